This is an optimization exercise on Yosys and OpenROAD, whose aim is small area, a short achievable clock period and few clock cycles, not a production implementation. Where RTL was checked, it was by simulation tests only, not by an equivalence proof against the original. The runs stand in the order in which they began. Some may have run side by side, so a run need not build on the results above it, and the first need not be the original design. Some runs may be left out. An edit can pass the tests and still lose a function that they never use. Function not checked in runs 2 to 10, 12, 15, 16, 20, 23, 24 and 29: the RTL went through the layout flow alone.

## flow/config.mk

```make
export PLATFORM = sky130hd
export DESIGN_NAME = EUCLIDs_GCD
export DESIGN_NICKNAME = EUCLIDs_GCD
export VERILOG_FILES = /design/flow/design.v
export SDC_FILE = /design/flow/constraint.sdc
export NUM_CORES = 4
export LEC_CHECK = 0
export CAP_MARGIN = 20
export CORE_MARGIN = 2
export CORE_UTILIZATION = 40
export SLEW_MARGIN = 20
```

## flow/constraint.sdc

```tcl
create_clock -name core_clock -period 6.0 [get_ports {clk}]
set_input_delay 1.2000 -clock core_clock [delete_from_list [all_inputs] [get_ports {clk}]]
set_output_delay 1.2000 -clock core_clock [all_outputs]
set_load 0.01 [all_outputs]
```

## flow/design.v

```verilog
`timescale 1ns / 1ps
module EUCLIDs_GCD #(parameter N = 32)(
    input [N-1:0] a,
    input [N-1:0] b,
    input clk, 
    input rst,
    input start,
    output reg [N-1:0] out,
    output reg done
);
    reg [N-1:0] temp_a, temp_b;
    reg [1:0] ps, ns;
    parameter idle = 2'b00,
              compare = 2'b01,
              finish = 2'b10;
    always @(posedge clk or posedge rst) begin
        if (rst) begin
            ps <= idle;
            temp_a <= 0;
            temp_b <= 0;
            out <= 0;
            done <= 1'b0;
        end else begin
            ps <= ns;
            done <= 1'b0;
            if (ps == idle) begin
                temp_a <= a;
                temp_b <= b;
            end else if (ps == compare) begin
                if (temp_a > temp_b) begin
                    temp_a <= temp_a - temp_b;
                end else if (temp_a < temp_b) begin
                    temp_b <= temp_b - temp_a;
                end
            end else if (ps == finish) begin
                out <= (temp_a == 0) ? temp_b : temp_a;
                done <= 1'b1;
            end
        end
    end
    always @(*) begin
        case (ps)
            idle: ns = start ? compare : idle;
            compare: ns = ((temp_a == temp_b) || (temp_a == 0) || (temp_b == 0)) ? finish : compare;
            finish: ns = idle;
            default: ns = idle;
        endcase
    end
endmodule
```

## flow/run.sh

```bash
#!/bin/bash
# synth_recipe.tcl (not shown) runs the flow's synth.tcl, then flattens the netlist and writes it again
# the make line also repeats each setting of config.mk as NAME=value (left out here)
make -C /OpenROAD-flow-scripts/flow DESIGN_CONFIG=/design/flow/config.mk WORK_HOME=/design/flow/orfs CLKGATE_MAP_FILE= SYNTH_SCRIPT=/design/flow/synth_recipe.tcl finish
```

==> out/qor.csv, run 1 <==
metric,value,unit
dr.pass1.iters,5,
synth-seq-area-share,0.308,
hold_path_startpoint,out[11]$_DFFE_PP0P_,
grt_usage,0.260,
min_path_type,register to register,
ios,100,
ys_types,73,
wl_met2,11800,µm
cts-hold-fix-buffers,0,
reg2regPathDepth,11,
cp_num_buf_inv,2,
rsz0062_at_grt,false,
cts_max_path_buffers,2,
critPathMaxStageDelay,0.59,ns
dr_wl_met3,1900,µm
cts_root_buf,clkbuf_16,
die_w,146,µm
max_cap_violations,0,
ys.flop_type,dfrtp_1,
synth.largest_area_cell,dfrtp_1,
clock_skew,0.0114,ns
crit_arrival,4.10,ns
vias,7667,
r2r_slack,2.10,ns
dp_hpwl,20900,µm
clock_sinks,99,
grt_overflow,0,
synth_common_cells,"a21oi_1, nand2_1, dfrtp_1",
critPathSlowestCell,ha_1,
fillers,1968,
worstMarginPinSlew,1.03,ns
synth_most_common_cell,a21oi_1,
coreArea,19600,µm²
fmax,257,MHz
drt-total-wl,27600,µm
r2r-start,temp_a[17]$_DFFE_PP0P_,
path_max_fanout,32,
diodes,0,
row_count,51,
drcViolationCount,0,
grt_pass1_vias,7383,
nets,1194,
postSynthAreaPerCell,7.95,µm²
post_drt_via_cell_ratio,5.76,
htree_levels,3,
holdPathStages,2,
async_reset_ff_frac,1.00,
place_ws,2.13,ns
antenna_found_initial,0,
grt_max_degree,66,
fp.dieH,146,µm
insertion_delay,0.37,ns
reg2reg_to,temp_a[16]$_DFFE_PP0P_,
cp.required,6.20,ns
setup-tns-final,0,ns
critical_path_class,register to register,
met1Wirelength,13400,µm
ant_nets,0,
grt_pass1_wl,43300,µm
path_cells,inv_1 -> ha_1 -> nand4_2 -> nor4_4 -> and3_1 -> nor3b_1 -> a22oi_4 -> buf_4 -> nor3_1 -> mux2i_1 -> o311ai_1,
fin_crit,3.90,ns
hold_path_end,out[11]$_DFFE_PP0P_,
clkTransAtPathRegs,0.07,ns
fin_ws,2.10,ns
syn2layout_area_growth,16.8,%
yosys_warnings,1,
netlist_area,8040,µm²
max_slew_margin,0.313,
worstSetupStartpointType,register,
post-route-period-util,0.649,
dieArea,21200,µm²
setup_viol,0,
synth.top_cell.area_share,0.308,
cts_buffers,9,
ys_ff_latch,99,
synthCells,1011,
post_cts_buffers,0,
portBuffers,99,
endpoint_kind,register,
cts_resized,0,
start_util,0.410,
cts_tree,yes,
highest_layer,met4,
cp_top_family,simple AND/OR/NAND/NOR gates,
drt_iter0_drc,689,
drive_gt1_frac,0.0487,
wl_per_cell,20.7,µm
final_hold_viol_count,0,
syn_nets,1143,
gp_congestion,0.940,
synthTopCellsByArea,"dfrtp_1, ha_1, a21oi_1",
finalMaxSlewViolations,0,
outcome,finished clean,
synth_edf_count,0,
## layer usage
metal	vias up	track usage
li1	3673	-
met1	3669	0.388
met2	294	0.381
met3	31	0.0458
met4	0	0.0784
met5	-	0
## worst max path at each step
stage	startpoint	to	slack (ns)	cells after the start
2_1_floorplan	rst	done$_DFF_PP0_	2.21	1
3_3_place_gp	temp_a[17]$_DFFE_PP0P_	temp_a[16]$_DFFE_PP0P_	2.14	11
3_5_place_dp	temp_a[17]$_DFFE_PP0P_	temp_a[16]$_DFFE_PP0P_	2.13	11
4_1_cts	temp_a[17]$_DFFE_PP0P_	temp_a[16]$_DFFE_PP0P_	2.13	11
5_1_grt	temp_a[17]$_DFFE_PP0P_	temp_a[16]$_DFFE_PP0P_	1.85	11
6_report	temp_a[17]$_DFFE_PP0P_	temp_a[16]$_DFFE_PP0P_	2.10	11
## logic make-up after synthesis
kind of cell,Yosys count,synth area share
compound gates,372,0.285
xor+xnor,55,0.0599
fa+ha+maj,65,0.103
buf+inv,138,0.0746
flops,99,0.308
mux,5,0.00623
simple gates,277,0.163
## placed cells by master (no fill, tap or decap), types with 26 or more instances in the layout
cell / count
nor2_1: 57
o21ai_1: 32
inv_1: 74
a21oi_1: 133
nand2_1: 120
dfrtp_1: 99
o21ai_0: 90
xnor2_1: 29
xor2_1: 26
clkdlybuf4s50_1: 99
ha_1: 63
## layout make-up
type	instances	area [µm²]	area share
Clock buffer	10	239	0.0254
Clock inverter	6	57.6	0.00613
Inverter	75	284	0.0302
Multi-Input combinational cell	774	4980	0.530
Sequential cell	99	2480	0.264
Tap cell	265	332	0.0353
Timing Repair Buffer	103	1020	0.109
## flip-flops by register name, summed over array words and instances, names as in the netlist
register,cells
out,32
temp_a,32
temp_b,32
ps,2
done,1
## per-stage QoR
step / cell area [µm²] / instances / hold WS, ns / util
floorplan: 8040 / 1011 / 0.516 / -
global placement: 9090 / 1316 / 0.460 / 0.464
detailed placement: 9090 / 1316 / 0.471 / 0.464
CTS: 9390 / 1332 / 0.487 / 0.479
global route: 9390 / 1332 / 0.507 / 0.479
finish: 9390 / 1332 / 0.480 / 0.479
## worst min-delay path, cell delays in order (launching register included)
cell	delay [ns]
dfrtp_1	0.34
nand2_1	0.05
o21ai_0	0.06
Testbench counts, summed over its fixed seeds: cycles 265,731.
Power of run 1 is not shown: the default activity estimate is doubtful for this run.
==> run 2: changes to the inputs <==
==> flow/design.v (replaced) <==
`timescale 1ns / 1ps
module EUCLIDs_GCD #(parameter N = 32)(
    input [N-1:0] a,
    input [N-1:0] b,
    input clk,
    input rst,
    input start,
    output [N-1:0] out,
    output reg done
);
    reg [N-1:0] u, v;
    reg [4:0] k;
    reg run, fin;
    assign out = u;
    wire term  = (v == 0) || (u == v);
    wire ue    = ~u[0];
    wire ve    = ~v[0];
    wire strip = ue & ve;
    wire swp0  = ue & ~ve;           
    wire [N-1:0] x = swp0 ? {N{1'b0}} : v;
    wire [N-1:0] y = ve   ? {N{1'b0}} : u;
    wire [N:0]   d1 = {1'b0, x} - {1'b0, y};
    wire         neg = d1[N];
    wire [N-1:0] d2 = y - x;
    wire [N-1:0] m  = neg ? d2 : d1[N-1:0];
    wire [2:0]   z  = x[3:1] ^ y[3:1];
    wire [N-1:0] vn = (strip | z[0]) ? {1'b0, m[N-1:1]} :
                      z[1]           ? {2'b0, m[N-1:2]} :
                                       {3'b0, m[N-1:3]};
    wire fin_now = (run & term) | fin;
    wire k_low = (k[4:1] == 4'd0);
    always @(posedge clk or posedge rst) begin
        if (rst) begin
            run  <= 1'b0;
            fin  <= 1'b0;
            done <= 1'b0;
        end else begin
            done <= 1'b0;
            if (fin_now) begin
                run <= 1'b0;
                fin <= ~k_low;
                done <= k_low;
            end else if (!run) begin
                run <= start;
            end
        end
    end
    always @(posedge clk) begin
        if (fin_now) begin
            if (k != 5'd0) begin
                u <= {u[N-2:0], 1'b0};
                k <= k - 5'd1;
            end
        end else if (run) begin
            v <= vn;
            if (neg | swp0)
                u <= v;
            else if (strip)
                u <= {1'b0, u[N-1:1]};
            if (strip)
                k <= k + 5'd1;
        end else begin
            u <= a;
            v <= b;
            k <= 5'd0;
        end
    end
endmodule
==> run 2 against run 1 <==
Net effect:
- sequential share of layout area shrank 5.2 points
- critical path depth grew 4
- setup slack lost 1.0 ns
- critical path type unchanged
==> out/qor.csv, run 2 <==
metric,value,unit,change
grt_max_degree,54,,was 66
drive_gt1_frac,0.0517,,was 0.0487
hold_path_startpoint,fin$_DFFE_PP0P_,,was out[11]$_DFFE_PP0P_
outcome,finished clean,,unchanged
synth_xor_area_frac,0.0628,,was 0.0599
diodes,0,,unchanged
worstMarginPinSlew,1.08,ns,was 1.03 ns
final_common_cell,nand2_1,,was a21oi_1
synth.top_cell.area_share,0.236,,was 0.308
grt_usage,0.268,,was 0.260
yosys_warnings,1,,unchanged
path_max_fanout,53,,was 32
htree_levels,3,,unchanged
post_drt_via_cell_ratio,6.02,,was 5.76
vias,8679,,"was 7,667"
synthTopCellsByArea,"edfxtp_1, ha_1, nand2_1",,"was dfrtp_1, ha_1, a21oi_1"
clock_skew,0.00990,ns,was 0.0114 ns
nets,1291,,"was 1,194"
syn_nets,1239,,"was 1,143"
grt_overflow,0,,unchanged
max_slew_margin,0.277,,was 0.313
ios,100,,unchanged
grt_pass1_wl,48500,µm,"was 43,300 µm"
ys_types,84,,was 73
drt_iter0_drc,836,,was 689
start_util,0.405,,was 0.410
gr-usage-met3,0.0387,,was 0.0458
post_dp_cell_area,9860,µm²,was 9090 µm²
r2r_slack,1.08,ns,was 2.10 ns
endpoint_kind,register,,unchanged
setup_viol,0,,unchanged
max_cap_violations,0,,unchanged
cts-hold-fix-buffers,0,,unchanged
finalMaxSlewViolations,0,,unchanged
synthMuxAreaShare,0.0416,,was 0.00623
drt-total-wl,31900,µm,"was 27,600 µm"
dieArea,23200,µm²,"was 21,200 µm²"
cts_max_path_buffers,2,,unchanged
gp_congestion,0.906,,was 0.940
post-route-period-util,0.820,,was 0.649
cts_resized,0,,unchanged
postSynthAreaPerCell,7.96,µm²,was 7.95 µm²
ys.flop_type,edfxtp_1,,was dfrtp_1
netlist_area,8790,µm²,was 8040 µm²
final_cell_area,10100,µm²,was 9390 µm²
critical_path_class,register to register,,unchanged
synth.largest_area_cell,edfxtp_1,,was dfrtp_1
dr.pass1.iters,5,,unchanged
die_w,152,µm,was 146 µm
crit_arrival,5.00,ns,was 4.10 ns
cts_tree,yes,,unchanged
cts_buffers,9,,unchanged
portBuffers,99,,unchanged
ys_ff_latch,72,,was 99
reg2reg_to,u[14]$_DFFE_PP_,,was temp_a[16]$_DFFE_PP0P_
r2r-start,u[0]$_SDFFCE_PP0P_,,was temp_a[17]$_DFFE_PP0P_
synth_edf_count,69,,was 0
worstSetupStartpointType,register,,unchanged
final_hold_viol_count,0,,unchanged
fmax,203,MHz,was 257 MHz
clock_sinks,72,,was 99
cp.required,6.08,ns,was 6.20 ns
fin_crit,4.92,ns,was 3.90 ns
ant_nets,0,,unchanged
insertion_delay,0.35,ns,was 0.37 ns
clkTransAtPathRegs,0.06,ns,was 0.07 ns
coreArea,21700,µm²,"was 19,600 µm²"
synthCells,1104,,"was 1,011"
top_regs,"u: 32 flops, v: 32 flops, k: 5 flops",,"was out: 32 flops, temp_a: 32 flops, temp_b: 32 flops"
wl_per_cell,22.2,µm,was 20.7 µm
synth-seq-area-share,0.244,,was 0.308
fillers,2188,,"was 1,968"
hold_path_end,k[0]$_DFFE_PP_,,was out[11]$_DFFE_PP0P_
layout_common_cells,"nand2_1, inv_1, clkdlybuf4s50_1, a21oi_1, edfxtp_1",,"was a21oi_1, nand2_1, dfrtp_1, clkdlybuf4s50_1, o21ai_0"
dp_cells,1425,,"was 1,316"
grt_use_met1,0.389,,was 0.388
regArea,2150,µm²,was 2480 µm²
fp.dieH,152,µm,was 146 µm
synth-compound-area-share,0.284,,was 0.285
use_met2,0.397,,was 0.381
antenna_found_initial,0,,unchanged
min_path_type,register to register,,unchanged
stdcell_count,1441,,"was 1,332"
grt_pass1_vias,8305,,"was 7,383"
reg2regPathDepth,15,,was 11
drcViolationCount,0,,unchanged
post_cts_buffers,0,,unchanged
multi_input_area,5830,µm²,was 4980 µm²
rsz0062_at_grt,false,,unchanged
dp_hpwl,24900,µm,"was 20,900 µm"
holdPathStages,2,,unchanged
synth_most_common_cell,nand2_1,,was a21oi_1
setup-tns-final,0,ns,unchanged
synth_common_cells,"nand2_1, inv_1, a21oi_1",,"was a21oi_1, nand2_1, dfrtp_1"
synth_top_family_by_area,compound AO/OA/AOI/OAI gates,,unchanged
cts_root_buf,clkbuf_16,,unchanged
gr-max-usage-layer,met2,,was met1
syn2layout_area_growth,15.2,%,was 16.8%
row_count,54,,was 51
async_reset_ff_frac,0.0417,,was 1.00
synth_simple_gate_area_frac,0.176,,was 0.163
synth_fa_ha_area_frac,0.0985,,was 0.103
-- run 2: changes by cell type after synthesis, sizes merged, moves of 11 or more --
cell    change
xor2       -11
a21oi      -60
nor2       -18
o221ai     +12
mux2i      +27
o21ai      -35
buf        +11
nor2b      +27
edfxtp     +69
dfrtp      -96
inv        +39
o211ai     +53
xnor2      +19
-- run 2: cell type report --
type,instances,share of cell area
clock inverter,5,0.00321
timing repair buffer,113,0.108
tap,280,0.0346
multi-input combinational,845,0.576
clock buffer,11,0.0230
sequential,72,0.212
inverter,115,0.0426
-- run 2: critical path, stage by stage, from the launching register on --
cell      delay, ns
edfxtp_1       0.38
inv_1          0.12
ha_1           0.16
buf_4          0.35
nor2b_1        0.12
ha_1           0.61
nand4_2        0.25
nor3_2         0.31
o211ai_1       0.27
and4b_1        0.38
or3_2          0.93
buf_4          0.34
nand2_1        0.07
o211ai_1       0.09
o211ai_1       0.14
o21ai_1        0.09
-- run 2: worst max path at each step --
stage                             startpoint            endpoint  slack, ns  cells after the start
after floorplan           u[0]$_SDFFCE_PP0P_  u[0]$_SDFFCE_PP0P_       1.94                     15
after global placement    u[0]$_SDFFCE_PP0P_      u[9]$_DFFE_PP_       1.31                     15
after detailed placement  u[0]$_SDFFCE_PP0P_     u[10]$_DFFE_PP_       1.19                     15
after CTS                 u[0]$_SDFFCE_PP0P_     u[14]$_DFFE_PP_       1.16                     15
after global routing      u[0]$_SDFFCE_PP0P_     u[14]$_DFFE_PP_       0.82                     15
final                     u[0]$_SDFFCE_PP0P_     u[14]$_DFFE_PP_       1.08                     15
-- run 2: cells by family (layout without fill, tap and decap cells) --
logic type	count (synthesis)	after routing
XOR/XNOR	63	63
multiplexers	36	36
AO/OA/AOI/OAI	367	367
adder cells (fa/ha/maj)	68	68
flip-flops	72	72
buffers and inverters	187	244
other	2	2
AND/OR/NAND/NOR	309	309
-- run 2: layer usage --
metal,vias up,part of all wire
met5,-,0
met1,4113,0.46
li1,4107,-
met4,0,0.037
met3,64,0.069
met2,395,0.43
-- run 2: metrics by stage --
| step | hold slack, ns | setup WS, ns | utilization |
|---|---|---|---|
| final | 0.608 | 1.08 | 0.467 |
| after floorplan | 0.542 | 1.94 | - |
| after CTS | 0.616 | 1.16 | 0.467 |
| after global routing | 0.701 | 0.821 | 0.467 |
| after detailed placement | 0.578 | 1.19 | 0.455 |
| after global placement | 0.578 | 1.31 | 0.455 |
Power of run 2 is left out: the tool's default activity adds up to more than one toggle a clock period on the data nets, which glitch-free logic cannot reach.
==> run 3: changes to the inputs <==
--- a/flow/design.v
+++ b/flow/design.v
@@ -20,8 +20,30 @@
     wire [N-1:0] x = swp0 ? {N{1'b0}} : v;
     wire [N-1:0] y = ve   ? {N{1'b0}} : u;
-    wire [N:0]   d1 = {1'b0, x} - {1'b0, y};
-    wire         neg = d1[N];
-    wire [N-1:0] d2 = y - x;
-    wire [N-1:0] m  = neg ? d2 : d1[N-1:0];
+    wire [N-1:0] p = x ^ ~y;
+    wire [N-1:0] g = x & ~y;
+    wire [N-1:0] G, P;
+    localparam L = $clog2(N);
+    wire [N-1:0] gl [0:L];
+    wire [N-1:0] pl [0:L];
+    assign gl[0] = g;
+    assign pl[0] = p;
+    genvar lv, i;
+    generate for (lv = 0; lv < L; lv = lv + 1) begin : lvl
+        for (i = 0; i < N; i = i + 1) begin : bit_
+            if ((i >> lv) & 1) begin : op
+                assign gl[lv+1][i] = gl[lv][i] | (pl[lv][i] & gl[lv][((i >> lv) << lv) - 1]);
+                assign pl[lv+1][i] = pl[lv][i] & pl[lv][((i >> lv) << lv) - 1];
+            end else begin : pass
+                assign gl[lv+1][i] = gl[lv][i];
+                assign pl[lv+1][i] = pl[lv][i];
+            end
+        end
+    end endgenerate
+    assign G = gl[L];
+    assign P = pl[L];
+    wire [N:0] c1 = {G | P, 1'b1};
+    wire [N:0] c0 = {G, 1'b0};
+    wire neg = ~c1[N];
+    wire [N-1:0] m = neg ? ~(p ^ c0[N-1:0]) : (p ^ c1[N-1:0]);
     wire [2:0]   z  = x[3:1] ^ y[3:1];
     wire [N-1:0] vn = (strip | z[0]) ? {1'b0, m[N-1:1]} :
--- a/flow/config.mk
+++ b/flow/config.mk
@@ -9,3 +9,4 @@
 export CORE_MARGIN = 2
 export CORE_UTILIZATION = 40
+export SETUP_SLACK_MARGIN = 2.5
 export SLEW_MARGIN = 20
==> run 3 against run 2 <==
Net effect:
- cell count decreased by 11%
- first-iteration DRC count is 8.0% higher
- synthesized area fell by 15%
- largest cell class unchanged
==> out/qor.csv, run 3 <==
metric,value,unit,change
syn2layout_area_growth,40.7,%,was 15.2%
drt_iter0_drc,903,,was 836
dp_hpwl,19400,µm,"was 24,900 µm"
drt-total-wl,29800,µm,"was 31,900 µm"
cp.required,6.10,ns,was 6.08 ns
max_cap_violations,0,,unchanged
worstMarginPinSlew,0.985,ns,was 1.08 ns
postSynthAreaPerCell,8.20,µm²,was 7.96 µm²
synthCells,916,,"was 1,104"
cp_num_buf_inv,4,,was 3
synth_xor_area_frac,0.0840,,was 0.0628
cts_root_buf,clkbuf_16,,unchanged
clkTransAtPathRegs,0.07,ns,was 0.06 ns
clock_sinks,72,,unchanged
row_count,50,,was 54
grt_pass1_wl,43800,µm,"was 48,500 µm"
synth_edf_count,69,,unchanged
grt_overflow,0,,unchanged
fin_crit,3.96,ns,was 4.92 ns
outcome,finished clean,,unchanged
wl_per_cell,23.3,µm,was 22.2 µm
setup-tns-final,0,ns,unchanged
nets,1153,,"was 1,291"
synthMuxAreaShare,0.0393,,was 0.0416
insertion_delay,0.35,ns,about the same
final_common_cell,nand2_1,,unchanged
finalMaxSlewViolations,0,,unchanged
worstSetupStartpointType,register,,unchanged
cts-hold-fix-buffers,0,,unchanged
path_cells,buf_6 -> ha_4 -> buf_8 -> nor2b_4 -> inv_2 -> fa_2 -> nand2b_4 -> a311oi_4 -> o21bai_4 -> a211oi_4 -> o21a_4 -> buf_6 -> mux2_4 -> xnor2_2 -> a22o_1 -> a221o_1,,was inv_1 -> ha_1 -> buf_4 -> nor2b_1 -> ha_1 -> nand4_2 -> nor3_2 -> o211ai_1 -> and4b_1 -> or3_2 -> buf_4 -> nand2_1 -> o211ai_1 -> o211ai_1 -> o21ai_1
final_hold_viol_count,0,,unchanged
min_path_type,register to register,,unchanged
synth-seq-area-share,0.286,,was 0.244
vias,7993,,"was 8,679"
synth_common_cells,"nand2_1, nor2_1, edfxtp_1",,"was nand2_1, inv_1, a21oi_1"
fmax,253,MHz,was 203 MHz
ys_types,67,,was 84
path_max_fanout,7,,was 53
antenna_found_initial,0,,unchanged
fp.dieH,141,µm,was 152 µm
dr.pass1.iters,5,,unchanged
max_slew_margin,0.341,,was 0.277
dieArea,19900,µm²,"was 23,200 µm²"
synth.largest_area_cell,edfxtp_1,,unchanged
synth_top_family_by_area,compound AO/OA/AOI/OAI gates,,unchanged
grt_usage,0.288,,was 0.268
post-route-period-util,0.659,,was 0.820
ys.flop_type,edfxtp_1,,unchanged
synth-compound-area-share,0.244,,was 0.284
critPathMaxStageDelay,0.43,ns,was 0.93 ns
async_reset_ff_frac,0.0417,,unchanged
yosys_warnings,1,,unchanged
cts_tree,yes,,unchanged
critPathSlowestCell,edfxtp_1,,was or3_2
netlist_area,7510,µm²,was 8790 µm²
crit_arrival,4.06,ns,was 5.00 ns
clock_skew,0.00991,ns,was 0.00990 ns
synth.top_cell.area_share,0.276,,was 0.236
gp_congestion,0.938,,was 0.906
endpoint_kind,register,,unchanged
start_util,0.404,,was 0.405
synth_most_common_cell,nand2_1,,unchanged
portBuffers,99,,unchanged
synth_simple_gate_area_frac,0.213,,was 0.176
critical_path_class,register to register,,unchanged
coreArea,18600,µm²,"was 21,700 µm²"
ant_nets,0,,unchanged
rsz0062_at_grt,true,,was false
cts_max_path_buffers,2,,unchanged
syn_nets,1028,,"was 1,239"
ios,100,,unchanged
die_w,141,µm,was 152 µm
layout_common_cells,"nand2_1, clkdlybuf4s50_1, nor2_1, edfxtp_1, buf_4",,"was nand2_1, inv_1, clkdlybuf4s50_1, a21oi_1, edfxtp_1"
grt_max_degree,71,,was 54
top_regs,"u: 32 flops, v: 32 flops, k: 5 flops",,unchanged
diodes,0,,unchanged
ys_ff_latch,72,,unchanged
critPathMostFrequentCell,buf_6,,was o211ai_1
cts_buffers,9,,unchanged
cp_top_family,compound AO/OA/AOI/OAI gates,,was simple AND/OR/NAND/NOR gates
htree_levels,3,,unchanged
grt_pass1_vias,7444,,"was 8,305"
synth_fa_ha_area_frac,0.0800,,was 0.0985
drive_gt1_frac,0.226,,was 0.0517
drcViolationCount,0,,unchanged
setup_viol,0,,unchanged
post_drt_via_cell_ratio,6.25,,was 6.02
synthTopCellsByArea,"edfxtp_1, nand2_1, ha_1",,"was edfxtp_1, ha_1, nand2_1"
## run 3: cell count changes after synthesis, moves of 26 or more
cell      delta
inv_1       -81
nor2_1      +53
o211ai_1    -50
o21ai_1     -42
a21oi_1     -29
a311oi_1    +27
ha_1        -26
## run 3: worst paths after layout
kind                                startpoint              end  slack, ns  cells past startpoint
worst max register to register  v[0]$_DFFE_PN_  v[18]$_DFFE_PN_       2.04                     16
max in group asynchronous                  rst    run$_DFF_PP0_       4.82                      2
worst min register to register  k[4]$_DFFE_PP_  fin$_DFFE_PP0P_       0.64                      2
worst min-delay path            k[4]$_DFFE_PP_  fin$_DFFE_PP0P_       0.64                      2
worst max-delay path            v[0]$_DFFE_PN_  v[18]$_DFFE_PN_       2.04                     16
min in group asynchronous                  rst   done$_DFF_PP0_       1.04                      2
## run 3: area by class of cell
cell class                      instances  area (µm²)
Multi-Input combinational cell        753        5870
Inverter                               34         136
Timing Repair Buffer                  169        1770
Clock buffer                            9         225
Clock inverter                          6         109
Tap cell                              234         293
Fill cell                            1701        8020
Sequential cell                        72        2150
Timing Repair inverter                  2        12.5
## run 3: repair_timing
action / 4_1_cts / 5_1_grt
setup endpoints to repair: 131 / 97
pin swaps: 26 / 37
gates cloned: 7 / 2
buffers inserted: 38 / 15
gates resized for setup: 86 / 107
## run 3: stage by stage
stage          setup WS [ns]  hold WS, ns  cell area [µm²]  cells  utilization
6_report                2.04        0.640            10600   1279        0.569
4_1_cts                 2.13        0.641             9930   1262        0.534
5_1_grt                 1.97        0.665            10600   1279        0.569
3_3_place_gp            1.11        0.604             8740   1202        0.471
3_5_place_dp           0.930        0.624             8740   1202        0.471
2_1_floorplan           2.34        0.560             7700    916            -
## run 3: worst reg2reg max path: stages, from the launching register on
cell	delay, ns
edfxtp_1	0.43
buf_6	0.15
ha_4	0.20
buf_8	0.16
nor2b_4	0.12
inv_2	0.04
fa_2	0.38
nand2b_4	0.17
a311oi_4	0.35
o21bai_4	0.11
a211oi_4	0.28
o21a_4	0.22
buf_6	0.13
mux2_4	0.31
xnor2_2	0.14
a22o_1	0.23
a221o_1	0.27
## run 3: kinds of logic after synthesis
logic type	Yosys count
multiplexers	29
XOR/XNOR	72
flip-flops	72
adder cells (fa/ha/maj)	45
buffers and inverters	94
AO/OA/AOI/OAI	253
AND/OR/NAND/NOR	351
## run 3: per-layer routing
layer / part of all wire / wire, µm / global-route usage / vias to the layer above
met1: 0.42 / 12500 / 0.414 / 3846
met2: 0.45 / 13500 / 0.436 / 466
met3: 0.092 / 2750 / 0.0431 / 66
met5: 0 / 0 / 0 / -
met4: 0.033 / 968 / 0.115 / 0
li1: - / - / - / 3615
Power of run 3 is left out for the same reason.
==> run 4: changes to the inputs <==
--- a/flow/design.v
+++ b/flow/design.v
@@ -13,5 +13,5 @@
     reg run, fin;
     assign out = u;
-    wire term  = (v == 0) || (u == v);
+    wire term  = (v == 0);
     wire ue    = ~u[0];
     wire ve    = ~v[0];
==> run 4 against run 3 <==
Net effect:
- synthesized cell count decreased by 13%
- routed wire length decreased by 9.4%
- still clean
- count of clock-buffer cells in the layout unchanged
- critical path depth increased by 1
- critical path type unchanged
- clock skew decreased by 0.0027 ns
- first-iteration DRC count decreased by 4.7%
- flip-flop and latch count unchanged
- cell count decreased by 9.5%
- critical endpoint is now v[17]$_DFFE_PN_
==> out/qor.csv, run 4 <==
metric,value,unit,change
outcome,finished clean,,unchanged
synthCells,796,,was 916
cts_root_buf,clkbuf_16,,unchanged
portBuffers,99,,unchanged
top_regs,"u: 32 flops, v: 32 flops, k: 5 flops",,unchanged
drt-total-wl,27000,µm,"was 29,800 µm"
grt_pass1_vias,6872,,"was 7,444"
clkTransAtPathRegs,0.07,ns,about the same
final_hold_viol_count,0,,unchanged
r2r_slack,2.12,ns,was 2.04 ns
fp.dieH,136,µm,was 141 µm
ys_ff_latch,72,,unchanged
fin_crit,3.88,ns,was 3.96 ns
reg2reg_to,v[17]$_DFFE_PN_,,was v[18]$_DFFE_PN_
postSynthAreaPerCell,8.80,µm²,was 8.20 µm²
synth.top_cell.area_share,0.296,,was 0.276
drcViolationCount,0,,unchanged
regArea,2150,µm²,about the same
synth-seq-area-share,0.307,,was 0.286
cts_tree,yes,,unchanged
endpoint_kind,register,,unchanged
diodes,0,,unchanged
finalMaxSlewViolations,0,,unchanged
cts-hold-fix-buffers,0,,unchanged
crit_arrival,3.98,ns,was 4.06 ns
yosys_warnings,1,,unchanged
die_w,136,µm,was 141 µm
ys.flop_type,edfxtp_1,,unchanged
drt_iter0_drc,861,,was 903
cts_buffers,9,,unchanged
min_path_type,register to register,,unchanged
worstSetupStartpointType,register,,unchanged
max_slew_margin,0.375,,was 0.341
synthTopCellsByArea,"edfxtp_1, mux2i_1, ha_1",,"was edfxtp_1, nand2_1, ha_1"
htree_levels,3,,unchanged
nets,1036,,"was 1,153"
netlist_area,7000,µm²,was 7510 µm²
post_dp_cell_area,8160,µm²,was 8740 µm²
insertion_delay,0.35,ns,about the same
synth_most_common_cell,nor2_1,,was nand2_1
syn_nets,904,,"was 1,028"
layout_common_cells,"clkdlybuf4s50_1, nor2_1, nand2_1, edfxtp_1",,"was nand2_1, clkdlybuf4s50_1, nor2_1, edfxtp_1, buf_4"
grt_max_degree,51,,was 71
drive_gt1_frac,0.223,,was 0.226
setup-tns-final,0,ns,unchanged
reg2regPathDepth,17,,was 16
start_util,0.408,,was 0.404
wl_per_cell,23.3,µm,about the same
setup_viol,0,,unchanged
ios,100,,unchanged
max_cap_violations,0,,unchanged
gp_congestion,0.918,,was 0.938
dr.pass1.iters,5,,unchanged
cp.required,6.10,ns,about the same
ys_types,66,,was 67
rsz0062_at_grt,true,,unchanged
final_cell_area,10100,µm²,"was 10,600 µm²"
async_reset_ff_frac,0.0417,,unchanged
r2r-start,u[0]$_SDFFCE_PP0P_,,was v[0]$_DFFE_PN_
coreArea,17200,µm²,"was 18,600 µm²"
crit_path_end,v[17]$_DFFE_PN_,,was v[18]$_DFFE_PN_
cts_max_path_buffers,2,,unchanged
synth_common_cells,"nor2_1, nand2_1, edfxtp_1",,"was nand2_1, nor2_1, edfxtp_1"
cp-startpoint,u[0]$_SDFFCE_PP0P_,,was v[0]$_DFFE_PN_
clock_sinks,72,,unchanged
multi_input_area,5330,µm²,was 5870 µm²
fmax,258,MHz,was 253 MHz
fillers,1479,,"was 1,701"
grt_pass1_wl,40300,µm,"was 43,800 µm"
grt_overflow,0,,unchanged
worstMarginPinSlew,0.934,ns,was 0.985 ns
path_max_fanout,6,,was 7
row_count,48,,was 50
clock_skew,0.00716,ns,was 0.00991 ns
vias,7233,,"was 7,993"
post_drt_via_cell_ratio,6.25,,about the same
grt_usage,0.283,,was 0.288
dp_hpwl,17400,µm,"was 19,400 µm"
final_common_cell,clkdlybuf4s50_1,,was nand2_1
ant_nets,0,,unchanged
post-route-period-util,0.647,,was 0.659
critical_path_class,register to register,,unchanged
dieArea,18600,µm²,"was 19,900 µm²"
syn2layout_area_growth,43.8,%,was 40.7%
antenna_found_initial,0,,unchanged
synth.largest_area_cell,edfxtp_1,,unchanged
synth_edf_count,69,,unchanged
==> run 4: changes by cell type after synthesis, moves of 25 or more <==
cell | before | now
nand2_1 | 141 | 74
mux2i_1 | 25 | 63
nor2b_1 | 35 | 2
and2_1 | 3 | 35
a311oi_1 | 31 | 1
xnor2_1 | 52 | 27
==> run 4: per-layer routing <==
metal | routed length, µm | up-vias | GRT usage
li1 | - | 3256 | -
met1 | 11500 | 3526 | 0.410
met2 | 12500 | 405 | 0.451
met3 | 2490 | 46 | 0.0354
met4 | 500 | 0 | 0.0642
met5 | 0 | - | 0
==> run 4: stage by stage <==
stage               hold slack (ns)  setup slack, ns   util  std cells
CTS                           0.626             2.22  0.561       1143
floorplan                     0.544             2.13      -        796
detailed placement            0.618            0.866  0.475       1077
global placement              0.609             1.04  0.475       1077
finish                        0.630             2.12  0.586       1158
global route                  0.640             1.99  0.586       1158
==> run 4: cells by family (layout without fill, tap and decap cells) <==
logic type / Yosys count / count (layout) / share of synthesized area
adders and majority gates: 41 / 41 / 0.0786
muxes: 65 / 65 / 0.0933
buffers and inverters: 85 / 217 / 0.0545
and+or+nand+nor: 248 / 250 / 0.164
AOI/OAI and AO/OA: 248 / 251 / 0.254
xor gates and xnor gates: 37 / 37 / 0.0484
DFF: 72 / 72 / 0.307
==> run 4: final cells by class <==
cell class | instances | share of cell area
tap | 225 | 0.0280
clock inverter | 7 | 0.00696
timing repair buffer | 169 | 0.188
sequential | 72 | 0.214
inverter | 32 | 0.0122
clock buffer | 9 | 0.0224
multi-input combinational | 644 | 0.529
==> run 4: worst min path at each step <==
stage / slack [ns] / to / start / cells after the start
CTS: 0.63 / u[14]$_DFFE_PP_ / u[13]$_DFFE_PP_ / 1
floorplan: 0.54 / k[0]$_DFFE_PP_ / fin$_DFFE_PP0P_ / 2
global placement: 0.61 / k[0]$_DFFE_PP_ / k[0]$_DFFE_PP_ / 1
finish: 0.63 / k[0]$_DFFE_PP_ / k[0]$_DFFE_PP_ / 1
global route: 0.64 / k[0]$_DFFE_PP_ / k[0]$_DFFE_PP_ / 1
detailed placement: 0.62 / u[14]$_DFFE_PP_ / u[13]$_DFFE_PP_ / 1
==> run 4: worst max-delay path: stages, from the launching register on <==
cell,delay (ns)
edfxtp_1,0.45
buf_4,0.20
and2_1,0.17
ha_1,0.20
inv_2,0.07
fa_2,0.23
a21boi_4,0.20
o21ai_2,0.08
a21o_1,0.20
a21o_4,0.25
a221oi_4,0.30
buf_12,0.19
buf_12,0.11
buf_16,0.13
mux2i_1,0.23
xnor2_1,0.22
o22ai_1,0.14
a211o_1,0.25
==> run 4: timing repair <==
action,CTS,global route
gates resized for setup,126,47
cloned,12,4
pin swaps,41,24
endpoints found under the setup margin,95,133
buffers inserted,38,11
Power of run 4 is left out for the same reason.
==> run 5: changes to the inputs <==
--- a/flow/design.v
+++ b/flow/design.v
@@ -13,5 +13,4 @@
     reg run, fin;
     assign out = u;
-    wire term  = (v == 0);
     wire ue    = ~u[0];
     wire ve    = ~v[0];
@@ -45,4 +44,5 @@
     wire [N:0] c0 = {G, 1'b0};
     wire neg = ~c1[N];
+    wire term = P[N-1] & ~swp0;
     wire [N-1:0] m = neg ? ~(p ^ c0[N-1:0]) : (p ^ c1[N-1:0]);
     wire [2:0]   z  = x[3:1] ^ y[3:1];
--- a/flow/config.mk
+++ b/flow/config.mk
@@ -9,4 +9,4 @@
 export CORE_MARGIN = 2
 export CORE_UTILIZATION = 40
-export SETUP_SLACK_MARGIN = 2.5
+export SETUP_SLACK_MARGIN = 2.0
 export SLEW_MARGIN = 20
==> run 5 against run 4 <==
Net effect:
- routed wire length shrank 7.5%
- still clean on timing, DRC and antenna
- synthesized area shrank 1.0%
- critical endpoint is now v[3]$_DFFE_PN_
- first-iteration DRC count shrank 7.7%
- die area shrank 0.99%
- cell count grew 0.17%
- flip-flop and latch count is the same
- largest cell class unchanged
==> out/qor.csv, run 5 <==
metric,value,unit,change
row_count,48,,unchanged
vias,6935,,"was 7,233"
drcViolationCount,0,,unchanged
post_drt_via_cell_ratio,5.98,,was 6.25
synth_edf_count,69,,unchanged
fp.dieH,136,µm,about the same
ios,100,,unchanged
grt_pass1_wl,36600,µm,"was 40,300 µm"
htree_levels,3,,unchanged
ys_types,65,,was 66
yosys_warnings,1,,unchanged
nets,1038,,"was 1,036"
max_slew_margin,0.268,,was 0.375
start_util,0.405,,was 0.408
finalMaxSlewViolations,0,,unchanged
wl_per_cell,21.5,µm,was 23.3 µm
antenna_found_initial,1,,was 0
top_regs,"u: 32 flops, v: 32 flops, k: 5 flops",,unchanged
die_w,136,µm,about the same
final_hold_viol_count,0,,unchanged
grt_max_degree,55,,was 51
gp_congestion,0.958,,was 0.918
ys_ff_latch,72,,unchanged
synth_most_common_cell,nand2_1,,was nor2_1
outcome,finished clean,,unchanged
crit_arrival,4.16,ns,was 3.98 ns
setup_viol,0,,unchanged
syn2layout_area_growth,37.7,%,was 43.8%
critPathMaxStageDelay,0.46,ns,was 0.45 ns
cts_buffers,9,,unchanged
path_max_fanout,8,,was 6
clock_skew,0.0104,ns,was 0.00716 ns
path_cells,buf_6 -> buf_6 -> nand2b_4 -> and2_4 -> ha_4 -> and3_4 -> a2111o_1 -> o31a_1 -> o21a_2 -> a21o_4 -> buf_12 -> mux2_4 -> a21oi_2 -> nor2_1 -> o32a_1,,was buf_4 -> and2_1 -> ha_1 -> inv_2 -> fa_2 -> a21boi_4 -> o21ai_2 -> a21o_1 -> a21o_4 -> a221oi_4 -> buf_12 -> buf_12 -> buf_16 -> mux2i_1 -> xnor2_1 -> o22ai_1 -> a211o_1
coreArea,17100,µm²,"was 17,200 µm²"
critPathSlowestCell,edfxtp_1,,unchanged
insertion_delay,0.35,ns,about the same
layout_common_cells,"clkdlybuf4s50_1, nand2_1, edfxtp_1, a21oi_1, buf_4",,"was clkdlybuf4s50_1, nor2_1, nand2_1, edfxtp_1"
drive_gt1_frac,0.198,,was 0.223
rsz0062_at_grt,true,,unchanged
synth.largest_area_cell,edfxtp_1,,unchanged
cts_max_path_buffers,2,,unchanged
critPathMostFrequentCell,buf_6,,was buf_12
grt_usage,0.257,,was 0.283
synthCells,802,,was 796
setup-tns-final,0,ns,unchanged
fmax,246,MHz,was 258 MHz
drt-total-wl,25000,µm,"was 27,000 µm"
clock_sinks,72,,unchanged
timing.hold.ws,0.616,ns,was 0.630 ns
ant_nets,0,,unchanged
synthTopCellsByArea,"edfxtp_1, mux2i_1, ha_1",,unchanged
synth.top_cell.area_share,0.299,,was 0.296
postSynthAreaPerCell,8.64,µm²,was 8.80 µm²
worstSetupStartpointType,register,,unchanged
dr.pass1.iters,5,,unchanged
ys.flop_type,edfxtp_1,,unchanged
synth_common_cells,"nand2_1, edfxtp_1, a21oi_1",,"was nor2_1, nand2_1, edfxtp_1"
cts-hold-fix-buffers,0,,unchanged
cts_tree,yes,,unchanged
worstMarginPinSlew,1.09,ns,was 0.934 ns
portBuffers,99,,unchanged
netlist_area,6930,µm²,was 7000 µm²
final_common_cell,clkdlybuf4s50_1,,unchanged
clkTransAtPathRegs,0.06,ns,was 0.07 ns
endpoint_kind,register,,unchanged
post-route-period-util,0.678,,was 0.647
critical_path_class,register to register,,unchanged
grt_pass1_vias,6722,,"was 6,872"
fin_crit,4.07,ns,was 3.88 ns
dp_hpwl,15200,µm,"was 17,400 µm"
syn_nets,910,,was 904
synth-seq-area-share,0.310,,was 0.307
async_reset_ff_frac,0.0417,,unchanged
cts_root_buf,clkbuf_16,,unchanged
cp.required,6.09,ns,was 6.10 ns
dieArea,18400,µm²,"was 18,600 µm²"
grt_overflow,0,,unchanged
min_path_type,register to register,,unchanged
max_cap_violations,0,,unchanged
drt_iter0_drc,795,,was 861
diodes,0,,unchanged
-- run 5: changes by cell type after synthesis, sizes merged, moves of 8 or more --
cell / delta
and2: +8
nand2: +11
o21ai: +34
a211oi: -25
a21oi: +26
nor2: -39
mux2i: -11
-- run 5: final timing paths --
kind / from / endpoint / slack (ns) / depth (start not counted)
max: u[0]$_SDFFCE_PP0P_ / v[3]$_DFFE_PN_ / 1.93 / 15
min: k[4]$_DFFE_PP_ / fin$_DFFE_PP0P_ / 0.62 / 2
max reg2reg: u[0]$_SDFFCE_PP0P_ / v[3]$_DFFE_PN_ / 1.93 / 15
min reg2reg: k[4]$_DFFE_PP_ / fin$_DFFE_PP0P_ / 0.62 / 2
max in group asynchronous: rst / run$_DFF_PP0_ / 4.85 / 2
min in group asynchronous: rst / run$_DFF_PP0_ / 1.01 / 2
-- run 5: kinds of logic (layout without fill, tap and decap cells) --
logic type | Yosys count | after routing | synth area share
AOI/OAI and AO/OA | 280 | 281 | 0.271
and+or+nand+nor | 228 | 233 | 0.159
buffers and inverters | 89 | 216 | 0.0531
DFF | 72 | 72 | 0.310
muxes | 55 | 55 | 0.0805
adders and majority gates | 41 | 41 | 0.0794
xor gates and xnor gates | 37 | 37 | 0.0468
-- run 5: layout make-up --
class / count / area (µm²)
clock buffer: 9 / 225
fill: 1532 / 7570
multi-input combinational: 647 / 5030
sequential: 72 / 2150
clock inverter: 7 / 62.6
inverter: 27 / 109
timing repair buffer: 173 / 1690
tap: 225 / 282
-- run 5: critical path, delay by kind of cell, from the launching register on --
family,cells,cell delay [ns]
compound gates,6,1.75
fa+ha+maj,1,0.22
buf+inv,3,0.45
flops,1,0.46
mux,1,0.33
simple gates,4,0.60
-- run 5: stage by stage --
stage / std cells / worst slack (ns) / cell area (µm²) / utilization
after global routing: 1160 / 1.89 / 9550 / 0.558
after floorplan: 802 / 1.86 / 7060 / -
after global placement: 1075 / 0.983 / 8100 / 0.473
after detailed placement: 1075 / 0.876 / 8110 / 0.474
after CTS: 1127 / 1.96 / 8950 / 0.523
final: 1160 / 1.93 / 9550 / 0.558
-- run 5: timing repair --
| action | 4_1_cts | 5_1_grt |
|---|---|---|
| pin swaps | 19 | 37 |
| resized for setup | 44 | 63 |
| setup buffers | 31 | 30 |
| gates cloned | 5 | 3 |
| endpoints found under the setup margin | 136 | 106 |
-- run 5: metal layers --
| layer | share of wire | GRT usage | vias to the layer above |
|---|---|---|---|
| li1 | - | - | 3232 |
| met1 | 0.45 | 0.354 | 3349 |
| met2 | 0.46 | 0.400 | 295 |
| met3 | 0.065 | 0.0426 | 59 |
| met4 | 0.033 | 0.105 | 0 |
| met5 | 0 | 0 | - |
Power of run 5 is left out for the same reason.
==> run 6: changes to the inputs <==
--- a/flow/config.mk
+++ b/flow/config.mk
@@ -9,4 +9,4 @@
 export CORE_MARGIN = 2
 export CORE_UTILIZATION = 40
-export SETUP_SLACK_MARGIN = 2.0
+export SETUP_SLACK_MARGIN = 3.0
 export SLEW_MARGIN = 20
==> run 6 against run 5 <==
Net effect:
- register-to-register slack gained 0.15 ns
- clock skew shrank 0.0041 ns
- routed wire length grew 17%
- critical path depth is the same
- synthesized cell count is the same
- largest cell class unchanged
- fmax grew 3.7%
- die area is the same
- setup slack gained 0.15 ns
- synthesized area is the same
- still clean on timing, DRC and antenna
- count of clock-buffer cells in the layout grew 1
==> out/qor.csv, run 6 <==
metric,value,unit,change
outcome,finished clean,,unchanged
ant_nets,0,,unchanged
final_common_cell,clkdlybuf4s50_1,,unchanged
antenna_found_initial,0,,was 1
async_reset_ff_frac,0.0417,,unchanged
synthTopCellsByArea,"edfxtp_1, mux2i_1, ha_1",,unchanged
synth.top_cell.area_share,0.299,,unchanged
ios,100,,unchanged
synth-seq-area-share,0.310,,unchanged
synth_common_cells,"nand2_1, edfxtp_1, a21oi_1",,unchanged
cp_num_buf_inv,3,,unchanged
path_cells,nand2b_4 -> and2_4 -> ha_4 -> and3_4 -> a2111o_1 -> o31a_1 -> nand4b_4 -> buf_12 -> a21oi_4 -> buf_6 -> buf_6 -> mux2i_2 -> xnor2_2 -> nor2_1 -> a221o_1,,was buf_6 -> buf_6 -> nand2b_4 -> and2_4 -> ha_4 -> and3_4 -> a2111o_1 -> o31a_1 -> o21a_2 -> a21o_4 -> buf_12 -> mux2_4 -> a21oi_2 -> nor2_1 -> o32a_1
endpoint_kind,register,,unchanged
row_count,48,,unchanged
syn2layout_area_growth,59.0,%,was 37.7%
setup_viol,0,,unchanged
dieArea,18400,µm²,unchanged
drt-total-wl,29200,µm,"was 25,000 µm"
clock_skew,0.00631,ns,was 0.0104 ns
critical_path_class,register to register,,unchanged
clock_sinks,72,,unchanged
worstSetupStartpointType,register,,unchanged
finalMaxSlewViolations,0,,unchanged
start_util,0.405,,unchanged
cp_top_family,compound AO/OA/AOI/OAI gates,,unchanged
critPathMostFrequentCell,buf_6,,unchanged
fp.dieH,136,µm,unchanged
critPathSlowestCell,edfxtp_1,,unchanged
portBuffers,99,,unchanged
cp-startpoint,u[0]$_SDFFCE_PP0P_,,unchanged
die_w,136,µm,unchanged
diodes,0,,unchanged
post-route-period-util,0.654,,was 0.678
syn_nets,910,,unchanged
cts_root_buf,clkbuf_16,,unchanged
cts_tree,yes,,unchanged
worstMarginPinSlew,1.10,ns,was 1.09 ns
drive_gt1_frac,0.314,,was 0.198
nets,1108,,"was 1,038"
vias,7722,,"was 6,935"
top_regs,"u: 32 flops, v: 32 flops, k: 5 flops",,unchanged
netlist_area,6930,µm²,unchanged
max_slew_margin,0.265,,was 0.268
drcViolationCount,0,,unchanged
min_path_type,register to register,,unchanged
drt_iter0_drc,884,,was 795
setup-tns-final,0,ns,unchanged
htree_levels,3,,unchanged
rsz0062_at_grt,true,,unchanged
grt_pass1_wl,42600,µm,"was 36,600 µm"
dp_hpwl,15700,µm,"was 15,200 µm"
coreArea,17100,µm²,unchanged
synth.largest_area_cell,edfxtp_1,,unchanged
cp.required,6.11,ns,was 6.09 ns
grt_overflow,0,,unchanged
clkTransAtPathRegs,0.06,ns,about the same
post_drt_via_cell_ratio,6.28,,was 5.98
ys_types,65,,unchanged
fmax,255,MHz,was 246 MHz
cts_buffers,9,,unchanged
r2r-start,u[0]$_SDFFCE_PP0P_,,unchanged
wl_per_cell,23.7,µm,was 21.5 µm
synth_most_common_cell,nand2_1,,unchanged
layout_common_cells,"clkdlybuf4s50_1, buf_4, nand2_1, edfxtp_1, a21oi_1",,"was clkdlybuf4s50_1, nand2_1, edfxtp_1, a21oi_1, buf_4"
grt_usage,0.304,,was 0.257
ys.flop_type,edfxtp_1,,unchanged
fin_crit,3.92,ns,was 4.07 ns
synthCells,802,,unchanged
hold_path_startpoint,u[4]$_DFFE_PP_,,was k[4]$_DFFE_PP_
grt_pass1_vias,7447,,"was 6,722"
critPathMaxStageDelay,0.49,ns,was 0.46 ns
crit_arrival,4.04,ns,was 4.16 ns
postSynthAreaPerCell,8.64,µm²,unchanged
gp_congestion,0.879,,was 0.958
ys_ff_latch,72,,unchanged
path_max_fanout,4,,was 8
grt_max_degree,47,,was 55
final_hold_viol_count,0,,unchanged
synth_edf_count,69,,unchanged
yosys_warnings,1,,unchanged
insertion_delay,0.36,ns,was 0.35 ns
cts_max_path_buffers,2,,unchanged
dr.pass1.iters,6,,was 5
timing.hold.ws,0.620,ns,was 0.616 ns
max_cap_violations,0,,unchanged
fin_ws,2.08,ns,was 1.93 ns
place_ws,0.826,ns,was 0.876 ns
[run 6: cell counts after synthesis]
No cell type changed its count.
[run 6: repair_timing]
action | 4_1_cts | 5_1_grt
endpoints found under the setup margin | 139 | 139
gates cloned | 14 | 1
buffers inserted | 92 | 32
hold buffers | 0 | 0
gates resized for setup | 153 | 100
pin swaps | 58 | 45
[run 6: per-layer routing]
layer  track usage  up-vias  share of wire
met5             0        -              0
met4         0.138        0          0.047
met3        0.0464       94          0.087
met2         0.495      489           0.47
met1         0.400     3742           0.40
li1              -     3397              -
[run 6: cells by family after synthesis]
family / after synthesis / synth area share
AOI/OAI and AO/OA: 280 / 0.271
xor gates and xnor gates: 37 / 0.0468
adders and majority gates: 41 / 0.0794
buffers and inverters: 89 / 0.0531
DFF: 72 / 0.310
muxes: 55 / 0.0805
and+or+nand+nor: 228 / 0.159
[run 6: worst paths after layout]
| check | to | slack, ns | cells past startpoint |
|---|---|---|---|
| worst max-delay path | v[14]$_DFFE_PN_ | 2.08 | 15 |
| worst min-delay path | u[5]$_DFFE_PP_ | 0.62 | 1 |
| worst max register to register | v[14]$_DFFE_PN_ | 2.08 | 15 |
| worst min register to register | u[5]$_DFFE_PP_ | 0.62 | 1 |
| max in group asynchronous | run$_DFF_PP0_ | 4.86 | 2 |
| min in group asynchronous | done$_DFF_PP0_ | 1.00 | 2 |
[run 6: per-stage QoR]
step	cells	util	cell area, µm²
after floorplan	802	-	7180
after global placement	1075	0.477	8160
after detailed placement	1075	0.477	8160
after CTS	1197	0.598	10200
after global routing	1230	0.644	11000
final	1230	0.644	11000
[run 6: layout make-up]
class	count	area, µm²
Fill cell	1331	6100
Multi-Input combinational cell	647	5560
Timing Repair Buffer	243	2610
Sequential cell	72	2150
Tap cell	225	282
Clock buffer	10	229
Inverter	27	130
Clock inverter	6	60.1
Power of run 6 is left out for the same reason.
==> run 7: changes to the inputs <==
--- a/flow/design.v
+++ b/flow/design.v
@@ -15,5 +15,5 @@
     wire ue    = ~u[0];
     wire ve    = ~v[0];
-    wire strip = ue & ve;
+    wire strip = ue & ve;            
     wire swp0  = ue & ~ve;           
     wire [N-1:0] x = swp0 ? {N{1'b0}} : v;
@@ -21,5 +21,4 @@
     wire [N-1:0] p = x ^ ~y;
     wire [N-1:0] g = x & ~y;
-    wire [N-1:0] G, P;
     localparam L = $clog2(N);
     wire [N-1:0] gl [0:L];
@@ -29,5 +28,5 @@
     genvar lv, i;
     generate for (lv = 0; lv < L; lv = lv + 1) begin : lvl
-        for (i = 0; i < N; i = i + 1) begin : bit_
+        for (i = 0; i < N; i = i + 1) begin : bt
             if ((i >> lv) & 1) begin : op
                 assign gl[lv+1][i] = gl[lv][i] | (pl[lv][i] & gl[lv][((i >> lv) << lv) - 1]);
@@ -39,15 +38,25 @@
         end
     end endgenerate
-    assign G = gl[L];
-    assign P = pl[L];
+    wire [N-1:0] G = gl[L];
+    wire [N-1:0] P = pl[L];
     wire [N:0] c1 = {G | P, 1'b1};
     wire [N:0] c0 = {G, 1'b0};
     wire neg = ~c1[N];
     wire term = P[N-1] & ~swp0;
-    wire [N-1:0] m = neg ? ~(p ^ c0[N-1:0]) : (p ^ c1[N-1:0]);
-    wire [2:0]   z  = x[3:1] ^ y[3:1];
-    wire [N-1:0] vn = (strip | z[0]) ? {1'b0, m[N-1:1]} :
-                      z[1]           ? {2'b0, m[N-1:2]} :
-                                       {3'b0, m[N-1:3]};
+    wire [N-1:0] dp = p ^ c1[N-1:0];         
+    wire [N-1:0] dn = ~(p ^ c0[N-1:0]);      
+    wire [3:0] z = x[4:1] ^ y[4:1];
+    wire s1 = strip | z[0];
+    wire s2 = ~s1 & z[1];
+    wire s3 = ~s1 & ~z[1] & z[2];
+    wire s4 = ~s1 & ~z[1] & ~z[2];
+    function [N-1:0] shr;
+        input [N-1:0] m;
+        input t1, t2, t3, t4;
+        shr = ({N{t1}} & {1'b0, m[N-1:1]}) | ({N{t2}} & {2'b0, m[N-1:2]}) |
+              ({N{t3}} & {3'b0, m[N-1:3]}) | ({N{t4}} & {4'b0, m[N-1:4]});
+    endfunction
+    wire [N-1:0] m  = neg ? dn : dp;
+    wire [N-1:0] vn = shr(m, s1, s2, s3, s4);
     wire fin_now = (run & term) | fin;
     wire k_low = (k[4:1] == 4'd0);
@@ -69,4 +78,5 @@
     end
     always @(posedge clk) begin
+        v <= (run | fin) ? vn : b;
         if (fin_now) begin
             if (k != 5'd0) begin
@@ -75,5 +85,4 @@
             end
         end else if (run) begin
-            v <= vn;
             if (neg | swp0)
                 u <= v;
@@ -84,5 +93,4 @@
         end else begin
             u <= a;
-            v <= b;
             k <= 5'd0;
         end
--- a/flow/config.mk
+++ b/flow/config.mk
@@ -9,4 +9,4 @@
 export CORE_MARGIN = 2
 export CORE_UTILIZATION = 40
-export SETUP_SLACK_MARGIN = 3.0
+export SETUP_SLACK_MARGIN = 2.0
 export SLEW_MARGIN = 20
==> run 7 against run 6 <==
Net effect:
- cell count about the same
- synthesized area up 2.1%
- via count down 0.79%
- critical endpoint is now v[5]$_DFF_P_
- largest cell class unchanged
==> out/qor.csv, run 7 <==
metric,value,unit,change
outcome,finished clean,,unchanged
fmax,242,MHz,was 255 MHz
clock_sinks,72,,unchanged
clkTransAtPathRegs,0.06,ns,about the same
worstMarginPinSlew,0.840,ns,was 1.10 ns
path_max_fanout,8,,was 4
ant_nets,0,,unchanged
coreArea,17300,µm²,"was 17,100 µm²"
drcViolationCount,0,,unchanged
stdcell_count,1231,,"was 1,230"
final_util,0.601,,was 0.644
post_drt_via_cell_ratio,6.22,,was 6.28
grt_max_degree,69,,was 47
portBuffers,99,,unchanged
netlist_area,7080,µm²,was 6930 µm²
dp_cells,1137,,"was 1,075"
synth.largest_area_cell,edfxtp_1,,unchanged
cts_root_buf,clkbuf_16,,unchanged
max_cap_violations,0,,unchanged
layout_common_cells,"clkdlybuf4s50_1, nor2_1, nand2_1, buf_4",,"was clkdlybuf4s50_1, buf_4, nand2_1, edfxtp_1, a21oi_1"
cts_tree,yes,,unchanged
syn2layout_area_growth,46.8,%,was 59.0%
synth_common_cells,"nor2_1, nand2_1, mux2i_1",,"was nand2_1, edfxtp_1, a21oi_1"
synth-compound-area-share,0.288,,was 0.271
grt_usage,0.276,,was 0.304
postSynthAreaPerCell,8.21,µm²,was 8.64 µm²
synth_edf_count,37,,was 69
setup_viol,0,,unchanged
synthTopCellsByArea,"edfxtp_1, dfxtp_1, mux2i_1",,"was edfxtp_1, mux2i_1, ha_1"
antenna_found_initial,0,,unchanged
critical_path_class,register to register,,unchanged
clock_skew,0.00773,ns,was 0.00631 ns
endpoint_kind,register,,unchanged
top_regs,"u: 32 flops, v: 32 flops, k: 5 flops",,unchanged
drt_iter0_drc,718,,was 884
grt_pass1_wl,39700,µm,"was 42,600 µm"
cts-hold-fix-buffers,0,,unchanged
synthMuxAreaShare,0.0894,,was 0.0805
async_reset_ff_frac,0.0417,,unchanged
dr.pass1.iters,6,,unchanged
crit_arrival,4.37,ns,was 4.04 ns
row_count,48,,unchanged
dieArea,18800,µm²,"was 18,400 µm²"
place_ws,1.29,ns,was 0.826 ns
drt-total-wl,28700,µm,"was 29,200 µm"
insertion_delay,0.35,ns,was 0.36 ns
synth.top_cell.area_share,0.157,,was 0.299
ios,100,,unchanged
dp_hpwl,16900,µm,"was 15,700 µm"
fin_crit,4.13,ns,was 3.92 ns
fp.dieH,137,µm,was 136 µm
start_util,0.409,,was 0.405
drive_gt1_frac,0.256,,was 0.314
post-route-period-util,0.689,,was 0.654
max_slew_margin,0.438,,was 0.265
synth_top_family_by_area,compound AO/OA/AOI/OAI gates,,unchanged
diodes,0,,unchanged
finalMaxSlewViolations,0,,unchanged
worstSetupStartpointType,register,,unchanged
synth_simple_gate_area_frac,0.182,,was 0.159
wl_per_cell,23.3,µm,was 23.7 µm
vias,7661,,"was 7,722"
cts_buffers,9,,unchanged
grt_overflow,0,,unchanged
fin_ws,1.87,ns,was 2.08 ns
synth_xor_area_frac,0.0493,,was 0.0468
die_w,137,µm,was 136 µm
min_path_type,register to register,,unchanged
rsz0062_at_grt,true,,unchanged
synth_fa_ha_area_frac,0.0767,,was 0.0794
cts_max_path_buffers,2,,unchanged
synth-seq-area-share,0.258,,was 0.310
ys_types,70,,was 65
synthCells,862,,was 802
synth_most_common_cell,nor2_1,,was nand2_1
syn_nets,970,,was 910
r2r_slack,1.87,ns,was 2.08 ns
setup-tns-final,0,ns,unchanged
gp_congestion,0.896,,was 0.879
nets,1109,,"was 1,108"
ys.flop_type,edfxtp_1,,unchanged
grt_pass1_vias,7267,,"was 7,447"
htree_levels,3,,unchanged
ys_ff_latch,72,,unchanged
final_common_cell,clkdlybuf4s50_1,,unchanged
cp.required,6.24,ns,was 6.11 ns
final_hold_viol_count,0,,unchanged
yosys_warnings,1,,unchanged
## run 7: cell count changes in the layout (fill, tap and decap cells not counted), moves of 20 or more
cell,before,now
a211oi_1,4,34
a21oi_1,59,32
buf_4,86,66
buf_6,26,4
dfxtp_1,0,31
edfxtp_1,69,37
nor2_1,38,83
o21ai_0,47,27
## run 7: cell families (layout without fill, tap and decap cells)
| logic type | after synthesis | count (layout) |
|---|---|---|
| compound gates | 282 | 284 |
| xor+xnor | 39 | 39 |
| fa+ha+maj | 41 | 41 |
| buf+inv | 92 | 231 |
| flops | 72 | 72 |
| mux | 62 | 62 |
| simple gates | 274 | 277 |
## run 7: what timing repair did
item | in CTS | in global routing
gates resized for setup | 52 | 138
endpoints found under the setup margin | 101 | 94
pin swaps | 19 | 73
buffers inserted | 30 | 38
cloned | 5 | 5
## run 7: critical path, stage by stage, from the launching register on
cell and delay, ns:
edfxtp_1 0.44, nand2b_4 0.22, buf_12 0.17, buf_8 0.14
and2_4 0.14, ha_4 0.31, nand4_1 0.15, nor3_2 0.28
nand4_1 0.27, or3_4 0.46, o41ai_4 0.09, a211o_4 0.23
buf_12 0.17, mux2i_4 0.31, xor2_4 0.13, a221o_1 0.36
o22a_1 0.16
## run 7: cell type report
type                    count  area, µm²
multi-input cells         703       5990
well taps                 225        282
clock buffers              13        250
flip-flops and latches     72       1830
inverters                  28        110
repair buffers            187       1910
fillers                  1514       6910
clock inverters             3       17.5
## run 7: routing by layer
layer  vias up  track usage  routed length, µm
met5         -            0                  0
met4         0        0.136               1460
met3       109       0.0544               2300
met2       393        0.440              13100
met1      3653        0.355              11800
li1       3506            -                  -
## run 7: worst paths after layout
| check | to | startpoint | depth (start not counted) |
|---|---|---|---|
| max reg2reg | v[5]$_DFF_P_ | u[0]$_SDFFCE_PP0P_ | 16 |
| min | u[31]$_DFFE_PP_ | v[31]$_SDFF_PN0_ | 2 |
| max in group asynchronous | run$_DFF_PP0_ | rst | 2 |
| min reg2reg | u[31]$_DFFE_PP_ | v[31]$_SDFF_PN0_ | 2 |
| min in group asynchronous | done$_DFF_PP0_ | rst | 2 |
| max | v[5]$_DFF_P_ | u[0]$_SDFFCE_PP0P_ | 16 |
## run 7: metrics by stage
stage | hold slack [ns] | instance area (µm²)
after global placement | 0.597 | 8360
after floorplan | 0.553 | 7370
after global routing | 0.639 | 10400
after CTS | 0.614 | 9230
final | 0.619 | 10400
after detailed placement | 0.591 | 8360
Power of run 7 is left out for the same reason.
==> run 8: changes to the inputs <==
--- a/flow/design.v
+++ b/flow/design.v
@@ -57,6 +57,7 @@
               ({N{t3}} & {3'b0, m[N-1:3]}) | ({N{t4}} & {4'b0, m[N-1:4]});
     endfunction
-    wire [N-1:0] m  = neg ? dn : dp;
-    wire [N-1:0] vn = shr(m, s1, s2, s3, s4);
+    wire [N-1:0] vp = shr(dp, s1, s2, s3, s4);
+    wire [N-1:0] vq = shr(dn, s1, s2, s3, s4);
+    wire [N-1:0] vn = neg ? vq : vp;
     wire fin_now = (run & term) | fin;
     wire k_low = (k[4:1] == 4'd0);
==> run 8 against run 7 <==
Net effect:
- highest routed layer is now met5
- hold slack got worse by 0.029 ns
- still clean
- die area is 12% higher
- register-to-register slack improved by 0.17 ns
==> out/qor.csv, run 8 <==
metric,value,unit,change
outcome,finished clean,,unchanged
gp_congestion,0.956,,was 0.896
synth.top_cell.area_share,0.140,,was 0.157
grt_pass1_wl,49000,µm,"was 39,700 µm"
diodes,0,,unchanged
insertion_delay,0.36,ns,was 0.35 ns
yosys_warnings,1,,unchanged
r2r-start,u[0]$_SDFFCE_PP0P_,,unchanged
post_drt_via_cell_ratio,6.50,,was 6.22
row_count,51,,was 48
drive_gt1_frac,0.165,,was 0.256
synth_common_cells,"nand2_1, o21ai_0, nor2_1",,"was nor2_1, nand2_1, mux2i_1"
ys_types,96,,was 70
final_util,0.528,,was 0.601
drt-total-wl,32800,µm,"was 28,700 µm"
clock_skew,0.0203,ns,was 0.00773 ns
dp_hpwl,21400,µm,"was 16,900 µm"
synth.largest_area_cell,edfxtp_1,,unchanged
cp.required,6.21,ns,was 6.24 ns
syn_nets,1144,,was 970
die_w,145,µm,was 137 µm
top_regs,"u: 32 flops, v: 32 flops, k: 5 flops",,unchanged
max_cap_violations,0,,unchanged
setup_viol,0,,unchanged
final_common_cell,nand2_1,,was clkdlybuf4s50_1
cts_tree,yes,,unchanged
ant_nets,0,,unchanged
synthTopCellsByArea,"edfxtp_1, dfxtp_1, nand2_1",,"was edfxtp_1, dfxtp_1, mux2i_1"
netlist_area,7950,µm²,was 7080 µm²
dr.pass1.iters,8,,was 6
antenna_found_initial,2,,was 0
synth_most_common_cell,nand2_1,,was nor2_1
finalMaxSlewViolations,0,,unchanged
synthCells,1036,,was 862
holdPathStages,2,,unchanged
grt_pass1_vias,8468,,"was 7,267"
reg2regPathDepth,15,,was 16
start_util,0.408,,was 0.409
cts-hold-fix-buffers,0,,unchanged
dieArea,21000,µm²,"was 18,800 µm²"
cts_root_buf,clkbuf_16,,unchanged
ys_ff_latch,72,,unchanged
critical_path_class,register to register,,unchanged
post-route-period-util,0.660,,was 0.689
clkTransAtPathRegs,0.07,ns,was 0.06 ns
setup-tns-final,0,ns,unchanged
ios,100,,unchanged
crit_arrival,4.16,ns,was 4.37 ns
fp.dieH,145,µm,was 137 µm
drcViolationCount,0,,unchanged
final_hold_viol_count,0,,unchanged
layout_common_cells,"nand2_1, clkdlybuf4s50_1, o21ai_0, nor2_1, a21oi_1",,"was clkdlybuf4s50_1, nor2_1, nand2_1, buf_4"
cts_buffers,9,,unchanged
fillers,1889,,"was 1,514"
cts_max_path_buffers,2,,unchanged
postSynthAreaPerCell,7.67,µm²,was 8.21 µm²
max_slew_margin,0.329,,was 0.438
endpoint_kind,register,,unchanged
dp_cells,1340,,"was 1,137"
min_path_type,register to register,,unchanged
hold_path_startpoint,k[1]$_DFFE_PP_,,was v[31]$_SDFF_PN0_
clock_sinks,72,,unchanged
grt_max_degree,61,,was 69
grt_use_met1,0.402,,was 0.355
path_max_fanout,6,,was 8
worstMarginPinSlew,1.00,ns,was 0.840 ns
drt_iter0_drc,1110,,was 718
worstSetupStartpointType,register,,unchanged
synth_edf_count,37,,unchanged
wl_per_cell,23.4,µm,was 23.3 µm
async_reset_ff_frac,0.0417,,unchanged
hold_path_end,fin$_DFFE_PP0P_,,was u[31]$_DFFE_PP_
grt_overflow,0,,unchanged
fmax,253,MHz,was 242 MHz
use_met2,0.460,,was 0.440
timing.hold.ws,0.590,ns,was 0.619 ns
nets,1241,,"was 1,109"
gr-max-usage-layer,met2,,unchanged
vias,9113,,"was 7,661"
portBuffers,99,,unchanged
stdcell_count,1403,,"was 1,231"
r2r_slack,2.04,ns,was 1.87 ns
rsz0062_at_grt,true,,unchanged
grt_usage,0.296,,was 0.276
gr-usage-met3,0.0594,,was 0.0544
ys.flop_type,edfxtp_1,,unchanged
coreArea,19500,µm²,"was 17,300 µm²"
syn2layout_area_growth,29.3,%,was 46.8%
fin_crit,3.96,ns,was 4.13 ns
reg2reg_to,v[20]$_DFF_P_,,was v[5]$_DFF_P_
synth-seq-area-share,0.230,,was 0.258
cp-startpoint,u[0]$_SDFFCE_PP0P_,,unchanged
htree_levels,3,,unchanged
-- run 8: per-stage QoR --
stage,cell area [µm²],setup slack (ns)
2_1_floorplan,8100,1.91
4_1_cts,9900,1.99
3_3_place_gp,9190,1.28
3_5_place_dp,9190,1.25
5_1_grt,10300,1.94
6_report,10300,2.04
-- run 8: how the worst max path moves through the flow --
stage / endpoint / depth (start not counted)
2_1_floorplan: u[0]$_SDFFCE_PP0P_ / 16
5_1_grt: v[15]$_DFF_P_ / 16
6_report: v[20]$_DFF_P_ / 15
4_1_cts: u[28]$_DFFE_PP_ / 14
3_5_place_dp: u[27]$_DFFE_PP_ / 14
3_3_place_gp: u[27]$_DFFE_PP_ / 14
-- run 8: critical path, cell delays in order (launching register included) --
cell and delay [ns]:
edfxtp_1 0.45, buf_4 0.18, and2_1 0.15, ha_1 0.20, fa_2 0.42, o21a_1 0.23, nor2_4 0.14, a211oi_4 0.08
buf_4 0.18, o31ai_4 0.37, nand2_4 0.16, a21boi_1 0.25, xor2_1 0.40, a22o_1 0.20, nor3_1 0.05, a221o_1 0.34
-- run 8: logic make-up after synthesis --
kind of cell | count (synthesis) | share of synthesized area
DFF | 72 | 0.230
buffers and inverters | 92 | 0.0520
adders and majority gates | 41 | 0.0683
and+or+nand+nor | 360 | 0.217
AOI/OAI and AO/OA | 410 | 0.360
xor gates and xnor gates | 50 | 0.0580
muxes | 11 | 0.0140
-- run 8: final cells by class --
| cell class | instances | area (µm²) | area share |
|---|---|---|---|
| multi-input combinational | 878 | 6210 | 0.604 |
| sequential | 72 | 1830 | 0.178 |
| timing repair buffer | 155 | 1540 | 0.150 |
| tap | 265 | 332 | 0.0323 |
| clock buffer | 11 | 243 | 0.0236 |
| inverter | 17 | 63.8 | 0.00621 |
| clock inverter | 5 | 55.1 | 0.00536 |
-- run 8: repair_timing --
| item | in CTS | in global routing |
|---|---|---|
| cloned | 5 | 3 |
| gates resized for setup | 23 | 49 |
| endpoints found under the setup margin | 98 | 98 |
| pin swaps | 15 | 18 |
| setup buffers | 25 | 14 |
-- run 8: layer usage --
layer,vias up,wire length [µm]
met5,-,39
met3,112,3370
met4,4,1230
met1,4355,13700
met2,561,14500
li1,4081,-
Power of run 8 is left out for the same reason.
==> run 9: changes to the inputs <==
--- a/flow/design.v
+++ b/flow/design.v
@@ -9,21 +9,24 @@
     output reg done
 );
-    reg [N-1:0] u, v;
+    localparam W = N + 1;
+    reg [N-1:0] u;
+    reg [W-1:0] v;
     reg [4:0] k;
     reg run, fin;
     assign out = u;
+    wire sv    = v[W-1];
     wire ue    = ~u[0];
     wire ve    = ~v[0];
     wire strip = ue & ve;            
     wire swp0  = ue & ~ve;           
-    wire [N-1:0] x = swp0 ? {N{1'b0}} : v;
-    wire [N-1:0] y = ve   ? {N{1'b0}} : u;
-    wire [N-1:0] p = x ^ ~y;
-    wire [N-1:0] g = x & ~y;
+    wire [W-1:0] x  = swp0 ? {W{1'b0}} : v;
+    wire [W-1:0] ye = ve ? {W{1'b1}} : sv ? {1'b0, u[N-1:1], 1'b0} : ~{1'b0, u};
+    wire [W-1:0] p = x ^ ye;
+    wire [W-1:0] g = x & ye;
     localparam L = $clog2(N);
     wire [N-1:0] gl [0:L];
     wire [N-1:0] pl [0:L];
-    assign gl[0] = g;
-    assign pl[0] = p;
+    assign gl[0] = g[N-1:0];
+    assign pl[0] = p[N-1:0];
     genvar lv, i;
     generate for (lv = 0; lv < L; lv = lv + 1) begin : lvl
@@ -40,24 +43,15 @@
     wire [N-1:0] G = gl[L];
     wire [N-1:0] P = pl[L];
-    wire [N:0] c1 = {G | P, 1'b1};
-    wire [N:0] c0 = {G, 1'b0};
-    wire neg = ~c1[N];
-    wire term = P[N-1] & ~swp0;
-    wire [N-1:0] dp = p ^ c1[N-1:0];         
-    wire [N-1:0] dn = ~(p ^ c0[N-1:0]);      
-    wire [3:0] z = x[4:1] ^ y[4:1];
-    wire s1 = strip | z[0];
-    wire s2 = ~s1 & z[1];
-    wire s3 = ~s1 & ~z[1] & z[2];
-    wire s4 = ~s1 & ~z[1] & ~z[2];
-    function [N-1:0] shr;
-        input [N-1:0] m;
-        input t1, t2, t3, t4;
-        shr = ({N{t1}} & {1'b0, m[N-1:1]}) | ({N{t2}} & {2'b0, m[N-1:2]}) |
-              ({N{t3}} & {3'b0, m[N-1:3]}) | ({N{t4}} & {4'b0, m[N-1:4]});
-    endfunction
-    wire [N-1:0] vp = shr(dp, s1, s2, s3, s4);
-    wire [N-1:0] vq = shr(dn, s1, s2, s3, s4);
-    wire [N-1:0] vn = neg ? vq : vp;
+    wire [W-1:0] c = {G | P, 1'b1};      
+    wire [W-1:0] w = p ^ c;
+    wire term = P[N-1] & p[N] & ~swp0;
+    wire swap = (w[W-1] ^ sv) | swp0;
+    wire s1 = strip | ~p[1];
+    wire s2 = ~s1 & ~p[2];
+    wire s3 = ~s1 & p[2] & ~p[3];
+    wire s4 = ~s1 & p[2] & p[3];
+    wire [W-1:0] vn = ({W{s1}} & {{1{w[W-1]}}, w[W-1:1]}) | ({W{s2}} & {{2{w[W-1]}}, w[W-1:2]}) |
+                      ({W{s3}} & {{3{w[W-1]}}, w[W-1:3]}) | ({W{s4}} & {{4{w[W-1]}}, w[W-1:4]});
+    wire [N-1:0] va = {v[N-1:1] ^ {(N-1){sv}}, 1'b1};
     wire fin_now = (run & term) | fin;
     wire k_low = (k[4:1] == 4'd0);
@@ -79,5 +73,5 @@
     end
     always @(posedge clk) begin
-        v <= (run | fin) ? vn : b;
+        v <= (run | fin) ? vn : {1'b0, b};
         if (fin_now) begin
             if (k != 5'd0) begin
@@ -86,6 +80,6 @@
             end
         end else if (run) begin
-            if (neg | swp0)
-                u <= v;
+            if (swap)
+                u <= va;
             else if (strip)
                 u <= {1'b0, u[N-1:1]};
==> run 9 against run 8 <==
Net effect:
- register-to-register slack improved by 0.08 ns
- synthesized area down 13%
- setup slack improved by 0.082 ns
- largest cell class unchanged
- first-iteration DRC count down 41%
- fmax increased by 2.1%
- cell count down 12%
- count of clock-buffer cells in the layout down 1
- critical path depth down 3
- synthesized cell count fell by 11%
- sequential share of layout area increased by 3.1 points
- die area fell by 13%
- via count decreased by 22%
==> out/qor.csv, run 9 <==
metric,value,unit,change
grt_overflow,0,,unchanged
path_max_fanout,16,,was 6
worstSetupStartpointType,register,,unchanged
critical_path_class,register to register,,unchanged
final_cell_area,8840,µm²,"was 10,300 µm²"
place_ws,1.33,ns,was 1.25 ns
htree_levels,3,,unchanged
critPathSlowestCell,a2111oi_4,,was edfxtp_1
cts_max_path_buffers,2,,unchanged
fmax,258,MHz,was 253 MHz
post-route-period-util,0.646,,was 0.660
finalMaxSlewViolations,0,,unchanged
cts_root_buf,clkbuf_16,,unchanged
post_dp_cell_area,8280,µm²,was 9190 µm²
clkTransAtPathRegs,0.06,ns,was 0.07 ns
gp_congestion,0.915,,was 0.956
antenna_found_initial,0,,was 2
synth_most_common_cell,o21ai_0,,was nand2_1
worstMarginPinSlew,0.869,ns,was 1.00 ns
dr.pass1.iters,5,,was 8
ys_types,66,,was 96
wl_per_cell,19.6,µm,was 23.4 µm
synth_common_cells,"o21ai_0, nor2_1, nand2_1",,"was nand2_1, o21ai_0, nor2_1"
crit_path_end,v[25]$_DFF_P_,,was v[20]$_DFF_P_
cp-startpoint,u[0]$_SDFFCE_PP0P_,,unchanged
insertion_delay,0.35,ns,was 0.36 ns
final_util,0.519,,was 0.528
die_w,135,µm,was 145 µm
dieArea,18300,µm²,"was 21,000 µm²"
reg2reg_to,v[25]$_DFF_P_,,was v[20]$_DFF_P_
final_common_cell,o21ai_0,,was nand2_1
ant_nets,0,,unchanged
r2r_slack,2.12,ns,was 2.04 ns
layout_common_cells,"o21ai_0, nor2_1, clkdlybuf4s50_1, nand2_1, xor2_1",,"was nand2_1, clkdlybuf4s50_1, o21ai_0, nor2_1, a21oi_1"
reg2regPathDepth,12,,was 15
min_path_type,register to register,,unchanged
postSynthAreaPerCell,7.49,µm²,was 7.67 µm²
clock_sinks,73,,was 72
portBuffers,99,,unchanged
drt_iter0_drc,656,,"was 1,110"
synth_edf_count,37,,unchanged
top_regs,"v: 33 flops, u: 32 flops, k: 5 flops",,"was u: 32 flops, v: 32 flops, k: 5 flops"
r2r-start,u[0]$_SDFFCE_PP0P_,,unchanged
row_count,48,,was 51
cts_buffers,9,,unchanged
cp.required,6.25,ns,was 6.21 ns
synthTopCellsByArea,"edfxtp_1, dfxtp_1, xor2_1",,"was edfxtp_1, dfxtp_1, nand2_1"
grt_pass1_wl,37300,µm,"was 49,000 µm"
diodes,0,,unchanged
endpoint_kind,register,,unchanged
drcViolationCount,0,,unchanged
ys_ff_latch,73,,was 72
path_cells,buf_4 -> nand2b_4 -> and2_1 -> ha_1 -> nand4_1 -> nor3b_4 -> a32o_2 -> nor2_1 -> a221o_1 -> a2111oi_4 -> a22oi_1 -> a31oi_2,,was buf_4 -> and2_1 -> ha_1 -> fa_2 -> o21a_1 -> nor2_4 -> a211oi_4 -> buf_4 -> o31ai_4 -> nand2_4 -> a21boi_1 -> xor2_1 -> a22o_1 -> nor3_1 -> a221o_1
setup-tns-final,0,ns,unchanged
fin_ws,2.12,ns,was 2.04 ns
fp.dieH,135,µm,was 145 µm
coreArea,17100,µm²,"was 19,500 µm²"
ys.flop_type,edfxtp_1,,unchanged
syn2layout_area_growth,28.1,%,was 29.3%
nets,1102,,"was 1,241"
top_register,v,,
max_slew_margin,0.420,,was 0.329
setup_viol,0,,unchanged
dp_hpwl,17200,µm,"was 21,400 µm"
grt_max_degree,45,,was 61
syn_nets,1025,,"was 1,144"
cts_tree,yes,,unchanged
vias,7136,,"was 9,113"
start_util,0.405,,was 0.408
drive_gt1_frac,0.104,,was 0.165
ios,100,,unchanged
synth-seq-area-share,0.267,,was 0.230
post_drt_via_cell_ratio,5.81,,was 6.50
fin_crit,3.88,ns,was 3.96 ns
synth.largest_area_cell,edfxtp_1,,unchanged
grt_pass1_vias,6606,,"was 8,468"
holdPathStages,2,,unchanged
critPathMaxStageDelay,0.48,ns,was 0.45 ns
rsz0062_at_grt,true,,unchanged
outcome,finished clean,,unchanged
cts-hold-fix-buffers,0,,unchanged
grt_usage,0.261,,was 0.296
synth.top_cell.area_share,0.161,,was 0.140
crit_arrival,4.12,ns,was 4.16 ns
netlist_area,6900,µm²,was 7950 µm²
drt-total-wl,24100,µm,"was 32,800 µm"
yosys_warnings,1,,unchanged
final_hold_viol_count,0,,unchanged
largest_reg_flops,33,,
max_cap_violations,0,,unchanged
synthCells,922,,"was 1,036"
clock_skew,0.0140,ns,was 0.0203 ns
async_reset_ff_frac,0.0411,,was 0.0417
run 9: cell types whose count changed after synthesis, sizes merged, moves of 16 or more:
cell | previous run | this run
nand2 | 159 | 83
o21ai | 92 | 151
xor2 | 28 | 70
nor2 | 69 | 108
a21o | 43 | 8
inv | 16 | 48
a31oi | 44 | 14
o22ai | 31 | 4
a211oi | 23 | 7
run 9: area by class of cell:
| cell class | count | area, µm² |
|---|---|---|
| multi-input combinational | 742 | 5000 |
| clock inverter | 6 | 67.6 |
| clock buffer | 10 | 229 |
| sequential | 73 | 1850 |
| tap | 225 | 282 |
| timing repair buffer | 125 | 1240 |
| inverter | 48 | 180 |
| fill | 1749 | 8210 |
run 9: logic make-up after synthesis:
family	Yosys count	share of synthesized area
XOR/XNOR	85	0.108
multiplexers	5	0.00761
buffers and inverters	109	0.0649
flip-flops	73	0.267
adder cells (fa/ha/maj)	36	0.0652
AND/OR/NAND/NOR	290	0.192
AO/OA/AOI/OAI	324	0.295
run 9: how the worst min path moves through the flow:
stage                    from         endpoint  slack (ns)
2_1_floorplan  k[1]$_DFFE_PP_  fin$_DFFE_PP0P_        0.54
3_3_place_gp   k[1]$_DFFE_PP_  fin$_DFFE_PP0P_        0.58
3_5_place_dp   k[1]$_DFFE_PP_  fin$_DFFE_PP0P_        0.60
4_1_cts        k[1]$_DFFE_PP_  fin$_DFFE_PP0P_        0.60
5_1_grt        k[0]$_DFFE_PP_   k[0]$_DFFE_PP_        0.65
6_report       k[1]$_DFFE_PP_  fin$_DFFE_PP0P_        0.60
run 9: metrics by stage:
| step | cells | hold WS [ns] |
|---|---|---|
| after floorplan | 922 | 0.539 |
| after global placement | 1198 | 0.583 |
| after detailed placement | 1198 | 0.599 |
| after CTS | 1219 | 0.603 |
| after global routing | 1229 | 0.651 |
| final | 1229 | 0.604 |
run 9: what timing repair did:
| item | CTS | global route |
|---|---|---|
| endpoints found under the setup margin | 84 | 54 |
| gates resized for setup | 9 | 15 |
| buffers inserted | 4 | 9 |
| endpoints found under the hold margin | 0 | 0 |
| pin swaps | 0 | 1 |
| gates cloned | 1 | 1 |
run 9: worst max-delay path, delay by kind of cell (launching register included):
kind	cells	cell delay [ns]
buf+inv	1	0.20
flops	1	0.47
simple gates	5	1.20
fa+ha+maj	1	0.31
compound gates	5	1.59
run 9: per-layer routing:
layer  vias up  part of all wire  GRT usage
li1       3457                 -          -
met1      3364              0.49      0.402
met2       297              0.42      0.375
met3        18             0.076     0.0509
met4         0             0.010     0.0550
met5         -                 0          0
Power of run 9 is left out for the same reason.
==> run 10: changes to the inputs <==
--- a/flow/design.v
+++ b/flow/design.v
@@ -49,8 +49,7 @@
     wire s1 = strip | ~p[1];
     wire s2 = ~s1 & ~p[2];
-    wire s3 = ~s1 & p[2] & ~p[3];
-    wire s4 = ~s1 & p[2] & p[3];
+    wire s3 = ~s1 & p[2];
     wire [W-1:0] vn = ({W{s1}} & {{1{w[W-1]}}, w[W-1:1]}) | ({W{s2}} & {{2{w[W-1]}}, w[W-1:2]}) |
-                      ({W{s3}} & {{3{w[W-1]}}, w[W-1:3]}) | ({W{s4}} & {{4{w[W-1]}}, w[W-1:4]});
+                      ({W{s3}} & {{3{w[W-1]}}, w[W-1:3]});
     wire [N-1:0] va = {v[N-1:1] ^ {(N-1){sv}}, 1'b1};
     wire fin_now = (run & term) | fin;
==> run 10 against run 9 <==
Net effect:
- global-route usage down 1.4 points
- critical path depth unchanged
- synthesized area down 3.6%
- setup slack better by 0.066 ns
- cell area down 4.8%
- die area down 3.5%
- core utilization down 0.56 points
- flip-flop and latch count unchanged
- cell count down 5.0%
- critical path type unchanged
==> out/qor.csv, run 10 <==
metric,value,unit,change
r2r-start,v[0]$_DFF_P_,,was u[0]$_SDFFCE_PP0P_
async_reset_ff_frac,0.0411,,unchanged
synth_fa_ha_area_frac,0.0677,,was 0.0652
wl_per_cell,19.0,µm,was 19.6 µm
setup-tns-final,0,ns,unchanged
synth_edf_count,37,,unchanged
cts-hold-fix-buffers,0,,unchanged
cts_root_buf,clkbuf_16,,unchanged
outcome,finished clean,,unchanged
rsz0062_at_grt,false,,was true
r2r_slack,2.19,ns,was 2.12 ns
top_regs,"v: 33 flops, u: 32 flops, k: 5 flops",,unchanged
grt_pass1_wl,34800,µm,"was 37,300 µm"
synth-compound-area-share,0.301,,was 0.295
synth_most_common_cell,a21oi_1,,was o21ai_0
worstSetupStartpointType,register,,unchanged
synthMuxAreaShare,0.0165,,was 0.00761
ys.flop_type,edfxtp_1,,unchanged
fp.dieH,133,µm,was 135 µm
fmax,262,MHz,was 258 MHz
max_cap_violations,0,,unchanged
synth_top_family_by_area,compound AO/OA/AOI/OAI gates,,unchanged
vias,6822,,"was 7,136"
worstMarginPinSlew,0.876,ns,was 0.869 ns
endpoint_kind,register,,unchanged
drt-total-wl,22100,µm,"was 24,100 µm"
diodes,0,,unchanged
clkTransAtPathRegs,0.06,ns,about the same
ys_types,68,,was 66
cp-startpoint,v[0]$_DFF_P_,,was u[0]$_SDFFCE_PP0P_
yosys_warnings,1,,unchanged
fillers,1594,,"was 1,749"
synth.top_cell.area_share,0.167,,was 0.161
holdPathStages,2,,unchanged
synth_common_cells,"a21oi_1, nand2_1, nor2_1",,"was o21ai_0, nor2_1, nand2_1"
layout_common_cells,"a21oi_1, clkdlybuf4s50_1, nand2_1, nor2_1, o21ai_0",,"was o21ai_0, nor2_1, clkdlybuf4s50_1, nand2_1, xor2_1"
drcViolationCount,0,,unchanged
stdcell_count,1167,,"was 1,229"
ios,100,,unchanged
cp.required,6.19,ns,was 6.25 ns
multi_input_area,4640,µm²,was 5000 µm²
insertion_delay,0.35,ns,about the same
synthTopCellsByArea,"edfxtp_1, dfxtp_1, a21oi_1",,"was edfxtp_1, dfxtp_1, xor2_1"
cts_buffers,9,,unchanged
grt_max_degree,46,,was 45
drive_gt1_frac,0.0813,,was 0.104
min_path_type,register to register,,unchanged
gp_congestion,0.903,,was 0.915
place_ws,0.969,ns,was 1.33 ns
synth-seq-area-share,0.278,,was 0.267
synth_xor_area_frac,0.0737,,was 0.108
regArea,1850,µm²,unchanged
dp_cells,1137,,"was 1,198"
dr.pass1.iters,5,,unchanged
cts_max_path_buffers,2,,unchanged
dp_hpwl,15000,µm,"was 17,200 µm"
ant_nets,0,,unchanged
clock_sinks,73,,unchanged
antenna_found_initial,0,,unchanged
setup_viol,0,,unchanged
grt_pass1_vias,6387,,"was 6,606"
htree_levels,3,,unchanged
post_drt_via_cell_ratio,5.85,,was 5.81
grt_usage,0.247,,was 0.261
start_util,0.406,,was 0.405
coreArea,16400,µm²,"was 17,100 µm²"
largest_reg_flops,33,,unchanged
row_count,47,,was 48
final_common_cell,a21oi_1,,was o21ai_0
clock_skew,0.0140,ns,about the same
hold_path_startpoint,v[27]$_DFF_P_,,was k[1]$_DFFE_PP_
top_register,v,,unchanged
cts_tree,yes,,unchanged
path_max_fanout,45,,was 16
drt_iter0_drc,540,,was 656
netlist_area,6650,µm²,was 6900 µm²
hold_path_end,u[27]$_DFFE_PP_,,was fin$_DFFE_PP0P_
nets,1045,,"was 1,102"
critical_path_class,register to register,,unchanged
synth.largest_area_cell,edfxtp_1,,unchanged
reg2reg_to,u[8]$_DFFE_PP_,,was v[25]$_DFF_P_
crit_arrival,4.00,ns,was 4.12 ns
dieArea,17700,µm²,"was 18,300 µm²"
synthCells,861,,was 922
timing.hold.ws,0.628,ns,was 0.604 ns
grt_overflow,0,,unchanged
finalMaxSlewViolations,0,,unchanged
portBuffers,99,,unchanged
final_hold_viol_count,0,,unchanged
fin_crit,3.81,ns,was 3.88 ns
post-route-period-util,0.635,,was 0.646
die_w,133,µm,was 135 µm
postSynthAreaPerCell,7.73,µm²,was 7.49 µm²
max_slew_margin,0.414,,was 0.420
ys_ff_latch,73,,unchanged
syn2layout_area_growth,26.5,%,was 28.1%
syn_nets,964,,"was 1,025"
reg2regPathDepth,12,,unchanged
synth_simple_gate_area_frac,0.212,,was 0.192
fin_ws,2.19,ns,was 2.12 ns
## run 10: changes by cell type in the layout (fill, tap and decap cells not counted), sizes merged, moves of 27 or more
| cell | before | now |
|---|---|---|
| a21oi | 58 | 104 |
| and3 | 8 | 37 |
| inv | 49 | 22 |
| nor2 | 108 | 76 |
| o21ai | 151 | 76 |
| o31ai | 1 | 38 |
| xor2 | 70 | 40 |
## run 10: stage by stage
| stage | cell area, µm² | utilization |
|---|---|---|
| finish | 8420 | 0.513 |
| global route | 8420 | 0.513 |
| CTS | 8250 | 0.503 |
| detailed placement | 7870 | 0.480 |
| global placement | 7870 | 0.480 |
| floorplan | 6760 | - |
## run 10: worst max-delay path: stages, from the launching register on
cell	delay, ns
dfxtp_1	0.47
buf_8	0.32
nand2_1	0.10
ha_1	0.38
and2_1	0.20
a311o_2	0.45
a21oi_4	0.27
o211ai_4	0.15
o21a_4	0.26
a211oi_4	0.27
buf_4	0.43
o31ai_1	0.12
o21ai_0	0.21
## run 10: layout make-up
| class | instances | share of cell area |
|---|---|---|
| clock inverter | 6 | 0.00996 |
| sequential | 73 | 0.220 |
| timing repair buffer | 129 | 0.149 |
| clock buffer | 10 | 0.0272 |
| tap | 220 | 0.0327 |
| multi-input combinational | 707 | 0.552 |
| inverter | 22 | 0.00981 |
## run 10: kinds of logic (layout without fill, tap and decap cells)
family | count (synthesis) | after routing
AND/OR/NAND/NOR | 289 | 289
multiplexers | 11 | 11
buffers and inverters | 81 | 167
flip-flops | 73 | 73
XOR/XNOR | 56 | 56
adder cells (fa/ha/maj) | 36 | 36
AO/OA/AOI/OAI | 315 | 315
## run 10: routing by layer
metal / track usage / wire, µm / vias up
met5: 0 / 0 / -
met4: 0.0741 / 363 / 0
met3: 0.0303 / 1100 / 27
met2: 0.411 / 10400 / 244
met1: 0.337 / 10300 / 3214
li1: - / - / 3337
## run 10: repair_timing
| action | CTS | global route |
|---|---|---|
| hold endpoints to repair | 0 | 0 |
| setup endpoints to repair | 86 | 66 |
| buffers inserted | 3 | 11 |
| pin swaps | 1 | 6 |
| gates resized for setup | 9 | 12 |
## run 10: worst max-delay path by stage
stage,to,slack [ns]
floorplan,u[0]$_SDFFCE_PP0P_,2.01
global placement,u[16]$_DFFE_PP_,1.13
detailed placement,u[17]$_DFFE_PP_,0.97
CTS,u[19]$_DFFE_PP_,2.03
global route,u[19]$_DFFE_PP_,1.99
finish,u[8]$_DFFE_PP_,2.19
Power of run 10 is left out for the same reason.
==> run 11: changes to the inputs <==
--- a/flow/design.v
+++ b/flow/design.v
@@ -24,5 +24,5 @@
     wire [W-1:0] p = x ^ ye;
     wire [W-1:0] g = x & ye;
-    localparam L = $clog2(N);
+    localparam L = 5;                    
     wire [N-1:0] gl [0:L];
     wire [N-1:0] pl [0:L];
==> run 11 against run 10 <==
Net effect:
- fmax unchanged
- via count is the same
- critical path depth did not move
- synthesized cell count unchanged
- critical endpoint unchanged
- largest cell class unchanged
==> out/qor.csv, run 11 <==
metric,value,unit,change
cts_buffers,9,,unchanged
top_regs,"v: 33 flops, u: 32 flops, k: 5 flops",,unchanged
grt_pass1_vias,6387,,unchanged
coreArea,16400,µm²,unchanged
max_slew_margin,0.414,,unchanged
rsz0062_at_grt,false,,unchanged
post_drt_via_cell_ratio,5.85,,unchanged
postSynthAreaPerCell,7.73,µm²,unchanged
max_cap_violations,0,,unchanged
cts_root_buf,clkbuf_16,,unchanged
cp-startpoint,v[0]$_DFF_P_,,unchanged
drive_gt1_frac,0.0813,,unchanged
netlist_area,6650,µm²,unchanged
cts-hold-fix-buffers,0,,unchanged
hold_path_startpoint,v[27]$_DFF_P_,,unchanged
final_common_cell,a21oi_1,,unchanged
start_util,0.406,,unchanged
synth_fa_ha_area_frac,0.0677,,unchanged
portBuffers,99,,unchanged
synth-compound-area-share,0.301,,unchanged
r2r-start,v[0]$_DFF_P_,,unchanged
cts_tree,yes,,unchanged
syn_nets,964,,unchanged
min_path_type,register to register,,unchanged
synthTopCellsByArea,"edfxtp_1, dfxtp_1, a21oi_1",,unchanged
drt-total-wl,22100,µm,unchanged
synth-seq-area-share,0.278,,unchanged
dp_hpwl,15000,µm,unchanged
fmax,262,MHz,unchanged
critical_path_class,register to register,,unchanged
final_hold_viol_count,0,,unchanged
async_reset_ff_frac,0.0411,,unchanged
syn2layout_area_growth,26.5,%,unchanged
synth_simple_gate_area_frac,0.212,,unchanged
ys_ff_latch,73,,unchanged
fin_crit,3.81,ns,unchanged
dr.pass1.iters,5,,unchanged
synth.largest_area_cell,edfxtp_1,,unchanged
dieArea,17700,µm²,unchanged
synthMuxAreaShare,0.0165,,unchanged
grt_overflow,0,,unchanged
setup_viol,0,,unchanged
grt_max_degree,46,,unchanged
ys.flop_type,edfxtp_1,,unchanged
synth_common_cells,"a21oi_1, nand2_1, nor2_1",,unchanged
clock_sinks,73,,unchanged
layout_common_cells,"a21oi_1, clkdlybuf4s50_1, nand2_1, nor2_1, o21ai_0",,unchanged
post-route-period-util,0.635,,unchanged
worstMarginPinSlew,0.876,ns,unchanged
fp.dieH,133,µm,unchanged
ant_nets,0,,unchanged
antenna_found_initial,0,,unchanged
clkTransAtPathRegs,0.06,ns,about the same
worstSetupStartpointType,register,,unchanged
grt_usage,0.247,,unchanged
cts_max_path_buffers,2,,unchanged
clock_skew,0.0140,ns,unchanged
endpoint_kind,register,,unchanged
wl_per_cell,19.0,µm,unchanged
synthCells,861,,unchanged
finalMaxSlewViolations,0,,unchanged
yosys_warnings,1,,unchanged
ys_types,68,,unchanged
die_w,133,µm,unchanged
top_register,v,,unchanged
htree_levels,3,,unchanged
insertion_delay,0.35,ns,about the same
outcome,finished clean,,unchanged
diodes,0,,unchanged
nets,1045,,unchanged
cp.required,6.19,ns,about the same
synth_xor_area_frac,0.0737,,unchanged
synth.top_cell.area_share,0.167,,unchanged
vias,6822,,unchanged
synth_top_family_by_area,compound AO/OA/AOI/OAI gates,,unchanged
path_max_fanout,45,,unchanged
row_count,47,,unchanged
drcViolationCount,0,,unchanged
drt_iter0_drc,540,,unchanged
grt_pass1_wl,34800,µm,unchanged
synth_most_common_cell,a21oi_1,,unchanged
synth_edf_count,37,,unchanged
crit_arrival,4.00,ns,about the same
ios,100,,unchanged
setup-tns-final,0,ns,unchanged
gp_congestion,0.903,,unchanged
largest_reg_flops,33,,unchanged
[run 11: critical path, cell delays in order, from the launching register on]
cell	delay, ns
dfxtp_1	0.47
buf_8	0.32
nand2_1	0.10
ha_1	0.38
and2_1	0.20
a311o_2	0.45
a21oi_4	0.27
o211ai_4	0.15
o21a_4	0.26
a211oi_4	0.27
buf_4	0.43
o31ai_1	0.12
o21ai_0	0.21
[run 11: per-stage QoR]
stage	area [µm²]	util	setup WS (ns)	cells	hold WS [ns]
after floorplan	6760	-	2.01	861	0.549
after global placement	7870	0.480	1.13	1137	0.601
after detailed placement	7870	0.480	0.969	1137	0.612
after CTS	8250	0.503	2.03	1156	0.626
after global routing	8420	0.513	1.99	1167	0.679
final	8420	0.513	2.19	1167	0.628
[run 11: cell type report]
cell class	count	area, µm²
Fill cell	1594	7990
Multi-Input combinational cell	707	4640
Sequential cell	73	1850
Timing Repair Buffer	129	1250
Tap cell	220	275
Clock buffer	10	229
Clock inverter	6	83.8
Inverter	22	82.6
[run 11: layer usage]
metal | track usage | up-vias | wire length, µm | share of wire
li1 | - | 3337 | - | -
met1 | 0.337 | 3214 | 10300 | 0.47
met2 | 0.411 | 244 | 10400 | 0.47
met3 | 0.0303 | 27 | 1100 | 0.049
met4 | 0.0741 | 0 | 363 | 0.016
met5 | 0 | - | 0 | 0
[run 11: kinds of logic (layout without fill, tap and decap cells)]
group | Yosys count | count (layout)
compound gates | 315 | 315
simple gates | 289 | 289
buf+inv | 81 | 167
flops | 73 | 73
xor+xnor | 56 | 56
fa+ha+maj | 36 | 36
mux | 11 | 11
[run 11: worst paths after layout]
| path | slack (ns) | to | depth (start not counted) |
|---|---|---|---|
| max | 2.19 | u[8]$_DFFE_PP_ | 12 |
| min | 0.63 | u[27]$_DFFE_PP_ | 2 |
| max reg2reg | 2.19 | u[8]$_DFFE_PP_ | 12 |
| min reg2reg | 0.63 | u[27]$_DFFE_PP_ | 2 |
| max in group asynchronous | 4.83 | fin$_DFFE_PP0P_ | 2 |
| min in group asynchronous | 1.04 | run$_DFF_PP0_ | 2 |
[run 11: what timing repair did]
| item | CTS | global route |
|---|---|---|
| pin swaps | 1 | 6 |
| endpoints found under the setup margin | 86 | 66 |
| buffers inserted | 3 | 11 |
| resized for setup | 9 | 12 |
Testbench counts for the RTL of run 11, summed over its fixed seeds: cycles 43,190.
Power of run 11 is left out for the same reason.
==> run 12: changes to the inputs <==
--- a/flow/design.v
+++ b/flow/design.v
@@ -15,18 +15,17 @@
     reg run, fin;
     assign out = u;
+    reg ue, ve;
     wire sv    = v[W-1];
-    wire ue    = ~u[0];
-    wire ve    = ~v[0];
     wire strip = ue & ve;            
     wire swp0  = ue & ~ve;           
-    wire [W-1:0] x  = swp0 ? {W{1'b0}} : v;
-    wire [W-1:0] ye = ve ? {W{1'b1}} : sv ? {1'b0, u[N-1:1], 1'b0} : ~{1'b0, u};
-    wire [W-1:0] p = x ^ ye;
-    wire [W-1:0] g = x & ye;
-    localparam L = 5;                    
+    wire [W-1:1] x  = swp0 ? {N{1'b0}} : v[W-1:1];
+    wire [W-1:1] ye = ve ? {N{1'b1}} : sv ? {1'b0, u[N-1:1]} : ~{1'b0, u[N-1:1]};
+    wire [N-1:0] p = x ^ ye;         
+    wire [N-1:0] g = x & ye;
+    localparam L = 5;                
     wire [N-1:0] gl [0:L];
     wire [N-1:0] pl [0:L];
-    assign gl[0] = g[N-1:0];
-    assign pl[0] = p[N-1:0];
+    assign gl[0] = g;
+    assign pl[0] = p;
     genvar lv, i;
     generate for (lv = 0; lv < L; lv = lv + 1) begin : lvl
@@ -43,13 +42,15 @@
     wire [N-1:0] G = gl[L];
     wire [N-1:0] P = pl[L];
-    wire [W-1:0] c = {G | P, 1'b1};      
-    wire [W-1:0] w = p ^ c;
-    wire term = P[N-1] & p[N] & ~swp0;
+    wire [N-1:0] c = {G[N-2:0] | P[N-2:0], 1'b1};    
+    wire [W-1:1] w = p ^ c;                          
+    wire term = P[N-1] & ~swp0;
     wire swap = (w[W-1] ^ sv) | swp0;
-    wire s1 = strip | ~p[1];
-    wire s2 = ~s1 & ~p[2];
-    wire s3 = ~s1 & p[2];
+    wire s1 = strip | ~p[0];
+    wire s2 = ~s1 & ~p[1];
+    wire s3 = ~s1 & p[1] & ~p[2];
+    wire s4 = ~s1 & p[1] & p[2];
     wire [W-1:0] vn = ({W{s1}} & {{1{w[W-1]}}, w[W-1:1]}) | ({W{s2}} & {{2{w[W-1]}}, w[W-1:2]}) |
-                      ({W{s3}} & {{3{w[W-1]}}, w[W-1:3]});
+                      ({W{s3}} & {{3{w[W-1]}}, w[W-1:3]}) | ({W{s4}} & {{4{w[W-1]}}, w[W-1:4]});
+    wire vn0 = strip ? ~p[0] : ~(p[0] & p[1] & p[2] & p[3]);
     wire [N-1:0] va = {v[N-1:1] ^ {(N-1){sv}}, 1'b1};
     wire fin_now = (run & term) | fin;
@@ -73,4 +74,5 @@
     always @(posedge clk) begin
         v <= (run | fin) ? vn : {1'b0, b};
+        ve <= (run | fin) ? ~vn0 : ~b[0];
         if (fin_now) begin
             if (k != 5'd0) begin
@@ -79,12 +81,16 @@
             end
         end else if (run) begin
-            if (swap)
+            if (swap) begin
                 u <= va;
-            else if (strip)
+                ue <= 1'b0;
+            end else if (strip) begin
                 u <= {1'b0, u[N-1:1]};
+                ue <= ~u[1];
+            end
             if (strip)
                 k <= k + 5'd1;
         end else begin
             u <= a;
+            ue <= ~a[0];
             k <= 5'd0;
         end
==> run 12 against run 11 <==
Net effect:
- still clean on timing, DRC and antenna
- cell count grew 22%
- via count grew 25%
- global-route usage grew 0.61 points
- setup slack lost 0.057 ns
- synthesized area grew 23%
- flip-flop and latch count grew 1
- hold slack lost 0.036 ns
- sequential share of layout area shrank 3.1 points
- non-clock buffer count grew 10
- count of clock-buffer cells in the layout is the same
- die area grew 23%
- fmax shrank 1.5%
- critical path type unchanged
==> out/qor.csv, run 12 <==
metric,value,unit,change
outcome,finished clean,,unchanged
path_cells,buf_4 -> xor2_1 -> nand2b_1 -> ha_1 -> nand4_2 -> nor4_4 -> a41oi_4 -> and2_1 -> buf_4 -> and4b_1 -> o21ai_0 -> o211ai_1,,was buf_8 -> nand2_1 -> ha_1 -> and2_1 -> a311o_2 -> a21oi_4 -> o211ai_4 -> o21a_4 -> a211oi_4 -> buf_4 -> o31ai_1 -> o21ai_0
path_max_fanout,36,,was 45
fp.dieH,147,µm,was 133 µm
vias,8499,,"was 6,822"
postSynthAreaPerCell,7.54,µm²,was 7.73 µm²
yosys_warnings,1,,unchanged
ys_ff_latch,74,,was 73
final_common_cell,o21ai_0,,was a21oi_1
htree_levels,3,,unchanged
synth_edf_count,38,,was 37
synth_common_cells,"o21ai_0, nor2_1, a21oi_1",,"was a21oi_1, nand2_1, nor2_1"
diodes,0,,unchanged
fillers,2003,,"was 1,594"
drcViolationCount,0,,unchanged
cp_top_family,simple AND/OR/NAND/NOR gates,,was compound AO/OA/AOI/OAI gates
wl_per_cell,19.7,µm,was 19.0 µm
crit_arrival,3.97,ns,was 4.00 ns
min_path_type,register to register,,unchanged
grt_max_degree,76,,was 46
portBuffers,99,,unchanged
rsz0062_at_grt,false,,unchanged
max_cap_violations,0,,unchanged
clock_skew,0.00563,ns,was 0.0140 ns
timing.hold.ws,0.592,ns,was 0.628 ns
synth.top_cell.area_share,0.139,,was 0.167
post_drt_via_cell_ratio,5.95,,was 5.85
cp_num_buf_inv,2,,unchanged
gp_congestion,0.934,,was 0.903
worstMarginPinSlew,1.06,ns,was 0.876 ns
setup_viol,0,,unchanged
synthCells,1087,,was 861
top_regs,"u: 32 flops, v: 32 flops, k: 5 flops",,"was v: 33 flops, u: 32 flops, k: 5 flops"
cp.required,6.10,ns,was 6.19 ns
grt_overflow,0,,unchanged
final_hold_viol_count,0,,unchanged
synthTopCellsByArea,"edfxtp_1, dfxtp_1, o21ai_0",,"was edfxtp_1, dfxtp_1, a21oi_1"
drive_gt1_frac,0.0915,,was 0.0813
syn_nets,1189,,was 964
synth_most_common_cell,o21ai_0,,was a21oi_1
clkTransAtPathRegs,0.07,ns,was 0.06 ns
endpoint_kind,register,,unchanged
dr.pass1.iters,5,,unchanged
critPathMaxStageDelay,0.46,ns,was 0.47 ns
finalMaxSlewViolations,0,,unchanged
critPathSlowestCell,dfxtp_4,,was dfxtp_1
critPathMostFrequentCell,buf_4,,
insertion_delay,0.36,ns,was 0.35 ns
drt-total-wl,28100,µm,"was 22,100 µm"
ys.flop_type,edfxtp_1,,unchanged
dp_hpwl,19000,µm,"was 15,000 µm"
grt_pass1_vias,7593,,"was 6,387"
fin_crit,3.87,ns,was 3.81 ns
post-route-period-util,0.645,,was 0.635
fmax,259,MHz,was 262 MHz
max_slew_margin,0.288,,was 0.414
drt_iter0_drc,871,,was 540
cts_buffers,9,,unchanged
synth-seq-area-share,0.229,,was 0.278
coreArea,20200,µm²,"was 16,400 µm²"
cts_max_path_buffers,2,,unchanged
cts_root_buf,clkbuf_16,,unchanged
grt_usage,0.253,,was 0.247
die_w,147,µm,was 133 µm
dieArea,21700,µm²,"was 17,700 µm²"
ios,100,,unchanged
syn2layout_area_growth,21.6,%,was 26.5%
clock_sinks,74,,was 73
antenna_found_initial,0,,unchanged
ys_types,86,,was 68
cts-hold-fix-buffers,0,,unchanged
critical_path_class,register to register,,unchanged
worstSetupStartpointType,register,,unchanged
layout_common_cells,"o21ai_0, clkdlybuf4s50_1, nor2_1, inv_1, a21oi_1",,"was a21oi_1, clkdlybuf4s50_1, nand2_1, nor2_1, o21ai_0"
synth.largest_area_cell,edfxtp_1,,unchanged
netlist_area,8200,µm²,was 6650 µm²
async_reset_ff_frac,0.0405,,was 0.0411
setup-tns-final,0,ns,unchanged
ant_nets,0,,unchanged
nets,1255,,"was 1,045"
row_count,52,,was 47
cts_tree,yes,,unchanged
grt_pass1_wl,43900,µm,"was 34,800 µm"
start_util,0.407,,was 0.406
==> run 12: worst paths after layout <==
path                                  startpoint              end  slack (ns)  cells past startpoint
worst max-delay path            v[32]$_SDFF_PP0_  u[31]$_DFFE_PP_        2.13                     12
worst min-delay path              k[1]$_DFFE_PP_   done$_DFF_PP0_        0.59                      1
max in group asynchronous                    rst   done$_DFF_PP0_        4.84                      2
worst max register to register  v[32]$_SDFF_PP0_  u[31]$_DFFE_PP_        2.13                     12
worst min register to register    k[1]$_DFFE_PP_   done$_DFF_PP0_        0.59                      1
min in group asynchronous                    rst    run$_DFF_PP0_        1.02                      2
==> run 12: metrics by stage <==
step / setup WS, ns / utilization / cells / area (µm²)
4_1_cts: 2.02 / 0.488 / 1419 / 9840
3_3_place_gp: 1.22 / 0.464 / 1388 / 9370
3_5_place_dp: 1.17 / 0.464 / 1388 / 9370
5_1_grt: 1.96 / 0.494 / 1428 / 9970
6_report: 2.13 / 0.494 / 1428 / 9970
2_1_floorplan: 2.01 / - / 1087 / 8220
==> run 12: logic make-up after synthesis <==
family | Yosys count | synth area share
mux | 11 | 0.0139
xor+xnor | 59 | 0.0630
fa+ha+maj | 35 | 0.0534
flops | 74 | 0.229
buf+inv | 164 | 0.0793
compound gates | 423 | 0.359
simple gates | 321 | 0.202
==> run 12: worst reg2reg max path, delay by kind of cell (launching register included) <==
family,cells,cell delay [ns]
simple gates,5,1.40
buf+inv,2,0.59
compound gates,3,0.57
flops,1,0.46
fa+ha+maj,1,0.41
xor+xnor,1,0.20
==> run 12: repair_timing <==
action	CTS	global route
gates resized for setup	12	11
setup buffers	13	8
pin swaps	4	2
setup endpoints to repair	83	80
gates cloned	2	1
==> run 12: cell type report <==
type	count	area, µm²	share of cell area
Clock buffer	10	239	0.0240
Clock inverter	6	41.3	0.00414
Inverter	78	293	0.0294
Multi-Input combinational cell	851	5800	0.582
Sequential cell	74	1880	0.189
Tap cell	270	338	0.0339
Timing Repair Buffer	139	1380	0.138
==> run 12: per-layer routing <==
layer  vias to the layer above  track usage  share of wire
li1                       4110            -              -
met1                      4009        0.401           0.49
met2                       344        0.355           0.42
met3                        36       0.0370          0.073
met4                         0       0.0649          0.018
met5                         -            0              0
Power of run 12 is left out for the same reason.
==> run 13: changes to the inputs <==
--- a/flow/design.v
+++ b/flow/design.v
@@ -15,5 +15,6 @@
     reg run, fin;
     assign out = u;
-    reg ue, ve;
+    wire ue    = ~u[0];
+    wire ve    = ~v[0];
     wire sv    = v[W-1];
     wire strip = ue & ve;            
@@ -74,5 +75,4 @@
     always @(posedge clk) begin
         v <= (run | fin) ? vn : {1'b0, b};
-        ve <= (run | fin) ? ~vn0 : ~b[0];
         if (fin_now) begin
             if (k != 5'd0) begin
@@ -83,8 +83,6 @@
             if (swap) begin
                 u <= va;
-                ue <= 1'b0;
             end else if (strip) begin
                 u <= {1'b0, u[N-1:1]};
-                ue <= ~u[1];
             end
             if (strip)
@@ -92,5 +90,4 @@
         end else begin
             u <= a;
-            ue <= ~a[0];
             k <= 5'd0;
         end
==> run 13 against run 12 <==
Net effect:
- flip-flop and latch count down 1
- critical path depth shrank 1
- synthesized area down 20%
- routed wire length shrank 26%
- synthesized cell count down 26%
- non-clock buffer count shrank 22
- hold slack improved by 0.034 ns
- sequential share of layout area is 3.8 points higher
- cell area decreased by 18%
- die area decreased by 20%
- setup slack improved by 0.016 ns
==> out/qor.csv, run 13 <==
metric,value,unit,change
drive_gt1_frac,0.0643,,was 0.0915
ant_nets,0,,unchanged
crit_arrival,3.83,ns,was 3.97 ns
drt-total-wl,20700,µm,"was 28,100 µm"
rsz0062_at_grt,true,,was false
worstMarginPinSlew,1.01,ns,was 1.06 ns
min_path_type,register to register,,unchanged
ys_ff_latch,73,,was 74
max_slew_margin,0.328,,was 0.288
grt_max_degree,68,,was 76
r2r_slack,2.15,ns,was 2.13 ns
die_w,132,µm,was 147 µm
row_count,46,,was 52
clock_sinks,73,,was 74
gp_congestion,0.894,,was 0.934
top_register,v,,
multi_input_area,4500,µm²,was 5800 µm²
ys_types,62,,was 86
dr_wl_met3,1390,µm,was 2050 µm
finalMaxSlewViolations,0,,unchanged
dr.pass1.iters,5,,unchanged
cts-hold-fix-buffers,0,,unchanged
final_cell_area,8150,µm²,was 9970 µm²
postSynthAreaPerCell,8.15,µm²,was 7.54 µm²
htree_levels,3,,unchanged
outcome,finished clean,,unchanged
antenna_found_initial,0,,unchanged
fillers,1579,,"was 2,003"
ys.flop_type,edfxtp_1,,unchanged
wl_met2,8740,µm,"was 11,700 µm"
critical_path_class,register to register,,unchanged
grt_overflow,0,,unchanged
post_dp_cell_area,7680,µm²,was 9370 µm²
cts_tree,yes,,unchanged
coreArea,15900,µm²,"was 20,200 µm²"
drcViolationCount,0,,unchanged
insertion_delay,0.35,ns,was 0.36 ns
met1Wirelength,10200,µm,"was 13,800 µm"
fp.dieH,132,µm,was 147 µm
synth.largest_area_cell,edfxtp_1,,unchanged
synth.top_cell.area_share,0.170,,was 0.139
vias,6335,,"was 8,499"
cts_max_path_buffers,2,,unchanged
syn2layout_area_growth,24.4,%,was 21.6%
post_drt_via_cell_ratio,5.75,,was 5.95
largest_reg_flops,33,,
top_regs,"v: 33 flops, u: 32 flops, k: 5 flops",,"was u: 32 flops, v: 32 flops, k: 5 flops"
setup_viol,0,,unchanged
layout_common_cells,"clkdlybuf4s50_1, nand2_1, a21oi_1, nor2_1, xor2_1",,"was o21ai_0, clkdlybuf4s50_1, nor2_1, inv_1, a21oi_1"
final_common_cell,clkdlybuf4s50_1,,was o21ai_0
post-route-period-util,0.642,,was 0.645
dieArea,17400,µm²,"was 21,700 µm²"
async_reset_ff_frac,0.0411,,was 0.0405
cts_buffers,9,,unchanged
wl_per_cell,18.8,µm,was 19.7 µm
regArea,1850,µm²,was 1880 µm²
start_util,0.411,,was 0.407
grt_pass1_vias,6154,,"was 7,593"
portBuffers,99,,unchanged
setup-tns-final,0,ns,unchanged
drt_iter0_drc,595,,was 871
diodes,0,,unchanged
final_hold_viol_count,0,,unchanged
yosys_warnings,1,,unchanged
clkTransAtPathRegs,0.06,ns,was 0.07 ns
nets,983,,"was 1,255"
max_cap_violations,0,,unchanged
synthTopCellsByArea,"edfxtp_1, dfxtp_1, xor2_1",,"was edfxtp_1, dfxtp_1, o21ai_0"
grt_usage,0.236,,was 0.253
worstSetupStartpointType,register,,unchanged
highest_layer,met4,,unchanged
dp_hpwl,15400,µm,"was 19,000 µm"
synthCells,804,,"was 1,087"
cp.required,5.98,ns,was 6.10 ns
grt_pass1_wl,33300,µm,"was 43,900 µm"
path_max_fanout,31,,was 36
synth_common_cells,"a21oi_1, nand2_1, nor2_1",,"was o21ai_0, nor2_1, a21oi_1"
cts_root_buf,clkbuf_16,,unchanged
clock_skew,0.00812,ns,was 0.00563 ns
synth-seq-area-share,0.282,,was 0.229
fmax,260,MHz,was 259 MHz
endpoint_kind,register,,unchanged
netlist_area,6550,µm²,was 8200 µm²
syn_nets,906,,"was 1,189"
synth_edf_count,37,,was 38
fin_crit,3.85,ns,was 3.87 ns
ios,100,,unchanged
## run 13: cell types whose count changed in the layout (fill, tap and decap cells not counted), moves of 33 or more
cell | before | now
inv_1 | 78 | 19
o22a_1 | 36 | 2
o211ai_1 | 34 | 1
nand2b_1 | 41 | 5
o21ai_0 | 115 | 22
## run 13: cell families after synthesis
family | Yosys count | synth area share
adders and majority gates | 35 | 0.0669
DFF | 73 | 0.282
xor gates and xnor gates | 86 | 0.115
muxes | 37 | 0.0566
buffers and inverters | 71 | 0.0449
AOI/OAI and AO/OA | 239 | 0.233
and+or+nand+nor | 263 | 0.201
## run 13: path summary, 6_finish.rpt
kind	cells past startpoint	endpoint	start
max in group asynchronous	2	done$_DFF_PP0_	rst
setup reg to reg	11	u[26]$_DFFE_PP_	u[0]$_SDFFCE_PP0P_
setup / recovery	11	u[26]$_DFFE_PP_	u[0]$_SDFFCE_PP0P_
hold / removal	1	k[0]$_DFFE_PP_	k[0]$_DFFE_PP_
min in group asynchronous	2	fin$_DFFE_PP0P_	rst
hold reg to reg	1	k[0]$_DFFE_PP_	k[0]$_DFFE_PP_
## run 13: layer usage
metal / global-route usage / vias up
met5: 0 / -
met4: 0.0682 / 0
met3: 0.0361 / 24
met2: 0.343 / 230
met1: 0.360 / 3004
li1: - / 3077
## run 13: what timing repair did
item                       in CTS  in global routing
setup buffers                   1                  7
gates resized for setup        12                  6
setup endpoints to repair     100                 87
pin swaps                       1                  2
cloned                          1                  0
## run 13: critical path, cell delays in order, from the launching register on
cell	delay, ns
edfxtp_1	0.50
nand2b_4	0.32
and2_1	0.23
ha_2	0.37
o21ai_0	0.43
a22oi_2	0.19
a22o_1	0.32
o21ai_2	0.18
and4_4	0.26
nor3_4	0.06
buf_4	0.16
a21oi_4	0.45
## run 13: through the flow
stage          utilization  hold WS, ns  cells  worst slack, ns
6_report             0.511        0.626   1102             2.15
3_3_place_gp         0.482        0.605   1077             1.38
3_5_place_dp         0.482        0.619   1077             1.18
4_1_cts              0.504        0.628   1095             2.01
5_1_grt              0.511        0.671   1102             1.97
2_1_floorplan            -        0.580    804             2.01
## run 13: final cells by class
cell class,instances,area share
Tap cell,216,0.0332
Timing Repair Buffer,117,0.145
Multi-Input combinational cell,661,0.553
Sequential cell,73,0.227
Clock inverter,7,0.00584
Clock buffer,9,0.0276
Inverter,19,0.00875
Testbench counts for the RTL of run 13, summed over its fixed seeds: cycles 40,805.
Power of run 13 is left out for the same reason.
==> run 14: changes to the inputs <==
--- a/flow/design.v
+++ b/flow/design.v
@@ -15,18 +15,18 @@
     reg run, fin;
     assign out = u;
+    wire sv    = v[W-1];
     wire ue    = ~u[0];
     wire ve    = ~v[0];
-    wire sv    = v[W-1];
     wire strip = ue & ve;            
     wire swp0  = ue & ~ve;           
-    wire [W-1:1] x  = swp0 ? {N{1'b0}} : v[W-1:1];
-    wire [W-1:1] ye = ve ? {N{1'b1}} : sv ? {1'b0, u[N-1:1]} : ~{1'b0, u[N-1:1]};
-    wire [N-1:0] p = x ^ ye;         
-    wire [N-1:0] g = x & ye;
-    localparam L = 5;                
+    wire [W-1:0] x  = swp0 ? {W{1'b0}} : v;
+    wire [W-1:0] ye = ve ? {W{1'b1}} : sv ? {1'b0, u[N-1:1], 1'b0} : ~{1'b0, u};
+    wire [W-1:0] p = x ^ ye;
+    wire [W-1:0] g = x & ye;
+    localparam L = 5;                    
     wire [N-1:0] gl [0:L];
     wire [N-1:0] pl [0:L];
-    assign gl[0] = g;
-    assign pl[0] = p;
+    assign gl[0] = g[N-1:0];
+    assign pl[0] = p[N-1:0];
     genvar lv, i;
     generate for (lv = 0; lv < L; lv = lv + 1) begin : lvl
@@ -43,15 +43,13 @@
     wire [N-1:0] G = gl[L];
     wire [N-1:0] P = pl[L];
-    wire [N-1:0] c = {G[N-2:0] | P[N-2:0], 1'b1};    
-    wire [W-1:1] w = p ^ c;                          
-    wire term = P[N-1] & ~swp0;
+    wire [W-1:0] c = {G | P, 1'b1};      
+    wire [W-1:0] w = p ^ c;
+    wire term = P[N-1] & p[N] & ~swp0;
     wire swap = (w[W-1] ^ sv) | swp0;
-    wire s1 = strip | ~p[0];
-    wire s2 = ~s1 & ~p[1];
-    wire s3 = ~s1 & p[1] & ~p[2];
-    wire s4 = ~s1 & p[1] & p[2];
+    wire s1 = strip | ~p[1];
+    wire s2 = ~s1 & ~p[2];
+    wire s3 = ~s1 & p[2];
     wire [W-1:0] vn = ({W{s1}} & {{1{w[W-1]}}, w[W-1:1]}) | ({W{s2}} & {{2{w[W-1]}}, w[W-1:2]}) |
-                      ({W{s3}} & {{3{w[W-1]}}, w[W-1:3]}) | ({W{s4}} & {{4{w[W-1]}}, w[W-1:4]});
-    wire vn0 = strip ? ~p[0] : ~(p[0] & p[1] & p[2] & p[3]);
+                      ({W{s3}} & {{3{w[W-1]}}, w[W-1:3]});
     wire [N-1:0] va = {v[N-1:1] ^ {(N-1){sv}}, 1'b1};
     wire fin_now = (run & term) | fin;
@@ -81,9 +79,8 @@
             end
         end else if (run) begin
-            if (swap) begin
+            if (swap)
                 u <= va;
-            end else if (strip) begin
+            else if (strip)
                 u <= {1'b0, u[N-1:1]};
-            end
             if (strip)
                 k <= k + 5'd1;
==> flow/flow/run.sh (new file) <==
#!/bin/bash
set -euo pipefail
export BUFFER_PORTS_ARGS="-buffer_cell sky130_fd_sc_hd__buf_1"
bash standard.sh finish > standard.log 2>&1
==> flow/standard.sh (new file) <==
#!/bin/bash
# synth_recipe.tcl (not shown) runs the flow's synth.tcl, then flattens the netlist and writes it again
# the make line also repeats each setting of config.mk as NAME=value (left out here)
make -C /OpenROAD-flow-scripts/flow DESIGN_CONFIG=/design/flow/config.mk WORK_HOME=/design/flow/orfs CLKGATE_MAP_FILE= SYNTH_SCRIPT=/design/flow/synth_recipe.tcl "${@:-finish}"
removed: flow/run.sh
==> run 14 against run 13 <==
Net effect:
- die area rose by 1.6%
- fmax increased by 1.6%
- synthesized area rose by 1.6%
- cell count grew 6.1%
- highest routed layer unchanged
- clock skew is 0.0014 ns higher
- critical endpoint is now u[7]$_DFFE_PP_
- routed wire length increased by 7.1%
- via count is 8.6% higher
- hold slack got worse by 0.0058 ns
- register-to-register slack better by 0.06 ns
- cell area fell by 4.3%
- global-route usage grew 1.5 points
- synthesized cell count up 7.1%
==> out/qor.csv, run 14 <==
metric,value,unit,change
outcome,finished clean,,unchanged
dp_hpwl,15300,µm,"was 15,400 µm"
wl_per_cell,18.9,µm,was 18.8 µm
post_drt_via_cell_ratio,5.89,,was 5.75
ys.flop_type,edfxtp_1,,unchanged
path_cells,inv_2 -> nand2_4 -> and2_1 -> ha_1 -> and2_1 -> a311o_2 -> a21oi_4 -> o211ai_4 -> o21a_4 -> a221o_2 -> buf_4 -> a21oi_1 -> o21ai_0,,was nand2b_4 -> and2_1 -> ha_2 -> o21ai_0 -> a22oi_2 -> a22o_1 -> o21ai_2 -> and4_4 -> nor3_4 -> buf_4 -> a21oi_4
vias,6881,,"was 6,335"
netlist_area,6650,µm²,was 6550 µm²
grt_pass1_vias,6509,,"was 6,154"
critPathMaxStageDelay,0.44,ns,was 0.50 ns
synth_xor_area_frac,0.0737,,was 0.115
synth-seq-area-share,0.278,,was 0.282
synth_common_cells,"a21oi_1, nand2_1, nor2_1",,unchanged
synth_most_common_cell,a21oi_1,,
clock_skew,0.00957,ns,was 0.00812 ns
crit_arrival,3.88,ns,was 3.83 ns
post_dp_cell_area,7280,µm²,was 7680 µm²
reg2regPathDepth,13,,was 11
clkTransAtPathRegs,0.07,ns,was 0.06 ns
setup-tns-final,0,ns,unchanged
fillers,1687,,"was 1,579"
cts_max_path_buffers,2,,unchanged
nets,1047,,was 983
top_register,v,,unchanged
yosys_warnings,1,,unchanged
start_util,0.406,,was 0.411
grt_pass1_wl,35000,µm,"was 33,300 µm"
cp.required,6.09,ns,was 5.98 ns
synth.top_cell.area_share,0.167,,was 0.170
final_hold_viol_count,0,,unchanged
diodes,0,,unchanged
coreArea,16400,µm²,"was 15,900 µm²"
grt_usage,0.251,,was 0.236
reg2reg_to,u[7]$_DFFE_PP_,,was u[26]$_DFFE_PP_
hold_path_end,u[28]$_DFFE_PP_,,was k[0]$_DFFE_PP_
cts_buffers,9,,unchanged
ys_ff_latch,73,,unchanged
postSynthAreaPerCell,7.73,µm²,was 8.15 µm²
ant_nets,0,,unchanged
drcViolationCount,0,,unchanged
fin_ws,2.21,ns,was 2.15 ns
top_regs,"v: 33 flops, u: 32 flops, k: 5 flops",,unchanged
synthMuxAreaShare,0.0165,,was 0.0566
htree_levels,3,,unchanged
path_max_fanout,32,,was 31
endpoint_kind,register,,unchanged
layout_common_cells,"a21oi_1, buf_1, nand2_1, nor2_1, o21ai_0",,"was clkdlybuf4s50_1, nand2_1, a21oi_1, nor2_1, xor2_1"
hold_path_startpoint,v[28]$_DFF_P_,,was k[0]$_DFFE_PP_
max_slew_margin,0.465,,was 0.328
synthTopCellsByArea,"edfxtp_1, dfxtp_1, a21oi_1",,"was edfxtp_1, dfxtp_1, xor2_1"
max_cap_violations,0,,unchanged
drt_iter0_drc,624,,was 595
worstSetupStartpointType,register,,unchanged
synth_simple_gate_area_frac,0.212,,was 0.201
syn_nets,964,,was 906
synth_edf_count,37,,unchanged
final_util,0.475,,was 0.511
setup_viol,0,,unchanged
critPathMostFrequentCell,and2_1,,
dieArea,17700,µm²,"was 17,400 µm²"
place_ws,1.26,ns,was 1.18 ns
synth.largest_area_cell,edfxtp_1,,unchanged
critical_path_class,register to register,,unchanged
r2r-start,u[0]$_SDFFCE_PP0P_,,unchanged
ys_types,68,,was 62
post-route-period-util,0.632,,was 0.642
r2r_slack,2.21,ns,was 2.15 ns
grt_max_degree,46,,was 68
regArea,1850,µm²,unchanged
dr.pass1.iters,5,,unchanged
insertion_delay,0.35,ns,about the same
synth_top_family_by_area,compound AO/OA/AOI/OAI gates,,unchanged
largest_reg_flops,33,,unchanged
holdPathStages,2,,was 1
drt-total-wl,22100,µm,"was 20,700 µm"
antenna_found_initial,0,,unchanged
min_path_type,register to register,,unchanged
synth-compound-area-share,0.301,,was 0.233
finalMaxSlewViolations,0,,unchanged
gp_congestion,0.918,,was 0.894
fmax,264,MHz,was 260 MHz
fp.dieH,133,µm,was 132 µm
cts_tree,yes,,unchanged
fin_crit,3.79,ns,was 3.85 ns
syn2layout_area_growth,17.1,%,was 24.4%
synth_fa_ha_area_frac,0.0677,,was 0.0669
portBuffers,99,,unchanged
grt_overflow,0,,unchanged
async_reset_ff_frac,0.0411,,unchanged
cts-hold-fix-buffers,0,,unchanged
drive_gt1_frac,0.0811,,was 0.0643
die_w,133,µm,was 132 µm
ios,100,,unchanged
synthCells,861,,was 804
worstMarginPinSlew,0.799,ns,was 1.01 ns
multi_input_area,4600,µm²,was 4500 µm²
cts_root_buf,clkbuf_16,,unchanged
final_cell_area,7790,µm²,was 8150 µm²
row_count,47,,was 46
critPathSlowestCell,a311o_2,,was edfxtp_1
rsz0062_at_grt,false,,was true
final_common_cell,a21oi_1,,was clkdlybuf4s50_1
clock_sinks,73,,unchanged
run 14: cell types whose count changed in the layout (fill, tap and decap cells not counted), sizes merged, moves of 26 or more:
| cell | previous run | this run |
|---|---|---|
| a21oi | 76 | 104 |
| and3 | 5 | 37 |
| buf | 18 | 131 |
| clkdlybuf4s50 | 99 | 0 |
| mux2i | 37 | 11 |
| nor3b | 30 | 1 |
| o31ai | 0 | 38 |
| xor2 | 70 | 40 |
run 14: cell type report:
class                      instances  area share
clock inverter                     6      0.0104
timing repair buffer             131      0.0851
tap                              220      0.0353
sequential                        73       0.237
multi-input combinational        707       0.590
inverter                          22      0.0106
clock buffer                      10      0.0307
run 14: critical path, delay by kind of cell, from the launching register on:
family,cells,cell delay [ns]
compound gates,7,1.76
fa+ha+maj,1,0.34
buf+inv,2,0.33
simple gates,3,0.65
flops,1,0.41
run 14: worst max-delay path by stage:
stage / cells past startpoint / start / slack [ns] / to
floorplan: 16 / u[0]$_SDFFCE_PP0P_ / 2.01 / u[0]$_SDFFCE_PP0P_
global placement: 13 / v[32]$_SDFF_PP0_ / 1.38 / u[3]$_DFFE_PP_
detailed placement: 13 / v[32]$_SDFF_PP0_ / 1.26 / u[7]$_DFFE_PP_
CTS: 12 / v[0]$_DFF_P_ / 2.14 / u[10]$_DFFE_PP_
global route: 13 / u[0]$_SDFFCE_PP0P_ / 2.01 / u[10]$_DFFE_PP_
finish: 13 / u[0]$_SDFFCE_PP0P_ / 2.21 / u[7]$_DFFE_PP_
run 14: timing repair:
action,4_1_cts,5_1_grt
endpoints found under the setup margin,72,64
buffers inserted,6,8
pin swaps,3,7
resized for setup,11,7
run 14: cell families (layout without fill, tap and decap cells):
logic type                 after synthesis  in the layout
muxes                                   11             11
DFF                                     73             73
AOI/OAI and AO/OA                      315            315
xor gates and xnor gates                56             56
buffers and inverters                   81            169
adders and majority gates               36             36
and+or+nand+nor                        289            289
run 14: layer usage:
layer  vias up  global-route usage  part of all wire  routed length (µm)
li1       3351                   -                 -                   -
met1      3242               0.339              0.45                9940
met2       253               0.408              0.47               10300
met3        35              0.0314             0.060                1320
met4         0               0.103             0.024                 537
met5         -                   0                 0                   0
run 14: metrics by stage:
step,std cells,hold slack [ns]
after CTS,1161,0.626
after floorplan,861,0.549
after global placement,1139,0.601
after detailed placement,1139,0.609
after global routing,1169,0.638
final,1169,0.620
Testbench counts for the RTL of run 14, summed over its fixed seeds: cycles 43,190.
Power of run 14 is left out for the same reason.
==> run 15: changes to the inputs <==
==> flow/design.v (replaced) <==
`timescale 1ns / 1ps
module EUCLIDs_GCD #(parameter N = 32)(
    input [N-1:0] a,
    input [N-1:0] b,
    input clk,
    input rst,
    input start,
    output [N-1:0] out,
    output done
);
    localparam W = N + 1;
    reg [N-1:0] u;
    reg [W-1:0] v;
    reg [4:0] k;
    reg run, fin;
    assign out = u;
    wire ue    = ~u[0];
    wire ve    = ~v[0];
    wire sv    = v[W-1];
    wire strip = ue & ve;            
    wire swp0  = ue & ~ve;           
    wire [W-1:1] x  = swp0 ? {N{1'b0}} : v[W-1:1];
    wire [W-1:1] ye = ve ? {N{1'b1}} : sv ? {1'b0, u[N-1:1]} : ~{1'b0, u[N-1:1]};
    wire [N-1:0] p = x ^ ye;         
    wire [N-1:0] g = x & ye;
    localparam L = 5;                
    wire [N-1:0] gl [0:L];
    wire [N-1:0] pl [0:L];
    assign gl[0] = g;
    assign pl[0] = p;
    genvar lv, i;
    generate for (lv = 0; lv < L; lv = lv + 1) begin : lvl
        for (i = 0; i < N; i = i + 1) begin : bt
            if ((i >> lv) & 1) begin : op
                assign gl[lv+1][i] = gl[lv][i] | (pl[lv][i] & gl[lv][((i >> lv) << lv) - 1]);
                assign pl[lv+1][i] = pl[lv][i] & pl[lv][((i >> lv) << lv) - 1];
            end else begin : pass
                assign gl[lv+1][i] = gl[lv][i];
                assign pl[lv+1][i] = pl[lv][i];
            end
        end
    end endgenerate
    wire [N-1:0] G = gl[L];
    wire [N-1:0] P = pl[L];
    wire [N-1:0] c = {G[N-2:0] | P[N-2:0], 1'b1};    
    wire [W-1:1] w = p ^ c;                          
    wire term = P[N-1] & ~swp0;
    wire swap = (w[W-1] ^ sv) | swp0;
    wire s1 = strip | ~p[0];
    wire s2 = ~s1 & ~p[1];
    wire s3 = ~s1 & p[1];
    wire [W-1:0] vn = ({W{s1}} & {{1{w[W-1]}}, w[W-1:1]}) | ({W{s2}} & {{2{w[W-1]}}, w[W-1:2]}) |
                      ({W{s3}} & {{3{w[W-1]}}, w[W-1:3]});
    wire vn0 = strip ? ~p[0] : ~(p[0] & p[1] & p[2]);
    wire [N-1:0] va = {v[N-1:1] ^ {(N-1){sv}}, 1'b1};
    wire k0   = (k == 5'd0);
    wire fin_now = (run & term) | fin;
    assign done = fin_now & k0;
    wire ld   = ~(run | fin) | done;    
    always @(posedge clk or posedge rst) begin
        if (rst) begin
            run  <= 1'b0;
            fin  <= 1'b0;
        end else if (ld) begin
            run <= start;
            fin <= 1'b0;
        end else if (fin_now) begin
            run <= 1'b0;
            fin <= 1'b1;
        end
    end
    always @(posedge clk) begin
        v <= ld ? {1'b0, b} : vn;
        if (ld) begin
            u <= a;
            k <= 5'd0;
        end else if (fin_now) begin
            u <= {u[N-2:0], 1'b0};
            k <= k - 5'd1;
        end else begin
            if (swap) begin
                u <= va;
            end else if (strip) begin
                u <= {1'b0, u[N-1:1]};
            end
            if (strip)
                k <= k + 5'd1;
        end
    end
endmodule
==> run 15 against run 14 <==
Net effect:
- still clean on timing, DRC and antenna
- sequential share of layout area down 2.4 points
- critical path depth down 1
- highest routed layer unchanged
- count of clock-buffer cells in the layout unchanged
- non-clock buffer count up 25
- routed wire length up 3.6%
- core utilization up 3.3 points
- fmax down 6.7%
- first-iteration DRC count down 21%
- largest cell class unchanged
==> out/qor.csv, run 15 <==
metric,value,unit,change
layout_common_cells,"buf_1, a21oi_1, nand2_1, o21ai_0, xor2_1",,"was a21oi_1, buf_1, nand2_1, nor2_1, o21ai_0"
critical_path_class,register to output port,,was register to register
vias,6741,,"was 6,881"
ys.flop_type,dfxtp_1,,was edfxtp_1
endpoint_kind,output port,,was register
reg2regPathDepth,11,,was 13
synthTopCellsByArea,"edfxtp_1, dfxtp_1, xor2_1",,"was edfxtp_1, dfxtp_1, a21oi_1"
dp_hpwl,15000,µm,"was 15,300 µm"
largest_reg_flops,33,,unchanged
setup-tns-final,0,ns,unchanged
rsz0062_at_grt,true,,was false
critPathMostFrequentCell,buf_12,,was and2_1
cts_root_buf,clkbuf_16,,unchanged
final_hold_viol_count,0,,unchanged
worstMarginPinSlew,0.991,ns,was 0.799 ns
finalMaxSlewViolations,0,,unchanged
outcome,finished clean,,unchanged
grt_overflow,0,,unchanged
post_dp_cell_area,7140,µm²,was 7280 µm²
nets,1041,,"was 1,047"
path_cells,buf_12 -> buf_12 -> xor2_1 -> nand2_1 -> ha_4 -> and4_4 -> nand4_1 -> nor4_4 -> nor2_4 -> buf_12 -> nor3_4 -> buf_2,,was inv_2 -> nand2_4 -> and2_1 -> ha_1 -> and2_1 -> a311o_2 -> a21oi_4 -> o211ai_4 -> o21a_4 -> a221o_2 -> buf_4 -> a21oi_1 -> o21ai_0
grt_usage,0.242,,was 0.251
antenna_found_initial,0,,unchanged
dieArea,17700,µm²,about the same
async_reset_ff_frac,0.0278,,was 0.0411
ys_ff_latch,72,,was 73
cp_num_buf_inv,4,,was 2
dr.pass1.iters,5,,unchanged
postSynthAreaPerCell,8.05,µm²,was 7.73 µm²
cp_top_family,simple AND/OR/NAND/NOR gates,,was compound AO/OA/AOI/OAI gates
ant_nets,0,,unchanged
min_path_type,register to register,,unchanged
gp_congestion,0.925,,was 0.918
start_util,0.406,,about the same
grt_pass1_wl,33300,µm,"was 35,000 µm"
cts_max_path_buffers,2,,unchanged
synth_common_cells,"a21oi_1, nand2_1, o21ai_0",,"was a21oi_1, nand2_1, nor2_1"
cp-startpoint,v[32]$_SDFF_PN0_,,was u[0]$_SDFFCE_PP0P_
netlist_area,6660,µm²,was 6650 µm²
r2r-start,u[0]$_DFFE_PP_,,was u[0]$_SDFFCE_PP0P_
cts_buffers,9,,unchanged
synth.top_cell.area_share,0.144,,was 0.167
synth-seq-area-share,0.266,,was 0.278
crit_arrival,2.86,ns,was 3.88 ns
max_cap_violations,0,,unchanged
synth_most_common_cell,a21oi_1,,unchanged
max_slew_margin,0.338,,was 0.465
hold_path_end,k[3]$_SDFFE_PN0P_,,was u[28]$_DFFE_PP_
timing.hold.ws,0.547,ns,was 0.620 ns
path_max_fanout,7,,was 32
setup_viol,0,,unchanged
yosys_warnings,1,,unchanged
fin_crit,4.06,ns,was 3.79 ns
final_common_cell,buf_1,,was a21oi_1
clkTransAtPathRegs,0.06,ns,was 0.07 ns
fmax,246,MHz,was 264 MHz
top_regs,"v: 33 flops, u: 32 flops, k: 5 flops",,unchanged
worstSetupStartpointType,register,,unchanged
synth_edf_count,32,,was 37
critPathSlowestCell,nor4_4,,was a311o_2
fillers,1589,,"was 1,687"
drcViolationCount,0,,unchanged
clock_skew,0.0112,ns,was 0.00957 ns
clock_sinks,72,,was 73
syn_nets,930,,was 964
post-route-period-util,0.677,,was 0.632
drt_iter0_drc,496,,was 624
cts_tree,yes,,unchanged
fp.dieH,133,µm,about the same
holdPathStages,2,,unchanged
wl_per_cell,19.7,µm,was 18.9 µm
synth.largest_area_cell,edfxtp_1,,unchanged
synthCells,827,,was 861
portBuffers,99,,unchanged
grt_pass1_vias,6172,,"was 6,509"
final_cell_area,8340,µm²,was 7790 µm²
r2r_slack,2.04,ns,was 2.21 ns
ios,100,,unchanged
cp.required,4.80,ns,was 6.09 ns
post_drt_via_cell_ratio,5.80,,was 5.89
ys_types,76,,was 68
diodes,0,,unchanged
htree_levels,3,,unchanged
coreArea,16400,µm²,unchanged
row_count,47,,unchanged
drt-total-wl,22900,µm,"was 22,100 µm"
insertion_delay,0.36,ns,was 0.35 ns
grt_max_degree,38,,was 46
syn2layout_area_growth,25.2,%,was 17.1%
drive_gt1_frac,0.143,,was 0.0811
die_w,133,µm,about the same
reg2reg_to,u[11]$_DFFE_PP_,,was u[7]$_DFFE_PP_
critPathMaxStageDelay,0.40,ns,was 0.44 ns
top_register,v,,unchanged
hold_path_startpoint,k[3]$_SDFFE_PN0P_,,was v[28]$_DFF_P_
-- run 15: changes by cell type after synthesis, moves of 8 or more --
cell / before / now
xor2_1: 40 / 68
a21oi_1: 103 / 79
and3_1: 37 / 7
o21ai_0: 66 / 75
mux2i_1: 11 / 37
o31ai_1: 38 / 0
nor2_1: 76 / 55
or3_1: 3 / 33
buf_2: 9 / 17
-- run 15: logic make-up after synthesis --
family	count (synthesis)	synth area share
AND/OR/NAND/NOR	259	0.197
AO/OA/AOI/OAI	256	0.240
XOR/XNOR	88	0.116
buffers and inverters	77	0.0518
flip-flops	72	0.266
multiplexers	39	0.0607
adder cells (fa/ha/maj)	36	0.0688
-- run 15: layout make-up --
class / instances / area (µm²) / share of cell area
multi-input combinational: 682 / 4950 / 0.594
tap: 220 / 275 / 0.0330
inverter: 17 / 63.8 / 0.00766
clock buffer: 10 / 229 / 0.0275
timing repair buffer: 156 / 972 / 0.117
sequential: 72 / 1780 / 0.213
clock inverter: 6 / 61.3 / 0.00736
-- run 15: routing by layer --
layer / track usage / vias to the layer above / wire [µm]
met2: 0.402 / 318 / 10900
met1: 0.307 / 3158 / 9690
met4: 0.105 / 0 / 753
met5: 0 / - / 0
met3: 0.0433 / 59 / 1580
li1: - / 3206 / -
-- run 15: what timing repair did --
action | in CTS | in global routing
buffers inserted | 11 | 32
gates resized for setup | 26 | 51
pin swaps | 3 | 25
cloned | 2 | 5
endpoints found under the setup margin | 103 | 72
hold buffers | 0 | 0
-- run 15: worst reg2reg max path, delay by kind of cell, from the launching register on --
family	cells	cell delay (ns)
AOI/OAI and AO/OA	4	1.00
adders and majority gates	1	0.26
buffers and inverters	1	0.15
DFF	1	0.47
muxes	1	0.38
and+or+nand+nor	4	1.34
-- run 15: worst max path at each step --
stage,end,cells past startpoint,slack (ns)
2_1_floorplan,done,14,2.03
3_3_place_gp,v[17]$_DFF_P_,14,1.06
3_5_place_dp,v[17]$_DFF_P_,14,0.83
4_1_cts,done,11,1.71
5_1_grt,done,12,1.86
6_report,done,12,1.94
-- run 15: metrics by stage --
| step | utilization | worst slack, ns | cells |
|---|---|---|---|
| after floorplan | - | 2.03 | 827 |
| after global placement | 0.435 | 1.06 | 1097 |
| after detailed placement | 0.435 | 0.834 | 1097 |
| after CTS | 0.468 | 1.71 | 1126 |
| after global routing | 0.508 | 1.86 | 1163 |
| final | 0.508 | 1.94 | 1163 |
Power of run 15 is left out for the same reason.
==> run 16: changes to the inputs <==
--- a/flow/design.v
+++ b/flow/design.v
@@ -49,8 +49,9 @@
     wire s1 = strip | ~p[0];
     wire s2 = ~s1 & ~p[1];
-    wire s3 = ~s1 & p[1];
+    wire s3 = ~s1 & p[1] & ~p[2];
+    wire s4 = ~s1 & p[1] & p[2];
     wire [W-1:0] vn = ({W{s1}} & {{1{w[W-1]}}, w[W-1:1]}) | ({W{s2}} & {{2{w[W-1]}}, w[W-1:2]}) |
-                      ({W{s3}} & {{3{w[W-1]}}, w[W-1:3]});
-    wire vn0 = strip ? ~p[0] : ~(p[0] & p[1] & p[2]);
+                      ({W{s3}} & {{3{w[W-1]}}, w[W-1:3]}) | ({W{s4}} & {{4{w[W-1]}}, w[W-1:4]});
+    wire vn0 = strip ? ~p[0] : ~(p[0] & p[1] & p[2] & p[3]);
     wire [N-1:0] va = {v[N-1:1] ^ {(N-1){sv}}, 1'b1};
     wire k0   = (k == 5'd0);
==> run 16 against run 15 <==
Net effect:
- still clean
- fmax increased by 0.49%
- cell area decreased by 0.38%
- synthesized area increased by 2.9%
- sequential share of layout area increased by 0.050 points
- core utilization decreased by 0.91 points
- cell count increased by 2.4%
- count of clock-buffer cells in the layout increased by 3
- first-iteration DRC count increased by 27%
- synthesized cell count increased by 4.5%
- critical path type unchanged
- highest routed layer unchanged
==> out/qor.csv, run 16 <==
metric,value,unit,change
yosys_warnings,1,,unchanged
synth_common_cells,"nor2_1, nand2_1, a21oi_1",,"was a21oi_1, nand2_1, o21ai_0"
post_drt_via_cell_ratio,5.85,,was 5.80
syn2layout_area_growth,21.1,%,was 25.2%
synth.largest_area_cell,edfxtp_1,,unchanged
vias,6971,,"was 6,741"
largest_reg_flops,33,,unchanged
synth-compound-area-share,0.257,,was 0.240
endpoint_kind,output port,,unchanged
synth_most_common_cell,nor2_1,,was a21oi_1
stdcell_count,1191,,"was 1,163"
cts_max_path_buffers,2,,unchanged
insertion_delay,0.36,ns,about the same
ys_ff_latch,72,,unchanged
fp.dieH,135,µm,was 133 µm
rsz0062_at_grt,true,,unchanged
cp.required,4.80,ns,about the same
portBuffers,99,,unchanged
dieArea,18200,µm²,"was 17,700 µm²"
post_dp_cell_area,7420,µm²,was 7140 µm²
dp_cells,1143,,"was 1,097"
cp_top_family,simple AND/OR/NAND/NOR gates,,unchanged
synthCells,864,,was 827
synthTopCellsByArea,"edfxtp_1, dfxtp_1, xor2_1",,unchanged
grt_pass1_wl,35100,µm,"was 33,300 µm"
grt_usage,0.244,,was 0.242
diodes,0,,unchanged
ant_nets,0,,unchanged
netlist_area,6860,µm²,was 6660 µm²
setup_viol,0,,unchanged
path_max_fanout,8,,was 7
min_path_type,register to register,,unchanged
cts_buffers,9,,unchanged
worstMarginPinSlew,1.01,ns,was 0.991 ns
synth.top_cell.area_share,0.140,,was 0.144
critPathMaxStageDelay,0.40,ns,about the same
dr.pass1.iters,7,,was 5
final_hold_viol_count,0,,unchanged
max_cap_violations,0,,unchanged
drt-total-wl,23200,µm,"was 22,900 µm"
cts_root_buf,clkbuf_16,,unchanged
synth_edf_count,32,,unchanged
r2r-start,u[0]$_DFFE_PP_,,unchanged
async_reset_ff_frac,0.0278,,unchanged
path_cells,nand2b_4 -> buf_12 -> and2_4 -> ha_4 -> nand4_1 -> a2111oi_4 -> a41oi_2 -> nor3_2 -> buf_2,,was buf_12 -> buf_12 -> xor2_1 -> nand2_1 -> ha_4 -> and4_4 -> nand4_1 -> nor4_4 -> nor2_4 -> buf_12 -> nor3_4 -> buf_2
coreArea,16600,µm²,"was 16,400 µm²"
synth_top_family_by_area,compound AO/OA/AOI/OAI gates,,unchanged
grt_pass1_vias,6579,,"was 6,172"
cp_num_buf_inv,2,,was 4
grt_overflow,0,,unchanged
finalMaxSlewViolations,0,,unchanged
drive_gt1_frac,0.129,,was 0.143
antenna_found_initial,1,,was 0
final_cell_area,8300,µm²,was 8340 µm²
clkTransAtPathRegs,0.06,ns,about the same
wl_per_cell,19.5,µm,was 19.7 µm
htree_levels,3,,unchanged
synth_xor_area_frac,0.114,,was 0.116
ios,100,,unchanged
synthMuxAreaShare,0.0619,,was 0.0607
post-route-period-util,0.674,,was 0.677
hold_path_startpoint,k[2]$_SDFFE_PN0P_,,was k[3]$_SDFFE_PN0P_
postSynthAreaPerCell,7.94,µm²,was 8.05 µm²
grt_max_degree,38,,unchanged
ys_types,76,,unchanged
dp_hpwl,14500,µm,"was 15,000 µm"
crit_arrival,2.84,ns,was 2.86 ns
row_count,47,,unchanged
layout_common_cells,"buf_1, nor2_1, nand2_1, a21oi_1, xor2_1",,"was buf_1, a21oi_1, nand2_1, o21ai_0, xor2_1"
critical_path_class,register to output port,,unchanged
clock_skew,0.00744,ns,was 0.0112 ns
worstSetupStartpointType,register,,unchanged
synth_simple_gate_area_frac,0.193,,was 0.197
ys.flop_type,dfxtp_1,,unchanged
die_w,135,µm,was 133 µm
clock_sinks,72,,unchanged
top_regs,"v: 33 flops, u: 32 flops, k: 5 flops",,unchanged
max_slew_margin,0.322,,was 0.338
cts_tree,yes,,unchanged
synth-seq-area-share,0.258,,was 0.266
top_register,v,,unchanged
fillers,1647,,"was 1,589"
drt_iter0_drc,629,,was 496
synth_fa_ha_area_frac,0.0668,,was 0.0688
fmax,247,MHz,was 246 MHz
nets,1069,,"was 1,041"
outcome,finished clean,,unchanged
syn_nets,967,,was 930
critPathSlowestCell,edfxtp_1,,was nor4_4
setup-tns-final,0,ns,unchanged
fin_crit,4.04,ns,was 4.06 ns
gp_congestion,0.889,,was 0.925
final_common_cell,buf_1,,unchanged
cp-startpoint,u[0]$_DFFE_PP_,,was v[32]$_SDFF_PN0_
drcViolationCount,0,,unchanged
start_util,0.412,,was 0.406
[run 16: changes by cell type in the layout (fill, tap and decap cells not counted), sizes merged, moves of 10 or more]
cell    change
or3        -31
o21ai      -41
nor2       +42
o22ai      +32
buf        -12
a221oi     +10
[run 16: worst min-delay path, cell delays in order (launching register included)]
cell,delay (ns)
dfxtp_1,0.35
a21oi_1,0.07
nor2_1,0.07
[run 16: worst paths after layout]
| check | to | slack (ns) | depth (start not counted) |
|---|---|---|---|
| max in group asynchronous | fin$_DFFE_PP0P_ | 5.25 | 2 |
| setup / recovery | done | 1.96 | 9 |
| setup reg to reg | u[21]$_DFFE_PP_ | 2.12 | 14 |
| hold reg to reg | k[2]$_SDFFE_PN0P_ | 0.52 | 2 |
| hold / removal | k[2]$_SDFFE_PN0P_ | 0.52 | 2 |
| min in group asynchronous | run$_DFFE_PP0P_ | 0.65 | 2 |
[run 16: area by class of cell]
type	instances	area, µm²	area share
sequential	72	1780	0.214
inverter	24	97.6	0.0118
clock inverter	3	16.3	0.00196
clock buffer	13	260	0.0313
timing repair buffer	143	843	0.102
multi-input combinational	716	5030	0.606
tap	220	275	0.0331
[run 16: cells by family after synthesis]
logic type	after synthesis
buffers and inverters	79
multiplexers	42
XOR/XNOR	89
flip-flops	72
AND/OR/NAND/NOR	285
adder cells (fa/ha/maj)	36
AO/OA/AOI/OAI	261
[run 16: per-layer routing]
layer	track usage	vias to the layer above	part of all wire
met5	0	-	0
met4	0.0836	0	0.020
met3	0.0372	29	0.078
met2	0.383	292	0.45
met1	0.341	3294	0.45
li1	-	3356	-
[run 16: per-stage QoR]
stage / hold slack, ns / util / setup WS, ns
5_1_grt: 0.584 / 0.499 / 1.89
4_1_cts: 0.531 / 0.473 / 1.88
3_5_place_dp: 0.517 / 0.446 / 1.24
6_report: 0.523 / 0.499 / 1.96
2_1_floorplan: 0.474 / - / 2.06
3_3_place_gp: 0.518 / 0.446 / 1.34
[run 16: what timing repair did]
item                                    CTS  global route
hold buffers                              0             0
gates resized for setup                  13            46
pin swaps                                 5            13
buffers inserted                         10            17
gates cloned                              2             3
endpoints found under the setup margin  104            78
Power of run 16 is left out for the same reason.
==> run 17: changes to the inputs <==
--- a/flow/design.v
+++ b/flow/design.v
@@ -7,5 +7,5 @@
     input start,
     output [N-1:0] out,
-    output done
+    output reg done
 );
     localparam W = N + 1;
@@ -55,29 +55,30 @@
     wire vn0 = strip ? ~p[0] : ~(p[0] & p[1] & p[2] & p[3]);
     wire [N-1:0] va = {v[N-1:1] ^ {(N-1){sv}}, 1'b1};
-    wire k0   = (k == 5'd0);
     wire fin_now = (run & term) | fin;
-    assign done = fin_now & k0;
-    wire ld   = ~(run | fin) | done;    
+    wire k_low = (k[4:1] == 4'd0);
     always @(posedge clk or posedge rst) begin
         if (rst) begin
             run  <= 1'b0;
             fin  <= 1'b0;
-        end else if (ld) begin
-            run <= start;
-            fin <= 1'b0;
-        end else if (fin_now) begin
-            run <= 1'b0;
-            fin <= 1'b1;
+            done <= 1'b0;
+        end else begin
+            done <= 1'b0;
+            if (fin_now) begin
+                run <= 1'b0;
+                fin <= ~k_low;
+                done <= k_low;
+            end else if (!run) begin
+                run <= start;
+            end
         end
     end
     always @(posedge clk) begin
-        v <= ld ? {1'b0, b} : vn;
-        if (ld) begin
-            u <= a;
-            k <= 5'd0;
-        end else if (fin_now) begin
-            u <= {u[N-2:0], 1'b0};
-            k <= k - 5'd1;
-        end else begin
+        v <= (run | fin) ? vn : {1'b0, b};
+        if (fin_now) begin
+            if (k != 5'd0) begin
+                u <= {u[N-2:0], 1'b0};
+                k <= k - 5'd1;
+            end
+        end else if (run) begin
             if (swap) begin
                 u <= va;
@@ -87,4 +88,7 @@
             if (strip)
                 k <= k + 5'd1;
+        end else begin
+            u <= a;
+            k <= 5'd0;
         end
     end
==> run 17 against run 16 <==
Net effect:
- still clean on timing, DRC and antenna
- clock skew fell by 0.0027 ns
- routed wire length shrank 13%
- first-iteration DRC count fell by 27%
- count of clock-buffer cells in the layout shrank 1
==> out/qor.csv, run 17 <==
metric,value,unit,change
cts_tree,yes,,unchanged
layout_common_cells,"buf_1, nand2_1, a21oi_1, nor2_1, xor2_1",,"was buf_1, nor2_1, nand2_1, a21oi_1, xor2_1"
endpoint_kind,register,,was output port
critPathSlowestCell,edfxtp_1,,unchanged
fin_crit,3.79,ns,was 4.04 ns
portBuffers,99,,unchanged
htree_levels,3,,unchanged
synth_common_cells,"a21oi_1, nand2_1, nor2_1",,"was nor2_1, nand2_1, a21oi_1"
setup-tns-final,0,ns,unchanged
final_hold_viol_count,0,,unchanged
top_regs,"v: 33 flops, u: 32 flops, k: 5 flops",,unchanged
synth-seq-area-share,0.282,,was 0.258
setup_viol,0,,unchanged
diodes,0,,unchanged
ant_nets,0,,unchanged
nets,980,,"was 1,069"
wl_per_cell,18.3,µm,was 19.5 µm
coreArea,15900,µm²,"was 16,600 µm²"
min_path_type,register to register,,unchanged
cts-hold-fix-buffers,0,,unchanged
cts_root_buf,clkbuf_16,,unchanged
fp.dieH,132,µm,was 135 µm
insertion_delay,0.34,ns,was 0.36 ns
fmax,264,MHz,was 247 MHz
hold_path_startpoint,k[0]$_DFFE_PP_,,was k[2]$_SDFFE_PN0P_
grt_pass1_vias,5903,,"was 6,579"
post_drt_via_cell_ratio,5.66,,was 5.85
cp-startpoint,u[0]$_SDFFCE_PP0P_,,was u[0]$_DFFE_PP_
drt_iter0_drc,459,,was 629
ios,100,,unchanged
max_cap_violations,0,,unchanged
ys_types,62,,was 76
largest_reg_flops,33,,unchanged
vias,6225,,"was 6,971"
row_count,46,,was 47
rsz0062_at_grt,false,,was true
grt_pass1_wl,31900,µm,"was 35,100 µm"
drive_gt1_frac,0.0555,,was 0.129
postSynthAreaPerCell,8.15,µm²,was 7.94 µm²
max_slew_margin,0.311,,was 0.322
crit_arrival,3.77,ns,was 2.84 ns
post-route-period-util,0.632,,was 0.674
outcome,finished clean,,unchanged
cp.required,5.97,ns,was 4.80 ns
drt-total-wl,20200,µm,"was 23,200 µm"
die_w,132,µm,was 135 µm
multi_input_area,4490,µm²,was 5030 µm²
dieArea,17400,µm²,"was 18,200 µm²"
path_cells,nand2b_4 -> and2_1 -> ha_1 -> nand3_1 -> a211o_1 -> and3_1 -> o32a_1 -> a31oi_1 -> nor3_4 -> buf_4 -> a21oi_4,,was nand2b_4 -> buf_12 -> and2_4 -> ha_4 -> nand4_1 -> a2111oi_4 -> a41oi_2 -> nor3_2 -> buf_2
path_max_fanout,31,,was 8
grt_overflow,0,,unchanged
yosys_warnings,1,,unchanged
r2r-start,u[0]$_SDFFCE_PP0P_,,was u[0]$_DFFE_PP_
synthTopCellsByArea,"edfxtp_1, dfxtp_1, xor2_1",,unchanged
critical_path_class,register to register,,was register to output port
gp_congestion,0.927,,was 0.889
async_reset_ff_frac,0.0411,,was 0.0278
syn_nets,906,,was 967
final_common_cell,buf_1,,unchanged
dp_hpwl,14700,µm,"was 14,500 µm"
dr.pass1.iters,5,,was 7
ys_ff_latch,73,,was 72
cts_buffers,9,,unchanged
grt_max_degree,67,,was 38
worstSetupStartpointType,register,,unchanged
antenna_found_initial,0,,was 1
clock_skew,0.00471,ns,was 0.00744 ns
top_register,v,,unchanged
cts_max_path_buffers,2,,unchanged
drcViolationCount,0,,unchanged
synthCells,804,,was 864
worstMarginPinSlew,1.03,ns,was 1.01 ns
finalMaxSlewViolations,0,,unchanged
ys.flop_type,edfxtp_1,,was dfxtp_1
grt_usage,0.227,,was 0.244
syn2layout_area_growth,14.4,%,was 21.1%
synth.top_cell.area_share,0.170,,was 0.140
clkTransAtPathRegs,0.06,ns,about the same
synth_edf_count,37,,was 32
regArea,1850,µm²,was 1780 µm²
netlist_area,6550,µm²,was 6860 µm²
critPathMaxStageDelay,0.50,ns,was 0.40 ns
synth.largest_area_cell,edfxtp_1,,unchanged
start_util,0.411,,was 0.412
fillers,1660,,"was 1,647"
clock_sinks,73,,was 72
run 17: cell types whose count changed after synthesis, sizes merged, moves of 6 or more:
| cell | change |
|---|---|
| buf | -10 |
| o22ai | -33 |
| nor2 | -25 |
| o21ai | +17 |
| nor3 | -11 |
| clkbuf | +7 |
| nor3b | +29 |
| a31oi | +6 |
| nand2 | -9 |
run 17: worst paths after layout:
| path | end | slack, ns | cells after the start |
|---|---|---|---|
| hold reg to reg | k[0]$_DFFE_PP_ | 0.63 | 1 |
| hold / removal | k[0]$_DFFE_PP_ | 0.63 | 1 |
| setup reg to reg | u[25]$_DFFE_PP_ | 2.21 | 11 |
| min in group asynchronous | done$_DFF_PP0_ | 0.69 | 2 |
| max in group asynchronous | fin$_DFFE_PP0P_ | 5.18 | 2 |
| setup / recovery | u[25]$_DFFE_PP_ | 2.21 | 11 |
run 17: area by class of cell:
class | instances | share of cell area
Clock inverter | 4 | 0.00584
Inverter | 19 | 0.00952
Timing Repair Buffer | 114 | 0.0699
Multi-Input combinational cell | 661 | 0.599
Sequential cell | 73 | 0.247
Clock buffer | 12 | 0.0329
Tap cell | 216 | 0.0361
run 17: cell families (layout without fill, tap and decap cells):
family	Yosys count	in the layout	synth area share
muxes	37	37	0.0566
DFF	73	73	0.282
xor gates and xnor gates	86	86	0.115
buffers and inverters	71	149	0.0449
adders and majority gates	35	35	0.0669
AOI/OAI and AO/OA	239	240	0.233
and+or+nand+nor	263	263	0.201
run 17: repair_timing:
action / in CTS / in global routing
gates resized for setup: 8 / 7
gates cloned: 1 / 0
buffers inserted: 1 / 3
pin swaps: 1 / 1
endpoints found under the setup margin: 93 / 84
run 17: per-stage QoR:
step                utilization  worst slack, ns  std cells  instance area [µm²]  hold slack [ns]
floorplan                     -             2.01        804                 6570            0.580
global placement          0.444             1.33       1078                 7070            0.620
detailed placement        0.444             1.22       1078                 7070            0.621
CTS                       0.466             2.01       1096                 7430            0.630
global route              0.470             2.03       1099                 7490            0.667
finish                    0.470             2.21       1099                 7490            0.632
run 17: critical path: cells and delay by family (launching register included):
| family | cells | cell delay (ns) |
|---|---|---|
| and+or+nand+nor | 5 | 0.99 |
| DFF | 1 | 0.50 |
| buffers and inverters | 1 | 0.15 |
| AOI/OAI and AO/OA | 4 | 1.35 |
| adders and majority gates | 1 | 0.42 |
run 17: per-layer routing:
layer	vias to the layer above	global-route usage	routed length, µm
met4	0	0.0646	257
li1	3072	-	-
met3	14	0.0288	991
met2	212	0.315	8240
met5	-	0	0
met1	2927	0.362	10700
Testbench counts for the RTL of run 17, summed over its fixed seeds: cycles 40,805.
Power of run 17 is left out for the same reason.
==> run 18: changes to the inputs <==
--- a/flow/config.mk
+++ b/flow/config.mk
@@ -9,4 +9,4 @@
 export CORE_MARGIN = 2
 export CORE_UTILIZATION = 40
-export SETUP_SLACK_MARGIN = 2.0
+export SETUP_SLACK_MARGIN = 1.5
 export SLEW_MARGIN = 20
==> run 18 against run 17 <==
Net effect:
- still clean on timing, DRC and antenna
- hold slack better by 0.010 ns
- critical path depth is 1 higher
- fmax is 7.3% lower
- via count fell by 1.4%
- flip-flop and latch count did not move
- setup slack lost 0.30 ns
- cell area is 0.25% lower
- routed wire length fell by 2.6%
- register-to-register slack lost 0.30 ns
- first-iteration DRC count rose by 1.7%
- largest cell class unchanged
- highest routed layer unchanged
==> out/qor.csv, run 18 <==
metric,value,unit,change
worstMarginPinSlew,0.724,ns,was 1.03 ns
synth-seq-area-share,0.282,,unchanged
ant_nets,0,,unchanged
cp-startpoint,v[32]$_SDFF_PP0_,,was u[0]$_SDFFCE_PP0P_
clkTransAtPathRegs,0.06,ns,about the same
reg2reg_to,u[5]$_DFFE_PP_,,was u[25]$_DFFE_PP_
syn_nets,906,,unchanged
vias,6140,,"was 6,225"
multi_input_area,4460,µm²,was 4490 µm²
critPathMaxStageDelay,0.63,ns,was 0.50 ns
coreArea,15900,µm²,unchanged
async_reset_ff_frac,0.0411,,unchanged
reg2regPathDepth,12,,was 11
fmax,244,MHz,was 264 MHz
htree_levels,3,,unchanged
crit_arrival,4.09,ns,was 3.77 ns
r2r-start,v[32]$_SDFF_PP0_,,was u[0]$_SDFFCE_PP0P_
ys_ff_latch,73,,unchanged
drt-total-wl,19600,µm,"was 20,200 µm"
ys.flop_type,edfxtp_1,,unchanged
path_max_fanout,35,,was 31
row_count,46,,unchanged
max_slew_margin,0.510,,was 0.311
wl_met2,7950,µm,was 8240 µm
fin_ws,1.91,ns,was 2.21 ns
setup-tns-final,0,ns,unchanged
fp.dieH,132,µm,unchanged
grt_usage,0.222,,was 0.227
top_regs,"v: 33 flops, u: 32 flops, k: 5 flops",,unchanged
rsz0062_at_grt,false,,unchanged
clock_sinks,73,,unchanged
place_ws,1.23,ns,was 1.22 ns
finalMaxSlewViolations,0,,unchanged
cts-hold-fix-buffers,0,,unchanged
met1Wirelength,10400,µm,"was 10,700 µm"
synth.largest_area_cell,edfxtp_1,,unchanged
post_drt_via_cell_ratio,5.59,,was 5.66
path_cells,buf_4 -> xor2_1 -> nand2_1 -> ha_1 -> nand4_1 -> nor3_2 -> and3_1 -> a21oi_1 -> nand2_1 -> buf_4 -> nor2_1 -> a21oi_4,,was nand2b_4 -> and2_1 -> ha_1 -> nand3_1 -> a211o_1 -> and3_1 -> o32a_1 -> a31oi_1 -> nor3_4 -> buf_4 -> a21oi_4
wl_per_cell,17.9,µm,was 18.3 µm
ios,100,,unchanged
drt_iter0_drc,467,,was 459
synthCells,804,,unchanged
clock_skew,0.00598,ns,was 0.00471 ns
outcome,finished clean,,unchanged
grt_max_degree,53,,was 67
final_common_cell,buf_1,,unchanged
grt_overflow,0,,unchanged
cts_root_buf,clkbuf_16,,unchanged
fillers,1625,,"was 1,660"
synth.top_cell.area_share,0.170,,unchanged
final_hold_viol_count,0,,unchanged
cts_max_path_buffers,2,,unchanged
dr.pass1.iters,4,,was 5
setup_viol,0,,unchanged
nets,979,,was 980
post-route-period-util,0.682,,was 0.632
postSynthAreaPerCell,8.15,µm²,unchanged
dp_hpwl,14700,µm,about the same
regArea,1850,µm²,unchanged
cts_tree,yes,,unchanged
insertion_delay,0.35,ns,was 0.34 ns
drive_gt1_frac,0.0510,,was 0.0555
largest_reg_flops,33,,unchanged
synthTopCellsByArea,"edfxtp_1, dfxtp_1, xor2_1",,unchanged
crit_path_end,u[5]$_DFFE_PP_,,was u[25]$_DFFE_PP_
start_util,0.411,,unchanged
die_w,132,µm,unchanged
worstSetupStartpointType,register,,unchanged
syn2layout_area_growth,14.2,%,was 14.4%
dr_wl_met3,1050,µm,was 991 µm
layout_common_cells,"buf_1, nand2_1, a21oi_1, nor2_1, xor2_1",,unchanged
portBuffers,99,,unchanged
gp_congestion,0.929,,was 0.927
yosys_warnings,1,,unchanged
fin_crit,4.09,ns,was 3.79 ns
grt_pass1_vias,5654,,"was 5,903"
drcViolationCount,0,,unchanged
critPathSlowestCell,dfxtp_4,,was edfxtp_1
highest_layer,met4,,unchanged
cp.required,5.99,ns,was 5.97 ns
netlist_area,6550,µm²,unchanged
cts_buffers,9,,unchanged
r2r_slack,1.91,ns,was 2.21 ns
synth_common_cells,"a21oi_1, nand2_1, nor2_1",,unchanged
critical_path_class,register to register,,unchanged
grt_pass1_wl,31100,µm,"was 31,900 µm"
dieArea,17400,µm²,unchanged
top_register,v,,unchanged
ys_types,62,,unchanged
diodes,0,,unchanged
synth_edf_count,37,,unchanged
antenna_found_initial,0,,unchanged
endpoint_kind,register,,unchanged
max_cap_violations,0,,unchanged
min_path_type,register to register,,unchanged
## run 18: timing repair
item	4_1_cts	5_1_grt
gates resized for setup	1	5
buffers inserted	0	1
endpoints found under the hold margin	0	0
cloned	1	0
pin swaps	0	0
setup endpoints to repair	64	78
## run 18: per-stage QoR
step	hold slack (ns)	cells	area (µm²)	utilization
after floorplan	0.580	804	6560	-
after global placement	0.624	1080	7090	0.445
after detailed placement	0.631	1080	7090	0.445
after CTS	0.638	1097	7430	0.466
after global routing	0.659	1098	7480	0.469
final	0.643	1098	7480	0.469
## run 18: worst min-delay path by stage
stage	from	depth (start not counted)	end
global route	k[0]$_DFFE_PP_	1	k[0]$_DFFE_PP_
CTS	k[0]$_DFFE_PP_	1	k[0]$_DFFE_PP_
floorplan	k[0]$_DFFE_PP_	1	k[0]$_DFFE_PP_
detailed placement	k[0]$_DFFE_PP_	1	k[0]$_DFFE_PP_
global placement	k[0]$_DFFE_PP_	1	k[0]$_DFFE_PP_
finish	k[0]$_DFFE_PP_	1	k[0]$_DFFE_PP_
## run 18: layer usage
layer  GRT usage  up-vias
met1       0.353     2850
met4      0.0562        0
met3      0.0342       14
li1            -     3077
met5           0        -
met2       0.308      199
## run 18: layout make-up
class                      count  share of cell area
multi-input combinational    661               0.596
clock inverter                 6              0.0142
sequential                    73               0.248
tap                          216              0.0362
inverter                      19             0.00954
clock buffer                  10              0.0306
timing repair buffer         113              0.0659
## run 18: kinds of logic after synthesis
family | Yosys count | share of synthesized area
buffers and inverters | 71 | 0.0449
AND/OR/NAND/NOR | 263 | 0.201
XOR/XNOR | 86 | 0.115
AO/OA/AOI/OAI | 239 | 0.233
multiplexers | 37 | 0.0566
adder cells (fa/ha/maj) | 35 | 0.0669
flip-flops | 73 | 0.282
## run 18: worst max-delay path, delay by kind of cell, from the launching register on
family | cells | cell delay [ns]
buffers and inverters | 2 | 0.61
AND/OR/NAND/NOR | 6 | 1.18
XOR/XNOR | 1 | 0.17
adder cells (fa/ha/maj) | 1 | 0.37
flip-flops | 1 | 0.63
AO/OA/AOI/OAI | 2 | 0.76
Power of run 18 is left out for the same reason.
==> run 19: changes to the inputs <==
--- a/flow/config.mk
+++ b/flow/config.mk
@@ -9,4 +9,4 @@
 export CORE_MARGIN = 2
 export CORE_UTILIZATION = 40
-export SETUP_SLACK_MARGIN = 1.5
+export SETUP_SLACK_MARGIN = 2.5
 export SLEW_MARGIN = 20
==> run 19 against run 18 <==
Net effect:
- clock skew hardly changed
- cell area grew 6.8%
- via count increased by 4.1%
- global-route usage up 1.0 points
- sequential share of layout area shrank 1.5 points
- setup slack improved by 0.56 ns
- critical path depth did not move
- synthesized area is the same
- largest cell class unchanged
- non-clock buffer count increased by 16
- synthesized cell count unchanged
- first-iteration DRC count grew 56%
- core utilization rose by 3.2 points
==> out/qor.csv, run 19 <==
metric,value,unit,change
coreArea,15900,µm²,unchanged
diodes,0,,unchanged
crit_arrival,3.62,ns,was 4.09 ns
fillers,1568,,"was 1,625"
grt_overflow,0,,unchanged
portBuffers,99,,unchanged
ys.flop_type,edfxtp_1,,unchanged
dieArea,17400,µm²,unchanged
finalMaxSlewViolations,0,,unchanged
clkTransAtPathRegs,0.06,ns,about the same
htree_levels,3,,unchanged
clock_skew,0.00637,ns,was 0.00598 ns
row_count,46,,unchanged
r2r_slack,2.47,ns,was 1.91 ns
cts_buffers,9,,unchanged
synth-seq-area-share,0.282,,unchanged
synth.top_cell.area_share,0.170,,unchanged
min_path_type,register to register,,unchanged
netlist_area,6550,µm²,unchanged
cts_max_path_buffers,2,,unchanged
cts_tree,yes,,unchanged
ys_ff_latch,73,,unchanged
nets,998,,was 979
worstMarginPinSlew,0.995,ns,was 0.724 ns
ios,100,,unchanged
path_cells,nand2b_4 -> and2_1 -> ha_1 -> nand4_1 -> nor3_4 -> a22o_4 -> o21ai_4 -> and4_4 -> nor3_4 -> clkbuf_16 -> mux2i_1 -> o21ai_1,,was buf_4 -> xor2_1 -> nand2_1 -> ha_1 -> nand4_1 -> nor3_2 -> and3_1 -> a21oi_1 -> nand2_1 -> buf_4 -> nor2_1 -> a21oi_4
antenna_found_initial,0,,unchanged
path_max_fanout,16,,was 35
gp_congestion,0.872,,was 0.929
dp_cells,1077,,"was 1,080"
synth_edf_count,37,,unchanged
setup_viol,0,,unchanged
synthTopCellsByArea,"edfxtp_1, dfxtp_1, xor2_1",,unchanged
post-route-period-util,0.589,,was 0.682
grt_max_degree,67,,was 53
syn_nets,906,,unchanged
ys_types,62,,unchanged
worstSetupStartpointType,register,,unchanged
drive_gt1_frac,0.113,,was 0.0510
dp_hpwl,14500,µm,"was 14,700 µm"
rsz0062_at_grt,true,,was false
post_drt_via_cell_ratio,5.72,,was 5.59
final_common_cell,buf_1,,unchanged
insertion_delay,0.35,ns,about the same
critPathMostFrequentCell,nor3_4,,
postSynthAreaPerCell,8.15,µm²,unchanged
reg2regPathDepth,12,,unchanged
post_dp_cell_area,7140,µm²,was 7090 µm²
cts-hold-fix-buffers,0,,unchanged
top_register,v,,unchanged
endpoint_kind,register,,unchanged
drt_iter0_drc,730,,was 467
clock_sinks,73,,unchanged
top_regs,"v: 33 flops, u: 32 flops, k: 5 flops",,unchanged
ant_nets,0,,unchanged
cp.required,6.09,ns,was 5.99 ns
grt_pass1_wl,32600,µm,"was 31,100 µm"
yosys_warnings,1,,unchanged
hold_path_startpoint,k[0]$_DFFE_PP_,,unchanged
synthCells,804,,unchanged
grt_usage,0.232,,was 0.222
grt_pass1_vias,5996,,"was 5,654"
max_cap_violations,0,,unchanged
largest_reg_flops,33,,unchanged
r2r-start,u[0]$_SDFFCE_PP0P_,,was v[32]$_SDFF_PP0_
hold_path_end,k[0]$_DFFE_PP_,,unchanged
drt-total-wl,21000,µm,"was 19,600 µm"
stdcell_count,1117,,"was 1,098"
max_slew_margin,0.336,,was 0.510
die_w,132,µm,unchanged
critPathMaxStageDelay,0.51,ns,was 0.63 ns
dr.pass1.iters,5,,was 4
synth.largest_area_cell,edfxtp_1,,unchanged
async_reset_ff_frac,0.0411,,unchanged
critical_path_class,register to register,,unchanged
synth_common_cells,"a21oi_1, nand2_1, nor2_1",,unchanged
reg2reg_to,u[22]$_DFFE_PP_,,was u[5]$_DFFE_PP_
final_util,0.501,,was 0.469
fp.dieH,132,µm,unchanged
holdPathStages,1,,unchanged
cts_root_buf,clkbuf_16,,unchanged
setup-tns-final,0,ns,unchanged
final_hold_viol_count,0,,unchanged
fin_crit,3.53,ns,was 4.09 ns
outcome,finished clean,,unchanged
vias,6392,,"was 6,140"
fmax,283,MHz,was 244 MHz
critPathSlowestCell,edfxtp_1,,was dfxtp_4
wl_per_cell,18.8,µm,was 17.9 µm
start_util,0.411,,unchanged
final_cell_area,7980,µm²,was 7480 µm²
syn2layout_area_growth,21.9,%,was 14.2%
layout_common_cells,"buf_1, nand2_1, xor2_1, nor2_1, a21oi_1",,"was buf_1, nand2_1, a21oi_1, nor2_1, xor2_1"
drcViolationCount,0,,unchanged
run 19: cell counts after synthesis:
No cell type changed its count.
run 19: how the worst max path moves through the flow:
| stage | endpoint | slack [ns] | start |
|---|---|---|---|
| after detailed placement | u[2]$_DFFE_PP_ | 1.67 | v[32]$_SDFF_PP0_ |
| after CTS | u[2]$_DFFE_PP_ | 2.47 | v[32]$_SDFF_PP0_ |
| after global placement | u[21]$_DFFE_PP_ | 1.72 | v[32]$_SDFF_PP0_ |
| final | u[22]$_DFFE_PP_ | 2.47 | u[0]$_SDFFCE_PP0P_ |
| after floorplan | u[0]$_SDFFCE_PP0P_ | 2.45 | v[32]$_SDFF_PP0_ |
| after global routing | u[22]$_DFFE_PP_ | 2.39 | u[0]$_SDFFCE_PP0P_ |
run 19: layout make-up:
| class | instances | area, µm² | area share |
|---|---|---|---|
| Tap cell | 216 | 270 | 0.0339 |
| Sequential cell | 73 | 1850 | 0.232 |
| Inverter | 19 | 71.3 | 0.00893 |
| Multi-Input combinational cell | 664 | 4780 | 0.599 |
| Clock inverter | 4 | 42.5 | 0.00533 |
| Timing Repair Buffer | 129 | 714 | 0.0895 |
| Clock buffer | 12 | 246 | 0.0309 |
run 19: metal layers:
layer	up-vias	track usage	wire, µm
met4	0	0.0652	348
met5	-	0	0
met1	3002	0.351	10100
met3	21	0.0308	1500
li1	3127	-	-
met2	242	0.344	9060
run 19: through the flow:
step | worst slack [ns] | hold slack [ns]
after global routing | 2.39 | 0.658
after global placement | 1.72 | 0.610
after detailed placement | 1.67 | 0.614
after floorplan | 2.45 | 0.580
after CTS | 2.47 | 0.623
final | 2.47 | 0.632
run 19: kinds of logic after synthesis:
logic type / share of synthesized area
XOR/XNOR: 0.115
AND/OR/NAND/NOR: 0.201
flip-flops: 0.282
AO/OA/AOI/OAI: 0.233
buffers and inverters: 0.0449
multiplexers: 0.0566
adder cells (fa/ha/maj): 0.0669
run 19: what timing repair did:
item                       4_1_cts  5_1_grt
setup endpoints to repair      104       91
cloned                           2        4
pin swaps                        3       10
setup buffers                    7       10
gates resized for setup         20       43
run 19: worst max-delay path, delay by kind of cell, from the launching register on:
family          cells  cell delay (ns)
mux                 1             0.21
simple gates        6             1.49
fa+ha+maj           1             0.39
flops               1             0.51
buf+inv             1             0.29
compound gates      3             0.36
Power of run 19 is left out for the same reason.
==> run 20: changes to the inputs <==
--- a/flow/design.v
+++ b/flow/design.v
@@ -50,8 +50,9 @@
     wire s2 = ~s1 & ~p[1];
     wire s3 = ~s1 & p[1] & ~p[2];
-    wire s4 = ~s1 & p[1] & p[2];
+    wire s4 = ~s1 & p[1] & p[2] & ~p[3];
+    wire s5 = ~s1 & p[1] & p[2] & p[3];
     wire [W-1:0] vn = ({W{s1}} & {{1{w[W-1]}}, w[W-1:1]}) | ({W{s2}} & {{2{w[W-1]}}, w[W-1:2]}) |
-                      ({W{s3}} & {{3{w[W-1]}}, w[W-1:3]}) | ({W{s4}} & {{4{w[W-1]}}, w[W-1:4]});
-    wire vn0 = strip ? ~p[0] : ~(p[0] & p[1] & p[2] & p[3]);
+                      ({W{s3}} & {{3{w[W-1]}}, w[W-1:3]}) | ({W{s4}} & {{4{w[W-1]}}, w[W-1:4]}) |
+                      ({W{s5}} & {{5{w[W-1]}}, w[W-1:5]});
     wire [N-1:0] va = {v[N-1:1] ^ {(N-1){sv}}, 1'b1};
     wire fin_now = (run & term) | fin;
--- a/flow/config.mk
+++ b/flow/config.mk
@@ -9,4 +9,4 @@
 export CORE_MARGIN = 2
 export CORE_UTILIZATION = 40
-export SETUP_SLACK_MARGIN = 2.5
+export SETUP_SLACK_MARGIN = 2.0
 export SLEW_MARGIN = 20
==> run 20 against run 19 <==
Net effect:
- cell area increased by 6.2%
- first-iteration DRC count increased by 4.8%
- clock skew increased by 0.0015 ns
- sequential share of layout area down 1.4 points
- critical path type unchanged
- via count grew 21%
==> out/qor.csv, run 20 <==
metric,value,unit,change
grt_overflow,0,,unchanged
top_regs,"v: 33 flops, u: 32 flops, k: 5 flops",,unchanged
worstSetupStartpointType,register,,unchanged
drt_iter0_drc,765,,was 730
synth_xor_area_frac,0.0709,,was 0.115
fmax,263,MHz,was 283 MHz
dieArea,19300,µm²,"was 17,400 µm²"
portBuffers,99,,unchanged
synthCells,964,,was 804
ant_nets,0,,unchanged
ys.flop_type,edfxtp_1,,unchanged
final_common_cell,nand2_1,,was buf_1
timing.hold.ws,0.575,ns,was 0.632 ns
synth_simple_gate_area_frac,0.222,,was 0.201
top_register,v,,unchanged
drive_gt1_frac,0.0820,,was 0.113
gp_congestion,0.917,,was 0.872
grt_usage,0.253,,was 0.232
synth.top_cell.area_share,0.152,,was 0.170
cp.required,6.27,ns,was 6.09 ns
synth_edf_count,37,,unchanged
endpoint_kind,register,,unchanged
final_cell_area,8480,µm²,was 7980 µm²
clock_sinks,73,,unchanged
clkTransAtPathRegs,0.06,ns,about the same
drt-total-wl,25400,µm,"was 21,000 µm"
htree_levels,3,,unchanged
synth-compound-area-share,0.332,,was 0.233
final_hold_viol_count,0,,unchanged
dp_hpwl,17400,µm,"was 14,500 µm"
diodes,0,,unchanged
largest_reg_flops,33,,unchanged
synth_fa_ha_area_frac,0.0601,,was 0.0669
cts_root_buf,clkbuf_16,,unchanged
row_count,49,,was 46
die_w,139,µm,was 132 µm
max_cap_violations,0,,unchanged
post-route-period-util,0.635,,was 0.589
post_dp_cell_area,7840,µm²,was 7140 µm²
start_util,0.407,,was 0.411
layout_common_cells,"nand2_1, buf_1, nor2_1, a21oi_1, o21ai_0",,"was buf_1, nand2_1, xor2_1, nor2_1, a21oi_1"
cts-hold-fix-buffers,0,,unchanged
post_drt_via_cell_ratio,6.13,,was 5.72
synthTopCellsByArea,"edfxtp_1, dfxtp_1, nand2_1",,"was edfxtp_1, dfxtp_1, xor2_1"
synth_most_common_cell,nand2_1,,
max_slew_margin,0.268,,was 0.336
clock_skew,0.00789,ns,was 0.00637 ns
min_path_type,register to register,,unchanged
cts_max_path_buffers,2,,unchanged
postSynthAreaPerCell,7.56,µm²,was 8.15 µm²
critical_path_class,register to register,,unchanged
grt_max_degree,45,,was 67
crit_arrival,4.07,ns,was 3.62 ns
dr.pass1.iters,5,,unchanged
synth-seq-area-share,0.253,,was 0.282
synth_top_family_by_area,compound AO/OA/AOI/OAI gates,,unchanged
wl_per_cell,20.1,µm,was 18.8 µm
synth_common_cells,"nand2_1, nor2_1, a21oi_1",,"was a21oi_1, nand2_1, nor2_1"
fillers,1815,,"was 1,568"
outcome,finished clean,,unchanged
coreArea,17900,µm²,"was 15,900 µm²"
insertion_delay,0.35,ns,about the same
worstMarginPinSlew,1.10,ns,was 0.995 ns
finalMaxSlewViolations,0,,unchanged
nets,1133,,was 998
ios,100,,unchanged
syn_nets,1066,,was 906
synthMuxAreaShare,0.0112,,was 0.0566
antenna_found_initial,0,,unchanged
netlist_area,7290,µm²,was 6550 µm²
yosys_warnings,1,,unchanged
cts_buffers,9,,unchanged
reg2regPathDepth,12,,unchanged
ys_types,72,,was 62
grt_pass1_vias,6989,,"was 5,996"
synth.largest_area_cell,edfxtp_1,,unchanged
setup_viol,0,,unchanged
path_max_fanout,12,,was 16
rsz0062_at_grt,false,,was true
vias,7758,,"was 6,392"
holdPathStages,1,,unchanged
fin_crit,3.81,ns,was 3.53 ns
grt_pass1_wl,39700,µm,"was 32,600 µm"
async_reset_ff_frac,0.0411,,unchanged
fp.dieH,139,µm,was 132 µm
syn2layout_area_growth,16.3,%,was 21.9%
ys_ff_latch,73,,unchanged
setup-tns-final,0,ns,unchanged
drcViolationCount,0,,unchanged
cts_tree,yes,,unchanged
## run 20: cell types whose count changed in the layout (fill, tap and decap cells not counted), moves of 29 or more
| cell | previous run | this run |
|---|---|---|
| mux2i_1 | 36 | 7 |
| nand2_1 | 75 | 137 |
| o211ai_1 | 1 | 34 |
| o21ai_0 | 18 | 53 |
| o31ai_1 | 0 | 31 |
| or3_1 | 1 | 32 |
## run 20: logic make-up (layout without fill, tap and decap cells)
logic type	count (synthesis)	count (layout)
AO/OA/AOI/OAI	352	352
AND/OR/NAND/NOR	348	350
buffers and inverters	89	159
flip-flops	73	73
XOR/XNOR	59	59
adder cells (fa/ha/maj)	35	35
multiplexers	8	8
## run 20: cell type report
class | instances | area [µm²] | area share
Sequential cell | 73 | 1850 | 0.218
Timing Repair inverter | 1 | 3.75 | 0.000443
Clock buffer | 12 | 246 | 0.0291
Multi-Input combinational cell | 804 | 5280 | 0.622
Tap cell | 229 | 287 | 0.0338
Timing Repair Buffer | 128 | 679 | 0.0801
Inverter | 14 | 57.6 | 0.00679
Clock inverter | 4 | 76.3 | 0.00900
## run 20: timing repair
item,4_1_cts,5_1_grt
setup buffers,3,11
gates cloned,2,1
setup endpoints to repair,107,81
pin swaps,3,4
resized for setup,16,17
## run 20: worst paths after layout
path	start	to	slack [ns]
max	v[32]$_SDFF_PP0_	v[28]$_DFF_P_	2.19
min	k[1]$_DFFE_PP_	done$_DFF_PP0_	0.57
max reg2reg	v[32]$_SDFF_PP0_	v[28]$_DFF_P_	2.19
min reg2reg	k[1]$_DFFE_PP_	done$_DFF_PP0_	0.57
max in group asynchronous	rst	done$_DFF_PP0_	5.18
min in group asynchronous	rst	run$_DFF_PP0_	0.69
## run 20: metal layers
| layer | global-route usage | up-vias | routed length, µm |
|---|---|---|---|
| li1 | - | 3694 | - |
| met1 | 0.386 | 3665 | 12000 |
| met2 | 0.365 | 360 | 10800 |
| met3 | 0.0421 | 39 | 2080 |
| met4 | 0.0707 | 0 | 475 |
| met5 | 0 | - | 0 |
## run 20: critical path: stages (launching register included)
cell	delay [ns]
dfxtp_4	0.51
buf_6	0.23
xor2_1	0.16
nand2_1	0.11
ha_1	0.45
nand4_1	0.19
nor3_2	0.39
a21oi_4	0.15
a21boi_0	0.42
o21ai_0	0.16
a311oi_2	0.56
a2bb2oi_1	0.13
a41oi_1	0.25
## run 20: per-stage QoR
step | util | setup WS [ns] | instances
after floorplan | - | 2.02 | 964
final | 0.474 | 2.19 | 1265
after detailed placement | 0.438 | 0.557 | 1232
after global placement | 0.438 | 0.739 | 1232
after CTS | 0.462 | 1.99 | 1253
after global routing | 0.474 | 1.98 | 1265
Power of run 20 is left out for the same reason.
==> run 21: changes to the inputs <==
--- a/flow/design.v
+++ b/flow/design.v
@@ -50,9 +50,8 @@
     wire s2 = ~s1 & ~p[1];
     wire s3 = ~s1 & p[1] & ~p[2];
-    wire s4 = ~s1 & p[1] & p[2] & ~p[3];
-    wire s5 = ~s1 & p[1] & p[2] & p[3];
+    wire s4 = ~s1 & p[1] & p[2];
     wire [W-1:0] vn = ({W{s1}} & {{1{w[W-1]}}, w[W-1:1]}) | ({W{s2}} & {{2{w[W-1]}}, w[W-1:2]}) |
-                      ({W{s3}} & {{3{w[W-1]}}, w[W-1:3]}) | ({W{s4}} & {{4{w[W-1]}}, w[W-1:4]}) |
-                      ({W{s5}} & {{5{w[W-1]}}, w[W-1:5]});
+                      ({W{s3}} & {{3{w[W-1]}}, w[W-1:3]}) | ({W{s4}} & {{4{w[W-1]}}, w[W-1:4]});
+    wire vn0 = strip ? ~p[0] : ~(p[0] & p[1] & p[2] & p[3]);
     wire [N-1:0] va = {v[N-1:1] ^ {(N-1){sv}}, 1'b1};
     wire fin_now = (run & term) | fin;
--- a/flow/config.mk
+++ b/flow/config.mk
@@ -9,4 +9,6 @@
 export CORE_MARGIN = 2
 export CORE_UTILIZATION = 40
-export SETUP_SLACK_MARGIN = 2.0
+export CTS_BUF_LIST = sky130_fd_sc_hd__clkbuf_8
+export CTS_CLUSTER_SIZE = 20
+export SETUP_SLACK_MARGIN = 2.5
 export SLEW_MARGIN = 20
==> run 21 against run 20 <==
Net effect:
- fmax increased by 8.4%
- hold slack improved by 0.078 ns
- core utilization increased by 3.3 points
- highest routed layer unchanged
- flip-flop and latch count is the same
==> out/qor.csv, run 21 <==
metric,value,unit,change
outcome,finished clean,,unchanged
insertion_delay,0.37,ns,was 0.35 ns
nets,1002,,"was 1,133"
dieArea,17400,µm²,"was 19,300 µm²"
dr.pass1.iters,5,,unchanged
coreArea,15900,µm²,"was 17,900 µm²"
cts-hold-fix-buffers,0,,unchanged
critPathMaxStageDelay,0.48,ns,was 0.56 ns
setup-tns-final,0,ns,unchanged
synth_edf_count,37,,unchanged
timing.hold.ws,0.653,ns,was 0.575 ns
start_util,0.411,,was 0.407
gp_congestion,0.872,,was 0.917
final_hold_viol_count,0,,unchanged
grt_max_degree,67,,was 45
largest_reg_flops,33,,unchanged
grt_usage,0.230,,was 0.253
min_path_type,input port to asynchronous set/reset pin,,was register to register
path_max_fanout,8,,was 12
ys_types,62,,was 72
worstSetupStartpointType,register,,unchanged
fp.dieH,132,µm,was 139 µm
grt_overflow,0,,unchanged
wl_per_cell,19.3,µm,was 20.1 µm
finalMaxSlewViolations,0,,unchanged
fmax,285,MHz,was 263 MHz
max_cap_violations,0,,unchanged
grt_pass1_vias,5971,,"was 6,989"
antenna_found_initial,0,,unchanged
cts_root_buf,clkbuf_8,,was clkbuf_16
portBuffers,99,,unchanged
setup_viol,0,,unchanged
fin_crit,3.51,ns,was 3.81 ns
postSynthAreaPerCell,8.15,µm²,was 7.56 µm²
rsz0062_at_grt,true,,was false
cts_tree,yes,,unchanged
grt_pass1_wl,32500,µm,"was 39,700 µm"
row_count,46,,was 49
netlist_area,6550,µm²,was 7290 µm²
syn2layout_area_growth,23.3,%,was 16.3%
final_common_cell,buf_1,,was nand2_1
synth_simple_gate_area_frac,0.201,,was 0.222
diodes,0,,unchanged
synth_xor_area_frac,0.115,,was 0.0709
vias,6539,,"was 7,758"
drt-total-wl,21600,µm,"was 25,400 µm"
endpoint_kind,register,,unchanged
async_reset_ff_frac,0.0411,,unchanged
cp_top_family,simple AND/OR/NAND/NOR gates,,was compound AO/OA/AOI/OAI gates
cp_num_buf_inv,3,,was 1
yosys_warnings,1,,unchanged
worstMarginPinSlew,0.993,ns,was 1.10 ns
critPathMostFrequentCell,buf_6,,
ios,100,,unchanged
syn_nets,906,,"was 1,066"
max_slew_margin,0.337,,was 0.268
drcViolationCount,0,,unchanged
top_regs,"v: 33 flops, u: 32 flops, k: 5 flops",,unchanged
fin_ws,2.49,ns,was 2.19 ns
synth_common_cells,"a21oi_1, nand2_1, nor2_1",,"was nand2_1, nor2_1, a21oi_1"
ant_nets,0,,unchanged
synthCells,804,,was 964
crit_arrival,3.63,ns,was 4.07 ns
clock_skew,0.0102,ns,was 0.00789 ns
synth.largest_area_cell,edfxtp_1,,unchanged
synth_fa_ha_area_frac,0.0669,,was 0.0601
synthMuxAreaShare,0.0566,,was 0.0112
critPathSlowestCell,edfxtp_1,,was a311oi_2
critical_path_class,register to register,,unchanged
htree_levels,3,,unchanged
layout_common_cells,"buf_1, nand2_1, xor2_1, a21oi_1, nor2_1",,"was nand2_1, buf_1, nor2_1, a21oi_1, o21ai_0"
synthTopCellsByArea,"edfxtp_1, dfxtp_1, xor2_1",,"was edfxtp_1, dfxtp_1, nand2_1"
dp_hpwl,14500,µm,"was 17,400 µm"
path_cells,buf_6 -> nand2b_4 -> and2_4 -> ha_4 -> nand4_1 -> a211o_1 -> and3_4 -> o32a_1 -> and4_4 -> nor3_4 -> buf_6 -> clkbuf_16 -> mux2i_1 -> o21ai_1,,was buf_6 -> xor2_1 -> nand2_1 -> ha_1 -> nand4_1 -> nor3_2 -> a21oi_4 -> a21boi_0 -> o21ai_0 -> a311oi_2 -> a2bb2oi_1 -> a41oi_1
cp.required,6.12,ns,was 6.27 ns
top_register,v,,unchanged
synth.top_cell.area_share,0.170,,was 0.152
ys_ff_latch,73,,unchanged
synth_top_family_by_area,compound AO/OA/AOI/OAI gates,,unchanged
post-route-period-util,0.585,,was 0.635
cts_max_path_buffers,2,,unchanged
ys.flop_type,edfxtp_1,,unchanged
clkTransAtPathRegs,0.08,ns,was 0.06 ns
cts_buffers,9,,unchanged
synth-seq-area-share,0.282,,was 0.253
clock_sinks,73,,unchanged
post_drt_via_cell_ratio,5.83,,was 6.13
synth-compound-area-share,0.233,,was 0.332
drt_iter0_drc,740,,was 765
place_ws,1.67,ns,was 0.557 ns
drive_gt1_frac,0.137,,was 0.0820
die_w,132,µm,was 139 µm
-- run 21: layout make-up --
cell class / count / area (µm²)
inverters: 19 / 71.3
clock buffers: 10 / 138
repair buffers: 133 / 785
clock inverters: 6 / 50.0
flip-flops and latches: 73 / 1850
multi-input cells: 664 / 4910
fillers: 1551 / 7870
well taps: 216 / 270
-- run 21: kinds of logic (layout without fill, tap and decap cells) --
group           count (synthesis)  after routing
compound gates                239            240
xor+xnor                       86             86
fa+ha+maj                      35             35
buf+inv                        71            168
flops                          73             73
mux                            37             37
simple gates                  263            266
-- run 21: path summary, 6_finish.rpt --
kind | cells past startpoint | to | slack (ns) | startpoint
min in group core_clock | 1 | k[0]$_DFFE_PP_ | 0.66 | k[0]$_DFFE_PP_
setup / recovery | 14 | u[17]$_DFFE_PP_ | 2.49 | u[0]$_SDFFCE_PP0P_
max in group asynchronous | 2 | fin$_DFFE_PP0P_ | 5.21 | rst
hold / removal | 2 | done$_DFF_PP0_ | 0.65 | rst
setup reg to reg | 14 | u[17]$_DFFE_PP_ | 2.49 | u[0]$_SDFFCE_PP0P_
hold reg to reg | 1 | k[0]$_DFFE_PP_ | 0.66 | k[0]$_DFFE_PP_
-- run 21: stage by stage --
stage	utilization	instances	instance area (µm²)
finish	0.506	1121	8070
global route	0.506	1121	8070
CTS	0.473	1105	7540
detailed placement	0.448	1077	7140
global placement	0.448	1077	7140
floorplan	-	804	6720
-- run 21: layer usage --
metal,up-vias,track usage,share of wire
met3,32,0.0315,0.067
li1,3125,-,-
met4,0,0.0543,0.016
met2,283,0.342,0.44
met1,3099,0.349,0.48
met5,-,0,0
-- run 21: what timing repair did --
action,4_1_cts,5_1_grt
buffers inserted,10,10
endpoints found under the setup margin,104,90
endpoints found under the hold margin,0,0
cloned,2,5
pin swaps,3,13
gates resized for setup,19,67
Testbench counts for the RTL of run 21, summed over its fixed seeds: cycles 40,805.
Power of run 21 is left out for the same reason.
==> run 22: changes to the inputs <==
--- a/flow/config.mk
+++ b/flow/config.mk
@@ -9,6 +9,4 @@
 export CORE_MARGIN = 2
 export CORE_UTILIZATION = 40
-export CTS_BUF_LIST = sky130_fd_sc_hd__clkbuf_8
-export CTS_CLUSTER_SIZE = 20
-export SETUP_SLACK_MARGIN = 2.5
+export SETUP_SLACK_MARGIN = 3.0
 export SLEW_MARGIN = 20
==> run 22 against run 21 <==
Net effect:
- first-iteration DRC count fell by 13%
- critical endpoint is now u[13]$_DFFE_PP_
- still clean on timing, DRC and antenna
- count of clock-buffer cells in the layout rose by 1
- synthesized cell count did not move
- sequential share of layout area fell by 3.4 points
==> out/qor.csv, run 22 <==
metric,value,unit,change
cts_buffers,9,,unchanged
outcome,finished clean,,unchanged
synth_common_cells,"a21oi_1, nand2_1, nor2_1",,unchanged
cts_max_path_buffers,2,,unchanged
synth_edf_count,37,,unchanged
crit_arrival,3.46,ns,was 3.63 ns
dr.pass1.iters,5,,unchanged
dp_hpwl,14600,µm,"was 14,500 µm"
htree_levels,3,,unchanged
synthTopCellsByArea,"edfxtp_1, dfxtp_1, xor2_1",,unchanged
netlist_area,6550,µm²,unchanged
wl_per_cell,20.5,µm,was 19.3 µm
syn_nets,906,,unchanged
ios,100,,unchanged
clock_skew,0.00901,ns,was 0.0102 ns
cp.required,6.10,ns,was 6.12 ns
portBuffers,99,,unchanged
yosys_warnings,1,,unchanged
post-route-period-util,0.560,,was 0.585
clock_sinks,73,,unchanged
async_reset_ff_frac,0.0411,,unchanged
ys_ff_latch,73,,unchanged
ys.flop_type,edfxtp_1,,unchanged
grt_max_degree,45,,was 67
grt_pass1_wl,35900,µm,"was 32,500 µm"
synth_fa_ha_area_frac,0.0669,,unchanged
rsz0062_at_grt,true,,unchanged
fp.dieH,132,µm,unchanged
synth-compound-area-share,0.233,,unchanged
row_count,46,,unchanged
diodes,0,,unchanged
dieArea,17400,µm²,unchanged
grt_usage,0.259,,was 0.230
synth.largest_area_cell,edfxtp_1,,unchanged
fillers,1376,,"was 1,551"
drt_iter0_drc,645,,was 740
synthMuxAreaShare,0.0566,,unchanged
synth_top_family_by_area,compound AO/OA/AOI/OAI gates,,unchanged
ys_types,62,,unchanged
coreArea,15900,µm²,unchanged
ant_nets,0,,unchanged
gp_congestion,0.925,,was 0.872
start_util,0.411,,unchanged
reg2regPathDepth,15,,was 14
finalMaxSlewViolations,0,,unchanged
reg2reg_to,u[13]$_DFFE_PP_,,was u[17]$_DFFE_PP_
path_max_fanout,8,,unchanged
cts_root_buf,clkbuf_16,,was clkbuf_8
synth_simple_gate_area_frac,0.201,,unchanged
setup_viol,0,,unchanged
die_w,132,µm,unchanged
cts-hold-fix-buffers,0,,unchanged
postSynthAreaPerCell,8.15,µm²,unchanged
layout_common_cells,"buf_1, buf_4, nand2_1, a21oi_1, xor2_1",,"was buf_1, nand2_1, xor2_1, a21oi_1, nor2_1"
synthCells,804,,unchanged
insertion_delay,0.35,ns,was 0.37 ns
drt-total-wl,24300,µm,"was 21,600 µm"
clkTransAtPathRegs,0.06,ns,was 0.08 ns
cts_tree,yes,,unchanged
largest_reg_flops,33,,unchanged
crit_path_end,u[13]$_DFFE_PP_,,was u[17]$_DFFE_PP_
syn2layout_area_growth,44.9,%,was 23.3%
drive_gt1_frac,0.292,,was 0.137
cp-startpoint,u[0]$_SDFFCE_PP0P_,,unchanged
top_regs,"v: 33 flops, u: 32 flops, k: 5 flops",,unchanged
max_slew_margin,0.506,,was 0.337
max_cap_violations,0,,unchanged
r2r_slack,2.64,ns,was 2.49 ns
fmax,297,MHz,was 285 MHz
min_path_type,register to register,,was input port to asynchronous set/reset pin
grt_pass1_vias,6376,,"was 5,971"
grt_overflow,0,,unchanged
drcViolationCount,0,,unchanged
critical_path_class,register to register,,unchanged
synth_xor_area_frac,0.115,,unchanged
post_drt_via_cell_ratio,5.89,,was 5.83
nets,1068,,"was 1,002"
setup-tns-final,0,ns,unchanged
worstSetupStartpointType,register,,unchanged
synth-seq-area-share,0.282,,unchanged
synth.top_cell.area_share,0.170,,unchanged
vias,6987,,"was 6,539"
worstMarginPinSlew,0.741,ns,was 0.993 ns
antenna_found_initial,0,,unchanged
final_common_cell,buf_1,,unchanged
r2r-start,u[0]$_SDFFCE_PP0P_,,unchanged
fin_crit,3.36,ns,was 3.51 ns
final_hold_viol_count,0,,unchanged
endpoint_kind,register,,unchanged
top_register,v,,unchanged
[run 22: cell counts after synthesis]
No cell type changed its count.
[run 22: logic make-up (layout without fill, tap and decap cells)]
group           after synthesis  in the layout
flops                        73             73
mux                          37             37
buf+inv                      71            233
xor+xnor                     86             86
fa+ha+maj                    35             35
simple gates                263            266
compound gates              239            241
[run 22: stage by stage]
step	cells	instance area, µm²	hold WS (ns)	worst slack (ns)	utilization
after global placement	1077	7180	0.605	1.70	0.450
after floorplan	804	6750	0.580	2.45	-
final	1187	9490	0.669	2.64	0.595
after global routing	1187	9490	0.690	2.48	0.595
after detailed placement	1077	7180	0.606	1.70	0.450
after CTS	1149	8890	0.614	2.78	0.557
[run 22: final cells by class]
type | count | area [µm²] | share of cell area
Sequential cell | 73 | 1850 | 0.195
Inverter | 19 | 71.3 | 0.00752
Multi-Input combinational cell | 665 | 5610 | 0.591
Tap cell | 216 | 270 | 0.0285
Clock inverter | 5 | 72.6 | 0.00765
Timing Repair Buffer | 198 | 1380 | 0.145
Clock buffer | 11 | 233 | 0.0245
[run 22: worst min path at each step]
stage                     slack (ns)            from  cells past startpoint               to
final                           0.67  k[0]$_DFFE_PP_                      1   k[0]$_DFFE_PP_
after detailed placement        0.61  k[0]$_DFFE_PP_                      1   k[0]$_DFFE_PP_
after floorplan                 0.58  k[0]$_DFFE_PP_                      1   k[0]$_DFFE_PP_
after global routing            0.69             rst                      2  fin$_DFFE_PP0P_
after global placement          0.61  k[0]$_DFFE_PP_                      1   k[0]$_DFFE_PP_
after CTS                       0.61  k[0]$_DFFE_PP_                      1   k[0]$_DFFE_PP_
[run 22: per-layer routing]
layer	part of all wire	GRT usage
met2	0.44	0.393
met1	0.45	0.376
met5	0	0
met4	0.025	0.0640
met3	0.081	0.0534
[run 22: critical path, stage by stage, from the launching register on]
cell and delay [ns]:
edfxtp_1 0.37, buf_6 0.16, nand2b_4 0.21, and2_4 0.18, ha_4 0.28, nand4_1 0.18
nor3_2 0.27, a22o_1 0.26, o21ai_2 0.10, and4_4 0.20, nor3_4 0.19, buf_6 0.16
buf_12 0.10, buf_16 0.13, mux2i_2 0.22, o21ai_1 0.08
[run 22: what timing repair did]
action                     4_1_cts  5_1_grt
gates cloned                     9        1
setup buffers                   47       37
pin swaps                       68       51
setup endpoints to repair      109      101
gates resized for setup        142       61
Power of run 22 is left out for the same reason.
==> run 23: changes to the inputs <==
--- a/flow/design.v
+++ b/flow/design.v
@@ -19,5 +19,5 @@
     wire sv    = v[W-1];
     wire strip = ue & ve;            
-    wire swp0  = ue & ~ve;           
+    reg swp0;
     wire [W-1:1] x  = swp0 ? {N{1'b0}} : v[W-1:1];
     wire [W-1:1] ye = ve ? {N{1'b1}} : sv ? {1'b0, u[N-1:1]} : ~{1'b0, u[N-1:1]};
@@ -75,4 +75,5 @@
     always @(posedge clk) begin
         v <= (run | fin) ? vn : {1'b0, b};
+        swp0 <= fin_now ? 1'b0 : run ? (strip & ~u[1] & v[1]) : (~a[0] & b[0]);
         if (fin_now) begin
             if (k != 5'd0) begin
--- a/flow/config.mk
+++ b/flow/config.mk
@@ -9,4 +9,4 @@
 export CORE_MARGIN = 2
 export CORE_UTILIZATION = 40
-export SETUP_SLACK_MARGIN = 3.0
+export SETUP_SLACK_MARGIN = 2.5
 export SLEW_MARGIN = 20
==> run 23 against run 22 <==
Net effect:
- still clean
- setup slack got worse by 0.16 ns
- sequential share of layout area rose by 2.5 points
- flip-flop and latch count rose by 1
- register-to-register slack got worse by 0.16 ns
- clock skew fell by 0.0021 ns
- global-route usage fell by 0.077 points
- critical path depth fell by 1
- largest cell class unchanged
==> out/qor.csv, run 23 <==
metric,value,unit,change
ant_nets,0,,unchanged
drt_iter0_drc,1002,,was 645
cp_top_family,compound AO/OA/AOI/OAI gates,,was simple AND/OR/NAND/NOR gates
cts_max_path_buffers,2,,unchanged
ys_ff_latch,74,,was 73
final_util,0.511,,was 0.595
crit_path_end,u[17]$_DFFE_PP_,,was u[13]$_DFFE_PP_
dieArea,18200,µm²,"was 17,400 µm²"
crit_arrival,3.59,ns,was 3.46 ns
drcViolationCount,0,,unchanged
path_max_fanout,9,,was 8
yosys_warnings,1,,unchanged
fin_crit,3.52,ns,was 3.36 ns
syn_nets,995,,was 906
cp-startpoint,v[32]$_SDFF_PP0_,,was u[0]$_SDFFCE_PP0P_
synth_common_cells,"o21ai_0, nor2_1, nand2_1",,"was a21oi_1, nand2_1, nor2_1"
synth.top_cell.area_share,0.162,,was 0.170
start_util,0.412,,was 0.411
min_path_type,register to register,,unchanged
htree_levels,3,,unchanged
critPathSlowestCell,dfxtp_4,,was edfxtp_1
critPathMaxStageDelay,0.41,ns,was 0.37 ns
die_w,135,µm,was 132 µm
gp_congestion,0.899,,was 0.925
postSynthAreaPerCell,7.67,µm²,was 8.15 µm²
grt_overflow,0,,unchanged
drt-total-wl,24100,µm,"was 24,300 µm"
r2r_slack,2.48,ns,was 2.64 ns
cts-hold-fix-buffers,0,,unchanged
synthTopCellsByArea,"edfxtp_1, dfxtp_1, xor2_1",,unchanged
synth_most_common_cell,o21ai_0,,
clkTransAtPathRegs,0.06,ns,about the same
met1Wirelength,11300,µm,"was 11,000 µm"
final_hold_viol_count,0,,unchanged
fmax,284,MHz,was 297 MHz
syn2layout_area_growth,24.3,%,was 44.9%
dp_hpwl,16000,µm,"was 14,600 µm"
max_cap_violations,0,,unchanged
largest_reg_flops,33,,unchanged
top_regs,"v: 33 flops, u: 32 flops, k: 5 flops",,unchanged
holdPathStages,2,,was 1
cp.required,6.07,ns,was 6.10 ns
crit_cells,14,,was 15
final_cell_area,8510,µm²,was 9490 µm²
final_common_cell,o21ai_0,,was buf_1
post-route-period-util,0.587,,was 0.560
synthCells,893,,was 804
reg2reg_to,u[17]$_DFFE_PP_,,was u[13]$_DFFE_PP_
grt_max_degree,44,,was 45
post_dp_cell_area,7490,µm²,was 7180 µm²
synth_edf_count,37,,unchanged
rsz0062_at_grt,true,,unchanged
cp_num_buf_inv,4,,unchanged
worstSetupStartpointType,register,,unchanged
synth-seq-area-share,0.273,,was 0.282
critical_path_class,register to register,,unchanged
reg2regPathDepth,14,,was 15
vias,7252,,"was 6,987"
antenna_found_initial,0,,unchanged
clock_sinks,74,,was 73
fp.dieH,135,µm,was 132 µm
ys.flop_type,edfxtp_1,,unchanged
path_cells,buf_4 -> buf_16 -> xor2_1 -> nand2_1 -> ha_1 -> a21oi_1 -> o21ai_0 -> a21oi_4 -> a21oi_2 -> a2111oi_4 -> mux2_4 -> a32oi_4 -> buf_6 -> buf_12,,was buf_6 -> nand2b_4 -> and2_4 -> ha_4 -> nand4_1 -> nor3_2 -> a22o_1 -> o21ai_2 -> and4_4 -> nor3_4 -> buf_6 -> buf_12 -> buf_16 -> mux2i_2 -> o21ai_1
top_register,v,,unchanged
post_drt_via_cell_ratio,5.96,,was 5.89
fin_ws,2.48,ns,was 2.64 ns
portBuffers,99,,unchanged
layout_common_cells,"o21ai_0, buf_1, nor2_1, nand2_1, xor2_1",,"was buf_1, buf_4, nand2_1, a21oi_1, xor2_1"
highest_layer,met4,,unchanged
insertion_delay,0.35,ns,about the same
clock_skew,0.00694,ns,was 0.00901 ns
place_ws,1.25,ns,was 1.70 ns
max_slew_margin,0.416,,was 0.506
row_count,47,,was 46
grt_pass1_wl,36700,µm,"was 35,900 µm"
ios,100,,unchanged
netlist_area,6850,µm²,was 6550 µm²
grt_pass1_vias,6533,,"was 6,376"
synth.largest_area_cell,edfxtp_1,,unchanged
finalMaxSlewViolations,0,,unchanged
worstMarginPinSlew,0.876,ns,was 0.741 ns
drive_gt1_frac,0.132,,was 0.292
endpoint_kind,register,,unchanged
cts_root_buf,clkbuf_16,,unchanged
wl_met2,10200,µm,"was 10,800 µm"
async_reset_ff_frac,0.0405,,was 0.0411
diodes,0,,unchanged
outcome,finished clean,,unchanged
r2r-start,v[32]$_SDFF_PP0_,,was u[0]$_SDFFCE_PP0P_
wl_per_cell,19.8,µm,was 20.5 µm
setup-tns-final,0,ns,unchanged
cts_tree,yes,,unchanged
cts_buffers,9,,unchanged
nets,1093,,"was 1,068"
grt_usage,0.259,,about the same
dr.pass1.iters,6,,was 5
coreArea,16600,µm²,"was 15,900 µm²"
setup_viol,0,,unchanged
ys_types,71,,was 62
dr_wl_met3,2150,µm,was 1960 µm
## run 23: cell count changes in the layout (fill, tap and decap cells not counted), sizes merged, moves of 5 or more
cell,delta
a21oi,-39
nor3b,-28
nor2b,+32
inv,+26
mux2i,-27
a221oi,-9
buf,-54
o211ai,+7
o21ai,+96
o31a,+5
and2,-30
o31ai,+5
nor2,+20
## run 23: cells by family after synthesis
kind of cell / count (synthesis) / synth area share
and+or+nand+nor: 264 / 0.180
AOI/OAI and AO/OA: 320 / 0.297
xor gates and xnor gates: 84 / 0.107
buffers and inverters: 105 / 0.0625
adders and majority gates: 35 / 0.0639
DFF: 74 / 0.273
muxes: 11 / 0.0168
## run 23: worst min-delay path by stage
stage | slack (ns) | endpoint | start
floorplan | 0.51 | swp0$_SDFF_PP0_ | v[1]$_DFF_P_
global placement | 0.57 | swp0$_SDFF_PP0_ | v[1]$_DFF_P_
detailed placement | 0.58 | swp0$_SDFF_PP0_ | v[1]$_DFF_P_
CTS | 0.59 | swp0$_SDFF_PP0_ | v[1]$_DFF_P_
global route | 0.66 | swp0$_SDFF_PP0_ | v[1]$_DFF_P_
finish | 0.62 | fin$_DFFE_PP0P_ | k[1]$_DFFE_PP_
## run 23: routing by layer
| metal | vias to the layer above | track usage |
|---|---|---|
| met5 | - | 0 |
| met4 | 0 | 0.0749 |
| met3 | 36 | 0.0507 |
| met2 | 382 | 0.373 |
| met1 | 3401 | 0.389 |
| li1 | 3433 | - |
## run 23: final cells by class
class | instances | area, µm²
Inverter | 46 | 173
Timing Repair Buffer | 143 | 860
Clock inverter | 4 | 51.3
Clock buffer | 12 | 246
Multi-Input combinational cell | 717 | 5030
Sequential cell | 74 | 1880
Tap cell | 220 | 275
Fill cell | 1627 | 8130
## run 23: per-stage QoR
| step | instances | hold slack [ns] |
|---|---|---|
| 6_report | 1216 | 0.625 |
| 5_1_grt | 1216 | 0.661 |
| 4_1_cts | 1205 | 0.589 |
| 3_5_place_dp | 1166 | 0.577 |
| 3_3_place_gp | 1166 | 0.567 |
| 2_1_floorplan | 893 | 0.514 |
## run 23: worst register-to-register path, cell delays in order, from the launching register on
cell       delay [ns]
dfxtp_4          0.41
buf_4            0.15
buf_16           0.13
xor2_1           0.15
nand2_1          0.07
ha_1             0.35
a21oi_1          0.19
o21ai_0          0.23
a21oi_4          0.27
a21oi_2          0.10
a2111oi_4        0.26
mux2_4           0.37
a32oi_4          0.26
buf_6            0.16
buf_12           0.13
## run 23: repair_timing
item	in CTS	in global routing
setup endpoints to repair	106	95
buffers inserted	18	10
gates resized for setup	30	41
pin swaps	8	14
cloned	5	1
Power of run 23 is left out for the same reason.
==> run 24: changes to the inputs <==
--- a/flow/design.v
+++ b/flow/design.v
@@ -7,5 +7,5 @@
     input start,
     output [N-1:0] out,
-    output reg done
+    output done
 );
     localparam W = N + 1;
@@ -56,40 +56,34 @@
     wire [N-1:0] va = {v[N-1:1] ^ {(N-1){sv}}, 1'b1};
     wire fin_now = (run & term) | fin;
-    wire k_low = (k[4:1] == 4'd0);
+    assign done = fin_now & (k == 5'd0);
+    wire ld = ~(run | fin) | done;       
     always @(posedge clk or posedge rst) begin
         if (rst) begin
-            run  <= 1'b0;
-            fin  <= 1'b0;
-            done <= 1'b0;
-        end else begin
-            done <= 1'b0;
-            if (fin_now) begin
-                run <= 1'b0;
-                fin <= ~k_low;
-                done <= k_low;
-            end else if (!run) begin
-                run <= start;
-            end
+            run <= 1'b0;
+            fin <= 1'b0;
+        end else if (ld) begin
+            run <= start;
+            fin <= 1'b0;
+        end else if (fin_now) begin
+            run <= 1'b0;
+            fin <= 1'b1;
         end
     end
     always @(posedge clk) begin
-        v <= (run | fin) ? vn : {1'b0, b};
-        swp0 <= fin_now ? 1'b0 : run ? (strip & ~u[1] & v[1]) : (~a[0] & b[0]);
-        if (fin_now) begin
-            if (k != 5'd0) begin
-                u <= {u[N-2:0], 1'b0};
-                k <= k - 5'd1;
-            end
-        end else if (run) begin
-            if (swap) begin
+        v <= ld ? {1'b0, b} : vn;
+        swp0 <= ld ? (~a[0] & b[0]) : (~fin_now & strip & ~u[1] & v[1]);
+        if (ld) begin
+            u <= a;
+            k <= 5'd0;
+        end else if (fin_now) begin
+            u <= {u[N-2:0], 1'b0};
+            k <= k - 5'd1;
+        end else begin
+            if (swap)
                 u <= va;
-            end else if (strip) begin
+            else if (strip)
                 u <= {1'b0, u[N-1:1]};
-            end
             if (strip)
                 k <= k + 5'd1;
-        end else begin
-            u <= a;
-            k <= 5'd0;
         end
     end
==> run 24 against run 23 <==
Net effect:
- clock skew about the same
- critical path depth decreased by 5
- highest routed layer unchanged
- cell area increased by 8.1%
- setup slack got worse by 0.29 ns
==> out/qor.csv, run 24 <==
metric,value,unit,change
outcome,finished clean,,unchanged
critPathMaxStageDelay,0.47,ns,was 0.41 ns
worstMarginPinSlew,0.839,ns,was 0.876 ns
clkTransAtPathRegs,0.06,ns,about the same
portBuffers,99,,unchanged
drcViolationCount,0,,unchanged
fin_crit,3.82,ns,was 3.52 ns
cts_root_buf,clkbuf_16,,unchanged
synth_common_cells,"a21oi_1, nand2_1, xor2_1",,"was o21ai_0, nor2_1, nand2_1"
rsz0062_at_grt,true,,unchanged
yosys_warnings,1,,unchanged
grt_pass1_vias,6699,,"was 6,533"
cts_max_path_buffers,2,,unchanged
die_w,135,µm,about the same
top_register,v,,unchanged
setup_viol,0,,unchanged
syn_nets,960,,was 995
synth_simple_gate_area_frac,0.196,,was 0.180
critPathSlowestCell,dfxtp_4,,unchanged
path_max_fanout,9,,unchanged
post_drt_via_cell_ratio,5.96,,about the same
post-route-period-util,0.636,,was 0.587
ys_ff_latch,73,,was 74
dieArea,18100,µm²,"was 18,200 µm²"
crit_arrival,2.62,ns,was 3.59 ns
synthTopCellsByArea,"edfxtp_1, dfxtp_1, xor2_1",,unchanged
synth_top_family_by_area,compound AO/OA/AOI/OAI gates,,unchanged
clock_skew,0.00708,ns,was 0.00694 ns
synth.largest_area_cell,edfxtp_1,,unchanged
path_cells,buf_12 -> xor2_1 -> nand2_1 -> ha_4 -> nand4_1 -> nor4b_4 -> a41oi_4 -> nor3_2 -> buf_4,,was buf_4 -> buf_16 -> xor2_1 -> nand2_1 -> ha_1 -> a21oi_1 -> o21ai_0 -> a21oi_4 -> a21oi_2 -> a2111oi_4 -> mux2_4 -> a32oi_4 -> buf_6 -> buf_12
antenna_found_initial,1,,was 0
ant_nets,0,,unchanged
synth_fa_ha_area_frac,0.0671,,was 0.0639
async_reset_ff_frac,0.0274,,was 0.0405
htree_levels,3,,unchanged
worstSetupStartpointType,register,,unchanged
ys_types,63,,was 71
endpoint_kind,output port,,was register
gr-max-usage-layer,met2,,was met1
insertion_delay,0.36,ns,was 0.35 ns
row_count,47,,unchanged
max_slew_margin,0.441,,was 0.416
finalMaxSlewViolations,0,,unchanged
synth_edf_count,32,,was 37
grt_use_met1,0.353,,was 0.389
layout_common_cells,"buf_1, a21oi_1, nand2_1, xor2_1, nor2_1",,"was o21ai_0, buf_1, nor2_1, nand2_1, xor2_1"
postSynthAreaPerCell,7.97,µm²,was 7.67 µm²
ios,100,,unchanged
wl_per_cell,20.5,µm,was 19.8 µm
drt-total-wl,25000,µm,"was 24,100 µm"
synthCells,857,,was 893
grt_usage,0.263,,was 0.259
nets,1094,,"was 1,093"
gp_congestion,0.922,,was 0.899
setup-tns-final,0,ns,unchanged
dr.pass1.iters,7,,was 6
final_common_cell,buf_1,,was o21ai_0
cp.required,4.80,ns,was 6.07 ns
min_path_type,register to register,,unchanged
drive_gt1_frac,0.191,,was 0.132
fmax,262,MHz,was 284 MHz
grt_max_degree,55,,was 44
ys.flop_type,dfxtp_1,,was edfxtp_1
synth_most_common_cell,a21oi_1,,was o21ai_0
cts_tree,yes,,unchanged
top_regs,"v: 33 flops, u: 32 flops, k: 5 flops",,unchanged
synth-compound-area-share,0.247,,was 0.297
syn2layout_area_growth,34.8,%,was 24.3%
start_util,0.410,,was 0.412
cts_buffers,9,,unchanged
dp_hpwl,15100,µm,"was 16,000 µm"
largest_reg_flops,33,,unchanged
synth-seq-area-share,0.262,,was 0.273
final_hold_viol_count,0,,unchanged
synth.top_cell.area_share,0.141,,was 0.162
critical_path_class,register to output port,,was register to register
synth_xor_area_frac,0.117,,was 0.107
use_met2,0.433,,was 0.373
drt_iter0_drc,688,,"was 1,002"
gr-usage-met3,0.0443,,was 0.0507
synthMuxAreaShare,0.0605,,was 0.0168
max_cap_violations,0,,unchanged
fp.dieH,135,µm,about the same
netlist_area,6830,µm²,was 6850 µm²
grt_overflow,0,,unchanged
clock_sinks,73,,was 74
grt_pass1_wl,37400,µm,"was 36,700 µm"
coreArea,16600,µm²,unchanged
vias,7253,,"was 7,252"
cts-hold-fix-buffers,0,,unchanged
## run 24: changes by cell type after synthesis, sizes merged, moves of 5 or more
| cell | before | now |
|---|---|---|
| or3 | 5 | 34 |
| o21ai | 151 | 63 |
| inv | 45 | 15 |
| nor2 | 91 | 64 |
| nand3 | 14 | 3 |
| dfxtp | 34 | 39 |
| xnor2 | 15 | 25 |
| mux2i | 10 | 39 |
| a21oi | 37 | 84 |
| buf | 10 | 16 |
| o31a | 6 | 0 |
| edfxtp | 37 | 32 |
| o221ai | 2 | 7 |
## run 24: cell type report
class / instances / area, µm²
antenna: 1 / 2.50
sequential: 73 / 1800
timing repair buffer: 185 / 1420
clock inverter: 5 / 104
tap: 220 / 275
clock buffer: 11 / 233
fill: 1547 / 7440
inverter: 15 / 60.1
multi-input combinational: 707 / 5310
## run 24: worst paths after layout
kind                                  startpoint         endpoint  slack, ns  cells past startpoint
min in group asynchronous                    rst  run$_DFFE_PP0P_       0.66                      2
worst max register to register  v[32]$_SDFF_PN0_   u[4]$_DFFE_PP_       2.20                     16
max in group asynchronous                    rst  fin$_DFFE_PP0P_       5.22                      2
worst min register to register      v[1]$_DFF_P_     swp0$_DFF_P_       0.54                      2
worst max-delay path            v[32]$_SDFF_PN0_             done       2.18                      9
worst min-delay path                v[1]$_DFF_P_     swp0$_DFF_P_       0.54                      2
## run 24: cells by family after synthesis
| family | Yosys count |
|---|---|
| buffers and inverters | 79 |
| xor gates and xnor gates | 91 |
| adders and majority gates | 36 |
| and+or+nand+nor | 270 |
| AOI/OAI and AO/OA | 267 |
| muxes | 41 |
| DFF | 73 |
## run 24: timing repair
| action | 4_1_cts | 5_1_grt |
|---|---|---|
| endpoints found under the setup margin | 106 | 100 |
| setup buffers | 31 | 27 |
| gates resized for setup | 95 | 52 |
| gates cloned | 7 | 4 |
| pin swaps | 17 | 24 |
## run 24: through the flow
step | util | hold slack, ns | setup slack (ns) | instances | instance area, µm²
2_1_floorplan | - | 0.469 | 1.65 | 857 | 6910
3_3_place_gp | 0.444 | 0.490 | 1.45 | 1131 | 7390
3_5_place_dp | 0.444 | 0.495 | 1.40 | 1131 | 7390
4_1_cts | 0.519 | 0.499 | 2.23 | 1185 | 8640
5_1_grt | 0.553 | 0.564 | 2.09 | 1216 | 9200
6_report | 0.553 | 0.543 | 2.18 | 1217 | 9200
## run 24: layer usage
metal | up-vias | routed length, µm
met5 | - | 0
met4 | 0 | 663
met3 | 48 | 1980
met2 | 348 | 11600
met1 | 3439 | 10700
li1 | 3418 | -
## run 24: worst max-delay path, delay by kind of cell (launching register included)
| kind | cells | cell delay [ns] |
|---|---|---|
| AND/OR/NAND/NOR | 4 | 0.79 |
| flip-flops | 1 | 0.47 |
| buffers and inverters | 2 | 0.35 |
| adder cells (fa/ha/maj) | 1 | 0.29 |
| XOR/XNOR | 1 | 0.18 |
| AO/OA/AOI/OAI | 1 | 0.17 |
Power of run 24 is left out for the same reason.
==> run 25: changes to the inputs <==
--- a/flow/design.v
+++ b/flow/design.v
@@ -7,5 +7,5 @@
     input start,
     output [N-1:0] out,
-    output done
+    output reg done
 );
     localparam W = N + 1;
@@ -19,5 +19,5 @@
     wire sv    = v[W-1];
     wire strip = ue & ve;            
-    reg swp0;
+    wire swp0  = ue & ~ve;           
     wire [W-1:1] x  = swp0 ? {N{1'b0}} : v[W-1:1];
     wire [W-1:1] ye = ve ? {N{1'b1}} : sv ? {1'b0, u[N-1:1]} : ~{1'b0, u[N-1:1]};
@@ -56,34 +56,39 @@
     wire [N-1:0] va = {v[N-1:1] ^ {(N-1){sv}}, 1'b1};
     wire fin_now = (run & term) | fin;
-    assign done = fin_now & (k == 5'd0);
-    wire ld = ~(run | fin) | done;       
+    wire k_low = (k[4:1] == 4'd0);
     always @(posedge clk or posedge rst) begin
         if (rst) begin
-            run <= 1'b0;
-            fin <= 1'b0;
-        end else if (ld) begin
-            run <= start;
-            fin <= 1'b0;
-        end else if (fin_now) begin
-            run <= 1'b0;
-            fin <= 1'b1;
+            run  <= 1'b0;
+            fin  <= 1'b0;
+            done <= 1'b0;
+        end else begin
+            done <= 1'b0;
+            if (fin_now) begin
+                run <= 1'b0;
+                fin <= ~k_low;
+                done <= k_low;
+            end else if (!run) begin
+                run <= start;
+            end
         end
     end
     always @(posedge clk) begin
-        v <= ld ? {1'b0, b} : vn;
-        swp0 <= ld ? (~a[0] & b[0]) : (~fin_now & strip & ~u[1] & v[1]);
-        if (ld) begin
+        v <= (run | fin) ? vn : {1'b0, b};
+        if (fin_now) begin
+            if (k != 5'd0) begin
+                u <= {u[N-2:0], 1'b0};
+                k <= k - 5'd1;
+            end
+        end else if (run) begin
+            if (swap) begin
+                u <= va;
+            end else if (strip) begin
+                u <= {1'b0, u[N-1:1]};
+            end
+            if (strip)
+                k <= k + 5'd1;
+        end else begin
             u <= a;
             k <= 5'd0;
-        end else if (fin_now) begin
-            u <= {u[N-2:0], 1'b0};
-            k <= k - 5'd1;
-        end else begin
-            if (swap)
-                u <= va;
-            else if (strip)
-                u <= {1'b0, u[N-1:1]};
-            if (strip)
-                k <= k + 5'd1;
         end
     end
--- a/flow/config.mk
+++ b/flow/config.mk
@@ -8,5 +8,5 @@
 export CAP_MARGIN = 20
 export CORE_MARGIN = 2
-export CORE_UTILIZATION = 40
+export CORE_UTILIZATION = 70
 export SETUP_SLACK_MARGIN = 2.5
 export SLEW_MARGIN = 20
==> run 25 against run 24 <==
Net effect:
- count of clock-buffer cells in the layout shrank 2
- routed wire length grew 14%
- critical path depth grew 5
- largest cell class unchanged
- global-route usage grew 14 points
==> out/qor.csv, run 25 <==
metric,value,unit,change
cts_max_path_buffers,2,,unchanged
grt_usage,0.401,,was 0.263
min_path_type,input port to asynchronous set/reset pin,,was register to register
antenna_found_initial,1,,unchanged
synthCells,804,,was 857
cp-startpoint,u[0]$_SDFFCE_PP0P_,,was v[32]$_SDFF_PN0_
async_reset_ff_frac,0.0411,,was 0.0274
drcViolationCount,0,,unchanged
htree_levels,3,,unchanged
synth_common_cells,"a21oi_1, nand2_1, nor2_1",,"was a21oi_1, nand2_1, xor2_1"
cts_buffers,9,,unchanged
drt-total-wl,28600,µm,"was 25,000 µm"
reg2regPathDepth,14,,was 16
post_drt_via_cell_ratio,7.84,,was 5.96
drive_gt1_frac,0.170,,was 0.191
cts_root_buf,clkbuf_8,,was clkbuf_16
diodes,0,,was 1
synthTopCellsByArea,"edfxtp_1, dfxtp_1, xor2_1",,unchanged
crit_path_end,u[23]$_DFFE_PP_,,was done
largest_reg_flops,33,,unchanged
outcome,finished clean,,unchanged
postSynthAreaPerCell,8.15,µm²,was 7.97 µm²
rsz0062_at_grt,true,,unchanged
ys_types,62,,was 63
max_cap_violations,0,,unchanged
grt_overflow,0,,unchanged
clock_sinks,73,,unchanged
ys.flop_type,edfxtp_1,,was dfxtp_1
grt_pass1_wl,32200,µm,"was 37,400 µm"
insertion_delay,0.38,ns,was 0.36 ns
worstMarginPinSlew,1.13,ns,was 0.839 ns
post-route-period-util,0.645,,was 0.636
grt_max_degree,68,,was 55
synth_edf_count,37,,was 32
portBuffers,99,,unchanged
die_w,101,µm,was 135 µm
nets,1011,,"was 1,094"
cp.required,6.11,ns,was 4.80 ns
r2r_slack,2.13,ns,was 2.20 ns
top_regs,"v: 33 flops, u: 32 flops, k: 5 flops",,unchanged
cts_tree,yes,,unchanged
vias,8041,,"was 7,253"
max_slew_margin,0.246,,was 0.441
synth.largest_area_cell,edfxtp_1,,unchanged
top_register,v,,unchanged
yosys_warnings,1,,unchanged
synth.top_cell.area_share,0.170,,was 0.141
fp.dieH,101,µm,was 135 µm
endpoint_kind,register,,was output port
gp_congestion,0.966,,was 0.922
fin_crit,3.87,ns,was 3.82 ns
ios,100,,unchanged
synth-seq-area-share,0.282,,was 0.262
cts-hold-fix-buffers,0,,unchanged
start_util,0.716,,was 0.410
finalMaxSlewViolations,0,,unchanged
coreArea,9150,µm²,"was 16,600 µm²"
final_hold_viol_count,0,,unchanged
clkTransAtPathRegs,0.10,ns,was 0.06 ns
fmax,259,MHz,was 262 MHz
ant_nets,0,,unchanged
drt_iter0_drc,1441,,was 688
clock_skew,0.0152,ns,was 0.00708 ns
setup-tns-final,0,ns,unchanged
grt_pass1_vias,6220,,"was 6,699"
dp_hpwl,14000,µm,"was 15,100 µm"
ys_ff_latch,73,,unchanged
path_max_fanout,8,,was 9
wl_per_cell,27.9,µm,was 20.5 µm
dr.pass1.iters,10,,was 7
crit_arrival,3.98,ns,was 2.62 ns
layout_common_cells,"buf_1, nand2_1, a21oi_1, xor2_1, nor2_1",,"was buf_1, a21oi_1, nand2_1, xor2_1, nor2_1"
r2r-start,u[0]$_SDFFCE_PP0P_,,was v[32]$_SDFF_PN0_
netlist_area,6550,µm²,was 6830 µm²
syn2layout_area_growth,26.4,%,was 34.8%
row_count,35,,was 47
critical_path_class,register to register,,was register to output port
syn_nets,906,,was 960
dieArea,10100,µm²,"was 18,100 µm²"
reg2reg_to,u[23]$_DFFE_PP_,,was u[4]$_DFFE_PP_
final_common_cell,buf_1,,unchanged
setup_viol,0,,unchanged
worstSetupStartpointType,register,,unchanged
[run 25: how the worst min path moves through the flow]
stage,to,depth (start not counted)
4_1_cts,k[0]$_DFFE_PP_,1
6_report,done$_DFF_PP0_,2
3_3_place_gp,k[0]$_DFFE_PP_,1
3_5_place_dp,k[0]$_DFFE_PP_,1
5_1_grt,run$_DFF_PP0_,2
2_1_floorplan,k[0]$_DFFE_PP_,1
[run 25: stage by stage]
| step | area, µm² | util | setup WS, ns | hold slack [ns] | instances |
|---|---|---|---|---|---|
| final | 8280 | 0.904 | 2.13 | 0.672 | 1025 |
| after global routing | 8280 | 0.904 | 2.25 | 0.691 | 1025 |
| after CTS | 7530 | 0.822 | 2.49 | 0.650 | 1002 |
| after detailed placement | 7000 | 0.765 | 1.40 | 0.638 | 971 |
| after global placement | 7000 | 0.765 | 1.60 | 0.624 | 971 |
| after floorplan | 6720 | - | 2.45 | 0.580 | 804 |
[run 25: repair_timing]
item,in CTS,in global routing
cloned,3,8
pin swaps,6,28
setup buffers,12,15
endpoints found under the setup margin,104,92
gates resized for setup,25,87
hold endpoints to repair,0,0
[run 25: cells by family (layout without fill, tap and decap cells)]
kind of cell             Yosys count  in the layout  synth area share
multiplexers                      37             37            0.0566
buffers and inverters             71            176            0.0449
AND/OR/NAND/NOR                  263            266             0.201
flip-flops                        73             73             0.282
XOR/XNOR                          86             86             0.115
AO/OA/AOI/OAI                    239            241             0.233
adder cells (fa/ha/maj)           35             35            0.0669
[run 25: final cells by class]
| class | instances | area, µm² |
|---|---|---|
| multi-input combinational | 665 | 5090 |
| clock inverter | 7 | 95.1 |
| fill | 349 | 876 |
| sequential | 73 | 1850 |
| timing repair buffer | 141 | 905 |
| tap | 111 | 139 |
| inverter | 19 | 71.3 |
| clock buffer | 9 | 124 |
[run 25: critical path, cell delays in order (launching register included)]
cell and delay [ns]:
edfxtp_1 0.52, buf_6 0.19, nand2b_4 0.21, and2_1 0.20, ha_2 0.42, and3_1 0.28, nand3_1 0.25, nor2_2 0.23
o21ai_4 0.11, and4_4 0.21, nor3_4 0.15, buf_4 0.18, clkbuf_16 0.17, mux2i_1 0.33, o21ai_1 0.13
[run 25: layer usage]
layer	GRT usage	vias up	routed length [µm]
li1	-	3144	-
met3	0.0777	309	4880
met2	0.610	1011	11700
met4	0.111	2	2550
met1	0.582	3575	9380
met5	0	-	13
Testbench counts for the RTL of run 25, summed over its fixed seeds: cycles 40,805.
Power of run 25 is left out for the same reason.
==> run 26: changes to the inputs <==
--- a/flow/config.mk
+++ b/flow/config.mk
@@ -8,5 +8,6 @@
 export CAP_MARGIN = 20
 export CORE_MARGIN = 2
-export CORE_UTILIZATION = 70
+export CORE_UTILIZATION = 60
+export GPL_TIMING_DRIVEN = 1
 export SETUP_SLACK_MARGIN = 2.5
 export SLEW_MARGIN = 20
==> run 26 against run 25 <==
Net effect:
- still clean on timing, DRC and antenna
- cell area is 4.9% lower
- global-route usage is 6.5 points lower
- setup slack better by 0.31 ns
- count of clock-buffer cells in the layout stayed put
- via count is 16% lower
- flip-flop and latch count stayed put
- core utilization is 17 points lower
- register-to-register slack better by 0.31 ns
- critical path depth stayed put
- non-clock buffer count is 14 lower
==> out/qor.csv, run 26 <==
metric,value,unit,change
outcome,finished clean,,unchanged
grt_overflow,0,,unchanged
cts_buffers,9,,unchanged
yosys_warnings,1,,unchanged
drt-total-wl,21400,µm,"was 28,600 µm"
endpoint_kind,register,,unchanged
htree_levels,3,,unchanged
synthTopCellsByArea,"edfxtp_1, dfxtp_1, xor2_1",,unchanged
final_common_cell,buf_1,,unchanged
worstMarginPinSlew,1.10,ns,was 1.13 ns
top_regs,"v: 33 flops, u: 32 flops, k: 5 flops",,unchanged
cts_root_buf,clkbuf_8,,unchanged
max_slew_margin,0.266,,was 0.246
portBuffers,99,,unchanged
grt_max_degree,67,,was 68
ant_nets,0,,unchanged
synth_common_cells,"a21oi_1, nand2_1, nor2_1",,unchanged
insertion_delay,0.37,ns,was 0.38 ns
dr.pass1.iters,6,,was 10
dieArea,11800,µm²,"was 10,100 µm²"
ys_ff_latch,73,,unchanged
synth.top_cell.area_share,0.170,,unchanged
final_hold_viol_count,0,,unchanged
min_path_type,register to register,,was input port to asynchronous set/reset pin
row_count,38,,was 35
cts-hold-fix-buffers,0,,unchanged
critical_path_class,register to register,,unchanged
top_register,v,,unchanged
worstSetupStartpointType,register,,unchanged
rsz0062_at_grt,true,,unchanged
setup_viol,0,,unchanged
max_cap_violations,0,,unchanged
syn_nets,906,,unchanged
fin_crit,3.56,ns,was 3.87 ns
path_max_fanout,8,,unchanged
synth.largest_area_cell,edfxtp_1,,unchanged
drt_iter0_drc,787,,"was 1,441"
coreArea,10700,µm²,was 9150 µm²
synth_edf_count,37,,unchanged
synthCells,804,,unchanged
post-route-period-util,0.593,,was 0.645
drive_gt1_frac,0.126,,was 0.170
diodes,0,,unchanged
fmax,281,MHz,was 259 MHz
finalMaxSlewViolations,0,,unchanged
wl_per_cell,20.6,µm,was 27.9 µm
ys.flop_type,edfxtp_1,,unchanged
drcViolationCount,0,,unchanged
async_reset_ff_frac,0.0411,,unchanged
die_w,108,µm,was 101 µm
grt_pass1_vias,5918,,"was 6,220"
post_drt_via_cell_ratio,6.49,,was 7.84
synth-seq-area-share,0.282,,unchanged
crit_arrival,3.64,ns,was 3.98 ns
fillers,845,,was 349
gp_congestion,0.962,,was 0.966
cts_max_path_buffers,2,,unchanged
dp_hpwl,14300,µm,"was 14,000 µm"
netlist_area,6550,µm²,unchanged
vias,6740,,"was 8,041"
grt_pass1_wl,30700,µm,"was 32,200 µm"
cts_tree,yes,,unchanged
layout_common_cells,"buf_1, nand2_1, xor2_1, a21oi_1, nor2_1",,"was buf_1, nand2_1, a21oi_1, xor2_1, nor2_1"
clkTransAtPathRegs,0.08,ns,was 0.10 ns
clock_sinks,73,,unchanged
ios,100,,unchanged
clock_skew,0.00857,ns,was 0.0152 ns
cp.required,6.08,ns,was 6.11 ns
ys_types,62,,unchanged
start_util,0.609,,was 0.716
setup-tns-final,0,ns,unchanged
postSynthAreaPerCell,8.15,µm²,unchanged
grt_usage,0.336,,was 0.401
nets,996,,"was 1,011"
largest_reg_flops,33,,unchanged
antenna_found_initial,0,,was 1
fp.dieH,108,µm,was 101 µm
syn2layout_area_growth,20.1,%,was 26.4%
==> run 26: cell type report <==
class,instances,area (µm²),area share
Multi-Input combinational cell,664,4870,0.618
Sequential cell,73,1850,0.235
Timing Repair Buffer,127,742,0.0943
Tap cell,140,175,0.0223
Clock buffer,9,124,0.0157
Inverter,19,71.3,0.00906
Clock inverter,7,37.5,0.00477
==> run 26: repair_timing <==
item / in CTS / in global routing
gates resized for setup: 20 / 52
buffers inserted: 10 / 4
pin swaps: 2 / 21
endpoints found under the setup margin: 104 / 92
cloned: 3 / 5
==> run 26: cell families (layout without fill, tap and decap cells) <==
family                   Yosys count  after routing  share of synthesized area
AND/OR/NAND/NOR                  263            266                      0.201
adder cells (fa/ha/maj)           35             35                     0.0669
buffers and inverters             71            162                     0.0449
flip-flops                        73             73                      0.282
AO/OA/AOI/OAI                    239            240                      0.233
multiplexers                      37             37                     0.0566
XOR/XNOR                          86             86                      0.115
==> run 26: layer usage <==
metal | vias to the layer above | wire length (µm) | track usage
li1 | 3115 | - | -
met1 | 3165 | 9530 | 0.519
met2 | 413 | 9290 | 0.488
met3 | 47 | 2150 | 0.0458
met4 | 0 | 406 | 0.0852
met5 | - | 0 | 0
==> run 26: final timing paths <==
| path | startpoint | end | slack, ns | depth (start not counted) |
|---|---|---|---|---|
| worst max-delay path | u[0]$_SDFFCE_PP0P_ | u[0]$_SDFFCE_PP0P_ | 2.44 | 14 |
| worst min-delay path | k[0]$_DFFE_PP_ | k[0]$_DFFE_PP_ | 0.63 | 1 |
| worst max register to register | u[0]$_SDFFCE_PP0P_ | u[0]$_SDFFCE_PP0P_ | 2.44 | 14 |
| worst min register to register | k[0]$_DFFE_PP_ | k[0]$_DFFE_PP_ | 0.63 | 1 |
| max in group asynchronous | rst | fin$_DFFE_PP0P_ | 5.20 | 2 |
| min in group asynchronous | rst | run$_DFF_PP0_ | 0.67 | 2 |
==> run 26: metrics by stage <==
stage	area (µm²)	setup slack [ns]	util	hold slack (ns)	cells
floorplan	6720	2.45	-	0.580	804
global placement	7050	1.55	0.656	0.612	1001
detailed placement	7050	1.37	0.656	0.608	1001
CTS	7460	2.46	0.695	0.618	1030
global route	7870	2.34	0.732	0.641	1039
finish	7870	2.44	0.732	0.635	1039
==> run 26: critical path, stage by stage, from the launching register on <==
cell and delay [ns]:
edfxtp_1 0.51, buf_6 0.17, nand2b_4 0.20, and2_4 0.19, ha_4 0.23, a21o_1 0.21
a31oi_4 0.20, and3_4 0.24, o32a_1 0.30, and4_4 0.28, nor3_4 0.05, buf_6 0.14
clkbuf_16 0.17, a21oi_4 0.21, buf_6 0.17
Power of run 26 is left out for the same reason.
==> run 27: changes to the inputs <==
--- a/flow/config.mk
+++ b/flow/config.mk
@@ -9,5 +9,4 @@
 export CORE_MARGIN = 2
 export CORE_UTILIZATION = 60
-export GPL_TIMING_DRIVEN = 1
 export SETUP_SLACK_MARGIN = 2.5
 export SLEW_MARGIN = 20
==> run 27 against run 26 <==
Net effect:
- first-iteration DRC count did not move
- highest routed layer unchanged
- core utilization did not move
- global-route usage did not move
- sequential share of layout area did not move
- setup slack did not move
- register-to-register slack barely moved
- critical path depth did not move
- routed wire length did not move
- synthesized area did not move
- critical endpoint unchanged
- flip-flop and latch count did not move
- hold slack did not move
==> out/qor.csv, run 27 <==
metric,value,unit,change
ys.flop_type,edfxtp_1,,unchanged
coreArea,10700,µm²,unchanged
grt_pass1_wl,30700,µm,unchanged
post_drt_via_cell_ratio,6.49,,unchanged
dr.pass1.iters,6,,unchanged
ios,100,,unchanged
finalMaxSlewViolations,0,,unchanged
min_path_type,register to register,,unchanged
synth_simple_gate_area_frac,0.201,,unchanged
max_cap_violations,0,,unchanged
synthMuxAreaShare,0.0566,,unchanged
fin_crit,3.56,ns,unchanged
post-route-period-util,0.593,,unchanged
cts-hold-fix-buffers,0,,unchanged
clock_skew,0.00857,ns,unchanged
fp.dieH,108,µm,unchanged
insertion_delay,0.37,ns,about the same
synthCells,804,,unchanged
outcome,finished clean,,unchanged
row_count,38,,unchanged
grt_max_degree,67,,unchanged
synth-compound-area-share,0.233,,unchanged
drcViolationCount,0,,unchanged
gp_congestion,0.962,,unchanged
max_slew_margin,0.266,,unchanged
critical_path_class,register to register,,unchanged
fmax,281,MHz,unchanged
drive_gt1_frac,0.126,,unchanged
synth.top_cell.area_share,0.170,,unchanged
setup_viol,0,,unchanged
htree_levels,3,,unchanged
synthTopCellsByArea,"edfxtp_1, dfxtp_1, xor2_1",,unchanged
worstMarginPinSlew,1.10,ns,unchanged
synth_edf_count,37,,unchanged
top_regs,"v: 33 flops, u: 32 flops, k: 5 flops",,unchanged
grt_usage,0.336,,unchanged
cts_tree,yes,,unchanged
dp_hpwl,14300,µm,unchanged
cts_max_path_buffers,2,,unchanged
synth_fa_ha_area_frac,0.0669,,unchanged
synth_common_cells,"a21oi_1, nand2_1, nor2_1",,unchanged
crit_arrival,3.64,ns,about the same
layout_common_cells,"buf_1, nand2_1, xor2_1, a21oi_1, nor2_1",,unchanged
ys_types,62,,unchanged
grt_pass1_vias,5918,,unchanged
cts_root_buf,clkbuf_8,,unchanged
vias,6740,,unchanged
clock_sinks,73,,unchanged
drt_iter0_drc,787,,unchanged
wl_per_cell,20.6,µm,unchanged
worstSetupStartpointType,register,,unchanged
final_hold_viol_count,0,,unchanged
diodes,0,,unchanged
grt_overflow,0,,unchanged
ant_nets,0,,unchanged
postSynthAreaPerCell,8.15,µm²,unchanged
syn_nets,906,,unchanged
dieArea,11800,µm²,unchanged
fillers,845,,unchanged
drt-total-wl,21400,µm,unchanged
portBuffers,99,,unchanged
endpoint_kind,register,,unchanged
netlist_area,6550,µm²,unchanged
die_w,108,µm,unchanged
syn2layout_area_growth,20.1,%,unchanged
path_max_fanout,8,,unchanged
rsz0062_at_grt,true,,unchanged
synth-seq-area-share,0.282,,unchanged
ys_ff_latch,73,,unchanged
cts_buffers,9,,unchanged
cp.required,6.08,ns,about the same
yosys_warnings,1,,unchanged
synth.largest_area_cell,edfxtp_1,,unchanged
synth_top_family_by_area,compound AO/OA/AOI/OAI gates,,unchanged
clkTransAtPathRegs,0.08,ns,about the same
regArea,1850,µm²,unchanged
final_common_cell,buf_1,,unchanged
antenna_found_initial,0,,unchanged
start_util,0.609,,unchanged
nets,996,,unchanged
setup-tns-final,0,ns,unchanged
largest_reg_flops,33,,unchanged
synth_xor_area_frac,0.115,,unchanged
async_reset_ff_frac,0.0411,,unchanged
top_register,v,,unchanged
multi_input_area,4870,µm²,unchanged
-- run 27: final timing paths --
| path | from | slack, ns | to | depth (start not counted) |
|---|---|---|---|---|
| min in group asynchronous | rst | 0.67 | run$_DFF_PP0_ | 2 |
| max in group asynchronous | rst | 5.20 | fin$_DFFE_PP0P_ | 2 |
| min reg2reg | k[0]$_DFFE_PP_ | 0.63 | k[0]$_DFFE_PP_ | 1 |
| min | k[0]$_DFFE_PP_ | 0.63 | k[0]$_DFFE_PP_ | 1 |
| max reg2reg | u[0]$_SDFFCE_PP0P_ | 2.44 | u[0]$_SDFFCE_PP0P_ | 14 |
| max | u[0]$_SDFFCE_PP0P_ | 2.44 | u[0]$_SDFFCE_PP0P_ | 14 |
-- run 27: cell type report --
type,count,share of cell area
clock inverter,7,0.00477
sequential,73,0.235
multi-input combinational,664,0.618
clock buffer,9,0.0157
timing repair buffer,127,0.0943
inverter,19,0.00906
tap,140,0.0223
-- run 27: repair_timing --
action	4_1_cts	5_1_grt
gates resized for setup	20	52
setup buffers	10	4
pin swaps	2	21
gates cloned	3	5
endpoints found under the setup margin	104	92
-- run 27: metrics by stage --
| stage | cells | utilization | cell area, µm² | hold slack (ns) | setup WS, ns |
|---|---|---|---|---|---|
| 2_1_floorplan | 804 | - | 6720 | 0.580 | 2.45 |
| 3_3_place_gp | 1001 | 0.656 | 7050 | 0.612 | 1.55 |
| 3_5_place_dp | 1001 | 0.656 | 7050 | 0.608 | 1.37 |
| 4_1_cts | 1030 | 0.695 | 7460 | 0.618 | 2.46 |
| 5_1_grt | 1039 | 0.732 | 7870 | 0.641 | 2.34 |
| 6_report | 1039 | 0.732 | 7870 | 0.635 | 2.44 |
-- run 27: worst max-delay path: stages (launching register included) --
cell and delay [ns]:
edfxtp_1 0.51, buf_6 0.17, nand2b_4 0.20, and2_4 0.19, ha_4 0.23, a21o_1 0.21
a31oi_4 0.20, and3_4 0.24, o32a_1 0.30, and4_4 0.28, nor3_4 0.05, buf_6 0.14
clkbuf_16 0.17, a21oi_4 0.21, buf_6 0.17
-- run 27: kinds of logic after synthesis --
logic type / after synthesis
compound gates: 239
xor+xnor: 86
fa+ha+maj: 35
buf+inv: 71
flops: 73
mux: 37
simple gates: 263
-- run 27: per-layer routing --
layer  part of all wire  routed length [µm]  vias to the layer above  global-route usage
met4              0.019                 406                        0              0.0852
met3               0.10                2150                       47              0.0458
li1                   -                   -                     3115                   -
met5                  0                   0                        -                   0
met1               0.45                9530                     3165               0.519
met2               0.43                9290                      413               0.488
Power of run 27 is left out for the same reason.
==> run 28: changes to the inputs <==
--- a/flow/config.mk
+++ b/flow/config.mk
@@ -9,4 +9,4 @@
 export CORE_MARGIN = 2
 export CORE_UTILIZATION = 60
-export SETUP_SLACK_MARGIN = 2.5
+export SETUP_SLACK_MARGIN = 2.7
 export SLEW_MARGIN = 20
==> run 28 against run 27 <==
Net effect:
- hold slack better by 0.024 ns
- clock skew barely moved
- synthesized cell count unchanged
- critical path depth fell by 1
==> out/qor.csv, run 28 <==
metric,value,unit,change
cts_root_buf,clkbuf_8,,unchanged
grt_pass1_vias,6134,,"was 5,918"
grt_overflow,0,,unchanged
fp.dieH,108,µm,unchanged
async_reset_ff_frac,0.0411,,unchanged
outcome,finished clean,,unchanged
netlist_area,6550,µm²,unchanged
cts_max_path_buffers,2,,unchanged
post-route-period-util,0.580,,was 0.593
start_util,0.609,,unchanged
reg2regPathDepth,13,,was 14
path_cells,buf_6 -> nand2b_4 -> and2_4 -> ha_4 -> nand4_1 -> nor3_2 -> buf_4 -> and3_1 -> a21o_2 -> buf_6 -> nor3b_1 -> a21oi_1 -> o21ai_1,,was buf_6 -> nand2b_4 -> and2_4 -> ha_4 -> a21o_1 -> a31oi_4 -> and3_4 -> o32a_1 -> and4_4 -> nor3_4 -> buf_6 -> clkbuf_16 -> a21oi_4 -> buf_6
reg2reg_to,u[1]$_DFFE_PP_,,was u[0]$_SDFFCE_PP0P_
ys.flop_type,edfxtp_1,,unchanged
final_common_cell,buf_1,,unchanged
dr.pass1.iters,5,,was 6
yosys_warnings,1,,unchanged
r2r_slack,2.52,ns,was 2.44 ns
syn_nets,906,,unchanged
wl_per_cell,21.1,µm,was 20.6 µm
critical_path_class,register to register,,unchanged
worstSetupStartpointType,register,,unchanged
gp_congestion,0.962,,unchanged
top_regs,"v: 33 flops, u: 32 flops, k: 5 flops",,unchanged
synth_common_cells,"a21oi_1, nand2_1, nor2_1",,unchanged
syn2layout_area_growth,26.2,%,was 20.1%
cts_buffers,9,,unchanged
die_w,108,µm,unchanged
critPathSlowestCell,edfxtp_1,,unchanged
rsz0062_at_grt,true,,unchanged
top_register,v,,unchanged
antenna_found_initial,0,,unchanged
synth.largest_area_cell,edfxtp_1,,unchanged
timing.hold.ws,0.659,ns,was 0.635 ns
synth_edf_count,37,,unchanged
critPathMostFrequentCell,buf_6,,unchanged
stdcell_count,1061,,"was 1,039"
drt_iter0_drc,1034,,was 787
min_path_type,input port to asynchronous set/reset pin,,was register to register
synthCells,804,,unchanged
dieArea,11800,µm²,unchanged
synth.top_cell.area_share,0.170,,unchanged
synth-seq-area-share,0.282,,unchanged
clkTransAtPathRegs,0.08,ns,about the same
cts-hold-fix-buffers,0,,unchanged
ys_ff_latch,73,,unchanged
cp.required,6.12,ns,was 6.08 ns
largest_reg_flops,33,,unchanged
path_max_fanout,66,,was 8
fin_crit,3.48,ns,was 3.56 ns
dp_cells,1001,,unchanged
cts_tree,yes,,unchanged
endpoint_kind,register,,unchanged
ant_nets,0,,unchanged
nets,1018,,was 996
worstMarginPinSlew,1.07,ns,was 1.10 ns
crit_arrival,3.60,ns,was 3.64 ns
clock_sinks,73,,unchanged
post_drt_via_cell_ratio,6.51,,was 6.49
synthTopCellsByArea,"edfxtp_1, dfxtp_1, xor2_1",,unchanged
postSynthAreaPerCell,8.15,µm²,unchanged
setup-tns-final,0,ns,unchanged
r2r-start,u[0]$_SDFFCE_PP0P_,,unchanged
setup_viol,0,,unchanged
dp_hpwl,14300,µm,unchanged
coreArea,10700,µm²,unchanged
vias,6903,,"was 6,740"
critPathMaxStageDelay,0.50,ns,was 0.51 ns
max_slew_margin,0.286,,was 0.266
clock_skew,0.00843,ns,was 0.00857 ns
fmax,287,MHz,was 281 MHz
diodes,0,,unchanged
finalMaxSlewViolations,0,,unchanged
layout_common_cells,"buf_1, nand2_1, a21oi_1, xor2_1, nor2_1",,"was buf_1, nand2_1, xor2_1, a21oi_1, nor2_1"
portBuffers,99,,unchanged
drcViolationCount,0,,unchanged
ys_types,62,,unchanged
ios,100,,unchanged
grt_pass1_wl,32500,µm,"was 30,700 µm"
grt_usage,0.356,,was 0.336
htree_levels,3,,unchanged
final_hold_viol_count,0,,unchanged
drt-total-wl,22400,µm,"was 21,400 µm"
row_count,38,,unchanged
insertion_delay,0.37,ns,about the same
max_cap_violations,0,,unchanged
drive_gt1_frac,0.177,,was 0.126
grt_max_degree,67,,unchanged
[run 28: cell counts after synthesis]
No cell type changed its count.
[run 28: worst max-delay path by stage]
stage	startpoint	endpoint	slack [ns]	cells after the start
CTS	u[0]$_SDFFCE_PP0P_	u[0]$_SDFFCE_PP0P_	2.63	14
detailed placement	v[32]$_SDFF_PP0_	u[22]$_DFFE_PP_	1.37	12
floorplan	v[32]$_SDFF_PP0_	u[0]$_SDFFCE_PP0P_	2.45	15
global placement	v[0]$_DFF_P_	u[24]$_DFFE_PP_	1.55	12
global route	u[0]$_SDFFCE_PP0P_	u[1]$_DFFE_PP_	2.41	13
finish	u[0]$_SDFFCE_PP0P_	u[1]$_DFFE_PP_	2.52	13
[run 28: per-layer routing]
layer	share of wire	global-route usage
met4	0.019	0.0971
met1	0.44	0.536
met2	0.44	0.529
met3	0.10	0.0530
met5	0	0
[run 28: metrics by stage]
stage                     area, µm²  setup WS (ns)   util
after floorplan                6720           2.45      -
after global placement         7050           1.55  0.656
after detailed placement       7050           1.37  0.656
after CTS                      7870           2.63  0.732
after global routing           8270           2.41  0.769
final                          8270           2.52  0.769
[run 28: layout make-up]
cell class / instances / area [µm²]
multi-input cells: 664 / 5060
fillers: 755 / 2480
flip-flops and latches: 73 / 1850
repair buffers: 149 / 943
well taps: 140 / 175
clock buffers: 9 / 124
inverters: 19 / 71.3
clock inverters: 7 / 37.5
[run 28: critical path, delay by kind of cell, from the launching register on]
family	cells	cell delay, ns
buffers and inverters	3	0.71
AOI/OAI and AO/OA	3	0.49
and+or+nand+nor	6	1.23
adders and majority gates	1	0.28
DFF	1	0.50
[run 28: cells by family (layout without fill, tap and decap cells)]
logic type               Yosys count  count (layout)  synth area share
flip-flops                        73              73             0.282
multiplexers                      37              37            0.0566
AO/OA/AOI/OAI                    239             240             0.233
adder cells (fa/ha/maj)           35              35            0.0669
XOR/XNOR                          86              86             0.115
buffers and inverters             71             184            0.0449
AND/OR/NAND/NOR                  263             266             0.201
[run 28: timing repair]
| item | 4_1_cts | 5_1_grt |
|---|---|---|
| gates cloned | 8 | 2 |
| setup endpoints to repair | 106 | 94 |
| pin swaps | 21 | 31 |
| setup buffers | 20 | 14 |
| resized for setup | 66 | 46 |
Power of run 28 is left out for the same reason.
==> run 29: changes to the inputs <==
--- a/flow/design.v
+++ b/flow/design.v
@@ -32,7 +32,7 @@
     generate for (lv = 0; lv < L; lv = lv + 1) begin : lvl
         for (i = 0; i < N; i = i + 1) begin : bt
-            if ((i >> lv) & 1) begin : op
-                assign gl[lv+1][i] = gl[lv][i] | (pl[lv][i] & gl[lv][((i >> lv) << lv) - 1]);
-                assign pl[lv+1][i] = pl[lv][i] & pl[lv][((i >> lv) << lv) - 1];
+            if (i >= (1 << lv)) begin : op
+                assign gl[lv+1][i] = gl[lv][i] | (pl[lv][i] & gl[lv][i - (1 << lv)]);
+                assign pl[lv+1][i] = pl[lv][i] & pl[lv][i - (1 << lv)];
             end else begin : pass
                 assign gl[lv+1][i] = gl[lv][i];
--- a/flow/config.mk
+++ b/flow/config.mk
@@ -9,4 +9,4 @@
 export CORE_MARGIN = 2
 export CORE_UTILIZATION = 60
-export SETUP_SLACK_MARGIN = 2.7
+export SETUP_SLACK_MARGIN = 2.5
 export SLEW_MARGIN = 20
==> run 29 against run 28 <==
Net effect:
- via count increased by 40%
- non-clock buffer count rose by 62
- flip-flop and latch count unchanged
- die area increased by 18%
- setup slack worse by 0.38 ns
- first-iteration DRC count increased by 62%
- synthesized cell count increased by 28%
- sequential share of layout area shrank 4.8 points
- routed wire length is 45% higher
- highest routed layer unchanged
- fmax is 9.9% lower
- global-route usage up 4.1 points
- hold slack improved by 0.019 ns
==> out/qor.csv, run 29 <==
metric,value,unit,change
async_reset_ff_frac,0.0411,,unchanged
ys.flop_type,edfxtp_1,,unchanged
start_util,0.615,,was 0.609
postSynthAreaPerCell,7.56,µm²,was 8.15 µm²
row_count,41,,was 38
synth_simple_gate_area_frac,0.230,,was 0.201
cts_buffers,9,,unchanged
grt_pass1_wl,44300,µm,"was 32,500 µm"
final_hold_viol_count,0,,unchanged
largest_reg_flops,33,,unchanged
max_cap_violations,0,,unchanged
yosys_warnings,1,,unchanged
setup-tns-final,0,ns,unchanged
drt-total-wl,32600,µm,"was 22,400 µm"
grt_pass1_vias,8058,,"was 6,134"
insertion_delay,0.36,ns,was 0.37 ns
clock_sinks,73,,unchanged
setup_viol,0,,unchanged
synthMuxAreaShare,0.0424,,was 0.0566
synth_fa_ha_area_frac,0.0562,,was 0.0669
fillers,774,,was 755
ys_ff_latch,73,,unchanged
grt_max_degree,52,,was 67
layout_common_cells,"buf_1, nor2_1, a21oi_1, nand2_1, buf_4",,"was buf_1, nand2_1, a21oi_1, xor2_1, nor2_1"
drcViolationCount,0,,unchanged
diodes,0,,unchanged
crit_arrival,4.06,ns,was 3.60 ns
rsz0062_at_grt,true,,unchanged
gp_congestion,0.971,,was 0.962
synth-seq-area-share,0.237,,was 0.282
finalMaxSlewViolations,0,,unchanged
antenna_found_initial,0,,unchanged
final_cell_area,10500,µm²,was 8270 µm²
vias,9674,,"was 6,903"
ys_types,66,,was 62
cts_root_buf,clkbuf_16,,was clkbuf_8
grt_overflow,0,,unchanged
post-route-period-util,0.644,,was 0.580
die_w,118,µm,was 108 µm
dieArea,13900,µm²,"was 11,800 µm²"
final_common_cell,buf_1,,unchanged
post_dp_cell_area,8300,µm²,was 7050 µm²
synth_edf_count,37,,unchanged
cts_tree,yes,,unchanged
endpoint_kind,register,,unchanged
synthTopCellsByArea,"edfxtp_1, dfxtp_1, a21oi_1",,"was edfxtp_1, dfxtp_1, xor2_1"
wl_per_cell,24.2,µm,was 21.1 µm
critical_path_class,register to register,,unchanged
stdcell_count,1344,,"was 1,061"
max_slew_margin,0.390,,was 0.286
clkTransAtPathRegs,0.06,ns,was 0.08 ns
post_drt_via_cell_ratio,7.20,,was 6.51
syn2layout_area_growth,35.1,%,was 26.2%
dr.pass1.iters,9,,was 5
synth_xor_area_frac,0.0798,,was 0.115
cp.required,6.20,ns,was 6.12 ns
top_register,v,,unchanged
cts_max_path_buffers,2,,unchanged
fmax,259,MHz,was 287 MHz
top_regs,"v: 33 flops, u: 32 flops, k: 5 flops",,unchanged
synth.largest_area_cell,edfxtp_1,,unchanged
min_path_type,input port to asynchronous set/reset pin,,unchanged
fin_crit,3.86,ns,was 3.48 ns
grt_usage,0.397,,was 0.356
dp_hpwl,17400,µm,"was 14,300 µm"
synth_common_cells,"nor2_1, a21oi_1, nand2_1",,"was a21oi_1, nand2_1, nor2_1"
r2r_slack,2.14,ns,was 2.52 ns
cts-hold-fix-buffers,0,,unchanged
dp_cells,1227,,"was 1,001"
synth_top_family_by_area,compound AO/OA/AOI/OAI gates,,unchanged
synth-compound-area-share,0.298,,was 0.233
ios,100,,unchanged
drive_gt1_frac,0.257,,was 0.177
ant_nets,0,,unchanged
synth.top_cell.area_share,0.143,,was 0.170
final_util,0.831,,was 0.769
fp.dieH,118,µm,was 108 µm
clock_skew,0.0167,ns,was 0.00843 ns
nets,1269,,"was 1,018"
portBuffers,99,,unchanged
coreArea,12700,µm²,"was 10,700 µm²"
synth_most_common_cell,nor2_1,,
synthCells,1030,,was 804
netlist_area,7790,µm²,was 6550 µm²
path_max_fanout,8,,was 66
syn_nets,1132,,was 906
outcome,finished clean,,unchanged
worstMarginPinSlew,0.912,ns,was 1.07 ns
drt_iter0_drc,1677,,"was 1,034"
worstSetupStartpointType,register,,unchanged
htree_levels,3,,unchanged
[run 29: timing repair]
item / CTS / global route
buffers inserted: 41 / 46
gates resized for setup: 107 / 70
setup endpoints to repair: 103 / 93
gates cloned: 10 / 4
pin swaps: 22 / 45
[run 29: final timing paths]
kind                             startpoint              end  cells past startpoint
max                        v[32]$_SDFF_PP0_  u[26]$_DFFE_PP_                     17
min                                     rst   done$_DFF_PP0_                      2
max reg2reg                v[32]$_SDFF_PP0_  u[26]$_DFFE_PP_                     17
min reg2reg                  k[0]$_DFFE_PP_   k[0]$_DFFE_PP_                      1
max in group asynchronous               rst    run$_DFF_PP0_                      2
min in group core_clock      k[0]$_DFFE_PP_   k[0]$_DFFE_PP_                      1
[run 29: cell type report]
class / count / area, µm² / area share
Clock buffer: 9 / 225 / 0.0214
Timing Repair Buffer: 211 / 1620 / 0.154
Inverter: 18 / 67.6 / 0.00642
Clock inverter: 7 / 95.1 / 0.00904
Tap cell: 172 / 215 / 0.0204
Sequential cell: 73 / 1850 / 0.176
Multi-Input combinational cell: 854 / 6450 / 0.613
[run 29: cell families (layout without fill, tap and decap cells)]
group	count (synthesis)	after routing
and+or+nand+nor	359	363
AOI/OAI and AO/OA	351	352
buffers and inverters	108	245
DFF	73	73
xor gates and xnor gates	71	71
adders and majority gates	35	35
muxes	33	33
[run 29: through the flow]
| step | setup WS, ns | hold WS, ns |
|---|---|---|
| final | 2.14 | 0.677 |
| after detailed placement | 1.08 | 0.667 |
| after floorplan | 1.79 | 0.582 |
| after CTS | 2.26 | 0.679 |
| after global routing | 2.04 | 0.703 |
| after global placement | 1.13 | 0.653 |
[run 29: worst max-delay path, stage by stage, from the launching register on]
cell	delay, ns
dfxtp_4	0.43
clkbuf_16	0.18
xor2_1	0.19
nand2_1	0.15
ha_4	0.30
a21oi_2	0.19
o21ai_2	0.12
a221oi_2	0.37
a2111o_1	0.24
and3_4	0.21
buf_4	0.12
buf_8	0.13
buf_12	0.12
buf_12	0.14
mux2i_1	0.29
o221a_2	0.25
o21ai_1	0.07
o21ai_1	0.17
[run 29: metal layers]
metal	vias up	part of all wire	track usage
li1	4107	-	-
met1	4474	0.37	0.566
met2	863	0.44	0.609
met3	230	0.13	0.0669
met4	0	0.059	0.133
met5	-	0	0
Power of run 29 is left out for the same reason.

## re-timing with driven ports
The results above use ideal ports. As a check the final layouts listed here were re-extracted and re-timed, cells and wires unchanged.
Step 1: set_driving_cell puts a clkbuf_16 on clk and a buf_2 on each other input, an assumption about the parent block.
Step 2 times the ports against the registers' clock, not the clock port: input delays grow and output delays shrink by t, the midpoint of the rising clock arrivals with the driver on.
Slacks: no drivers / after step 1 / after step 2; pairs: no drivers / after step 1.
| run | shift t [ns] | slack for setup (ns) | clock arrival spread, ns | cell pins on the clock port's net |
|---|---|---|---|---|
| run 1 | 0.407 | 2.104 / 2.104 / 2.104 | 0.012 / 0.011 | 1 |
| run 2 | 0.387 | 1.078 / 1.078 / 1.078 | 0.010 / 0.010 | 1 |
| run 3 | 0.389 | 2.044 / 2.044 / 2.044 | 0.010 / 0.010 | 1 |
| run 4 | 0.380 | 2.118 / 2.118 / 2.118 | 0.007 / 0.007 | 1 |
| run 5 | 0.394 | 1.930 / 1.930 / 1.930 | 0.011 / 0.010 | 1 |
| run 6 | 0.401 | 2.075 / 2.075 / 2.075 | 0.006 / 0.006 | 1 |
| run 7 | 0.390 | 1.869 / 1.869 / 1.869 | 0.008 / 0.008 | 1 |
| run 8 | 0.400 | 2.041 / 2.041 / 2.041 | 0.021 / 0.020 | 1 |
| run 9 | 0.393 | 2.123 / 2.123 / 2.123 | 0.014 / 0.014 | 1 |
| run 10 | 0.390 | 2.189 / 2.189 / 2.189 | 0.014 / 0.014 | 1 |
| run 11 | 0.390 | 2.189 / 2.189 / 2.189 | 0.014 / 0.014 | 1 |
| run 12 | 0.401 | 2.132 / 2.132 / 2.132 | 0.006 / 0.006 | 1 |
| run 13 | 0.382 | 2.148 / 2.148 / 2.148 | 0.008 / 0.008 | 1 |
| run 14 | 0.390 | 2.207 / 2.207 / 2.207 | 0.010 / 0.009 | 1 |
| run 15 | 0.396 | 1.935 / 1.891 / 2.036 | 0.011 / 0.011 | 1 |
| run 16 | 0.396 | 1.955 / 1.911 / 2.119 | 0.007 / 0.008 | 1 |
| run 17 | 0.379 | 2.205 / 2.205 / 2.205 | 0.005 / 0.005 | 1 |
| run 18 | 0.391 | 1.907 / 1.907 / 1.907 | 0.006 / 0.006 | 1 |
| run 19 | 0.385 | 2.467 / 2.467 / 2.467 | 0.006 / 0.006 | 1 |
| run 20 | 0.390 | 2.193 / 2.193 / 2.193 | 0.008 / 0.008 | 1 |
| run 21 | 0.405 | 2.489 / 2.489 / 2.489 | 0.010 / 0.010 | 1 |
| run 22 | 0.390 | 2.638 / 2.638 / 2.638 | 0.009 / 0.009 | 1 |
| run 23 | 0.391 | 2.476 / 2.476 / 2.476 | 0.007 / 0.006 | 1 |
| run 24 | 0.396 | 2.183 / 2.140 / 2.197 | 0.008 / 0.007 | 1 |
| run 25 | 0.410 | 2.133 / 2.133 / 2.133 | 0.015 / 0.015 | 1 |
| run 26 | 0.401 | 2.443 / 2.443 / 2.443 | 0.008 / 0.008 | 1 |
| run 27 | 0.401 | 2.443 / 2.443 / 2.443 | 0.008 / 0.008 | 1 |
| run 28 | 0.400 | 2.519 / 2.519 / 2.519 | 0.009 / 0.009 | 1 |
| run 29 | 0.398 | 2.137 / 2.137 / 2.137 | 0.017 / 0.017 | 1 |
After both steps setup and hold are still met in every run listed.
